Source: an optimization exercise on an open RTL-to-GDS flow (aim: small area, a short achievable clock period and few clock cycles). Production flows keep margins and buffers that such runs may drop. The RTL was checked by simulation tests, not by an equivalence proof against the original design. The runs stand in the order in which they began. Some may have run side by side, so a run need not build on the results above it, and the first need not be the original design. Some runs may be left out. An edit can pass the tests and still lose a function that they never use. Power figures rest on the tool's default switching activity, not on a simulated workload.

`flow/run.sh`:
```
#!/bin/bash
# synth_recipe.tcl (not shown) runs the flow's synth.tcl, then flattens the netlist and writes it again
# the make line also repeats each setting of config.mk as NAME=value (left out here)
make -C /OpenROAD-flow-scripts/flow DESIGN_CONFIG=/design/flow/config.mk WORK_HOME=/design/flow/orfs CLKGATE_MAP_FILE= SYNTH_SCRIPT=/design/flow/synth_recipe.tcl finish
```
`flow/config.mk`:
```
export PLATFORM = sky130hd
export DESIGN_NAME = cpu
export DESIGN_NICKNAME = cpu
export VERILOG_FILES = /design/flow/design.v
export SDC_FILE = /design/flow/constraint.sdc
export NUM_CORES = 4
export LEC_CHECK = 0
export CAP_MARGIN = 20
export CORE_MARGIN = 2
export CORE_UTILIZATION = 40
export SLEW_MARGIN = 20
```
`flow/constraint.sdc`:
```
create_clock -name core_clock -period 5.5 [get_ports {clk}]
set_input_delay 1.1000 -clock core_clock [delete_from_list [all_inputs] [get_ports {clk}]]
set_output_delay 1.1000 -clock core_clock [all_outputs]
set_load 0.01 [all_outputs]
```
`flow/design.v`:
```
module instruction_register(in, load, instruction, clk);
  parameter n = 16;   
  input clk, load ;
  input  [n-1:0] in ;
  output [n-1:0] instruction ;
  reg    [n-1:0] instruction ;
  wire   [n-1:0] next_out ;
  assign next_out = load ? in : instruction;
  always @(posedge clk) begin
    instruction <= next_out;  
  end
endmodule
module Instruction_Decoder(
  input [15:0] instruction,
  input [2:0] nsel,
  output [2:0] opcode,
  output [1:0] op,
  output [2:0] writenum,
  output [2:0] readnum,
  output [1:0] shift,
  output [15:0] sximm8,
  output [15:0] sximm5,
  output [1:0] ALUop
);
wire [2:0] Rn, Rd, Rm;
reg [2:0] num;
assign opcode = instruction [15:13];
assign op = instruction [12:11];
assign shift = instruction [4:3];
assign ALUop = instruction [12:11];
assign Rn = instruction [10:8];
assign Rd = instruction [7:5];
assign Rm = instruction [2:0];
Mux #(3) muxInDecoder (
  .Rn(Rn),
  .Rd(Rd),
  .Rm(Rm),
  .nsel(nsel),
  .num(num)
);
assign writenum = num;
assign readnum = num;
SignExtension #(8,16) extend8(
  .in(instruction[7:0]),
  .out(sximm8)
);
SignExtension #(5,16) extend5(
  .in(instruction[4:0]),
  .out(sximm5)
);
endmodule: Instruction_Decoder
module Mux(Rn, Rd, Rm, nsel, num);
 parameter n = 3;
  input [n-1:0] Rm, Rd, Rn ;   
  input [2:0]   nsel ; 
  output[n-1:0] num ;
  reg [n-1:0] num ;
  always_comb begin
    case(nsel) 				 
      3'b100: num = Rn ;
      3'b010: num = Rd ;
      3'b001: num = Rm ;
      default: num =  {n{1'b0}} ;
    endcase
  end
endmodule: Mux
module SignExtension #(
  parameter InputWidth  = 8,
  parameter OutputWidth = 16
) (
  input  logic signed [InputWidth-1:0]  in,
  output logic signed [OutputWidth-1:0] out
);
  assign out = { {OutputWidth-InputWidth{in[InputWidth-1]}}, in };
endmodule
module fsm_controller(reset,w,loads, s,op, opcode,clk,loada,loadb,loadc,asel,bsel,vsel,write,nsel);
input reset, s,clk;
input [1:0] op;
input [2:0] opcode;
output reg w, loada,loadb,loadc,asel,bsel,write,loads;
output reg [2:0] nsel;
output reg [1:0] vsel;
wire [3:0]  next_state_reset; 
reg [3:0] current_state;
reg [3:0] next_state;
assign next_state_reset = reset ? 4'b0000 : next_state;
always @(posedge clk) begin
	current_state <= next_state_reset;
end
always @(*) begin     
    casex({current_state,s,opcode,op})
        {4'b0000,6'b1xxxxx}: next_state = 4'b0001;
        {4'b0000,6'bxxxxxx}: next_state = 4'b0000;
        {4'b0001,6'bx11010}: next_state = 4'b0110;
        {4'b0001,6'bx11000}: next_state = 4'b0011;
        {4'b0011, 6'bx11000}: next_state = 4'b1111;
        {4'b1111, 6'bxxxxxx}: next_state = 4'b0101;
        {4'b0110,6'bxxxxxx}: next_state = 4'b0000;
        {4'b0001,6'bxxxxxx}: next_state = 4'b0011;
        {4'b0011,6'bx11000}: next_state = 4'b0111;
        {4'b0111,6'bxxxxx}: next_state = 4'b0101;
        {4'b0011,6'bx10111}: next_state = 4'b1000;
        {4'b0011,6'bx101xx}: next_state = 4'b0010;
        {4'b0010,6'bxxxx00}: next_state = 4'b1001;
        {4'b0010,6'bxxxx01}: next_state = 4'b1010;
        {4'b0010,6'bxxxx10}: next_state = 4'b1011;
        {4'b1000,6'bxxxxxx}: next_state = 4'b0101;
        {4'b1001, 6'bxxxxxx}: next_state = 4'b0111;
        {4'b1011, 6'bxxxxxx}: next_state = 4'b0111;
        {4'b1010, 6'bxxxxxx}: next_state = 4'b0000;
        default: next_state = 4'b0000;
    endcase
end
always @(*) begin
    case(current_state)  
        4'b0000: {w, loada, loadb, loadc, vsel, asel, bsel, nsel, loads, write} = 13'b1000000000000; 
        4'b0001: {w, loada, loadb, loadc, vsel, asel, bsel, nsel, loads, write} = 13'b0000000000000;
        4'b0110: {w, loada, loadb, loadc, vsel, asel, bsel, nsel, loads, write} = 13'b0000100010001;
        4'b0010: {w, loada, loadb, loadc, vsel, asel, bsel, nsel, loads, write} = 13'b0100000010000;
        4'b0011: {w, loada, loadb, loadc, vsel, asel, bsel, nsel, loads, write} = 13'b0010000000100;
        4'b1001: {w, loada, loadb, loadc, vsel, asel, bsel, nsel, loads, write} = 13'b0001000000000;
        4'b0101: {w, loada, loadb, loadc, vsel, asel, bsel, nsel, loads, write} = 13'b0000000001001;
        4'b0111: {w, loada, loadb, loadc, vsel, asel, bsel, nsel, loads, write} = 13'b0001000000000;
        4'b1111: {w, loada, loadb, loadc, vsel, asel, bsel, nsel, loads, write} = 13'b0_0_0_1_00_1_000000;
        4'b1000: {w, loada, loadb, loadc, vsel, asel, bsel, nsel, loads, write} = 13'b0001001000000; 
        4'b1010: {w, loada, loadb, loadc, vsel, asel, bsel, nsel, loads, write} = 13'b0000000000010;
        4'b1011: {w, loada, loadb, loadc, vsel, asel, bsel, nsel, loads, write} = 13'b0001000000000;
        default: {w, loada, loadb, loadc, vsel, asel, bsel, nsel, loads, write} = 13'b0000000000000;
    endcase
end
endmodule
module shifter(in, shift, sout);
input [15:0] in;
input [1:0] shift;
output [15:0] sout;
reg [15:0] sout;
always_comb begin
    case(shift)
    2'b00: sout = in;
    2'b01: sout = {in[14:0], 1'b0};
    2'b10: sout = {1'b0, in[15:1]};
    2'b11: sout = {in[15], in[15:1]};
    default: sout = in;
    endcase
end
endmodule
module ALU (
    Ain, 
    Bin,
    ALUop,
    out,
    status
);
input [15:0] Ain, Bin;
input [1:0] ALUop;
output reg [15:0] out;
output [2:0] status;
wire Z;
wire N;
wire V;
always @(*) begin
    case(ALUop)
    2'b00: out = Ain + Bin;
    2'b01: out = Ain - Bin;
    2'b10: out = Ain & Bin;
    2'b11: out = -Bin;
    default: out = Ain;
    endcase
end
assign Z = (out==16'b0) ? 1'b1 : 1'b0;
assign N = (out[15]== 1'b1) ? 1'b1 : 1'b0;
assign V = (Ain[15] == 0  && Bin[15] == 0 && out[15] == 1) ? 1'b1 :
			  (Ain[15] == 1  && Bin[15] == 1 && out[15] == 0) ? 1'b1 : 1'b0;
assign status = {N,V,Z};
endmodule
module regfile(data_in, writenum, write, readnum, clk, data_out);
  input [15:0] data_in;
  input [2:0] writenum, readnum;
  input write, clk;
  output signed [15:0] data_out;
  wire [7:0] onehotWrite;
  wire [7:0] onehotRead;
  wire [15:0] R0, R1, R2, R3, R4, R5, R6, R7;
  assign onehotWrite = 8'd1 << writenum;
  assign onehotRead = 8'd1 << readnum;
regfile_load #(16) load0(
   .clk(clk),
   .en(onehotWrite[0] & write),
   .in(data_in),
   .out(R0)
);
regfile_load #(16) load1(
   .clk(clk),
   .en(onehotWrite[1] & write),
   .in(data_in),
   .out(R1)
);
regfile_load #(16) load2(
   .clk(clk),
   .en(onehotWrite[2] & write),
   .in(data_in),
   .out(R2)
);
regfile_load #(16) load3(
   .clk(clk),
   .en(onehotWrite[3] & write),
   .in(data_in),
   .out(R3)
);
regfile_load #(16) load4(
   .clk(clk),
   .en(onehotWrite[4] & write),
   .in(data_in),
   .out(R4)
);
regfile_load #(16) load5(
   .clk(clk),
   .en(onehotWrite[5] & write),
   .in(data_in),
   .out(R5)
);
regfile_load #(16) load6(
   .clk(clk),
   .en(onehotWrite[6] & write),
   .in(data_in),
   .out(R6)
);
regfile_load #(16) load7(
   .clk(clk),
   .en(onehotWrite[7] & write),
   .in(data_in),
   .out(R7)
);
assign data_out = (onehotRead == 8'b00000001) ? R0 :
                  (onehotRead == 8'b00000010) ? R1 :
                  (onehotRead == 8'b00000100) ? R2 :
                  (onehotRead == 8'b00001000) ? R3 :
                  (onehotRead == 8'b00010000) ? R4 :
                  (onehotRead == 8'b00100000) ? R5 :
                  (onehotRead == 8'b01000000) ? R6 :
                  (onehotRead == 8'b10000000) ? R7 :
                  16'b0;
endmodule: regfile
module regfile_load(clk,en,in, out);
parameter n=16;  
input clk, en;
input [n-1:0] in;
output reg [n-1:0] out;
wire [n-1:0] next_out;
assign next_out = (en) ? in : out;
always @(posedge clk) begin
    out <= next_out;
end
endmodule
module datapath(
  input [2:0] writenum,
  input write,
  input [2:0] readnum,
  input clk,
  output signed [15:0] datapath_out,
  input [1:0] vsel,
  input asel,
  input bsel,
  input loada,
  input loadb,
  input loadc,
  input loads,
  input [15:0] sximm8,
  input [15:0] sximm5,
  input [15:0] mdata,
  input [7:0] PC,
  input [1:0] shift,
  input [1:0] ALUop,
  output N,
  output V,
  output Z
);
wire [15:0] data_in;
wire [15:0] data_out;
reg [15:0] in;
reg [15:0] sout;
reg [15:0] Ain;
reg [15:0] Bin;
reg [15:0] out;
reg [15:0] A3out;
wire [2:0] status;
reg [2:0] statusout;
assign data_in = (vsel == 2'b00) ? datapath_out :
                (vsel == 2'b01) ? {8'b0, PC} :
                (vsel == 2'b10) ? sximm8 :
                (vsel == 2'b11) ? mdata : 16'b0;  
regfile REGFILE (
  .data_in(data_in),
  .writenum(writenum),
  .write(write),
  .readnum(readnum),
  .clk(clk),
  .data_out(data_out)
);
reg_load #(16) A3(
   .clk(clk),
   .en(loada),
   .in(data_out),
   .out(A3out)
);
source_mux_a A6(
  .sel(asel),
  .in(A3out),
  .out(Ain)
);
reg_load #(16) B4(
   .clk(clk),
   .en(loadb),
   .in(data_out),
   .out(in)
);
shifter U1_inst (
  .in(in),
  .shift(shift),
  .sout(sout)
);
source_mux_b B7(
  .bsel(bsel),
  .data_input(sximm5),   
  .shifter_output(sout),
  .data_out(Bin)
);
ALU alu_inst (
    .Ain(Ain),
    .Bin(Bin),
    .ALUop(ALUop),
    .out(out),
    .status(status)
);
always_ff @ (posedge clk) begin
	if(loads)
	 statusout <= status;
	else
	statusout <= statusout;
	end
assign N = statusout[2];
assign V = statusout[1];
assign Z = statusout[0];
reg_load #(16) C5(
   .clk(clk),
   .en(loadc),
   .in(out),
   .out(datapath_out)
);
endmodule: datapath
module reg_load(clk,en,in, out);
parameter n=16;  
input clk, en;
input [n-1:0] in;
output reg [n-1:0] out;
wire [n-1:0] next_out;
assign next_out = (en) ? in : out;
always @(posedge clk) begin
    out <= next_out;  
end
endmodule
module source_mux_a(sel, in, out);
input sel;
input [15:0] in;
output [15:0] out;
assign out = (sel) ? 16'b0 : in;
endmodule
module source_mux_b(bsel, data_input,shifter_output, data_out);
input bsel;
input [15:0] data_input;
input [15:0] shifter_output;
output [15:0] data_out;
assign data_out = (bsel) ? data_input : shifter_output  ;
endmodule 
module cpu(clk,reset,s,load,in,out,N,V,Z,w);
input clk, reset, s, load;
input [15:0] in;
output [15:0] out;
output N, V, Z, w;
wire [15:0] instruction, sximm5, sximm8, mdata;  
wire [7:0] PC;
wire [2:0] opcode, writenum, readnum, nsel;
wire [1:0] op, vsel, shift, ALUop;
wire loada, loadb, loadc, loads, asel, bsel, write;
assign mdata = 16'd0;
assign PC = 8'd0;
instruction_register #(16) instructionRegister(
    .in(in),
    .load(load),
    .instruction(instruction),
    .clk(clk)
);
Instruction_Decoder instructionDecoder(
  .instruction(instruction),
  .nsel(nsel),  
  .opcode(opcode),  
  .op(op),  
  .writenum(writenum),  
  .readnum(readnum),  
  .shift(shift),  
  .sximm8(sximm8),  
  .sximm5(sximm5),  
  .ALUop(ALUop)  
);
fsm_controller FSM(
    .clk(clk),
    .s(s),
    .reset(reset),
    .opcode(opcode),
    .op(op),
    .vsel(vsel),
    .nsel(nsel),
    .w(w),
    .loada(loada),
    .loadb(loadb),
    .loadc(loadc),
    .loads(loads),
    .asel(asel),
    .bsel(bsel),
    .write(write)
);
datapath DP(
    .writenum(writenum),
    .readnum(readnum),
    .write(write),
    .clk(clk),
    .datapath_out(out),
    .vsel(vsel),
    .asel(asel),
    .bsel(bsel),
    .loada(loada),
    .loadb(loadb),
    .loadc(loadc),
    .loads(loads),
    .sximm5(sximm5),
    .sximm8(sximm8),
    .mdata(mdata),
    .PC(PC), 			 
    .shift(shift),
    .ALUop(ALUop),
    .Z(Z), 			 
	.N(N),
	.V(V)
);
endmodule
```
==> run summary, run 1 <==
* Run status: finished clean
* IO buf count at 39
* Vias per inst at roughly 5.6
* Setup repair after global routing missed its margin: false
* Post-synth top area cell: sky130_fd_sc_hd__edfxtp_1
* FF+latch count, synth at a little under 200
* Row Count at between 50 and 60
* Proportion of power drawn by flip-flops and latches at between 50 and 60%
* Detailed Route WL at approximately 26000 µm
* Number of violations of the max-capacitance limit at 0
* Final antenna diode count at 0
* Post-synth EDFFs at around 200
* Critical Path Sink Type: flop
* WS Path Type: flop to flop
* Number of gates resized after cts at 0
* Crit path launch type: flop
* Max transition margin at between 20% and 30%
* Synth Instances at 915
* Clock sink count at roughly 200
* Crit share post-route at 80.6%
* Top flip-flop cell by instance count after synthesis: sky130_fd_sc_hd__edfxtp_1
* Filler Cell Count at approximately 2300
* Synthesized area at 10400 µm²
* Final count of pins violating max slew at 0
* DP HPWL at about 18000 µm
* Standard cell core area at roughly 25000 µm²
* Initial core utilization at about 40%
* # hold bufs at CTS at 0
* Slew at the pin closest to its max-slew limit at around 1.1 ns
* Layout Utilization at 46.3%
* Antenna violations before repair at 0
* Largest net degree at the start of global routing at 39
* Switching share of power at around 25%
* I/O pin total at 40
* Clock edge transition at the registers on the reported setup and hold paths at ~0.080 ns
* Number of nets still failing antenna checks after routing at 0
* Leak pwr at 4.35 nW
* DRC at 0
* Path category of the worst min-delay check: flop to flop
* Weighted congestion at the end of routability-driven global placement at between 0.8 and 0.9
* Combinational fraction of design power at roughly 10%
* Critical-path maximum fanout at 13
* Highest achievable clock rate at approximately 230 MHz
* Clk Latency, worst-skew pair at around 0.44 ns
* Die Wd at ~160 µm
* Overflow after GRT at 0
* Post-CTS Setup Repair Bufs at 0
* Total die area at between 20000 and 30000 µm²
* Die boundary height at between 150 and 200 µm
* Worst endpoint data arrival time at approximately 4.7 ns
* Yosys warning count at 8
* Sequential-to-total area share from yosys stat at 57.3%
* Total power per unit cell area at 279 nW/µm²
* Pint at 0.00245 W
* Number of H-tree levels at 4
* WL per Instance at ~20 µm
* Area growth syn-to-layout at 13.4%
* Initial DRC Count at ~500
* Clock network fraction of total power at between 30 and 40%
* Worst reg-to-reg setup slack at roughly 1.1 ns
* Minimum clock period at 4.43 ns
* Number of failing hold endpoints at the final stage at 0
* Number of CTS-inserted buffers at 17
* Buffers from clock root to sink, at most at 2
* Total Routing Usage GR at roughly 20%
* Yosys cell types at 73
* Post-synthesis area per instance at between 10 and 15 µm²
* Clock tree from TritonCTS: yes
* Root Driver: sky130_fd_sc_hd__clkbuf_16
* Max IR drop VDD at 192 µV
* Leading cell types by total area after synthesis: sky130_fd_sc_hd__edfxtp_1 57%, sky130_fd_sc_hd__nand2_1 5.9%, sky130_fd_sc_hd__ha_1 4.3%, sky130_fd_sc_hd__mux2i_1 3.3%, sky130_fd_sc_hd__and3_1 2.4%
* Leading cell type in the layout, fill and taps excluded: sky130_fd_sc_hd__edfxtp_1
* Worst EP required at just under 6 ns
* Setup-violating endpoint count in the final report at 0
* Psw at a little over 0.0008 W
* Global-route wire length before repair at between 30000 and 40000 µm
* Via count of the routed design at ~7200
* Worst setup skew after layout at around 0.012 ns
* Ys async rst share at 0%
* Number of search-and-repair iterations in the first detailed-routing pass at 4
* Portion of synthesized cell area occupied by the leading cell type at a little under three fifths
* Final layout net count at 1004
* Number of global-route vias before repair at 6807
* Layout cell share with drive strength beyond 1 at a little under a tenth
* Commonest cells after routing, fill and taps aside: 195 x sky130_fd_sc_hd__edfxtp_1, 162 x sky130_fd_sc_hd__nand2_1, 48 x sky130_fd_sc_hd__o21ai_0, 41 x sky130_fd_sc_hd__nor2_1, 39 x sky130_fd_sc_hd__clkdlybuf4s50_1
* TNS Setup at 0 ns
through the flow:
stage | cell area [µm²] | cells | setup WS, ns | total power (W) | hold slack [ns]
final | 11700 | 1289 | 1.07 | 0.00327 | 0.582
after detailed placement | 11100 | 1257 | 1.11 | 0.00203 | 0.573
after floorplan | 10400 | 915 | 1.61 | 0.00194 | 0.534
after global placement | 11100 | 1257 | 1.22 | 0.00202 | 0.562
after global routing | 11700 | 1289 | 0.646 | 0.00338 | 0.601
after CTS | 11700 | 1289 | 1.07 | 0.00330 | 0.579
critical path, cell delays in order, from the launching register on:
cell	delay, ns
sky130_fd_sc_hd__dfxtp_1	0.46
sky130_fd_sc_hd__ha_1	0.41
sky130_fd_sc_hd__mux2i_1	0.15
sky130_fd_sc_hd__nand2b_1	0.33
sky130_fd_sc_hd__and2_1	0.28
sky130_fd_sc_hd__nand2_1	0.07
sky130_fd_sc_hd__ha_1	0.20
sky130_fd_sc_hd__inv_1	0.07
sky130_fd_sc_hd__fa_1	0.45
sky130_fd_sc_hd__a21oi_1	0.22
sky130_fd_sc_hd__o22ai_1	0.15
sky130_fd_sc_hd__o21ai_1	0.35
sky130_fd_sc_hd__o21a_1	0.24
sky130_fd_sc_hd__mux2_2	0.35
sky130_fd_sc_hd__o2bb2ai_1	0.18
sky130_fd_sc_hd__o211ai_1	0.12
sky130_fd_sc_hd__nor4_2	0.23
worst paths after layout:
kind                                               from              end  cells after the start
worst max-delay path               FSM.current_state[1]  DP.statusout[0]                     16
worst min-delay path            DP.REGFILE.load0.out[2]     DP.A3.out[2]                      1
worst max register to register     FSM.current_state[1]  DP.statusout[0]                     16
worst min register to register  DP.REGFILE.load0.out[2]     DP.A3.out[2]                      1
routing by layer:
metal  part of all wire (%)  vias to the layer above  global-route usage, %
li1                       -                     3476                      -
met1                     47                     3513                   27.2
met2                     48                      158                   32.9
met3                    3.7                       20                   2.89
met4                    1.3                        0                   4.70
met5                      0                        -                      0
area by class of cell:
| type | count | area (µm²) | share of cell area [%] |
|---|---|---|---|
| Tap cell | 330 | 413 | 3.52 |
| Clock inverter | 14 | 180 | 1.53 |
| Sequential cell | 199 | 5940 | 50.6 |
| Multi-Input combinational cell | 634 | 4120 | 35.1 |
| Clock buffer | 18 | 429 | 3.66 |
| Timing Repair Buffer | 57 | 526 | 4.48 |
| Inverter | 37 | 139 | 1.18 |
logic make-up after synthesis:
logic type,count (synthesis),share of synthesized area [%]
AND/OR/NAND/NOR,346,15.9
buffers and inverters,82,3.46
AO/OA/AOI/OAI,194,13.2
adder cells (fa/ha/maj),38,4.74
XOR/XNOR,13,1.10
multiplexers,43,4.27
flip-flops,199,57.3
power by group through the flow:
stage / combinational (W) / sequential, W / clock [W]
after floorplan: 0.000238 / 0.00170 / 0
after global placement: 0.000313 / 0.00171 / 0
after detailed placement: 0.000315 / 0.00171 / 0
after CTS: 0.000317 / 0.00168 / 0.00130
after global routing: 0.000353 / 0.00168 / 0.00135
final: 0.000320 / 0.00168 / 0.00128
synthesized netlist by cell type, types with 7 or more instances:
master / number
sky130_fd_sc_hd__a211oi_1: 11
sky130_fd_sc_hd__a21o_1: 7
sky130_fd_sc_hd__a21oi_1: 28
sky130_fd_sc_hd__a221o_1: 14
sky130_fd_sc_hd__a311oi_1: 14
sky130_fd_sc_hd__and2_1: 22
sky130_fd_sc_hd__and3_1: 40
sky130_fd_sc_hd__buf_2: 13
sky130_fd_sc_hd__clkbuf_1: 23
sky130_fd_sc_hd__edfxtp_1: 195
sky130_fd_sc_hd__ha_1: 36
sky130_fd_sc_hd__inv_1: 37
sky130_fd_sc_hd__mux2_2: 9
sky130_fd_sc_hd__mux2i_1: 34
sky130_fd_sc_hd__nand2_1: 162
sky130_fd_sc_hd__nand3_1: 17
sky130_fd_sc_hd__nor2_1: 41
sky130_fd_sc_hd__nor3_1: 20
sky130_fd_sc_hd__nor4_1: 7
sky130_fd_sc_hd__o211ai_1: 8
sky130_fd_sc_hd__o21a_1: 9
sky130_fd_sc_hd__o21ai_0: 49
sky130_fd_sc_hd__xor2_1: 7
Testbench counts, summed over its fixed seeds: cycles 131,278.
==> run 2, diff against run 1 <==
==> flow/design.v (replaced) <==
module Instruction_Decoder(
  input        pend,
  input  [2:0] in_n, in_m,    
  input  [2:0] ir_n, ir_m,    
  input        en_n, en_m,    
  input  [7:0] busy,          
  output [7:0] sel_n, sel_m,  
  output       fwd_n, fwd_m   
);
wire [7:0] dn = pend ? (8'd1 << ir_n) : (8'd1 << in_n);
wire [7:0] dm = pend ? (8'd1 << ir_m) : (8'd1 << in_m);
assign sel_n = dn & ~busy & {8{en_n}};
assign sel_m = dm & ~busy & {8{en_m}};
assign fwd_n = |(dn & busy) & en_n;
assign fwd_m = |(dm & busy) & en_m;
endmodule
module ALU(
  input  [15:0] p,       
  input  [15:0] g,       
  input         inv,     
  input         a15,     
  input         is_and,  
  input         wc,      
  input         cmp,     
  input  [15:0] c,       
  input  [2:0]  nvz,     
  output [15:0] res,     
  output [15:0] out_n,   
  output [2:0]  nvz_n    
);
wire [15:0] gl [0:4];
wire [15:0] pl [0:4];
assign gl[0] = g;
assign pl[0] = p;
genvar l, i;
generate
  for (l = 0; l < 4; l = l + 1) begin : lvl
    for (i = 0; i < 16; i = i + 1) begin : bt
      if (i >= (1 << l)) begin : comb
        assign gl[l+1][i] = gl[l][i] | (pl[l][i] & gl[l][i - (1 << l)]);
        assign pl[l+1][i] = pl[l][i] & pl[l][i - (1 << l)];
      end else begin : pass
        assign gl[l+1][i] = gl[l][i];
        assign pl[l+1][i] = pl[l][i];
      end
    end
  end
endgenerate
wire [15:0] cy = {gl[4][14:0], 1'b0};
wire [15:0] r0 = is_and ? g : (p ^ {16{inv}});
wire [15:0] r1 = is_and ? g : ~(p ^ {16{inv}});
wire [15:0] o0 = wc ? r0 : c;
wire [15:0] o1 = wc ? r1 : c;
genvar k;
generate
  for (k = 0; k < 16; k = k + 1) begin : sel
    assign res[k]   = cy[k] ? r1[k] : r0[k];
    assign out_n[k] = cy[k] ? o1[k] : o0[k];
  end
endgenerate
wire r15 = ~(p[15] ^ cy[15]);
assign nvz_n = cmp ? {r15, p[15] & (r15 ^ a15), &p} : nvz;
endmodule
module cpu(clk,reset,s,load,in,out,N,V,Z,w);
input clk, reset, s, load;
input [15:0] in;
output [15:0] out;
output N, V, Z, w;
reg [15:0] ir;
reg [15:0] R [0:7];
reg pending;
always @(posedge clk) begin
  if (load) ir <= in;
  pending <= s & ~load & ~reset;
end
wire [15:0] ins = pending ? ir : in;
wire [2:0] opcode = ins[15:13];
wire [1:0] op = ins[12:11];
wire [2:0] rn = ins[10:8];
wire [2:0] rd = ins[7:5];
wire [1:0] sh = ins[4:3];
wire [2:0] rm = ins[2:0];
wire go = ((s & load) | pending) & ~reset;
wire is_movi = (opcode == 3'b110) & (op == 2'b10);
wire is_mov  = (opcode == 3'b110) & (op == 2'b00);
wire is_alu  = (opcode == 3'b101);
wire is_cmp  = is_alu & (op == 2'b01);
wire is_and  = is_alu & (op == 2'b10);
wire writes_c = is_mov | (is_alu & (op != 2'b01));
wire use_a   = is_alu & (op != 2'b11);    
wire inv     = is_alu & op[0];
reg [15:0] p2, g2;
reg a15_2, inv2, and2, wr2, wc2, cmp2;
reg [2:0] wa2;
reg [15:0] c;
reg [2:0] nvz;
wire [15:0] res, out_n;
wire [2:0] nvz_n;
wire [7:0] busy = {8{wr2}} & (8'd1 << wa2);
wire [7:0] sel_n, sel_m;
wire fwd_n, fwd_m;
Instruction_Decoder dec(.pend(pending), .in_n(in[10:8]), .in_m(in[2:0]),
  .ir_n(ir[10:8]), .ir_m(ir[2:0]), .en_n(1'b1), .en_m(~is_movi), .busy(busy),
  .sel_n(sel_n), .sel_m(sel_m), .fwd_n(fwd_n), .fwd_m(fwd_m));
reg [15:0] a, bs;
integer k;
always @(*) begin
  a  = {16{fwd_n}} & res;
  bs = {16{fwd_m}} & res;
  for (k = 0; k < 8; k = k + 1) begin
    a  = a  | ({16{sel_n[k]}} & R[k]);
    bs = bs | ({16{sel_m[k]}} & R[k]);
  end
end
reg  [15:0] b;
always @(*)
  case (sh)
    2'b00: b = bs;
    2'b01: b = {bs[14:0], 1'b0};
    2'b10: b = {1'b0, bs[15:1]};
    default: b = {bs[15], bs[15:1]};
  endcase
wire [15:0] x = is_movi ? {{8{ins[7]}}, ins[7:0]} : ((use_a ? a : 16'd0) ^ {16{inv}});
always @(posedge clk) begin
  p2    <= x ^ b;
  g2    <= x & b;
  a15_2 <= a[15];
  inv2  <= inv;
  and2  <= is_and;
  wr2   <= go & (is_movi | writes_c);
  wc2   <= go & writes_c;
  cmp2  <= go & is_cmp;
  wa2   <= is_movi ? rn : rd;
end
ALU alu(.p(p2), .g(g2), .inv(inv2), .a15(a15_2), .is_and(and2), .wc(wc2),
        .cmp(cmp2), .c(c), .nvz(nvz), .res(res), .out_n(out_n), .nvz_n(nvz_n));
always @(posedge clk) begin
  if (wr2) R[wa2] <= res;
  c   <= out_n;
  nvz <= nvz_n;
end
assign out = out_n;
assign {N, V, Z} = nvz_n;
assign w = ~pending;
endmodule
==> flow/flow/run.sh (new file) <==
#!/bin/bash
# The standard layout, with plain buffers (rather than the delay cells
# buffer_ports picks by default) on the input and output ports.
set -euo pipefail
bash standard.sh BUFFER_PORTS_ARGS="-buffer_cell sky130_fd_sc_hd__buf_2" finish > standard.log 2>&1
==> flow/standard.sh (new file) <==
#!/bin/bash
# synth_recipe.tcl (not shown) runs the flow's synth.tcl, then flattens the netlist and writes it again
# the make line also repeats each setting of config.mk as NAME=value (left out here)
make -C /OpenROAD-flow-scripts/flow DESIGN_CONFIG=/design/flow/config.mk WORK_HOME=/design/flow/orfs CLKGATE_MAP_FILE= SYNTH_SCRIPT=/design/flow/synth_recipe.tcl "${@:-finish}"
--- a/flow/config.mk
+++ b/flow/config.mk
@@ -8,4 +8,10 @@
 export CAP_MARGIN = 20
 export CORE_MARGIN = 2
 export CORE_UTILIZATION = 40
+export CTS_BUF_LIST = sky130_fd_sc_hd__clkbuf_8
+export CTS_CLUSTER_DIAMETER = 60
+export CTS_CLUSTER_SIZE = 20
+export SETUP_SLACK_MARGIN = 2.5
 export SLEW_MARGIN = 20
+export SYNTH_HIERARCHICAL = 1
+export TNS_END_PERCENT = 0
removed: flow/run.sh
==> run 2 against run 1 <==
Net effect:
- wire length up 7.7%
- sequential share of layout area down 1.0 points
- via count up 0.35%
- sequential power up 15%
- power up 15%
- critical endpoint is now out[10]
- register-to-register slack better by 0.91 ns
- highest routed layer unchanged
- clock power down 21%
- clock skew up 0.040 ns
- worst hold slack worse by 0.11 ns
==> run summary, run 2 <==
* Met1 Resource Use GR at 29.2% (+2.0 points)
* FF+latch count, synth at 205 (+3.0%)
* Overflow after GRT at 0 (unchanged)
* Worst reg-to-reg setup slack at 1.98 ns (+0.91 ns)
* Global-route wire length before repair at 42700 µm (+7.5%)
* Setup-violating endpoint count in the final report at 0 (unchanged)
* Crit share post-route at 66.2% (-14 points)
* Largest stage delay, worst path at 0.37 ns (-0.09 ns)
* Post-synth top area cell: sky130_fd_sc_hd__edfxtp_1
* Worst reg2reg endpoint: p2[15]
* Worst path buffer plus inverter count at 2 (+1)
* Root Driver: sky130_fd_sc_hd__clkbuf_8
* DP HPWL at 18300 µm (-0.68%)
* Max IR drop VDD at 201 µV (+4.8%)
* Power Total at 0.00377 W (+15%)
* Largest Register: R
* Largest net degree at the start of global routing at 32 (-18%)
* Total die area at 26100 µm² (-4.0%)
* Synth Instances at 813 (-11%)
* Sequential-to-total area share from yosys stat at 55.8% (-1.5 points)
* TNS Setup at 0 ns (unchanged)
* Critical-path maximum fanout at 3 (-10)
* Final layout net count at 893 (-11%)
* Highest achievable clock rate at 275 MHz (+22%)
* Via count of the routed design at 7192 (+0.35%)
* Commonest cells after routing, fill and taps aside: 144 x sky130_fd_sc_hd__edfxtp_1, 52 x sky130_fd_sc_hd__dfxtp_1, 49 x sky130_fd_sc_hd__a22oi_1, 39 x sky130_fd_sc_hd__nor2_1, 38 x sky130_fd_sc_hd__buf_2
* Hold Slack at 0.473 ns (-0.109 ns)
* Reg-to-Reg Start: pending
* Leading cell type in the layout, fill and taps excluded: sky130_fd_sc_hd__edfxtp_1
* Hold path depth at 2 (+1)
* Sequence of cells on the critical path: a211oi_4, o211ai_1, a221oi_2, xnor2_1, mux2i_1, buf_4, mux2_4, buf_6
* Worst setup skew after layout at 0.0514 ns (+0.0397 ns)
* Total power per unit cell area at 335 nW/µm² (+20%)
* Portion of synthesized cell area occupied by the leading cell type at 43.5% (-13 points)
* Crit path launch type: flop
* Flip-flop count of the largest register after layout at between 100 and 150
* Layout cell share with drive strength beyond 1 at 21.6% (+13 points)
* Area growth syn-to-layout at 13.1%
* IO buf count at 39 (unchanged)
* # hold bufs at CTS at 0 (unchanged)
* Number of search-and-repair iterations in the first detailed-routing pass at 8 (+4)
* Worst Hold Endpoint: c[15]
* I/O pin total at 40 (unchanged)
* Yosys warning count at 8 (unchanged)
* Met3 usage in global routing at 3.31% (+0.42 points)
* Minimum clock period at 3.64 ns (-0.795 ns)
* Depth of the worst register-to-register path at 12 (-4)
* Crit-path slowest cell: sky130_fd_sc_hd__dfxtp_4
* Detailed Route WL at 28000 µm (+7.7%)
* Met2 global-route usage at 35.3% (+2.4 points)
* Row Count at 57 (-1.7%)
* Yosys cell types at 61 (-16%)
* WL per Instance at 23.5 µm (+16%)
* Run status: finished clean
* Final count of pins violating max slew at 0 (unchanged)
* Critical Path Sink Type: output port
* Vias per inst at 6.02 (+8.3%)
* Initial core utilization at 40.8% (-0.046 points)
* Die boundary height at 162 µm (-2.0%)
* Post-synth EDFFs at 144 (-26%)
* Clock edge transition at the registers on the reported setup and hold paths at 0.10 ns (+0.02 ns)
* Buffers from clock root to sink, at most at 3 (+1)
* Number of H-tree levels at 1 (-3)
* Cell types with the highest counts after synthesis: 144 x sky130_fd_sc_hd__edfxtp_1, 61 x sky130_fd_sc_hd__dfxtp_1, 49 x sky130_fd_sc_hd__a22oi_1
* Multi-input combinational cell area at 4260 µm² (+3.5%)
* Register area at 5560 µm² (-6.3%)
* Post-synthesis area per instance at 12.2 µm² (+7.9%)
* Leak pwr at 4.00 nW (-8.1%)
* Number of global-route vias before repair at 7216 (+6.0%)
* Ys async rst share at 0% (unchanged)
* Slew at the pin closest to its max-slew limit at 0.961 ns (-0.125 ns)
* Initial DRC Count at 975 (+95%)
* Number of violations of the max-capacitance limit at 0 (unchanged)
* Final antenna diode count at 0 (unchanged)
* Total Routing Usage GR at 21.5% (+1.8 points)
* Clock tree from TritonCTS: yes
* Setup repair after global routing missed its margin: true
* Antenna violations before repair at 0 (unchanged)
* Clk Latency, worst-skew pair at 0.56 ns (+0.12 ns)
* Die Wd at 162 µm (-2.0%)
* Kind of cell with the highest combined delay on the critical path: compound AO/OA/AOI/OAI gates
* Number of CTS-inserted buffers at 19 (+2)
* WS Path Type: flop to output port
* Filler Cell Count at 2199 (-5.3%)
* Leading cell types by total area after synthesis: sky130_fd_sc_hd__edfxtp_1 44%, sky130_fd_sc_hd__dfxtp_1 12%, sky130_fd_sc_hd__mux2i_1 3.8%, sky130_fd_sc_hd__a22oi_1 3.7%, sky130_fd_sc_hd__a222oi_1 3.2%
* Startpoint of the lowest-slack hold path: c[15]
* Layout Utilization at 46.2% (-0.16 points)
* Clock sink count at 205 (+3.0%)
* Path category of the worst min-delay check: flop to flop
* Most heavily used metal layer in global routing: met2
* Synthesized area at 9930 µm² (-4.1%)
* Weighted congestion at the end of routability-driven global placement at 0.892 (+4.7%)
* Worst EP required at 4.40 ns (-1.37 ns)
* Standard cell core area at 24300 µm² (-4.0%)
* Post-place instance area at 10600 µm² (-4.4%)
* Number of nets still failing antenna checks after routing at 0 (unchanged)
* Max transition margin at 35.6% (+8.0 points)
* Worst endpoint data arrival time at 2.54 ns (-2.16 ns)
* Final Cell Area at 11200 µm² (-4.3%)
* Count leader, synth: sky130_fd_sc_hd__edfxtp_1
* DRC at 0 (unchanged)
* Number of failing hold endpoints at the final stage at 0 (unchanged)
* Top flip-flop cell by instance count after synthesis: sky130_fd_sc_hd__edfxtp_1
-- run 2: cell count changes after synthesis, sizes merged, moves of 20 or more --
| cell | delta |
|---|---|
| nand2 | -143 |
| dfxtp | +57 |
| edfxtp | -51 |
| a22oi | +49 |
| and3 | -37 |
| a222oi | +32 |
| a22o | +27 |
| and2 | -20 |
| clkbuf | +20 |
| ha | -20 |
| inv | -20 |
-- run 2: metal layers --
metal,vias up,share of wire [%]
li1,3303,-
met4,0,2.7
met5,-,0
met1,3471,43
met3,63,8.0
met2,355,46
-- run 2: how the worst max path moves through the flow --
stage          depth (start not counted)      end  startpoint
2_1_floorplan                         13   p2[15]      in[11]
3_3_place_gp                          13   p2[10]      in[10]
3_5_place_dp                          13   p2[15]      in[11]
4_1_cts                                8  out[10]       p2[1]
5_1_grt                                8  out[10]       g2[0]
6_report                               8  out[10]       p2[1]
-- run 2: cell families after synthesis --
kind of cell / synth area share, %
flops: 55.8
fa+ha+maj: 2.02
mux: 7.18
other cells: 0.0378
compound gates: 19.2
buf+inv: 3.44
simple gates: 8.35
xor+xnor: 3.97
-- run 2: Yosys stat by module, one instance, submodules excluded --
module	flip-flops and latches	cell area, µm²	cells inside
cpu	205	8330	584
ALU	0	1160	169
Instruction_Decoder	0	447	60
-- run 2: report_power, final --
part	internal, W	leakage, nW	total [W]	switching (W)
combinational	0.000316	1.97	0.000814	0.000498
sequential	0.00186	1.82	0.00194	0.0000829
clock	0.000416	0.211	0.00101	0.000591
total	0.00259	4.00	0.00377	0.00117
-- run 2: area by class of cell --
class                   count  area share [%]
clock buffers              19            2.33
clock inverters            15            1.55
inverters                  18           0.613
multi-input cells         537            37.9
flip-flops and latches    205            49.5
well taps                 324            3.61
repair buffers             76            4.44
-- run 2: repair_timing --
action | 4_1_cts | 5_1_grt
cloned | 0 | 0
setup endpoints to repair | 53 | 51
buffers inserted | 7 | 0
gates resized for setup | 22 | 4
pin swaps | 8 | 0
-- run 2: worst min-delay path, stage by stage (launching register included) --
cell and delay [ns]:
sky130_fd_sc_hd__dfxtp_1 0.31, sky130_fd_sc_hd__inv_1 0.04, sky130_fd_sc_hd__o22ai_1 0.07
-- run 2: per-stage QoR --
step,setup slack (ns),cells
6_report,1.86,1194
5_1_grt,1.72,1194
4_1_cts,1.84,1194
3_5_place_dp,1.08,1153
3_3_place_gp,1.11,1153
2_1_floorplan,2.04,816
Testbench counts for the RTL of run 2, summed over its fixed seeds: cycles 24,064.
==> run 3, diff against run 2 <==
--- a/flow/design.v
+++ b/flow/design.v
@@ -100,7 +100,7 @@
 wire [7:0] sel_n, sel_m;
 wire fwd_n, fwd_m;
 Instruction_Decoder dec(.pend(pending), .in_n(in[10:8]), .in_m(in[2:0]),
-  .ir_n(ir[10:8]), .ir_m(ir[2:0]), .en_n(1'b1), .en_m(~is_movi), .busy(busy),
+  .ir_n(ir[10:8]), .ir_m(ir[2:0]), .en_n(1'b1), .en_m(1'b1), .busy(busy),
   .sel_n(sel_n), .sel_m(sel_m), .fwd_n(fwd_n), .fwd_m(fwd_m));
 reg [15:0] a, bs;
 integer k;
@@ -112,15 +112,19 @@
     bs = bs | ({16{sel_m[k]}} & R[k]);
   end
 end
-reg  [15:0] b;
+wire sh_n = ~is_movi & (sh == 2'b00);    
+wire sh_l = ~is_movi & (sh == 2'b01);    
+wire sh_r = ~is_movi & sh[1];            
+wire sh_a = ~is_movi & (sh == 2'b11);    
+wire [15:0] b = ({16{sh_n}} & bs) | ({16{sh_l}} & {bs[14:0], 1'b0}) |
+                ({16{sh_r}} & {1'b0, bs[15:1]}) | {sh_a & bs[15], 15'd0};
+wire [15:0] imm = {{8{ins[7]}}, ins[7:0]};
+wire [15:0] x0 = is_movi ? imm : {16{inv}};
+wire [15:0] x1 = is_movi ? imm : {16{use_a ^ inv}};
+reg  [15:0] x;
 always @(*)
-  case (sh)
-    2'b00: b = bs;
-    2'b01: b = {bs[14:0], 1'b0};
-    2'b10: b = {1'b0, bs[15:1]};
-    default: b = {bs[15], bs[15:1]};
-  endcase
-wire [15:0] x = is_movi ? {{8{ins[7]}}, ins[7:0]} : ((use_a ? a : 16'd0) ^ {16{inv}});
+  for (k = 0; k < 16; k = k + 1)
+    x[k] = a[k] ? x1[k] : x0[k];
 always @(posedge clk) begin
   p2    <= x ^ b;
   g2    <= x & b;
==> run 3 against run 2 <==
Net effect:
- via count is 6.6% higher
- worst setup slack got worse by 0.054 ns
- register-to-register slack about the same
- design area grew 0.93%
- clock power is 7% higher
- wire length grew 4.8%
- non-clock buffer count is 1 higher
- global-route usage up 0.70 points
==> run summary, run 3 <==
* Final antenna diode count at 0 (unchanged)
* Synth Instances at 839 (+3.2%)
* Number of search-and-repair iterations in the first detailed-routing pass at 8 (unchanged)
* Run status: finished clean
* Filler Cell Count at 2240 (+1.9%)
* Worst setup slack before clock tree synthesis at 1.67 ns (+0.586 ns)
* Final layout net count at 930 (+4.1%)
* Final count of pins violating max slew at 0 (unchanged)
* Vias per inst at 6.22 (+3.2%)
* Setup repair after global routing missed its margin: true
* Critical Path Sink Type: output port
* Total power per unit cell area at 335 nW/µm² (about the same)
* Sequence of cells on the critical path: o211ai_1, buf_4, o2111ai_4, a41oi_2, xnor2_1, mux2_4, mux2_2, buf_2
* Number of H-tree levels at 1 (unchanged)
* Crit share post-route at 67.1% (+0.98 points)
* Cell types with the highest counts after synthesis: 144 x sky130_fd_sc_hd__edfxtp_1, 90 x sky130_fd_sc_hd__a22oi_1, 61 x sky130_fd_sc_hd__dfxtp_1
* Die boundary height at 162 µm (+0.46%)
* Number of CTS-inserted buffers at 22 (+3)
* Depth of the worst register-to-register path at 13 (+1)
* Kind of cell with the highest combined delay on the critical path: multiplexers
* Buffers from clock root to sink, at most at 3 (unchanged)
* Number of nets still failing antenna checks after routing at 0 (unchanged)
* Critical-path maximum fanout at 11 (+8)
* Hold path depth at 2 (unchanged)
* Largest net degree at the start of global routing at 28 (-13%)
* Clock sink count at 205 (unchanged)
* Minimum clock period at 3.69 ns (+0.0539 ns)
* Largest stage delay, worst path at 0.40 ns (+0.03 ns)
* Worst path buffer plus inverter count at 2 (unchanged)
* Flip-flop count of the largest register after layout at 128 (unchanged)
* Post-synth top area cell: sky130_fd_sc_hd__edfxtp_1
* Leading cell types by total area after synthesis: sky130_fd_sc_hd__edfxtp_1 43%, sky130_fd_sc_hd__dfxtp_1 12%, sky130_fd_sc_hd__a22oi_1 6.7%, sky130_fd_sc_hd__a222oi_1 3.1%, sky130_fd_sc_hd__mux2i_1 2.4%
* WP depth at 8 (unchanged)
* Worst endpoint data arrival time at 2.59 ns (+0.05 ns)
* Weighted congestion at the end of routability-driven global placement at 0.899 (+0.80%)
* Commonest cells after routing, fill and taps aside: 144 x sky130_fd_sc_hd__edfxtp_1, 90 x sky130_fd_sc_hd__a22oi_1, 55 x sky130_fd_sc_hd__dfxtp_1, 39 x sky130_fd_sc_hd__nand3_1
* Number of failing hold endpoints at the final stage at 0 (unchanged)
* Root Driver: sky130_fd_sc_hd__clkbuf_8
* Synthesized area at 10000 µm² (+0.94%)
* Path category of the worst min-delay check: flop to flop
* Post-synth EDFFs at 144 (unchanged)
* IO buf count at 39 (unchanged)
* Detailed Route WL at 29400 µm (+4.8%)
* Sequential-to-total area share from yosys stat at 55.3% (-0.52 points)
* Beginning of the critical path: p2[4]
* TNS Setup at 0 ns (unchanged)
* Area growth syn-to-layout at 13.1% (about the same)
* Clock edge transition at the registers on the reported setup and hold paths at 0.12 ns (+0.02 ns)
* WL per Instance at 23.8 µm (+1.4%)
* Leading cell type in the layout, fill and taps excluded: sky130_fd_sc_hd__edfxtp_1
* Clock tree from TritonCTS: yes
* Crit path launch type: flop
* FF+latch count, synth at 205 (unchanged)
* Slew at the pin closest to its max-slew limit at 1.08 ns (+0.115 ns)
* Antenna violations before repair at 0 (unchanged)
* Max transition margin at 27.9% (-7.7 points)
* Crit-path slowest cell: sky130_fd_sc_hd__dfxtp_2
* Leak pwr at 4.00 nW (+0.16%)
* Portion of synthesized cell area occupied by the leading cell type at 43.1% (-0.41 points)
* DRC at 0 (unchanged)
* Via count of the routed design at 7670 (+6.6%)
* Max IR drop VDD at 138 µV (-31%)
* Post-synthesis area per instance at 11.9 µm² (-2.2%)
* Yosys cell types at 67 (+9.8%)
* Worst EP required at 4.40 ns (about the same)
* Final worst setup slack at 1.81 ns (-0.0539 ns)
* Initial DRC Count at 1095 (+12%)
* Number of violations of the max-capacitance limit at 0 (unchanged)
* Worst reg2reg endpoint: p2[11]
* Clk Latency, worst-skew pair at 0.56 ns (about the same)
* Number of global-route vias before repair at 7477 (+3.6%)
* DP HPWL at 19500 µm (+6.6%)
* # hold bufs at CTS at 0 (unchanged)
* Initial core utilization at 41.0% (+0.15 points)
* Total die area at 26300 µm² (+0.92%)
* Capture point of the critical path: out[9]
* Global-route wire length before repair at 44400 µm (+4.1%)
* WS Path Type: flop to output port
* Standard cell core area at 24500 µm² (+0.59%)
* Highest achievable clock rate at 271 MHz (-1.5%)
* Count leader, synth: sky130_fd_sc_hd__edfxtp_1
* Row Count at 57 (unchanged)
* I/O pin total at 40 (unchanged)
* Worst setup skew after layout at 0.0226 ns (-0.0288 ns)
* Overflow after GRT at 0 (unchanged)
* Layout cell share with drive strength beyond 1 at 20.7% (-0.95 points)
* Ys async rst share at 0% (unchanged)
* Largest Register: R
* Top flip-flop cell by instance count after synthesis: sky130_fd_sc_hd__edfxtp_1
* Die Wd at 162 µm (+0.46%)
* Setup-violating endpoint count in the final report at 0 (unchanged)
* Yosys warning count at 8 (unchanged)
* Worst reg-to-reg setup slack at 1.97 ns (about the same)
* Reg-to-Reg Start: g2[2]
* Total Routing Usage GR at 22.2% (+0.70 points)
-- run 3: routing by layer --
| metal | global-route usage, % | up-vias | share of wire (%) |
|---|---|---|---|
| li1 | - | 3464 | - |
| met1 | 29.6 | 3660 | 41 |
| met2 | 34.8 | 448 | 44 |
| met3 | 4.93 | 98 | 10 |
| met4 | 9.53 | 0 | 4.7 |
| met5 | 0 | - | 0 |
-- run 3: layout make-up --
type	instances	area (µm²)	share of cell area, %
repair buffers	77	487	4.29
clock buffers	23	317	2.79
well taps	324	405	3.58
flip-flops and latches	205	5560	49.0
clock inverters	17	161	1.42
multi-input cells	572	4350	38.3
inverters	16	61.3	0.541
-- run 3: power by group --
part           internal (W)  switching (W)  total (W)  leakage (nW)
Sequential          0.00186      0.0000850    0.00195          1.82
Clock              0.000439       0.000637    0.00108         0.243
Combinational      0.000296       0.000479   0.000775          1.94
Total               0.00260        0.00120    0.00380          4.00
-- run 3: how the worst min path moves through the flow --
stage	startpoint	end
2_1_floorplan	c[8]	c[8]
3_3_place_gp	c[15]	c[15]
3_5_place_dp	c[7]	c[7]
4_1_cts	c[4]	c[4]
5_1_grt	c[8]	c[8]
6_report	c[4]	c[4]
-- run 3: metrics by stage --
stage / utilization, % / cells / power (W) / hold WS (ns) / cell area (µm²)
3_5_place_dp: 44.0 / 1188 / 0.00271 / 0.462 / 10800
2_1_floorplan: - / 846 / 0.00243 / 0.473 / 10100
3_3_place_gp: 44.0 / 1188 / 0.00270 / 0.453 / 10800
4_1_cts: 46.2 / 1232 / 0.00380 / 0.478 / 11300
6_report: 46.3 / 1234 / 0.00380 / 0.468 / 11300
5_1_grt: 46.3 / 1234 / 0.00397 / 0.491 / 11300
-- run 3: cell families (layout without fill, tap and decap cells) --
family                   Yosys count  in the layout  synth area share [%]
AND/OR/NAND/NOR                  194            194                  10.4
XOR/XNOR                          32             32                  2.80
adder cells (fa/ha/maj)           16             16                  2.00
other                              1              8                0.0374
flip-flops                       205            205                  55.3
buffers and inverters             69            133                  3.09
multiplexers                      50             50                  5.77
AO/OA/AOI/OAI                    272            272                  20.6
-- run 3: modules after synthesis (local to each module, per instance) --
module	area, µm²	cells	flops+latches	times used
ALU	1160	169	0	1
Instruction_Decoder	447	60	0	1
cpu	8420	610	205	1
-- run 3: worst min-delay path, cell delays in order (launching register included) --
cell and delay (ns):
sky130_fd_sc_hd__dfxtp_1 0.31, sky130_fd_sc_hd__inv_1 0.04, sky130_fd_sc_hd__o22ai_1 0.07
-- run 3: repair_timing --
action | CTS | global route
gates resized for setup | 10 | 6
buffers inserted | 4 | 2
setup endpoints to repair | 51 | 53
pin swaps | 4 | 3
Testbench counts for the RTL of run 3, summed over its fixed seeds: cycles 24,064.
==> run 4, diff against run 3 <==
--- a/flow/design.v
+++ b/flow/design.v
@@ -14,6 +14,14 @@
 assign fwd_n = |(dn & busy) & en_n;
 assign fwd_m = |(dm & busy) & en_m;
 endmodule
+module shifter(
+  input  s,
+  input  a0,
+  input  a1,
+  output y
+);
+assign y = s ? a1 : a0;
+endmodule
 module ALU(
   input  [15:0] p,       
   input  [15:0] g,       
@@ -22,6 +30,7 @@
   input         is_and,  
   input         wc,      
   input         cmp,     
+  input         movi,    
   input  [15:0] c,       
   input  [2:0]  nvz,     
   output [15:0] res,     
@@ -48,18 +57,22 @@
 endgenerate
 wire [15:0] cy = {gl[4][14:0], 1'b0};
 wire [15:0] r0 = is_and ? g : (p ^ {16{inv}});
-wire [15:0] r1 = is_and ? g : ~(p ^ {16{inv}});
 wire [15:0] o0 = wc ? r0 : c;
-wire [15:0] o1 = wc ? r1 : c;
+wire [15:0] o1 = wc ? (is_and ? g : ~r0) : c;
 genvar k;
 generate
   for (k = 0; k < 16; k = k + 1) begin : sel
-    assign res[k]   = cy[k] ? r1[k] : r0[k];
-    assign out_n[k] = cy[k] ? o1[k] : o0[k];
+    shifter mo(.s(cy[k]), .a0(o0[k]), .a1(o1[k]), .y(out_n[k]));
   end
 endgenerate
-wire r15 = ~(p[15] ^ cy[15]);
-assign nvz_n = cmp ? {r15, p[15] & (r15 ^ a15), &p} : nvz;
+assign res = movi ? p : out_n;
+wire n0 = cmp ? ~p[15] : nvz[2];
+wire n1 = cmp ? p[15] : nvz[2];
+wire v0 = cmp ? p[15] & (~p[15] ^ a15) : nvz[1];
+wire v1 = cmp ? p[15] & (p[15] ^ a15) : nvz[1];
+shifter mn(.s(cy[15]), .a0(n0), .a1(n1), .y(nvz_n[2]));
+shifter mv(.s(cy[15]), .a0(v0), .a1(v1), .y(nvz_n[1]));
+assign nvz_n[0] = cmp ? &p : nvz[0];
 endmodule
 module cpu(clk,reset,s,load,in,out,N,V,Z,w);
 input clk, reset, s, load;
@@ -90,7 +103,7 @@
 wire use_a   = is_alu & (op != 2'b11);    
 wire inv     = is_alu & op[0];
 reg [15:0] p2, g2;
-reg a15_2, inv2, and2, wr2, wc2, cmp2;
+reg a15_2, inv2, and2, wr2, wc2, cmp2, movi2;
 reg [2:0] wa2;
 reg [15:0] c;
 reg [2:0] nvz;
@@ -100,7 +113,7 @@
 wire [7:0] sel_n, sel_m;
 wire fwd_n, fwd_m;
 Instruction_Decoder dec(.pend(pending), .in_n(in[10:8]), .in_m(in[2:0]),
-  .ir_n(ir[10:8]), .ir_m(ir[2:0]), .en_n(1'b1), .en_m(1'b1), .busy(busy),
+  .ir_n(ir[10:8]), .ir_m(ir[2:0]), .en_n(1'b1), .en_m(~is_movi), .busy(busy),
   .sel_n(sel_n), .sel_m(sel_m), .fwd_n(fwd_n), .fwd_m(fwd_m));
 reg [15:0] a, bs;
 integer k;
@@ -112,19 +125,15 @@
     bs = bs | ({16{sel_m[k]}} & R[k]);
   end
 end
-wire sh_n = ~is_movi & (sh == 2'b00);    
-wire sh_l = ~is_movi & (sh == 2'b01);    
-wire sh_r = ~is_movi & sh[1];            
-wire sh_a = ~is_movi & (sh == 2'b11);    
-wire [15:0] b = ({16{sh_n}} & bs) | ({16{sh_l}} & {bs[14:0], 1'b0}) |
-                ({16{sh_r}} & {1'b0, bs[15:1]}) | {sh_a & bs[15], 15'd0};
-wire [15:0] imm = {{8{ins[7]}}, ins[7:0]};
-wire [15:0] x0 = is_movi ? imm : {16{inv}};
-wire [15:0] x1 = is_movi ? imm : {16{use_a ^ inv}};
-reg  [15:0] x;
+reg  [15:0] b;
 always @(*)
-  for (k = 0; k < 16; k = k + 1)
-    x[k] = a[k] ? x1[k] : x0[k];
+  case (sh)
+    2'b00: b = bs;
+    2'b01: b = {bs[14:0], 1'b0};
+    2'b10: b = {1'b0, bs[15:1]};
+    default: b = {bs[15], bs[15:1]};
+  endcase
+wire [15:0] x = is_movi ? {{8{ins[7]}}, ins[7:0]} : ((use_a ? a : 16'd0) ^ {16{inv}});
 always @(posedge clk) begin
   p2    <= x ^ b;
   g2    <= x & b;
@@ -134,10 +143,11 @@
   wr2   <= go & (is_movi | writes_c);
   wc2   <= go & writes_c;
   cmp2  <= go & is_cmp;
+  movi2 <= is_movi;
   wa2   <= is_movi ? rn : rd;
 end
 ALU alu(.p(p2), .g(g2), .inv(inv2), .a15(a15_2), .is_and(and2), .wc(wc2),
-        .cmp(cmp2), .c(c), .nvz(nvz), .res(res), .out_n(out_n), .nvz_n(nvz_n));
+        .cmp(cmp2), .movi(movi2), .c(c), .nvz(nvz), .res(res), .out_n(out_n), .nvz_n(nvz_n));
 always @(posedge clk) begin
   if (wr2) R[wa2] <= res;
   c   <= out_n;
==> run 4 against run 3 <==
Net effect:
- largest cell class unchanged
- sequential share of layout area fell by 1.0 points
- highest routed layer unchanged
- largest power group unchanged
- worst setup slack improved by 0.083 ns
- area after synthesis grew 3.0%
==> run summary, run 4 <==
* Initial core utilization at 40.9% (-0.096 points)
* Via count of the routed design at 7852 (+2.4%)
* Initial DRC Count at 986 (-10%)
* Critical-path maximum fanout at 5 (-6)
* Row Count at 58 (+1.8%)
* Antenna violations before repair at 0 (unchanged)
* Worst path buffer plus inverter count at 1 (-1)
* Synthesized area at 10300 µm² (+3.0%)
* Buffers from clock root to sink, at most at 3 (unchanged)
* Path category of the worst min-delay check: flop to flop
* WL per Instance at 23.6 µm (-0.89%)
* IO buf count at 39 (unchanged)
* Count leader, synth: sky130_fd_sc_hd__edfxtp_1
* Synth Instances at 894 (+6.6%)
* Clock edge transition at the registers on the reported setup and hold paths at 0.11 ns (about the same)
* Detailed Route WL at 30100 µm (+2.4%)
* Worst setup skew after layout at 0.0317 ns (+0.00910 ns)
* Post-synth EDFFs at 144 (unchanged)
* Leading cell types by total area after synthesis: sky130_fd_sc_hd__edfxtp_1 42%, sky130_fd_sc_hd__dfxtp_1 12%, sky130_fd_sc_hd__a22oi_1 6.3%, sky130_fd_sc_hd__mux2_2 3.9%, sky130_fd_sc_hd__a21oi_1 3.2%
* Root Driver: sky130_fd_sc_hd__clkbuf_8
* Kind of cell with the highest combined delay on the critical path: compound AO/OA/AOI/OAI gates
* Worst setup slack before clock tree synthesis at 1.36 ns (-0.311 ns)
* Max transition margin at 25.2% (-2.7 points)
* Highest achievable clock rate at 277 MHz (+2.3%)
* Clock sink count at 206 (+0.49%)
* Number of violations of the max-capacitance limit at 0 (unchanged)
* Number of nets still failing antenna checks after routing at 0 (unchanged)
* Slew at the pin closest to its max-slew limit at 1.12 ns (+0.0429 ns)
* Ys async rst share at 0% (unchanged)
* Number of global-route vias before repair at 7426 (-0.68%)
* Minimum clock period at 3.61 ns (-0.0827 ns)
* Post-place instance area at 11100 µm² (+2.9%)
* Worst EP required at 4.40 ns (about the same)
* Hold Slack at 0.500 ns (+0.0323 ns)
* Final layout net count at 970 (+4.3%)
* Flip-flop count of the largest register after layout at 128 (unchanged)
* Die Wd at 165 µm (+1.4%)
* TNS Setup at 0 ns (unchanged)
* Largest net degree at the start of global routing at 36 (+29%)
* Final worst setup slack at 1.89 ns (+0.0827 ns)
* Layout cell share with drive strength beyond 1 at 21.7% (+1.0 points)
* Run status: finished clean
* FF+latch count, synth at 206 (+0.49%)
* # hold bufs at CTS at 0 (unchanged)
* Clock tree from TritonCTS: yes
* Leading cell type in the layout, fill and taps excluded: sky130_fd_sc_hd__edfxtp_1
* Final Cell Area at 11600 µm² (+2.6%)
* Total Routing Usage GR at 22.0% (-0.19 points)
* Overflow after GRT at 0 (unchanged)
* Number of search-and-repair iterations in the first detailed-routing pass at 9 (+1)
* Setup repair after global routing missed its margin: true
* I/O pin total at 40 (unchanged)
* Total die area at 27100 µm² (+2.9%)
* Leak pwr at 4.19 nW (+4.7%)
* Post-synthesis area per instance at 11.6 µm² (-3.3%)
* Critical Path Sink Type: output port
* Power Total at 0.00410 W (+7.8%)
* Largest Register: R
* Worst endpoint data arrival time at 2.51 ns (-0.08 ns)
* WS Path Type: flop to output port
* Crit-path slowest cell: sky130_fd_sc_hd__dfxtp_4
* Cell types with the highest counts after synthesis: 144 x sky130_fd_sc_hd__edfxtp_1, 86 x sky130_fd_sc_hd__a22oi_1, 65 x sky130_fd_sc_hd__a21oi_1
* Total power per unit cell area at 352 nW/µm² (+5.2%)
* Yosys warning count at 8 (unchanged)
* Crit share post-route at 65.6% (-1.5 points)
* Top flip-flop cell by instance count after synthesis: sky130_fd_sc_hd__edfxtp_1
* Vias per inst at 6.16 (-0.92%)
* Number of CTS-inserted buffers at 18 (-18%)
* Sequence of cells on the critical path: a21oi_2, nor2b_2, o32a_4, a21o_1, a221o_1, mux2_4, buf_6
* Final antenna diode count at 0 (unchanged)
* DP HPWL at 19800 µm (+1.8%)
* Number of failing hold endpoints at the final stage at 0 (unchanged)
* Final count of pins violating max slew at 0 (unchanged)
* Portion of synthesized cell area occupied by the leading cell type at 41.9% (-1.3 points)
* Largest stage delay, worst path at 0.38 ns (-0.02 ns)
* Sequential-to-total area share from yosys stat at 53.9% (-1.4 points)
* Weighted congestion at the end of routability-driven global placement at 0.869 (-3.3%)
* Crit path launch type: flop
* Number of H-tree levels at 1 (unchanged)
* Area growth syn-to-layout at 12.6%
* Yosys cell types at 61 (-9.0%)
* Standard cell core area at 25300 µm² (+3.2%)
* Commonest cells after routing, fill and taps aside: 144 x sky130_fd_sc_hd__edfxtp_1, 86 x sky130_fd_sc_hd__a22oi_1, 63 x sky130_fd_sc_hd__a21oi_1, 63 x sky130_fd_sc_hd__nor2_1, 55 x sky130_fd_sc_hd__dfxtp_1
* Clk Latency, worst-skew pair at 0.54 ns (-0.02 ns)
* Max IR drop VDD at 308 µV (+120%)
* Die boundary height at 165 µm (+1.4%)
* DRC at 0 (unchanged)
* Setup-violating endpoint count in the final report at 0 (unchanged)
* Post-synth top area cell: sky130_fd_sc_hd__edfxtp_1
* Global-route wire length before repair at 45000 µm (+1.3%)
run 4: cell count changes in the layout (fill, tap and decap cells not counted), sizes merged, moves of 7 or more:
cell,change
a21bo,-8
a21oi,+32
o21ba,+8
nand3,-26
o211ai,-7
nor2,+39
xnor2,-24
nand2,+7
mux2,+35
xor2,+8
a2bb2oi,-7
run 4: per-stage QoR:
stage | std cells | utilization, %
final | 1275 | 46.0
after global routing | 1275 | 46.0
after CTS | 1274 | 45.9
after detailed placement | 1236 | 43.8
after global placement | 1236 | 43.8
after floorplan | 897 | -
run 4: logic make-up (layout without fill, tap and decap cells):
| kind of cell | count (synthesis) | in the layout | synth area share, % |
|---|---|---|---|
| XOR/XNOR | 16 | 16 | 1.36 |
| multiplexers | 83 | 83 | 9.65 |
| other | 2 | 5 | 0.0727 |
| buffers and inverters | 78 | 126 | 3.17 |
| adder cells (fa/ha/maj) | 16 | 16 | 1.94 |
| AND/OR/NAND/NOR | 226 | 226 | 11.4 |
| flip-flops | 206 | 206 | 53.9 |
| AO/OA/AOI/OAI | 267 | 267 | 18.5 |
run 4: final timing paths:
path	from	to	slack [ns]	cells after the start
max	p2[4]	out[15]	1.89	7
min	nvz[0]	nvz[0]	0.50	1
max reg2reg	p2[4]	p2[15]	1.91	12
min reg2reg	nvz[0]	nvz[0]	0.50	1
run 4: cell type report:
type,instances,area [µm²]
clock buffer,19,262
sequential,206,5580
tap,330,413
multi-input combinational,613,4640
inverter,21,83.8
timing repair buffer,74,500
clock inverter,12,145
fill,2255,13600
run 4: timing repair:
action	in CTS	in global routing
setup buffers	7	1
gates resized for setup	9	9
setup endpoints to repair	52	52
hold endpoints to repair	0	0
pin swaps	5	5
run 4: power breakdown:
part / switching (W) / internal (W) / total (W)
sequential: 0.000102 / 0.00193 / 0.00203
combinational: 0.000634 / 0.000430 / 0.00106
clock: 0.000593 / 0.000409 / 0.00100
run 4: layer usage:
layer  vias to the layer above  track usage [%]  routed length (µm)  share of wire, %
li1                       3597                -                   -                 -
met1                      3738             29.7               12500                42
met2                       432             35.6               13800                46
met3                        85             4.37                2950               9.8
met4                         0             7.11                 883               2.9
met5                         -                0                   0                 0
run 4: per-module statistics from Yosys (local to each module, per instance):
module               flip-flops and latches  cells  cell area, µm²  copies in the design
Instruction_Decoder                       0     60             447                     1
shifter                                   0      1            15.0                    18
ALU                                       0    211            1270                     1
cpu                                     206    605            8340                     1
run 4: worst reg2reg max path: stages (launching register included):
cell                       delay (ns)
sky130_fd_sc_hd__dfxtp_4         0.38
sky130_fd_sc_hd__a21oi_2         0.13
sky130_fd_sc_hd__nor2b_2         0.06
sky130_fd_sc_hd__o32a_4          0.38
sky130_fd_sc_hd__a21o_1          0.18
sky130_fd_sc_hd__a221o_1         0.38
sky130_fd_sc_hd__mux2_4          0.36
sky130_fd_sc_hd__mux2_4          0.34
sky130_fd_sc_hd__a222oi_1        0.38
sky130_fd_sc_hd__and3_1          0.24
sky130_fd_sc_hd__nand2_1         0.08
sky130_fd_sc_hd__a221o_1         0.33
sky130_fd_sc_hd__ha_1            0.27
Testbench counts for the RTL of run 4, summed over its fixed seeds: cycles 24,064.
==> run 5, diff against run 4 <==
--- a/flow/design.v
+++ b/flow/design.v
@@ -15,12 +15,12 @@
 assign fwd_m = |(dm & busy) & en_m;
 endmodule
 module shifter(
-  input  s,
-  input  a0,
-  input  a1,
-  output y
+  input  [15:0] cy,
+  input         t,
+  input  [15:0] d,
+  output [15:0] y
 );
-assign y = s ? a1 : a0;
+assign y = d ^ (cy & {16{t}});
 endmodule
 module ALU(
   input  [15:0] p,       
@@ -30,7 +30,6 @@
   input         is_and,  
   input         wc,      
   input         cmp,     
-  input         movi,    
   input  [15:0] c,       
   input  [2:0]  nvz,     
   output [15:0] res,     
@@ -58,21 +57,11 @@
 wire [15:0] cy = {gl[4][14:0], 1'b0};
 wire [15:0] r0 = is_and ? g : (p ^ {16{inv}});
 wire [15:0] o0 = wc ? r0 : c;
-wire [15:0] o1 = wc ? (is_and ? g : ~r0) : c;
-genvar k;
-generate
-  for (k = 0; k < 16; k = k + 1) begin : sel
-    shifter mo(.s(cy[k]), .a0(o0[k]), .a1(o1[k]), .y(out_n[k]));
-  end
-endgenerate
-assign res = movi ? p : out_n;
-wire n0 = cmp ? ~p[15] : nvz[2];
-wire n1 = cmp ? p[15] : nvz[2];
-wire v0 = cmp ? p[15] & (~p[15] ^ a15) : nvz[1];
-wire v1 = cmp ? p[15] & (p[15] ^ a15) : nvz[1];
-shifter mn(.s(cy[15]), .a0(n0), .a1(n1), .y(nvz_n[2]));
-shifter mv(.s(cy[15]), .a0(v0), .a1(v1), .y(nvz_n[1]));
-assign nvz_n[0] = cmp ? &p : nvz[0];
+shifter fr(.cy(cy), .t(~is_and), .d(r0), .y(res));
+shifter fo(.cy(cy), .t(wc & ~is_and), .d(o0), .y(out_n));
+wire [1:0] nv0 = cmp ? {~p[15], p[15] & (~p[15] ^ a15)} : nvz[2:1];
+wire [1:0] nv1 = cmp ? {p[15], p[15] & (p[15] ^ a15)} : nvz[2:1];
+assign nvz_n = {cy[15] ? nv1 : nv0, cmp ? &p : nvz[0]};
 endmodule
 module cpu(clk,reset,s,load,in,out,N,V,Z,w);
 input clk, reset, s, load;
@@ -103,7 +92,7 @@
 wire use_a   = is_alu & (op != 2'b11);    
 wire inv     = is_alu & op[0];
 reg [15:0] p2, g2;
-reg a15_2, inv2, and2, wr2, wc2, cmp2, movi2;
+reg a15_2, inv2, and2, wr2, wc2, cmp2;
 reg [2:0] wa2;
 reg [15:0] c;
 reg [2:0] nvz;
@@ -113,7 +102,7 @@
 wire [7:0] sel_n, sel_m;
 wire fwd_n, fwd_m;
 Instruction_Decoder dec(.pend(pending), .in_n(in[10:8]), .in_m(in[2:0]),
-  .ir_n(ir[10:8]), .ir_m(ir[2:0]), .en_n(1'b1), .en_m(~is_movi), .busy(busy),
+  .ir_n(ir[10:8]), .ir_m(ir[2:0]), .en_n(1'b1), .en_m(1'b1), .busy(busy),
   .sel_n(sel_n), .sel_m(sel_m), .fwd_n(fwd_n), .fwd_m(fwd_m));
 reg [15:0] a, bs;
 integer k;
@@ -125,15 +114,19 @@
     bs = bs | ({16{sel_m[k]}} & R[k]);
   end
 end
-reg  [15:0] b;
+wire sh_n = ~is_movi & (sh == 2'b00);    
+wire sh_l = ~is_movi & (sh == 2'b01);    
+wire sh_r = ~is_movi & sh[1];            
+wire sh_a = ~is_movi & (sh == 2'b11);    
+wire [15:0] b = ({16{sh_n}} & bs) | ({16{sh_l}} & {bs[14:0], 1'b0}) |
+                ({16{sh_r}} & {1'b0, bs[15:1]}) | {sh_a & bs[15], 15'd0};
+wire [15:0] imm = {{8{ins[7]}}, ins[7:0]};
+wire [15:0] x0 = is_movi ? imm : {16{inv}};
+wire [15:0] x1 = is_movi ? imm : {16{use_a ^ inv}};
+reg  [15:0] x;
 always @(*)
-  case (sh)
-    2'b00: b = bs;
-    2'b01: b = {bs[14:0], 1'b0};
-    2'b10: b = {1'b0, bs[15:1]};
-    default: b = {bs[15], bs[15:1]};
-  endcase
-wire [15:0] x = is_movi ? {{8{ins[7]}}, ins[7:0]} : ((use_a ? a : 16'd0) ^ {16{inv}});
+  for (k = 0; k < 16; k = k + 1)
+    x[k] = a[k] ? x1[k] : x0[k];
 always @(posedge clk) begin
   p2    <= x ^ b;
   g2    <= x & b;
@@ -143,11 +136,10 @@
   wr2   <= go & (is_movi | writes_c);
   wc2   <= go & writes_c;
   cmp2  <= go & is_cmp;
-  movi2 <= is_movi;
   wa2   <= is_movi ? rn : rd;
 end
 ALU alu(.p(p2), .g(g2), .inv(inv2), .a15(a15_2), .is_and(and2), .wc(wc2),
-        .cmp(cmp2), .movi(movi2), .c(c), .nvz(nvz), .res(res), .out_n(out_n), .nvz_n(nvz_n));
+        .cmp(cmp2), .c(c), .nvz(nvz), .res(res), .out_n(out_n), .nvz_n(nvz_n));
 always @(posedge clk) begin
   if (wr2) R[wa2] <= res;
   c   <= out_n;
==> run 5 against run 4 <==
Net effect:
- design area down 1.5%
- worst hold slack worse by 0.0089 ns
- sequential power fell by 3%
- worst setup slack better by 0.025 ns
- synthesized cell count is 1.3% lower
- global-route usage about the same
- maximum frequency up 0.69%
- count of clock-buffer cells in the layout did not move
- final cell count decreased by 0.55%
==> run summary, run 5 <==
* Largest stage delay, worst path at 0.37 ns (about the same)
* Crit-path slowest cell: sky130_fd_sc_hd__dfxtp_4
* Crit share post-route at 65.2% (-0.45 points)
* WL per Instance at 23.3 µm (-1.3%)
* Largest Register: R
* Final count of pins violating max slew at 0 (unchanged)
* Worst reg2reg endpoint: p2[11]
* Sequence of cells on the critical path: a211oi_2, o21ai_2, a221o_2, a221o_1, a21o_1, nand2_2, xnor2_2, buf_2
* Post-synthesis area per instance at 11.7 µm² (+0.97%)
* Worst setup skew after layout at 0.0243 ns (-0.00747 ns)
* DRC at 0 (unchanged)
* Max transition margin at 18.5% (-6.6 points)
* Weighted congestion at the end of routability-driven global placement at 0.899 (+3.4%)
* Layout cell share with drive strength beyond 1 at 20.7% (-1.0 points)
* Worst reg-to-reg setup slack at 2.06 ns (+0.15 ns)
* DP HPWL at 20100 µm (+1.3%)
* Clk Latency, worst-skew pair at 0.55 ns (about the same)
* Via count of the routed design at 7793 (-0.75%)
* Run status: finished clean
* Psw at 0.00115 W (-13%)
* Number of global-route vias before repair at 7615 (+2.5%)
* IO buf count at 39 (unchanged)
* Depth of the worst register-to-register path at 13 (+1)
* Standard cell core area at 25200 µm² (-0.29%)
* Combinational fraction of design power at 21.1% (-4.9 points)
* Row Count at 58 (unchanged)
* Multiplexer fraction of the synthesized cell area at 5.45% (-4.2 points)
* Final layout net count at 962 (-0.82%)
* Top flip-flop cell by instance count after synthesis: sky130_fd_sc_hd__edfxtp_1
* Leading cell types by total area after synthesis: sky130_fd_sc_hd__edfxtp_1 42%, sky130_fd_sc_hd__dfxtp_1 12%, sky130_fd_sc_hd__a22oi_1 6.6%, sky130_fd_sc_hd__xnor2_1 4.2%, sky130_fd_sc_hd__a222oi_1 3.0%
* Max IR drop VDD at 258 µV (-16%)
* Leak pwr at 4.03 nW (-3.9%)
* I/O pin total at 40 (unchanged)
* TNS Setup at 0 ns (unchanged)
* Worst endpoint data arrival time at 2.49 ns (-0.02 ns)
* Worst EP required at 4.40 ns (about the same)
* Number of H-tree levels at 1 (unchanged)
* Vias per inst at 6.15 (-0.20%)
* Clock network fraction of total power at 26.3% (+1.8 points)
* Synth Instances at 882 (-1.3%)
* Critical-path maximum fanout at 2 (-3)
* Portion of synthesized cell area occupied by the leading cell type at 42.0% (+0.16 points)
* Area growth syn-to-layout at 11.3%
* Setup repair after global routing missed its margin: true
* Post-synth EDFFs at 144 (unchanged)
* Worst path buffer plus inverter count at 1 (unchanged)
* # hold bufs at CTS at 0 (unchanged)
* Share of the synthesized netlist area taken by xor and xnor gates at 4.17% (+2.8 points)
* Number of CTS-inserted buffers at 18 (unchanged)
* Clock sink count at 205 (-0.49%)
* Number of nets still failing antenna checks after routing at 0 (unchanged)
* Leading cell type in the layout, fill and taps excluded: sky130_fd_sc_hd__edfxtp_1
* Crit path launch type: flop
* WS Path Type: flop to output port
* Count leader, synth: sky130_fd_sc_hd__edfxtp_1
* Flip-flop count of the largest register after layout at 128 (unchanged)
* Initial core utilization at 40.8% (-0.041 points)
* Reg-to-Reg Start: p2[3]
* Fraction of the mapped netlist area in compound gates at 18.9% (+0.41 points)
* Synth Area in Adders at 1.95% (+0.0075 points)
* Sequential-to-total area share from yosys stat at 53.9% (about the same)
* Final antenna diode count at 0 (unchanged)
* Initial DRC Count at 1091 (+11%)
* Hold path depth at 2 (+1)
* Number of violations of the max-capacitance limit at 0 (unchanged)
* Proportion of power drawn by flip-flops and latches at 52.6% (+3.0 points)
* Post-synth top area cell: sky130_fd_sc_hd__edfxtp_1
* Worst Hold Endpoint: nvz[0]
* Largest family of logic cells by synthesized area: compound AO/OA/AOI/OAI gates
* Slew at the pin closest to its max-slew limit at 1.22 ns (+0.0964 ns)
* Die boundary height at 164 µm (-0.19%)
* Power Total at 0.00373 W (-8.9%)
* Switching share of power at 30.8% (-1.6 points)
* Total die area at 27000 µm² (-0.38%)
* Total power per unit cell area at 326 nW/µm² (-7.5%)
* Yosys warning count at 8 (unchanged)
* Total Routing Usage GR at 22.0% (about the same)
* Pint at 0.00258 W (-6.8%)
* Kind of cell with the highest combined delay on the critical path: compound AO/OA/AOI/OAI gates
* Buffers from clock root to sink, at most at 3 (unchanged)
* Number of search-and-repair iterations in the first detailed-routing pass at 10 (+1)
* Largest net degree at the start of global routing at 35 (-2.8%)
* Number of failing hold endpoints at the final stage at 0 (unchanged)
* Setup-violating endpoint count in the final report at 0 (unchanged)
* Minimum clock period at 3.59 ns (-0.0247 ns)
* Ys async rst share at 0% (unchanged)
* Die Wd at 164 µm (-0.19%)
* Overflow after GRT at 0 (unchanged)
* Yosys cell types at 68 (+11%)
* Detailed Route WL at 29500 µm (-1.8%)
* Critical Path Sink Type: output port
* Root Driver: sky130_fd_sc_hd__clkbuf_8
* Highest achievable clock rate at 279 MHz (+0.69%)
* Global-route wire length before repair at 45000 µm (about the same)
* Commonest cells after routing, fill and taps aside: 144 x sky130_fd_sc_hd__edfxtp_1, 90 x sky130_fd_sc_hd__a22oi_1, 72 x sky130_fd_sc_hd__nand2_1, 53 x sky130_fd_sc_hd__dfxtp_1, 45 x sky130_fd_sc_hd__xnor2_1
* Synthesized area at 10300 µm² (-0.39%)
* Cell types with the highest counts after synthesis: 144 x sky130_fd_sc_hd__edfxtp_1, 90 x sky130_fd_sc_hd__a22oi_1, 72 x sky130_fd_sc_hd__nand2_1
* Startpoint of the lowest-slack hold path: nvz[0]
* Antenna violations before repair at 0 (unchanged)
* FF+latch count, synth at 205 (-0.49%)
* Clock tree from TritonCTS: yes
* Synth Area in Simple Gates at 12.1% (+0.70 points)
* Path category of the worst min-delay check: flop to flop
* Clock edge transition at the registers on the reported setup and hold paths at 0.11 ns (about the same)
run 5: worst reg2reg max path, stage by stage, from the launching register on:
cell and delay [ns]:
sky130_fd_sc_hd__dfxtp_1 0.41, sky130_fd_sc_hd__o211ai_1 0.13, sky130_fd_sc_hd__o21ai_2 0.20, sky130_fd_sc_hd__a221o_2 0.21
sky130_fd_sc_hd__buf_4 0.13, sky130_fd_sc_hd__a21oi_2 0.06, sky130_fd_sc_hd__o21ai_1 0.24, sky130_fd_sc_hd__nand2_2 0.09
sky130_fd_sc_hd__xnor2_1 0.84, sky130_fd_sc_hd__a22oi_1 0.20, sky130_fd_sc_hd__and3_1 0.25, sky130_fd_sc_hd__a21bo_2 0.21
sky130_fd_sc_hd__nand3_1 0.12, sky130_fd_sc_hd__ha_1 0.27
run 5: cell families (layout without fill, tap and decap cells):
family,Yosys count,after routing
compound gates,259,259
simple gates,235,235
flops,205,205
buf+inv,67,115
xor+xnor,49,49
mux,49,49
fa+ha+maj,16,16
other cells,2,10
run 5: worst max path at each step:
stage	cells after the start	start	to	slack, ns
final	8	p2[1]	out[13]	1.91
after detailed placement	10	in[2]	p2[12]	1.70
after global routing	8	p2[1]	out[13]	1.82
after floorplan	10	in[10]	p2[12]	2.41
after CTS	8	p2[1]	out[13]	1.89
after global placement	10	in[2]	p2[7]	1.71
run 5: metal layers:
layer	vias up	global-route usage, %	wire length [µm]
met5	-	0	0
met4	0	8.17	949
met3	74	4.19	2780
met2	417	34.8	13300
met1	3748	29.9	12500
li1	3554	-	-
run 5: repair_timing:
action,CTS,global route
endpoints found under the setup margin,51,52
setup buffers,5,0
resized for setup,8,9
hold endpoints to repair,0,0
pin swaps,5,1
run 5: Yosys stat by module (local to each module, per instance):
module,flip-flops and latches,copies in the design,cells inside
Instruction_Decoder,0,1,60
shifter,0,2,34
cpu,205,1,610
ALU,0,1,144
run 5: final cells by class:
type	count	area [µm²]
Inverter	9	33.8
Tap cell	330	413
Clock inverter	13	148
Sequential cell	205	5560
Timing Repair Buffer	74	458
Multi-Input combinational cell	618	4570
Clock buffer	19	262
Fill cell	2305	13700
run 5: power groups by stage:
stage	Combinational, W	Sequential, W	Clock (W)
6_report	0.000788	0.00196	0.000980
5_1_grt	0.000859	0.00198	0.00105
4_1_cts	0.000769	0.00196	0.000998
3_5_place_dp	0.000753	0.00199	0
3_3_place_gp	0.000743	0.00199	0
2_1_floorplan	0.000521	0.00195	0
run 5: through the flow:
step,instance area (µm²),instances,setup slack (ns),util [%],hold slack [ns]
2_1_floorplan,10300,890,2.41,-,0.489
3_3_place_gp,10900,1231,1.71,43.4,0.477
3_5_place_dp,10900,1231,1.70,43.4,0.480
4_1_cts,11400,1268,1.89,45.3,0.495
5_1_grt,11400,1268,1.82,45.5,0.511
6_report,11400,1268,1.91,45.5,0.491
Testbench counts for the RTL of run 5, summed over its fixed seeds: cycles 24,064.
==> run 6, diff against run 5 <==
--- a/flow/design.v
+++ b/flow/design.v
@@ -13,14 +13,6 @@
 assign sel_m = dm & ~busy & {8{en_m}};
 assign fwd_n = |(dn & busy) & en_n;
 assign fwd_m = |(dm & busy) & en_m;
-endmodule
-module shifter(
-  input  [15:0] cy,
-  input         t,
-  input  [15:0] d,
-  output [15:0] y
-);
-assign y = d ^ (cy & {16{t}});
 endmodule
 module ALU(
   input  [15:0] p,       
@@ -56,12 +48,18 @@
 endgenerate
 wire [15:0] cy = {gl[4][14:0], 1'b0};
 wire [15:0] r0 = is_and ? g : (p ^ {16{inv}});
+wire [15:0] r1 = is_and ? g : ~(p ^ {16{inv}});
 wire [15:0] o0 = wc ? r0 : c;
-shifter fr(.cy(cy), .t(~is_and), .d(r0), .y(res));
-shifter fo(.cy(cy), .t(wc & ~is_and), .d(o0), .y(out_n));
-wire [1:0] nv0 = cmp ? {~p[15], p[15] & (~p[15] ^ a15)} : nvz[2:1];
-wire [1:0] nv1 = cmp ? {p[15], p[15] & (p[15] ^ a15)} : nvz[2:1];
-assign nvz_n = {cy[15] ? nv1 : nv0, cmp ? &p : nvz[0]};
+wire [15:0] o1 = wc ? r1 : c;
+genvar k;
+generate
+  for (k = 0; k < 16; k = k + 1) begin : sel
+    assign res[k]   = cy[k] ? r1[k] : r0[k];
+    assign out_n[k] = cy[k] ? o1[k] : o0[k];
+  end
+endgenerate
+wire r15 = ~(p[15] ^ cy[15]);
+assign nvz_n = cmp ? {r15, p[15] & (r15 ^ a15), &p} : nvz;
 endmodule
 module cpu(clk,reset,s,load,in,out,N,V,Z,w);
 input clk, reset, s, load;
--- a/flow/config.mk
+++ b/flow/config.mk
@@ -11,7 +11,7 @@
 export CTS_BUF_LIST = sky130_fd_sc_hd__clkbuf_8
 export CTS_CLUSTER_DIAMETER = 60
 export CTS_CLUSTER_SIZE = 20
-export SETUP_SLACK_MARGIN = 2.5
+export SETUP_SLACK_MARGIN = 3.0
 export SLEW_MARGIN = 20
 export SYNTH_HIERARCHICAL = 1
 export TNS_END_PERCENT = 0
==> run 6 against run 5 <==
Net effect:
- still clean on timing, DRC and antenna
- maximum frequency fell by 2.9%
- via count fell by 1.6%
- sequential power is essentially flat
- wire length shrank 0.56%
- area after synthesis down 2.5%
- combinational power down 2%
- global-route usage increased by 0.19 points
- count of clock-buffer cells in the layout increased by 4
- largest cell class unchanged
- largest power group unchanged
- highest routed layer unchanged
==> run summary, run 6 <==
* Run status: finished clean
* Combinational fraction of design power at 20.4% (-0.7 points)
* Row Count at 57 (-1.7%)
* Synthesized area at 10000 µm² (-2.5%)
* Setup repair after global routing missed its margin: true
* Clk Latency, worst-skew pair at 0.56 ns (about the same)
* Minimum clock period at 3.69 ns (+0.107 ns)
* Final count of pins violating max slew at 0 (unchanged)
* Critical Path Sink Type: output port
* Commonest cells after routing, fill and taps aside: 144 x sky130_fd_sc_hd__edfxtp_1, 90 x sky130_fd_sc_hd__a22oi_1, 55 x sky130_fd_sc_hd__dfxtp_1, 39 x sky130_fd_sc_hd__nand3_1
* Number of search-and-repair iterations in the first detailed-routing pass at 8 (-2)
* Initial DRC Count at 1095 (+0.37%)
* Max IR drop VDD at 138 µV (-46%)
* Total Routing Usage GR at 22.2% (+0.19 points)
* Layout cell share with drive strength beyond 1 at 20.7% (-0.023 points)
* Via count of the routed design at 7670 (-1.6%)
* Met3 usage in global routing at 4.93% (+0.74 points)
* DRC at 0 (unchanged)
* Worst endpoint data arrival time at 2.59 ns (+0.10 ns)
* Clock sink count at 205 (unchanged)
* Switching share of power at 31.6% (+0.79 points)
* Post-synthesis area per instance at 11.9 µm² (+2.5%)
* Leak pwr at 4.00 nW (-0.57%)
* Most heavily used metal layer in global routing: met2
* Die Wd at 162 µm (-1.2%)
* TNS Setup at 0 ns (unchanged)
* Max transition margin at 27.9% (+9.3 points)
* Cell types with the highest counts after synthesis: 144 x sky130_fd_sc_hd__edfxtp_1, 90 x sky130_fd_sc_hd__a22oi_1, 61 x sky130_fd_sc_hd__dfxtp_1
* DP HPWL at 19500 µm (-3.1%)
* Worst reg-to-reg setup slack at 1.97 ns (-0.09 ns)
* Area growth syn-to-layout at 13.1%
* Final antenna diode count at 0 (unchanged)
* Beginning of the critical path: p2[4]
* Worst setup skew after layout at 0.0226 ns (-0.00163 ns)
* WL per Instance at 23.8 µm (+2.2%)
* Crit path launch type: flop
* # hold bufs at CTS at 0 (unchanged)
* Yosys warning count at 8 (unchanged)
* Capture point of the critical path: out[9]
* Vias per inst at 6.22 (+1.1%)
* Synth Instances at 839 (-4.9%)
* Number of global-route vias before repair at 7477 (-1.8%)
* Crit-path slowest cell: sky130_fd_sc_hd__dfxtp_2
* Ys async rst share at 0% (unchanged)
* Clock edge transition at the registers on the reported setup and hold paths at 0.12 ns (about the same)
* Overflow after GRT at 0 (unchanged)
* Proportion of power drawn by flip-flops and latches at 51.3% (-1.3 points)
* Largest net degree at the start of global routing at 28 (-20%)
* Number of H-tree levels at 1 (unchanged)
* Clock network fraction of total power at 28.3% (+2.0 points)
* Initial core utilization at 41.0% (+0.14 points)
* Global-route wire length before repair at 44400 µm (-1.2%)
* Total die area at 26300 µm² (-2.5%)
* Sequential-to-total area share from yosys stat at 55.3% (+1.4 points)
* Flip-flop count of the largest register after layout at 128 (unchanged)
* Kind of cell with the highest combined delay on the critical path: multiplexers
* Final worst setup slack at 1.81 ns (-0.107 ns)
* Pint at 0.00260 W (+0.65%)
* Final Cell Area at 11300 µm² (-0.96%)
* Slew at the pin closest to its max-slew limit at 1.08 ns (-0.139 ns)
* Buffers from clock root to sink, at most at 3 (unchanged)
* WP depth at 8 (unchanged)
* Crit share post-route at 67.1% (+2.0 points)
* Root Driver: sky130_fd_sc_hd__clkbuf_8
* Path category of the worst min-delay check: flop to flop
* I/O pin total at 40 (unchanged)
* Met1 Resource Use GR at 29.6% (-0.28 points)
* Number of CTS-inserted buffers at 22 (+4)
* Depth of the worst register-to-register path at 13 (unchanged)
* Worst setup slack before clock tree synthesis at 1.67 ns (-0.0276 ns)
* Total power per unit cell area at 335 nW/µm² (+2.8%)
* Die boundary height at 162 µm (-1.2%)
* Post-place instance area at 10800 µm² (-1.7%)
* Standard cell core area at 24500 µm² (-2.9%)
* Number of violations of the max-capacitance limit at 0 (unchanged)
* Met2 global-route usage at 34.8% (about the same)
* Sequence of cells on the critical path: o211ai_1, buf_4, o2111ai_4, a41oi_2, xnor2_1, mux2_4, mux2_2, buf_2
* Number of nets still failing antenna checks after routing at 0 (unchanged)
* Reg-to-Reg Start: g2[2]
* Yosys cell types at 67 (-1.5%)
* Critical-path maximum fanout at 11 (+9)
* Highest achievable clock rate at 271 MHz (-2.9%)
* WS Path Type: flop to output port
* Antenna violations before repair at 0 (unchanged)
* Worst path buffer plus inverter count at 2 (+1)
* Count leader, synth: sky130_fd_sc_hd__edfxtp_1
* Leading cell type in the layout, fill and taps excluded: sky130_fd_sc_hd__edfxtp_1
* Portion of synthesized cell area occupied by the leading cell type at 43.1% (+1.1 points)
* IO buf count at 39 (unchanged)
* Setup-violating endpoint count in the final report at 0 (unchanged)
* Worst EP required at 4.40 ns (about the same)
* Detailed Route WL at 29400 µm (-0.56%)
* Worst reg2reg endpoint: p2[11]
* Number of failing hold endpoints at the final stage at 0 (unchanged)
* Largest Register: R
* Top flip-flop cell by instance count after synthesis: sky130_fd_sc_hd__edfxtp_1
* Clock tree from TritonCTS: yes
* Final layout net count at 930 (-3.3%)
* Hold Slack at 0.468 ns (-0.0234 ns)
* Largest stage delay, worst path at 0.40 ns (+0.03 ns)
* Post-synth top area cell: sky130_fd_sc_hd__edfxtp_1
* FF+latch count, synth at 205 (unchanged)
* Psw at 0.00120 W (+4.4%)
* Leading cell types by total area after synthesis: sky130_fd_sc_hd__edfxtp_1 43%, sky130_fd_sc_hd__dfxtp_1 12%, sky130_fd_sc_hd__a22oi_1 6.7%, sky130_fd_sc_hd__a222oi_1 3.1%, sky130_fd_sc_hd__mux2i_1 2.4%
* Post-synth EDFFs at 144 (unchanged)
* Weighted congestion at the end of routability-driven global placement at 0.899 (about the same)
## run 6: changes by cell type after synthesis, moves of 6 or more
cell and change:
sky130_fd_sc_hd__inv_1 +6, sky130_fd_sc_hd__xor2_1 +8, sky130_fd_sc_hd__a21oi_1 +8, sky130_fd_sc_hd__nand2_1 -37, sky130_fd_sc_hd__o21ai_0 -9, sky130_fd_sc_hd__xnor2_1 -25, sky130_fd_sc_hd__nand2_2 -10, sky130_fd_sc_hd__nor2_1 +10
## run 6: Yosys stat by module, one instance, submodules excluded
module | times used | flip-flops and latches | cells
ALU | 1 | 0 | 169
Instruction_Decoder | 1 | 0 | 60
cpu | 1 | 205 | 610
## run 6: how the worst min path moves through the flow
stage	cells after the start	slack, ns	endpoint	startpoint
6_report	2	0.47	c[4]	c[4]
5_1_grt	1	0.49	c[8]	c[8]
4_1_cts	2	0.48	c[4]	c[4]
3_5_place_dp	1	0.46	c[7]	c[7]
3_3_place_gp	2	0.45	c[15]	c[15]
2_1_floorplan	1	0.47	c[8]	c[8]
## run 6: worst register-to-register path: cells and delay by family, from the launching register on
family                   cells  cell delay, ns
AO/OA/AOI/OAI                7            2.05
buffers and inverters        2            0.32
XOR/XNOR                     1            0.15
adder cells (fa/ha/maj)      1            0.28
flip-flops                   1            0.36
AND/OR/NAND/NOR              2            0.26
## run 6: layout make-up
class	count	area (µm²)
fill	2240	13100
sequential	205	5560
multi-input combinational	572	4350
timing repair buffer	77	487
tap	324	405
clock buffer	23	317
clock inverter	17	161
inverter	16	61.3
## run 6: power groups by stage
stage,Clock (W),Sequential [W],Combinational [W]
2_1_floorplan,0,0.00195,0.000482
3_3_place_gp,0,0.00198,0.000726
3_5_place_dp,0,0.00198,0.000735
4_1_cts,0.00110,0.00194,0.000756
5_1_grt,0.00116,0.00196,0.000846
6_report,0.00108,0.00195,0.000775
## run 6: what timing repair did
action                     4_1_cts  5_1_grt
setup endpoints to repair       73       87
resized for setup               10        6
pin swaps                        4        3
buffers inserted                 4        2
## run 6: metal layers
metal / wire [µm] / part of all wire (%) / vias to the layer above
met1: 12100 / 41 / 3660
met3: 3010 / 10 / 98
met2: 12900 / 44 / 448
li1: - / - / 3464
met4: 1370 / 4.7 / 0
met5: 0 / 0 / -
## run 6: cells by family (layout without fill, tap and decap cells)
group,count (synthesis),in the layout,synth area share (%)
compound gates,272,272,20.6
flops,205,205,55.3
simple gates,194,194,10.4
buf+inv,69,133,3.09
mux,50,50,5.77
xor+xnor,32,32,2.80
fa+ha+maj,16,16,2.00
other cells,1,8,0.0374
## run 6: per-stage QoR
step / total power, W / cells / utilization [%]
after floorplan: 0.00243 / 846 / -
after global placement: 0.00270 / 1188 / 44.0
after detailed placement: 0.00271 / 1188 / 44.0
after CTS: 0.00380 / 1232 / 46.2
after global routing: 0.00397 / 1234 / 46.3
final: 0.00380 / 1234 / 46.3
Testbench counts for the RTL of run 6, summed over its fixed seeds: cycles 24,064.
==> run 7, diff against run 6 <==
--- a/flow/design.v
+++ b/flow/design.v
@@ -14,6 +14,14 @@
 assign fwd_n = |(dn & busy) & en_n;
 assign fwd_m = |(dm & busy) & en_m;
 endmodule
+module shifter(
+  input  [15:0] cy,
+  input         t,
+  input  [15:0] d,
+  output [15:0] y
+);
+assign y = d ^ (cy & {16{t}});
+endmodule
 module ALU(
   input  [15:0] p,       
   input  [15:0] g,       
@@ -28,38 +36,55 @@
   output [15:0] out_n,   
   output [2:0]  nvz_n    
 );
-wire [15:0] gl [0:4];
-wire [15:0] pl [0:4];
-assign gl[0] = g;
-assign pl[0] = p;
-genvar l, i;
-generate
-  for (l = 0; l < 4; l = l + 1) begin : lvl
-    for (i = 0; i < 16; i = i + 1) begin : bt
-      if (i >= (1 << l)) begin : comb
-        assign gl[l+1][i] = gl[l][i] | (pl[l][i] & gl[l][i - (1 << l)]);
-        assign pl[l+1][i] = pl[l][i] & pl[l][i - (1 << l)];
-      end else begin : pass
-        assign gl[l+1][i] = gl[l][i];
-        assign pl[l+1][i] = pl[l][i];
-      end
-    end
-  end
-endgenerate
-wire [15:0] cy = {gl[4][14:0], 1'b0};
+wire [14:0] ng1, g2, ng3, g4;
+wire [14:2] np1;
+wire [14:4] p2;
+wire [14:8] np3;
+ks_l0 l0(.g(g[14:0]), .p(p[14:0]), .ng(ng1), .np(np1));
+ks_l1 l1(.ng(ng1), .np(np1), .g(g2), .p(p2));
+ks_l2 l2(.g(g2), .p(p2), .ng(ng3), .np(np3));
+ks_l3 l3(.ng(ng3), .np(np3), .g(g4));
+wire [15:0] cy = {g4, 1'b0};
 wire [15:0] r0 = is_and ? g : (p ^ {16{inv}});
-wire [15:0] r1 = is_and ? g : ~(p ^ {16{inv}});
 wire [15:0] o0 = wc ? r0 : c;
-wire [15:0] o1 = wc ? r1 : c;
-genvar k;
-generate
-  for (k = 0; k < 16; k = k + 1) begin : sel
-    assign res[k]   = cy[k] ? r1[k] : r0[k];
-    assign out_n[k] = cy[k] ? o1[k] : o0[k];
-  end
-endgenerate
-wire r15 = ~(p[15] ^ cy[15]);
-assign nvz_n = cmp ? {r15, p[15] & (r15 ^ a15), &p} : nvz;
+shifter fr(.cy(cy), .t(~is_and), .d(r0), .y(res));
+shifter fo(.cy(cy), .t(wc & ~is_and), .d(o0), .y(out_n));
+wire [1:0] nv0 = cmp ? {~p[15], p[15] & (~p[15] ^ a15)} : nvz[2:1];
+wire [1:0] nv1 = cmp ? {p[15], p[15] & (p[15] ^ a15)} : nvz[2:1];
+assign nvz_n = {cy[15] ? nv1 : nv0, cmp ? &p : nvz[0]};
+endmodule
+module ks_l0(
+  input  [14:0] g, p,
+  output [14:0] ng,    
+  output [14:2] np     
+);
+assign ng = {~(g[14:1] | (p[14:1] & g[13:0])), ~g[0]};
+assign np = ~(p[14:2] & p[13:1]);
+endmodule
+module ks_l1(
+  input  [14:0] ng,
+  input  [14:2] np,
+  output [14:0] g,
+  output [14:4] p
+);
+assign g = {~(ng[14:2] & (np[14:2] | ng[12:0])), ~ng[1:0]};
+assign p = ~(np[14:4] | np[12:2]);
+endmodule
+module ks_l2(
+  input  [14:0] g,
+  input  [14:4] p,
+  output [14:0] ng,
+  output [14:8] np
+);
+assign ng = {~(g[14:4] | (p[14:4] & g[10:0])), ~g[3:0]};
+assign np = ~(p[14:8] & p[10:4]);
+endmodule
+module ks_l3(
+  input  [14:0] ng,
+  input  [14:8] np,
+  output [14:0] g
+);
+assign g = {~(ng[14:8] & (np[14:8] | ng[6:0])), ~ng[7:0]};
 endmodule
 module cpu(clk,reset,s,load,in,out,N,V,Z,w);
 input clk, reset, s, load;
--- a/flow/config.mk
+++ b/flow/config.mk
@@ -9,9 +9,9 @@
 export CORE_MARGIN = 2
 export CORE_UTILIZATION = 40
 export CTS_BUF_LIST = sky130_fd_sc_hd__clkbuf_8
-export CTS_CLUSTER_DIAMETER = 60
-export CTS_CLUSTER_SIZE = 20
-export SETUP_SLACK_MARGIN = 3.0
+export CTS_CLUSTER_DIAMETER = 50
+export CTS_CLUSTER_SIZE = 16
+export SETUP_SLACK_MARGIN = 2.5
 export SLEW_MARGIN = 20
 export SYNTH_HIERARCHICAL = 1
 export TNS_END_PERCENT = 0
==> run 7 against run 6 <==
Net effect:
- first-iteration DRC count rose by 11%
- via count rose by 7.3%
- worst setup slack improved by 0.50 ns
- critical path depth fell by 1
- count of clock-buffer cells in the layout rose by 4
==> run summary, run 7 <==
* Hold Slack at 0.465 ns (-0.00273 ns)
* Overflow after GRT at 0 (unchanged)
* Capture point of the critical path: out[9]
* Setup-violating endpoint count in the final report at 0 (unchanged)
* DP HPWL at 21200 µm (+9.0%)
* Worst EP required at 4.40 ns (about the same)
* Count leader, synth: sky130_fd_sc_hd__edfxtp_1
* Number of H-tree levels at 1 (unchanged)
* Run status: finished clean
* Number of CTS-inserted buffers at 27 (+23%)
* Synth Instances at 917 (+9.3%)
* Global-route wire length before repair at 47700 µm (+7.4%)
* Buffers from clock root to sink, at most at 3 (unchanged)
* Yosys warning count at 7 (-1)
* Vias per inst at 6.13 (-1.3%)
* Post-synth top area cell: sky130_fd_sc_hd__edfxtp_1
* Post-synthesis area per instance at 11.4 µm² (-4.5%)
* Depth of the worst register-to-register path at 9 (-4)
* Cell repeated most along the worst path: sky130_fd_sc_hd__nand2_1
* Worst endpoint data arrival time at 2.09 ns (-0.50 ns)
* Worst reg-to-reg setup slack at 2.40 ns (+0.43 ns)
* Synthesized area at 10500 µm² (+4.4%)
* Largest Register: R
* Final count of pins violating max slew at 0 (unchanged)
* Row Count at 59 (+3.5%)
* Cell types with the highest counts after synthesis: 144 x sky130_fd_sc_hd__edfxtp_1, 90 x sky130_fd_sc_hd__a22oi_1, 83 x sky130_fd_sc_hd__nand2_1
* Crit share post-route at 58.0% (-9.1 points)
* Beginning of the critical path: p2[8]
* Leak pwr at 4.39 nW (+9.6%)
* Portion of synthesized cell area occupied by the leading cell type at 41.3% (-1.8 points)
* Initial core utilization at 40.5% (-0.49 points)
* TNS Setup at 0 ns (unchanged)
* Die Wd at 166 µm (+2.1%)
* Reg-to-Reg Start: wa2[2]
* Placed cells at 1275 (+7.3%)
* Sequential-to-total area share from yosys stat at 53.0% (-2.3 points)
* Via count of the routed design at 8227 (+7.3%)
* Number of nets still failing antenna checks after routing at 0 (unchanged)
* Largest stage delay, worst path at 0.41 ns (about the same)
* DRC at 0 (unchanged)
* Highest achievable clock rate at 314 MHz (+16%)
* Worst reg2reg endpoint: p2[11]
* Post-synth EDFFs at 144 (unchanged)
* Antenna violations before repair at 0 (unchanged)
* Clock tree from TritonCTS: yes
* Leading cell type in the layout, fill and taps excluded: sky130_fd_sc_hd__edfxtp_1
* Max IR drop VDD at 289 µV (+110%)
* Kind of cell with the highest combined delay on the critical path: simple AND/OR/NAND/NOR gates
* Number of search-and-repair iterations in the first detailed-routing pass at 9 (+1)
* Layout Utilization at 47.5% (+1.2 points)
* Critical-path maximum fanout at 5 (-6)
* Layout cell share with drive strength beyond 1 at 28.9% (+8.3 points)
* Path category of the worst min-delay check: flop to flop
* Non-filler instance count after layout at 1341 (+8.7%)
* Final layout net count at 1022 (+9.9%)
* # hold bufs at CTS at 0 (unchanged)
* Number of global-route vias before repair at 8048 (+7.6%)
* Initial DRC Count at 1212 (+11%)
* Critical Path Sink Type: output port
* Total die area at 27500 µm² (+4.3%)
* Die boundary height at 166 µm (+2.1%)
* Area growth syn-to-layout at 17.3%
* Yosys cell types at 60 (-10%)
* WS Path Type: flop to output port
* I/O pin total at 40 (unchanged)
* Number of violations of the max-capacitance limit at 0 (unchanged)
* Crit-path slowest cell: sky130_fd_sc_hd__dfxtp_4
* Setup repair after global routing missed its margin: true
* Largest net degree at the start of global routing at 35 (+25%)
* Root Driver: sky130_fd_sc_hd__clkbuf_8
* Clock sink count at 205 (unchanged)
* Sequence of cells on the critical path: nand2_1, nor2_2, nand2_1, o21ai_2, nand2_1, xnor2_1, buf_2
* Clk Latency, worst-skew pair at 0.57 ns (about the same)
* Number of failing hold endpoints at the final stage at 0 (unchanged)
* Worst setup skew after layout at 0.0205 ns (-0.00212 ns)
* FF+latch count, synth at 205 (unchanged)
* Detailed Route WL at 31600 µm (+7.5%)
* Crit path launch type: flop
* Max transition margin at 24.0% (-3.9 points)
* Final antenna diode count at 0 (unchanged)
* Leading cell types by total area after synthesis: sky130_fd_sc_hd__edfxtp_1 41%, sky130_fd_sc_hd__dfxtp_1 12%, sky130_fd_sc_hd__a22oi_1 6.5%, sky130_fd_sc_hd__xnor2_1 3.7%, sky130_fd_sc_hd__nand2_1 3.0%
* Minimum clock period at 3.19 ns (-0.503 ns)
* Top flip-flop cell by instance count after synthesis: sky130_fd_sc_hd__edfxtp_1
* Flip-flop count of the largest register after layout at 128 (unchanged)
* Standard cell core area at 25800 µm² (+5.6%)
* Clock edge transition at the registers on the reported setup and hold paths at 0.08 ns (-0.04 ns)
* Total Routing Usage GR at 22.2% (+0.025 points)
* Total power per unit cell area at 338 nW/µm² (+0.77%)
* Weighted congestion at the end of routability-driven global placement at 0.915 (+1.8%)
* Slew at the pin closest to its max-slew limit at 1.14 ns (+0.0644 ns)
* Ys async rst share at 0% (unchanged)
* WL per Instance at 23.6 µm (-1.1%)
* Worst path buffer plus inverter count at 1 (-1)
* WP depth at 7 (-1)
* Commonest cells after routing, fill and taps aside: 144 x sky130_fd_sc_hd__edfxtp_1, 90 x sky130_fd_sc_hd__a22oi_1, 80 x sky130_fd_sc_hd__nand2_1, 43 x sky130_fd_sc_hd__buf_4, 42 x sky130_fd_sc_hd__dfxtp_1
* IO buf count at 39 (unchanged)
==> run 7: through the flow <==
step,setup WS (ns),instance area [µm²],power (W)
finish,2.31,12300,0.00414
global placement,1.67,11100,0.00278
detailed placement,1.62,11100,0.00279
CTS,2.34,12000,0.00409
floorplan,2.41,10500,0.00250
global route,2.24,12300,0.00432
==> run 7: routing by layer <==
metal / vias to the layer above / wire [µm] / GRT usage, %
li1: 3708 / - / -
met1: 3983 / 12900 / 29.5
met2: 439 / 14800 / 36.6
met3: 97 / 2730 / 3.86
met4: 0 / 1190 / 8.32
met5: - / 0 / 0
==> run 7: repair_timing <==
action | in CTS | in global routing
pin swaps | 9 | 8
resized for setup | 74 | 34
setup buffers | 10 | 7
setup endpoints to repair | 52 | 51
gates cloned | 0 | 0
==> run 7: area by class of cell <==
cell class | count | area, µm²
Multi-Input combinational cell | 646 | 5000
Sequential cell | 205 | 5600
Timing Repair Buffer | 87 | 591
Inverter | 19 | 71.3
Clock inverter | 22 | 218
Tap cell | 335 | 419
Fill cell | 2326 | 13600
Clock buffer | 27 | 372
==> run 7: worst min-delay path by stage <==
stage,start,to,depth (start not counted)
floorplan,nvz[0],nvz[0],2
CTS,nvz[0],nvz[0],2
finish,nvz[1],nvz[1],2
detailed placement,nvz[0],nvz[0],2
global route,nvz[1],nvz[1],2
global placement,nvz[2],nvz[2],1
==> run 7: report_power, final <==
part / switching, W / total [W] / internal [W]
Clock: 0.000681 / 0.00124 / 0.000559
Combinational: 0.000560 / 0.000927 / 0.000367
Sequential: 0.0000975 / 0.00198 / 0.00188
Total: 0.00134 / 0.00414 / 0.00281
==> run 7: logic make-up after synthesis <==
logic type	after synthesis	synth area share [%]
xor gates and xnor gates	51	4.70
adders and majority gates	16	1.91
DFF	205	53.0
muxes	50	5.46
other	2	0.0718
and+or+nand+nor	245	11.9
buffers and inverters	74	3.87
AOI/OAI and AO/OA	274	19.0
==> run 7: worst reg2reg max path: stages, from the launching register on <==
cell and delay, ns:
sky130_fd_sc_hd__dfxtp_1 0.51, sky130_fd_sc_hd__nand2b_1 0.25, sky130_fd_sc_hd__nor2_1 0.14, sky130_fd_sc_hd__nor3_2 0.85, sky130_fd_sc_hd__buf_4 0.34, sky130_fd_sc_hd__a22oi_1 0.09
sky130_fd_sc_hd__and3_1 0.22, sky130_fd_sc_hd__a21bo_2 0.22, sky130_fd_sc_hd__nand3_1 0.11, sky130_fd_sc_hd__ha_1 0.24
==> run 7: per-module statistics from Yosys, one instance, submodules excluded <==
| module | copies in the design | area [µm²] | flip-flops and latches | cells inside |
|---|---|---|---|---|
| cpu | 1 | 8420 | 205 | 610 |
| shifter | 2 | 244 | 0 | 34 |
| ks_l2 | 1 | 96.3 | 0 | 22 |
| Instruction_Decoder | 1 | 447 | 0 | 60 |
| ALU | 1 | 708 | 0 | 88 |
| ks_l3 | 1 | 65.1 | 0 | 15 |
| ks_l1 | 1 | 114 | 0 | 26 |
| ks_l0 | 1 | 123 | 0 | 28 |
Testbench counts for the RTL of run 7, summed over its fixed seeds: cycles 24,064.
==> run 8, diff against run 7 <==
--- a/flow/config.mk
+++ b/flow/config.mk
@@ -8,9 +8,6 @@
 export CAP_MARGIN = 20
 export CORE_MARGIN = 2
 export CORE_UTILIZATION = 40
-export CTS_BUF_LIST = sky130_fd_sc_hd__clkbuf_8
-export CTS_CLUSTER_DIAMETER = 50
-export CTS_CLUSTER_SIZE = 16
 export SETUP_SLACK_MARGIN = 2.5
 export SLEW_MARGIN = 20
 export SYNTH_HIERARCHICAL = 1
==> run 8 against run 7 <==
Net effect:
- global-route usage decreased by 0.086 points
- non-clock buffer count increased by 3
- first-iteration DRC count decreased by 1.7%
- sequential power about the same
- still clean
- critical endpoint is now p2[3]
- core utilization increased by 1.2 points
- critical path depth increased by 4
- combinational power increased by 2%
- maximum frequency increased by 1.7%
==> run summary, run 8 <==
* Run status: finished clean
* TNS Setup at 0 ns (unchanged)
* Clock sink count at 205 (unchanged)
* Total power per unit cell area at 354 nW/µm² (+4.8%)
* Non-filler instance count after layout at 1336 (-0.37%)
* WS Path Type: primary input to flop
* Crit path launch type: primary input
* Initial core utilization at 40.5% (unchanged)
* Placed cells at 1275 (unchanged)
* Initial DRC Count at 1192 (-1.7%)
* Cell types with the highest counts after synthesis: 144 x sky130_fd_sc_hd__edfxtp_1, 90 x sky130_fd_sc_hd__a22oi_1, 83 x sky130_fd_sc_hd__nand2_1
* Overflow after GRT at 0 (unchanged)
* Worst setup skew after layout at 0.0134 ns (-0.00715 ns)
* IO buf count at 39 (unchanged)
* Total Routing Usage GR at 22.1% (-0.086 points)
* Setup-violating endpoint count in the final report at 0 (unchanged)
* Number of search-and-repair iterations in the first detailed-routing pass at 7 (-2)
* Die Wd at 166 µm (unchanged)
* Sequential-to-total area share from yosys stat at 53.0% (unchanged)
* Final layout net count at 1021 (-0.098%)
* Area growth syn-to-layout at 20.2%
* Path category of the worst min-delay check: flop to flop
* Post-synth top area cell: sky130_fd_sc_hd__edfxtp_1
* Clock edge transition at the registers on the reported setup and hold paths at 0.07 ns (about the same)
* Yosys cell types at 60 (unchanged)
* Buffers from clock root to sink, at most at 3 (unchanged)
* Top flip-flop cell by instance count after synthesis: sky130_fd_sc_hd__edfxtp_1
* Largest Register: R
* Via count of the routed design at 8242 (+0.18%)
* Number of failing hold endpoints at the final stage at 0 (unchanged)
* Critical-path maximum fanout at 5 (unchanged)
* Flip-flop count of the largest register after layout at 128 (unchanged)
* Post-synth EDFFs at 144 (unchanged)
* Largest net degree at the start of global routing at 35 (unchanged)
* Total die area at 27500 µm² (unchanged)
* Final antenna diode count at 0 (unchanged)
* Portion of synthesized cell area occupied by the leading cell type at 41.3% (unchanged)
* Highest achievable clock rate at 319 MHz (+1.7%)
* Number of nets still failing antenna checks after routing at 0 (unchanged)
* Number of global-route vias before repair at 7989 (-0.73%)
* Number of CTS-inserted buffers at 23 (-15%)
* Clock tree from TritonCTS: yes
* Minimum clock period at 3.14 ns (-0.0520 ns)
* Root Driver: sky130_fd_sc_hd__clkbuf_16
* Standard cell core area at 25800 µm² (unchanged)
* Max IR drop VDD at 357 µV (+23%)
* Detailed Route WL at 31800 µm (+0.74%)
* Filler Cell Count at 2260 (-2.8%)
* Leak pwr at 4.47 nW (+1.9%)
* I/O pin total at 40 (unchanged)
* Register area at 5600 µm² (about the same)
* Layout cell share with drive strength beyond 1 at 29.2% (+0.24 points)
* Synth Instances at 917 (unchanged)
* Hold path depth at 2 (unchanged)
* Critical Path Sink Type: flop
* Worst EP required at 5.91 ns (+1.51 ns)
* Yosys warning count at 7 (unchanged)
* Crit share post-route at 57.0% (-0.95 points)
* FF+latch count, synth at 205 (unchanged)
* Antenna violations before repair at 0 (unchanged)
* Depth of the worst register-to-register path at 11 (+2)
* Layout Utilization at 48.7% (+1.2 points)
* Global-route wire length before repair at 47400 µm (-0.69%)
* Number of H-tree levels at 1 (unchanged)
* # hold bufs at CTS at 0 (unchanged)
* Vias per inst at 6.17 (+0.56%)
* Multi-input combinational cell area at 5090 µm² (+1.8%)
* Max transition margin at 26.7% (+2.7 points)
* WL per Instance at 23.8 µm (+1.1%)
* Ys async rst share at 0% (unchanged)
* Synthesized area at 10500 µm² (unchanged)
* Number of violations of the max-capacitance limit at 0 (unchanged)
* DP HPWL at 21200 µm (unchanged)
* Worst endpoint data arrival time at 3.55 ns (+1.46 ns)
* Row Count at 59 (unchanged)
* Final count of pins violating max slew at 0 (unchanged)
* Count leader, synth: sky130_fd_sc_hd__edfxtp_1
* Clk Latency, worst-skew pair at 0.52 ns (-0.05 ns)
* Setup repair after global routing missed its margin: true
* Post-synthesis area per instance at 11.4 µm² (unchanged)
* DRC at 0 (unchanged)
* Die boundary height at 166 µm (unchanged)
* Slew at the pin closest to its max-slew limit at 1.10 ns (-0.0401 ns)
* Weighted congestion at the end of routability-driven global placement at 0.915 (unchanged)
* Leading cell type in the layout, fill and taps excluded: sky130_fd_sc_hd__edfxtp_1
* Leading cell types by total area after synthesis: sky130_fd_sc_hd__edfxtp_1 41%, sky130_fd_sc_hd__dfxtp_1 12%, sky130_fd_sc_hd__a22oi_1 6.5%, sky130_fd_sc_hd__xnor2_1 3.7%, sky130_fd_sc_hd__nand2_1 3.0%
* Commonest cells after routing, fill and taps aside: 144 x sky130_fd_sc_hd__edfxtp_1, 89 x sky130_fd_sc_hd__a22oi_1, 79 x sky130_fd_sc_hd__nand2_1, 43 x sky130_fd_sc_hd__buf_4, 42 x sky130_fd_sc_hd__dfxtp_1
[run 8: cell counts after synthesis]
Identical to the previous run, type by type.
[run 8: critical path: stages]
cell                       delay, ns
sky130_fd_sc_hd__buf_8          0.10
sky130_fd_sc_hd__mux2i_4        0.27
sky130_fd_sc_hd__mux2i_1        0.25
sky130_fd_sc_hd__o22ai_1        0.10
sky130_fd_sc_hd__or2_4          0.30
sky130_fd_sc_hd__buf_6          0.12
sky130_fd_sc_hd__a222oi_1       0.48
sky130_fd_sc_hd__nand4_1        0.22
sky130_fd_sc_hd__mux2i_1        0.19
sky130_fd_sc_hd__a21oi_1        0.10
sky130_fd_sc_hd__ha_1           0.30
[run 8: repair_timing]
action | CTS | global route
pin swaps | 7 | 32
cloned | 0 | 0
setup endpoints to repair | 51 | 51
gates resized for setup | 70 | 69
buffers inserted | 8 | 12
[run 8: modules after synthesis (local to each module, per instance)]
module,cells inside,flip-flops and latches,copies in the design,cell area (µm²)
ks_l2,22,0,1,96.3
ks_l3,15,0,1,65.1
cpu,610,205,1,8420
shifter,34,0,2,244
ks_l1,26,0,1,114
ks_l0,28,0,1,123
Instruction_Decoder,60,0,1,447
ALU,88,0,1,708
[run 8: final cells by class]
cell class                 instances  share of cell area [%]
inverter                          19                   0.567
sequential                       205                    44.5
multi-input combinational        646                    40.5
clock inverter                    15                    1.22
tap                              335                    3.33
timing repair buffer              90                    5.20
clock buffer                      26                    4.66
[run 8: report_power, final]
part,internal [W],switching (W)
Sequential,0.00188,0.0000982
Clock,0.000907,0.000622
Combinational,0.000374,0.000568
[run 8: cells by family after synthesis]
| kind of cell | after synthesis | synth area share, % |
|---|---|---|
| simple gates | 245 | 11.9 |
| compound gates | 274 | 19.0 |
| xor+xnor | 51 | 4.70 |
| fa+ha+maj | 16 | 1.91 |
| buf+inv | 74 | 3.87 |
| other cells | 2 | 0.0718 |
| flops | 205 | 53.0 |
| mux | 50 | 5.46 |
[run 8: metrics by stage]
stage	power, W	hold WS [ns]	setup slack (ns)	cell area, µm²
after floorplan	0.00250	0.486	2.41	10500
after global placement	0.00278	0.457	1.67	11100
final	0.00445	0.461	2.36	12600
after CTS	0.00436	0.473	2.40	12200
after global routing	0.00461	0.490	2.24	12600
after detailed placement	0.00279	0.463	1.62	11100
[run 8: layer usage]
metal  GRT usage (%)  routed length, µm  share of wire (%)  vias to the layer above
met5               0                  0                  0                        -
met4            9.15               1350                4.3                        0
met3            4.00               3080                9.7                      105
met2            36.2              14800                 47                      471
met1            29.0              12600                 39                     3955
li1                -                  -                  -                     3711
[run 8: final timing paths]
kind         startpoint  slack [ns]     end
max reg2reg     pending        2.45   p2[3]
min              nvz[1]        0.46  nvz[1]
max               in[2]        2.36   p2[3]
min reg2reg      nvz[1]        0.46  nvz[1]
==> run 9, diff against run 8 <==
--- a/flow/design.v
+++ b/flow/design.v
@@ -14,13 +14,13 @@
 assign fwd_n = |(dn & busy) & en_n;
 assign fwd_m = |(dm & busy) & en_m;
 endmodule
-module shifter(
-  input  [15:0] cy,
-  input         t,
-  input  [15:0] d,
-  output [15:0] y
+module shifter #(parameter W = 16) (
+  input  [W-1:0] cy,
+  input  [W-1:0] t,
+  input  [W-1:0] d,
+  output [W-1:0] y
 );
-assign y = d ^ (cy & {16{t}});
+assign y = d ^ (cy & t);
 endmodule
 module ALU(
   input  [15:0] p,       
@@ -47,11 +47,13 @@
 wire [15:0] cy = {g4, 1'b0};
 wire [15:0] r0 = is_and ? g : (p ^ {16{inv}});
 wire [15:0] o0 = wc ? r0 : c;
-shifter fr(.cy(cy), .t(~is_and), .d(r0), .y(res));
-shifter fo(.cy(cy), .t(wc & ~is_and), .d(o0), .y(out_n));
-wire [1:0] nv0 = cmp ? {~p[15], p[15] & (~p[15] ^ a15)} : nvz[2:1];
-wire [1:0] nv1 = cmp ? {p[15], p[15] & (p[15] ^ a15)} : nvz[2:1];
-assign nvz_n = {cy[15] ? nv1 : nv0, cmp ? &p : nvz[0]};
+shifter fr(.cy(cy), .t({16{~is_and}}), .d(r0), .y(res));
+shifter fo(.cy(cy), .t({16{wc & ~is_and}}), .d(o0), .y(out_n));
+wire n0 = cmp ? ~p[15] : nvz[2];
+wire v0 = cmp ? p[15] & (~p[15] ^ a15) : nvz[1];
+shifter #(2) fnv(.cy({2{cy[15]}}), .t({cmp, cmp & p[15]}), .d({n0, v0}),
+                 .y(nvz_n[2:1]));
+assign nvz_n[0] = cmp ? &p : nvz[0];
 endmodule
 module ks_l0(
   input  [14:0] g, p,
--- a/flow/config.mk
+++ b/flow/config.mk
@@ -8,6 +8,9 @@
 export CAP_MARGIN = 20
 export CORE_MARGIN = 2
 export CORE_UTILIZATION = 40
+export CTS_BUF_LIST = sky130_fd_sc_hd__clkbuf_8
+export CTS_CLUSTER_DIAMETER = 50
+export CTS_CLUSTER_SIZE = 16
 export SETUP_SLACK_MARGIN = 2.5
 export SLEW_MARGIN = 20
 export SYNTH_HIERARCHICAL = 1
==> run 9 against run 8 <==
Net effect:
- synthesized cell count down 0.22%
- area after synthesis down 1.3%
- sequential cell count unchanged
- sequential share of layout area up 0.65 points
- wire length up 0.56%
- design area down 1.3%
- critical endpoint is now N
==> run summary, run 9 <==
* Initial DRC Count at 1010 (-15%)
* Total die area at 27100 µm² (-1.3%)
* Power Total at 0.00400 W (-10%)
* Cell repeated most along the worst path: sky130_fd_sc_hd__nand2_2
* Sequence of cells on the critical path: nand2_2, nor2_2, nand2_1, o21ai_4, nand2_2, xnor2_2, buf_2
* Minimum clock period at 3.10 ns (-0.0368 ns)
* Path category of the worst min-delay check: flop to flop
* Antenna violations before repair at 0 (unchanged)
* Number of nets still failing antenna checks after routing at 0 (unchanged)
* Max transition margin at 25.0% (-1.6 points)
* Total Routing Usage GR at 22.9% (+0.81 points)
* Final layout net count at 1022 (+0.098%)
* Total power per unit cell area at 323 nW/µm² (-8.8%)
* Area growth syn-to-layout at 20.1% (about the same)
* Final worst setup slack at 2.40 ns (+0.0368 ns)
* Leading cell types by total area after synthesis: sky130_fd_sc_hd__edfxtp_1 42%, sky130_fd_sc_hd__dfxtp_1 12%, sky130_fd_sc_hd__a22oi_1 6.5%, sky130_fd_sc_hd__xnor2_1 4.3%, sky130_fd_sc_hd__nand2_1 3.5%
* Commonest cells after routing, fill and taps aside: 144 x sky130_fd_sc_hd__edfxtp_1, 90 x sky130_fd_sc_hd__a22oi_1, 88 x sky130_fd_sc_hd__nand2_1, 39 x sky130_fd_sc_hd__buf_2, 39 x sky130_fd_sc_hd__buf_4
* Portion of synthesized cell area occupied by the leading cell type at 41.9% (+0.54 points)
* Slew at the pin closest to its max-slew limit at 1.12 ns (+0.0166 ns)
* Via count of the routed design at 8262 (+0.24%)
* Number of CTS-inserted buffers at 23 (unchanged)
* Buffers from clock root to sink, at most at 3 (unchanged)
* Detailed Route WL at 32000 µm (+0.56%)
* Worst setup skew after layout at 0.0378 ns (+0.0244 ns)
* Number of global-route vias before repair at 7892 (-1.2%)
* FF+latch count, synth at 205 (unchanged)
* Hold path depth at 1 (-1)
* Yosys cell types at 58 (-3.3%)
* Setup-violating endpoint count in the final report at 0 (unchanged)
* Largest Register: R
* Top flip-flop cell by instance count after synthesis: sky130_fd_sc_hd__edfxtp_1
* Weighted congestion at the end of routability-driven global placement at 0.920 (+0.59%)
* Clock sink count at 205 (unchanged)
* Leak pwr at 4.40 nW (-1.5%)
* WL per Instance at 24.0 µm (+0.86%)
* Worst endpoint data arrival time at 2.00 ns (-1.55 ns)
* Final antenna diode count at 0 (unchanged)
* Sequential-to-total area share from yosys stat at 53.7% (+0.69 points)
* Yosys warning count at 7 (unchanged)
* Overflow after GRT at 0 (unchanged)
* Largest stage delay, worst path at 0.40 ns (-0.08 ns)
* Critical Path Sink Type: output port
* DP HPWL at 20300 µm (-4.5%)
* Standard cell core area at 25300 µm² (-2.3%)
* I/O pin total at 40 (unchanged)
* Die boundary height at 165 µm (-0.63%)
* Crit-path slowest cell: sky130_fd_sc_hd__dfxtp_4
* Clock tree from TritonCTS: yes
* Run status: finished clean
* Initial core utilization at 40.9% (+0.40 points)
* Critical-path maximum fanout at 5 (unchanged)
* Post-synth top area cell: sky130_fd_sc_hd__edfxtp_1
* Count leader, synth: sky130_fd_sc_hd__edfxtp_1
* Setup repair after global routing missed its margin: true
* Number of search-and-repair iterations in the first detailed-routing pass at 10 (+3)
* Final count of pins violating max slew at 0 (unchanged)
* Filler Cell Count at 2249 (-0.49%)
* Worst setup slack before clock tree synthesis at 1.59 ns (-0.0370 ns)
* DRC at 0 (unchanged)
* Final Cell Area at 12400 µm² (-1.3%)
* Number of failing hold endpoints at the final stage at 0 (unchanged)
* # hold bufs at CTS at 0 (unchanged)
* Number of H-tree levels at 1 (unchanged)
* Crit share post-route at 56.4% (-0.67 points)
* TNS Setup at 0 ns (unchanged)
* Worst EP required at 4.40 ns (-1.51 ns)
* Post-synth EDFFs at 144 (unchanged)
* Ys async rst share at 0% (unchanged)
* Clk Latency, worst-skew pair at 0.58 ns (+0.06 ns)
* Number of violations of the max-capacitance limit at 0 (unchanged)
* Cell types with the highest counts after synthesis: 144 x sky130_fd_sc_hd__edfxtp_1, 96 x sky130_fd_sc_hd__nand2_1, 90 x sky130_fd_sc_hd__a22oi_1
* Crit path launch type: flop
* Depth of the worst register-to-register path at 10 (-1)
* Vias per inst at 6.20 (+0.54%)
* Root Driver: sky130_fd_sc_hd__clkbuf_8
* Flip-flop count of the largest register after layout at 128 (unchanged)
* Row Count at 58 (-1.7%)
* Placed cells at 1265 (-0.78%)
* Highest achievable clock rate at 322 MHz (+1.2%)
* IO buf count at 39 (unchanged)
* Die Wd at 165 µm (-0.63%)
* Max IR drop VDD at 247 µV (-31%)
* Post-place instance area at 11000 µm² (-0.96%)
* Synth Instances at 915 (-0.22%)
* Layout cell share with drive strength beyond 1 at 30.3% (+1.2 points)
* Synthesized area at 10300 µm² (-1.3%)
* WS Path Type: flop to output port
* Global-route wire length before repair at 46700 µm (-1.5%)
* Post-synthesis area per instance at 11.3 µm² (-1.1%)
* Leading cell type in the layout, fill and taps excluded: sky130_fd_sc_hd__edfxtp_1
* Clock edge transition at the registers on the reported setup and hold paths at 0.09 ns (+0.02 ns)
* Non-filler instance count after layout at 1332 (-0.30%)
* Largest net degree at the start of global routing at 37 (+5.7%)
-- run 9: through the flow --
stage          utilization [%]  hold WS, ns
6_report                  49.1        0.488
5_1_grt                   49.1        0.511
4_1_cts                   47.2        0.479
3_5_place_dp              43.6        0.445
3_3_place_gp              43.6        0.462
2_1_floorplan                -        0.489
-- run 9: report_power, final --
group | total, W | switching, W | internal, W
Sequential | 0.00197 | 0.0000935 | 0.00188
Clock | 0.00107 | 0.000632 | 0.000438
Combinational | 0.000963 | 0.000581 | 0.000382
-- run 9: kinds of logic (layout without fill, tap and decap cells) --
logic type / after synthesis / in the layout / share of synthesized area [%]
buf+inv: 70 / 148 / 3.34
xor+xnor: 51 / 51 / 4.32
compound gates: 275 / 275 / 19.3
flops: 205 / 205 / 53.7
fa+ha+maj: 16 / 16 / 1.94
mux: 49 / 49 / 5.46
simple gates: 247 / 248 / 11.9
other cells: 2 / 10 / 0.0727
-- run 9: final timing paths --
kind | start | endpoint | slack (ns)
setup / recovery | p2[7] | N | 2.40
hold / removal | nvz[0] | nvz[0] | 0.49
setup reg to reg | wr2 | p2[15] | 2.44
hold reg to reg | nvz[0] | nvz[0] | 0.49
-- run 9: layout make-up --
cell class,instances,area [µm²],area share (%)
Clock buffer,23,317,2.55
Tap cell,330,413,3.33
Inverter,19,71.3,0.575
Multi-Input combinational cell,649,5170,41.6
Timing Repair Buffer,88,671,5.40
Sequential cell,205,5610,45.2
Clock inverter,18,166,1.34
-- run 9: critical path, delay by kind of cell, from the launching register on --
kind	cells	cell delay, ns
simple gates	4	0.52
flops	1	0.40
buf+inv	1	0.15
compound gates	1	0.21
xor+xnor	1	0.17
-- run 9: metal layers --
layer	wire [µm]	vias to the layer above	GRT usage, %
li1	-	3708	-
met1	12800	3967	30.3
met2	14800	488	37.1
met3	3240	99	4.50
met4	1250	0	9.29
met5	0	-	0
-- run 9: timing repair --
item | in CTS | in global routing
gates cloned | 0 | 2
resized for setup | 88 | 70
pin swaps | 10 | 16
setup buffers | 10 | 14
endpoints found under the setup margin | 51 | 50
-- run 9: Yosys stat by module (local to each module, per instance), excerpt --
module | flops+latches | copies in the design
ALU | 0 | 1
Instruction_Decoder | 0 | 1
cpu | 205 | 1
ks_l0 | 0 | 1
ks_l1 | 0 | 1
ks_l2 | 0 | 1
ks_l3 | 0 | 1
shifter | 0 | 2
Testbench counts for the RTL of run 9, summed over its fixed seeds: cycles 24,064.
==> run 10, diff against run 9 <==
--- a/flow/design.v
+++ b/flow/design.v
@@ -14,13 +14,13 @@
 assign fwd_n = |(dn & busy) & en_n;
 assign fwd_m = |(dm & busy) & en_m;
 endmodule
-module shifter #(parameter W = 16) (
-  input  [W-1:0] cy,
-  input  [W-1:0] t,
-  input  [W-1:0] d,
-  output [W-1:0] y
+module shifter(
+  input  [15:0] cy,
+  input         t,
+  input  [15:0] d,
+  output [15:0] y
 );
-assign y = d ^ (cy & t);
+assign y = d ^ (cy & {16{t}});
 endmodule
 module ALU(
   input  [15:0] p,       
@@ -47,13 +47,11 @@
 wire [15:0] cy = {g4, 1'b0};
 wire [15:0] r0 = is_and ? g : (p ^ {16{inv}});
 wire [15:0] o0 = wc ? r0 : c;
-shifter fr(.cy(cy), .t({16{~is_and}}), .d(r0), .y(res));
-shifter fo(.cy(cy), .t({16{wc & ~is_and}}), .d(o0), .y(out_n));
-wire n0 = cmp ? ~p[15] : nvz[2];
-wire v0 = cmp ? p[15] & (~p[15] ^ a15) : nvz[1];
-shifter #(2) fnv(.cy({2{cy[15]}}), .t({cmp, cmp & p[15]}), .d({n0, v0}),
-                 .y(nvz_n[2:1]));
-assign nvz_n[0] = cmp ? &p : nvz[0];
+shifter fr(.cy(cy), .t(~is_and), .d(r0), .y(res));
+shifter fo(.cy(cy), .t(wc & ~is_and), .d(o0), .y(out_n));
+wire [1:0] nv0 = cmp ? {~p[15], p[15] & (~p[15] ^ a15)} : nvz[2:1];
+wire [1:0] nv1 = cmp ? {p[15], p[15] & (p[15] ^ a15)} : nvz[2:1];
+assign nvz_n = {cy[15] ? nv1 : nv0, cmp ? &p : nvz[0]};
 endmodule
 module ks_l0(
   input  [14:0] g, p,
--- a/flow/config.mk
+++ b/flow/config.mk
@@ -11,7 +11,7 @@
 export CTS_BUF_LIST = sky130_fd_sc_hd__clkbuf_8
 export CTS_CLUSTER_DIAMETER = 50
 export CTS_CLUSTER_SIZE = 16
-export SETUP_SLACK_MARGIN = 2.5
+export SETUP_SLACK_MARGIN = 2.1
 export SLEW_MARGIN = 20
 export SYNTH_HIERARCHICAL = 1
 export TNS_END_PERCENT = 0
==> run 10 against run 9 <==
Net effect:
- clock skew shrank 0.018 ns
- final cell count is 1.6% lower
- area after synthesis is 1.3% higher
- critical path depth unchanged
- global-route usage down 0.51 points
- non-clock buffer count decreased by 27
- critical endpoint unchanged
- highest routed layer unchanged
==> run summary, run 10 <==
* Worst setup skew after layout at 0.0195 ns (-0.0183 ns)
* Largest net degree at the start of global routing at 35 (-5.4%)
* Number of global-route vias before repair at 8018 (+1.6%)
* Yosys warning count at 7 (unchanged)
* Standard cell core area at 25800 µm² (+2.3%)
* Final antenna diode count at 0 (unchanged)
* Global-route wire length before repair at 47800 µm (+2.4%)
* Die boundary height at 166 µm (+0.63%)
* Final count of pins violating max slew at 0 (unchanged)
* Worst Hold Endpoint: nvz[0]
* Die Wd at 166 µm (+0.63%)
* Clock tree from TritonCTS: yes
* Worst EP required at 4.40 ns (about the same)
* Sequential-to-total area share from yosys stat at 53.0% (-0.69 points)
* Crit path launch type: flop
* Antenna violations before repair at 0 (unchanged)
* Detailed Route WL at 31800 µm (-0.73%)
* Post-synthesis area per instance at 11.4 µm² (+1.1%)
* Buffers from clock root to sink, at most at 3 (unchanged)
* Final layout net count at 994 (-2.7%)
* Number of violations of the max-capacitance limit at 0 (unchanged)
* Worst endpoint data arrival time at 2.28 ns (+0.28 ns)
* Number of nets still failing antenna checks after routing at 0 (unchanged)
* Total Routing Usage GR at 22.4% (-0.51 points)
* Synthesized area at 10500 µm² (+1.3%)
* Number of CTS-inserted buffers at 25 (+8.7%)
* Via count of the routed design at 8117 (-1.8%)
* Number of search-and-repair iterations in the first detailed-routing pass at 8 (-2)
* Startpoint of the lowest-slack hold path: nvz[0]
* Total power per unit cell area at 339 nW/µm² (+5.0%)
* Highest achievable clock rate at 296 MHz (-8.3%)
* Synth Instances at 917 (+0.22%)
* WS Path Type: flop to output port
* Layout cell share with drive strength beyond 1 at 21.1% (-9.2 points)
* Post-synth top area cell: sky130_fd_sc_hd__edfxtp_1
* Worst reg-to-reg setup slack at 2.17 ns (-0.27 ns)
* Run status: finished clean
* # hold bufs at CTS at 0 (unchanged)
* DP HPWL at 20100 µm (-0.82%)
* Initial core utilization at 40.5% (-0.40 points)
* Ys async rst share at 0% (unchanged)
* WL per Instance at 24.2 µm (+0.87%)
* Hold path depth at 2 (+1)
* Critical-path maximum fanout at 4 (-1)
* Overflow after GRT at 0 (unchanged)
* Clk Latency, worst-skew pair at 0.56 ns (-0.02 ns)
* Crit share post-route at 61.5% (+5.1 points)
* FF+latch count, synth at 205 (unchanged)
* Portion of synthesized cell area occupied by the leading cell type at 41.3% (-0.54 points)
* Depth of the worst register-to-register path at 9 (-1)
* Setup-violating endpoint count in the final report at 0 (unchanged)
* Leak pwr at 4.04 nW (-8.3%)
* Clock edge transition at the registers on the reported setup and hold paths at 0.08 ns (about the same)
* Beginning of the critical path: g2[7]
* Vias per inst at 6.19 (-0.18%)
* Area growth syn-to-layout at 12.6%
* Leading cell types by total area after synthesis: sky130_fd_sc_hd__edfxtp_1 41%, sky130_fd_sc_hd__dfxtp_1 12%, sky130_fd_sc_hd__a22oi_1 6.5%, sky130_fd_sc_hd__xnor2_1 3.7%, sky130_fd_sc_hd__nand2_1 3.0%
* Initial DRC Count at 1057 (+4.7%)
* Minimum clock period at 3.38 ns (+0.280 ns)
* Commonest cells after routing, fill and taps aside: 144 x sky130_fd_sc_hd__edfxtp_1, 90 x sky130_fd_sc_hd__a22oi_1, 83 x sky130_fd_sc_hd__nand2_1, 55 x sky130_fd_sc_hd__dfxtp_1, 41 x sky130_fd_sc_hd__a21oi_1
* Number of failing hold endpoints at the final stage at 0 (unchanged)
* TNS Setup at 0 ns (unchanged)
* Top flip-flop cell by instance count after synthesis: sky130_fd_sc_hd__edfxtp_1
* Setup repair after global routing missed its margin: true
* Row Count at 59 (+1.7%)
* Weighted congestion at the end of routability-driven global placement at 0.920 (about the same)
* Number of H-tree levels at 1 (unchanged)
* Max IR drop VDD at 235 µV (-4.8%)
* Cell types with the highest counts after synthesis: 144 x sky130_fd_sc_hd__edfxtp_1, 90 x sky130_fd_sc_hd__a22oi_1, 83 x sky130_fd_sc_hd__nand2_1
* Root Driver: sky130_fd_sc_hd__clkbuf_8
* Count leader, synth: sky130_fd_sc_hd__edfxtp_1
* Power Total at 0.00399 W (-0.30%)
* Max transition margin at 22.6% (-2.4 points)
* Largest Register: R
* I/O pin total at 40 (unchanged)
* Leading cell type in the layout, fill and taps excluded: sky130_fd_sc_hd__edfxtp_1
* Worst reg2reg endpoint: p2[2]
* DRC at 0 (unchanged)
* Reg-to-Reg Start: pending
* Path category of the worst min-delay check: flop to flop
* Flip-flop count of the largest register after layout at 128 (unchanged)
* Total die area at 27500 µm² (+1.3%)
* Clock sink count at 205 (unchanged)
* Critical Path Sink Type: output port
* Slew at the pin closest to its max-slew limit at 1.16 ns (+0.0403 ns)
* IO buf count at 39 (unchanged)
* Post-synth EDFFs at 144 (unchanged)
* Yosys cell types at 60 (+3.4%)
==> run 10: cells by family (layout without fill, tap and decap cells) <==
kind of cell / after synthesis / count (layout) / synth area share [%]
AOI/OAI and AO/OA: 274 / 274 / 19.0
and+or+nand+nor: 245 / 245 / 11.9
DFF: 205 / 205 / 53.0
buffers and inverters: 74 / 125 / 3.87
xor gates and xnor gates: 51 / 51 / 4.70
muxes: 50 / 50 / 5.46
adders and majority gates: 16 / 16 / 1.91
other: 2 / 10 / 0.0718
==> run 10: through the flow <==
step / std cells / worst slack, ns / instance area [µm²] / hold slack, ns / util [%]
2_1_floorplan: 925 / 2.22 / 10500 / 0.486 / -
4_1_cts: 1307 / 2.03 / 11600 / 0.474 / 45.1
3_3_place_gp: 1262 / 1.39 / 11100 / 0.460 / 42.9
3_5_place_dp: 1262 / 1.30 / 11100 / 0.461 / 42.9
6_report: 1311 / 2.12 / 11800 / 0.472 / 45.6
5_1_grt: 1311 / 1.97 / 11800 / 0.491 / 45.6
==> run 10: area by class of cell <==
type,count,area [µm²]
clock buffers,25,344
multi-input cells,646,4780
clock inverters,20,216
repair buffers,61,389
well taps,335,419
fillers,2365,14100
flip-flops and latches,205,5560
inverters,19,71.3
==> run 10: modules after synthesis (local to each module, per instance) <==
module / copies in the design / flops+latches / cell area, µm² / cells
ks_l3: 1 / 0 / 65.1 / 15
cpu: 1 / 205 / 8420 / 610
ks_l1: 1 / 0 / 114 / 26
ks_l2: 1 / 0 / 96.3 / 22
ALU: 1 / 0 / 708 / 88
Instruction_Decoder: 1 / 0 / 447 / 60
ks_l0: 1 / 0 / 123 / 28
shifter: 2 / 0 / 244 / 34
==> run 10: worst max path at each step <==
stage                     cells after the start      to
final                                         7       N
after global placement                       10  p2[15]
after global routing                          8       V
after floorplan                              10  p2[12]
after detailed placement                     10  p2[15]
after CTS                                    11  p2[13]
==> run 10: per-layer routing <==
layer	track usage, %	share of wire, %
met5	0	0
met2	35.3	45
met1	29.8	40
met4	9.45	3.3
met3	5.22	11
==> run 10: repair_timing <==
item / in CTS / in global routing
gates resized for setup: 5 / 17
endpoints found under the setup margin: 44 / 39
pin swaps: 1 / 1
buffers inserted: 0 / 4
==> run 10: worst max-delay path: stages (launching register included) <==
cell and delay (ns):
sky130_fd_sc_hd__dfxtp_1 0.37, sky130_fd_sc_hd__a21oi_1 0.25, sky130_fd_sc_hd__o21ai_1 0.12, sky130_fd_sc_hd__a21oi_1 0.27, sky130_fd_sc_hd__o21ai_4 0.14, sky130_fd_sc_hd__xnor2_1 0.16, sky130_fd_sc_hd__mux2_2 0.28, sky130_fd_sc_hd__buf_2 0.14
==> run 10: power breakdown <==
part	switching (W)	leakage [nW]	total (W)	internal (W)
logic	0.000524	1.94	0.000834	0.000310
registers	0.0000893	1.82	0.00196	0.00187
clock network	0.000669	0.279	0.00120	0.000529
Testbench counts for the RTL of run 10, summed over its fixed seeds: cycles 24,064.
==> run 11, diff against run 10 <==
==> flow/config.mk (replaced) <==
export PLATFORM = sky130hd
export DESIGN_NAME = cpu
export DESIGN_NICKNAME = cpu
export VERILOG_FILES = /design/flow/design.v
export SDC_FILE = /design/flow/constraint.sdc
export NUM_CORES = 4
export LEC_CHECK = 0
export CAP_MARGIN = 20
export CORE_MARGIN = 2
export CORE_UTILIZATION = 40
export CTS_BUF_LIST = sky130_fd_sc_hd__clkbuf_4
export CTS_CLUSTER_DIAMETER = 40
export CTS_CLUSTER_SIZE = 10
export SETUP_SLACK_MARGIN = 2.5
export SLEW_MARGIN = 20
export SYNTH_HIERARCHICAL = 1
export TNS_END_PERCENT = 0
==> run 11 against run 10 <==
Net effect:
- still clean
- register-to-register slack improved by 0.14 ns
- first-iteration DRC count rose by 2.6%
- clock skew increased by 0.042 ns
- worst setup slack gained 0.14 ns
- core utilization is 1.5 points higher
- largest cell class unchanged
- largest power group unchanged
- highest routed layer unchanged
==> run summary, run 11 <==
* Worst EP required at 4.40 ns (about the same)
* Layout cell share with drive strength beyond 1 at 29.5% (+8.4 points)
* Setup repair after global routing missed its margin: true
* Post-place instance area at 11100 µm² (+0.36%)
* Crit share post-route at 58.9% (-2.5 points)
* Total die area at 27500 µm² (unchanged)
* Crit-path slowest cell: sky130_fd_sc_hd__dfxtp_1
* Path category of the worst min-delay check: flop to flop
* Worst path buffer plus inverter count at 1 (unchanged)
* Sequential-to-total area share from yosys stat at 53.0% (unchanged)
* Post-synthesis area per instance at 11.4 µm² (unchanged)
* Leading cell types by total area after synthesis: sky130_fd_sc_hd__edfxtp_1 41%, sky130_fd_sc_hd__dfxtp_1 12%, sky130_fd_sc_hd__a22oi_1 6.5%, sky130_fd_sc_hd__xnor2_1 3.7%, sky130_fd_sc_hd__nand2_1 3.0%
* Clock sink count at 205 (unchanged)
* Worst endpoint data arrival time at 2.14 ns (-0.14 ns)
* Yosys cell types at 60 (unchanged)
* Synthesized area at 10500 µm² (unchanged)
* Number of nets still failing antenna checks after routing at 0 (unchanged)
* Pint at 0.00286 W (+5.6%)
* Post-synth EDFFs at 144 (unchanged)
* Initial core utilization at 40.5% (unchanged)
* WL per Instance at 23.6 µm (-2.6%)
* Total power per unit cell area at 338 nW/µm² (-0.30%)
* Final Cell Area at 12200 µm² (+3.4%)
* Yosys warning count at 7 (unchanged)
* Leak pwr at 4.35 nW (+7.7%)
* Run status: finished clean
* Via count of the routed design at 8228 (+1.4%)
* Largest stage delay, worst path at 0.37 ns (about the same)
* Largest net degree at the start of global routing at 35 (unchanged)
* Kind of cell with the highest combined delay on the critical path: compound AO/OA/AOI/OAI gates
* WS Path Type: flop to output port
* I/O pin total at 40 (unchanged)
* Synth Instances at 917 (unchanged)
* Top flip-flop cell by instance count after synthesis: sky130_fd_sc_hd__edfxtp_1
* TNS Setup at 0 ns (unchanged)
* Buffers from clock root to sink, at most at 3 (unchanged)
* Number of search-and-repair iterations in the first detailed-routing pass at 7 (-1)
* DRC at 0 (unchanged)
* Detailed Route WL at 31900 µm (+0.27%)
* Highest achievable clock rate at 309 MHz (+4.3%)
* Critical-path maximum fanout at 3 (-1)
* Row Count at 59 (unchanged)
* Number of failing hold endpoints at the final stage at 0 (unchanged)
* Clock tree from TritonCTS: yes
* Initial DRC Count at 1085 (+2.6%)
* Setup-violating endpoint count in the final report at 0 (unchanged)
* Minimum clock period at 3.24 ns (-0.140 ns)
* Sequence of cells on the critical path: a21oi_4, o21ai_2, a21oi_2, o21ai_2, xnor2_2, mux2_2, buf_2
* Final count of pins violating max slew at 0 (unchanged)
* Global-route wire length before repair at 48300 µm (+1.0%)
* Worst setup skew after layout at 0.0611 ns (+0.0417 ns)
* Post-synth top area cell: sky130_fd_sc_hd__edfxtp_1
* Proportion of power drawn by flip-flops and latches at 48.1% (-1.0 points)
* Critical Path Sink Type: output port
* Final layout net count at 1031 (+3.7%)
* Die boundary height at 166 µm (unchanged)
* Number of H-tree levels at 2 (+1)
* Clk Latency, worst-skew pair at 0.67 ns (+0.11 ns)
* Cell types with the highest counts after synthesis: 144 x sky130_fd_sc_hd__edfxtp_1, 90 x sky130_fd_sc_hd__a22oi_1, 83 x sky130_fd_sc_hd__nand2_1
* Flip-flop count of the largest register after layout at 128 (unchanged)
* Max transition margin at 23.4% (+0.80 points)
* Root Driver: sky130_fd_sc_hd__clkbuf_4
* Number of global-route vias before repair at 8207 (+2.4%)
* Number of violations of the max-capacitance limit at 0 (unchanged)
* DP HPWL at 21200 µm (+5.6%)
* Ys async rst share at 0% (unchanged)
* Hold Slack at 0.468 ns (-0.00431 ns)
* Crit path launch type: flop
* Overflow after GRT at 0 (unchanged)
* Placed cells at 1275 (+1.0%)
* IO buf count at 39 (unchanged)
* Portion of synthesized cell area occupied by the leading cell type at 41.3% (unchanged)
* Psw at 0.00125 W (-2.4%)
* Total Routing Usage GR at 22.6% (+0.15 points)
* Clock edge transition at the registers on the reported setup and hold paths at 0.09 ns (about the same)
* Combinational fraction of design power at 22.5% (+1.6 points)
* Count leader, synth: sky130_fd_sc_hd__edfxtp_1
* Cell repeated most along the worst path: sky130_fd_sc_hd__o21ai_2
* Number of CTS-inserted buffers at 34 (+36%)
* Non-filler instance count after layout at 1349 (+2.9%)
* Area growth syn-to-layout at 16.4%
* FF+latch count, synth at 205 (unchanged)
* Vias per inst at 6.10 (-1.5%)
* Clock network fraction of total power at 29.4% (-0.6 points)
* Weighted congestion at the end of routability-driven global placement at 0.915 (-0.60%)
* Antenna violations before repair at 1 (+1)
* Max IR drop VDD at 237 µV (+0.89%)
* Leading cell type in the layout, fill and taps excluded: sky130_fd_sc_hd__edfxtp_1
* Slew at the pin closest to its max-slew limit at 1.14 ns (-0.0145 ns)
* Switching share of power at 30.4% (-1.7 points)
* Standard cell core area at 25800 µm² (unchanged)
* Commonest cells after routing, fill and taps aside: 144 x sky130_fd_sc_hd__edfxtp_1, 90 x sky130_fd_sc_hd__a22oi_1, 76 x sky130_fd_sc_hd__nand2_1, 45 x sky130_fd_sc_hd__buf_4
* Largest Register: R
* Die Wd at 166 µm (unchanged)
==> run 11: cell counts after synthesis <==
No cell type changed its count.
==> run 11: power by group through the flow <==
stage	Sequential (W)	Combinational, W	Clock (W)
5_1_grt	0.00199	0.00100	0.00130
2_1_floorplan	0.00196	0.000548	0
3_3_place_gp	0.00199	0.000790	0
3_5_place_dp	0.00199	0.000802	0
4_1_cts	0.00198	0.000881	0.00124
6_report	0.00198	0.000926	0.00121
==> run 11: worst min-delay path, stage by stage (launching register included) <==
cell                      delay, ns
sky130_fd_sc_hd__dfxtp_1       0.31
sky130_fd_sc_hd__inv_1         0.04
sky130_fd_sc_hd__o21ai_1       0.07
==> run 11: metal layers <==
metal | track usage, % | vias up | wire, µm
li1 | - | 3731 | -
met1 | 29.1 | 3971 | 12700
met2 | 37.1 | 436 | 15100
met3 | 4.93 | 90 | 2950
met4 | 9.07 | 0 | 1120
met5 | 0 | - | 0
==> run 11: per-module statistics from Yosys, one instance, submodules excluded <==
| module | cells inside | times used |
|---|---|---|
| cpu | 610 | 1 |
| ks_l3 | 15 | 1 |
| ks_l0 | 28 | 1 |
| Instruction_Decoder | 60 | 1 |
| shifter | 34 | 2 |
| ks_l1 | 26 | 1 |
| ks_l2 | 22 | 1 |
| ALU | 88 | 1 |
==> run 11: logic make-up (layout without fill, tap and decap cells) <==
family	after synthesis	after routing	share of synthesized area [%]
mux	50	50	5.46
fa+ha+maj	16	16	1.91
other cells	2	11	0.0718
buf+inv	74	162	3.87
xor+xnor	51	51	4.70
simple gates	245	245	11.9
compound gates	274	274	19.0
flops	205	205	53.0
==> run 11: worst paths after layout <==
check | start | endpoint | slack, ns | cells past startpoint
max | g2[1] | N | 2.26 | 7
min | nvz[1] | nvz[1] | 0.47 | 2
max reg2reg | wa2[2] | p2[13] | 2.31 | 9
min reg2reg | nvz[1] | nvz[1] | 0.47 | 2
==> run 11: repair_timing <==
item | in CTS | in global routing
cloned | 0 | 0
hold buffers | 0 | 0
setup buffers | 16 | 3
endpoints found under the setup margin | 52 | 51
pin swaps | 11 | 7
gates resized for setup | 92 | 17
==> run 11: final cells by class <==
cell class,instances,area [µm²]
antenna,1,2.50
tap,335,419
multi-input combinational,646,4960
clock inverter,18,251
fill,2326,13700
inverter,19,71.3
clock buffer,36,270
sequential,205,5610
timing repair buffer,89,597
==> run 11: per-stage QoR <==
step / setup slack (ns) / utilization [%] / power [W]
floorplan: 2.41 / - / 0.00250
global route: 2.12 / 47.1 / 0.00429
finish: 2.26 / 47.1 / 0.00411
detailed placement: 1.62 / 43.0 / 0.00279
global placement: 1.67 / 43.0 / 0.00278
CTS: 2.30 / 46.7 / 0.00409
==> run 12, diff against run 11 <==
--- a/flow/design.v
+++ b/flow/design.v
@@ -9,18 +9,24 @@
 );
 wire [7:0] dn = pend ? (8'd1 << ir_n) : (8'd1 << in_n);
 wire [7:0] dm = pend ? (8'd1 << ir_m) : (8'd1 << in_m);
-assign sel_n = dn & ~busy & {8{en_n}};
-assign sel_m = dm & ~busy & {8{en_m}};
+selgate gn(.a(dn), .b(~busy & {8{en_n}}), .y(sel_n));
+selgate gm(.a(dm), .b(~busy & {8{en_m}}), .y(sel_m));
 assign fwd_n = |(dn & busy) & en_n;
 assign fwd_m = |(dm & busy) & en_m;
 endmodule
-module shifter(
-  input  [15:0] cy,
-  input         t,
-  input  [15:0] d,
-  output [15:0] y
+module selgate(
+  input  [7:0] a, b,
+  output [7:0] y
 );
-assign y = d ^ (cy & {16{t}});
+assign y = a & b;
+endmodule
+module shifter #(parameter W = 16) (
+  input  [W-1:0] cy,
+  input  [W-1:0] t,
+  input  [W-1:0] d,
+  output [W-1:0] y
+);
+assign y = d ^ (cy & t);
 endmodule
 module ALU(
   input  [15:0] p,       
@@ -47,11 +53,13 @@
 wire [15:0] cy = {g4, 1'b0};
 wire [15:0] r0 = is_and ? g : (p ^ {16{inv}});
 wire [15:0] o0 = wc ? r0 : c;
-shifter fr(.cy(cy), .t(~is_and), .d(r0), .y(res));
-shifter fo(.cy(cy), .t(wc & ~is_and), .d(o0), .y(out_n));
-wire [1:0] nv0 = cmp ? {~p[15], p[15] & (~p[15] ^ a15)} : nvz[2:1];
-wire [1:0] nv1 = cmp ? {p[15], p[15] & (p[15] ^ a15)} : nvz[2:1];
-assign nvz_n = {cy[15] ? nv1 : nv0, cmp ? &p : nvz[0]};
+shifter fr(.cy(cy), .t({16{~is_and}}), .d(r0), .y(res));
+shifter fo(.cy(cy), .t({16{wc & ~is_and}}), .d(o0), .y(out_n));
+wire n0 = cmp ? ~p[15] : nvz[2];
+wire v0 = cmp ? p[15] & (~p[15] ^ a15) : nvz[1];
+shifter #(2) fnv(.cy({2{cy[15]}}), .t({cmp, cmp & p[15]}), .d({n0, v0}),
+                 .y(nvz_n[2:1]));
+assign nvz_n[0] = cmp ? &p : nvz[0];
 endmodule
 module ks_l0(
   input  [14:0] g, p,
--- a/flow/config.mk
+++ b/flow/config.mk
@@ -8,9 +8,9 @@
 export CAP_MARGIN = 20
 export CORE_MARGIN = 2
 export CORE_UTILIZATION = 40
-export CTS_BUF_LIST = sky130_fd_sc_hd__clkbuf_4
-export CTS_CLUSTER_DIAMETER = 40
-export CTS_CLUSTER_SIZE = 10
+export CTS_BUF_LIST = sky130_fd_sc_hd__clkbuf_8
+export CTS_CLUSTER_DIAMETER = 50
+export CTS_CLUSTER_SIZE = 16
 export SETUP_SLACK_MARGIN = 2.5
 export SLEW_MARGIN = 20
 export SYNTH_HIERARCHICAL = 1
==> run 12 against run 11 <==
Net effect:
- core utilization increased by 1.3 points
- critical endpoint is now out[3]
- critical path depth is 1 lower
- area after synthesis is essentially flat
- design area up 2.7%
- still clean
- clock power hardly changed
- wire length up 0.19%
- highest routed layer unchanged
- power down 0.35%
==> run summary, run 12 <==
* Detailed-route wire length on metal 1 at 12900 µm (+1.3%)
* Non-filler instance count after layout at 1370 (+1.6%)
* Largest stage delay, worst path at 0.40 ns (+0.03 ns)
* Crit-path slowest cell: sky130_fd_sc_hd__dfxtp_4
* Vias per inst at 6.14 (+0.63%)
* Crit share post-route at 56.9% (-2.0 points)
* Buffers from clock root to sink, at most at 3 (unchanged)
* Setup repair after global routing missed its margin: true
* Flip-flop count of the largest register after layout at 128 (unchanged)
* Cell types with the highest counts after synthesis: 144 x sky130_fd_sc_hd__edfxtp_1, 104 x sky130_fd_sc_hd__nand2_1, 90 x sky130_fd_sc_hd__a22oi_1
* Post-synthesis area per instance at 11.1 µm² (-2.7%)
* Max transition margin at 29.5% (+6.1 points)
* Crit path launch type: flop
* Top sig layer: met4
* Total power per unit cell area at 328 nW/µm² (-3.0%)
* Minimum clock period at 3.13 ns (-0.109 ns)
* Via count of the routed design at 8409 (+2.2%)
* Row Count at 59 (unchanged)
* Sequence of cells on the critical path: buf_4, xnor2_1, o21ai_1, mux2_4, xnor2_2, buf_2
* Leading cell type in the layout, fill and taps excluded: sky130_fd_sc_hd__edfxtp_1
* Synth Instances at 943 (+2.8%)
* WS Path Type: flop to output port
* Beginning of the critical path: inv2
* Post-synth top area cell: sky130_fd_sc_hd__edfxtp_1
* Capture point of the critical path: out[3]
* Ys async rst share at 0% (unchanged)
* Overflow after GRT at 0 (unchanged)
* Kind of cell with the highest combined delay on the critical path: flip-flops
* Slew at the pin closest to its max-slew limit at 1.05 ns (-0.0922 ns)
* Critical-path maximum fanout at 6 (+3)
* Clock sink count at 205 (unchanged)
* Yosys cell types at 62 (+3.3%)
* Sequential-to-total area share from yosys stat at 53.0% (about the same)
* Filler Cell Count at 2300 (-1.1%)
* Setup-violating endpoint count in the final report at 0 (unchanged)
* Number of search-and-repair iterations in the first detailed-routing pass at 9 (+2)
* Final antenna diode count at 0 (-1)
* Final count of pins violating max slew at 0 (unchanged)
* Layout cell share with drive strength beyond 1 at 28.8% (-0.72 points)
* Final layout net count at 1053 (+2.1%)
* Worst setup skew after layout at 0.0168 ns (-0.0443 ns)
* Routed length on met3 at 3200 µm (+8.5%)
* Critical Path Sink Type: output port
* Area growth syn-to-layout at 19.5%
* Worst setup slack before clock tree synthesis at 1.57 ns (-0.0562 ns)
* WP depth at 6 (-1)
* Hold Slack at 0.482 ns (+0.0139 ns)
* Worst reg-to-reg setup slack at 2.37 ns (+0.06 ns)
* Number of nets still failing antenna checks after routing at 0 (unchanged)
* Worst reg2reg endpoint: p2[9]
* Depth of the worst register-to-register path at 12 (+3)
* Worst path buffer plus inverter count at 2 (+1)
* Run status: finished clean
* Reg-to-Reg Start: wa2[2]
* Commonest cells after routing, fill and taps aside: 144 x sky130_fd_sc_hd__edfxtp_1, 93 x sky130_fd_sc_hd__nand2_1, 90 x sky130_fd_sc_hd__a22oi_1, 42 x sky130_fd_sc_hd__dfxtp_1, 39 x sky130_fd_sc_hd__buf_4
* DP HPWL at 20000 µm (-5.8%)
* Root Driver: sky130_fd_sc_hd__clkbuf_8
* Startpoint of the lowest-slack hold path: nvz[0]
* Number of global-route vias before repair at 7898 (-3.8%)
* Top flip-flop cell by instance count after synthesis: sky130_fd_sc_hd__edfxtp_1
* Worst endpoint data arrival time at 2.03 ns (-0.11 ns)
* Antenna violations before repair at 0 (-1)
* Highest achievable clock rate at 319 MHz (+3.5%)
* TNS Setup at 0 ns (unchanged)
* IO buf count at 39 (unchanged)
* Synthesized area at 10500 µm² (about the same)
* Largest Register: R
* Portion of synthesized cell area occupied by the leading cell type at 41.3% (about the same)
* # hold bufs at CTS at 0 (unchanged)
* Max IR drop VDD at 278 µV (+17%)
* Initial core utilization at 40.5% (about the same)
* Global-route wire length before repair at 47100 µm (-2.4%)
* Leak pwr at 4.47 nW (+2.9%)
* Register area at 5600 µm² (-0.11%)
* Leading cell types by total area after synthesis: sky130_fd_sc_hd__edfxtp_1 41%, sky130_fd_sc_hd__dfxtp_1 12%, sky130_fd_sc_hd__a22oi_1 6.5%, sky130_fd_sc_hd__xnor2_1 4.3%, sky130_fd_sc_hd__nand2_1 3.7%
* Clk Latency, worst-skew pair at 0.56 ns (-0.11 ns)
* Standard cell core area at 25800 µm² (unchanged)
* Number of violations of the max-capacitance limit at 0 (unchanged)
* Initial DRC Count at 1172 (+8.0%)
* DRC at 0 (unchanged)
* Yosys warning count at 7 (unchanged)
* Clock edge transition at the registers on the reported setup and hold paths at 0.10 ns (about the same)
* I/O pin total at 40 (unchanged)
* Die boundary height at 166 µm (about the same)
* Multi-input combinational cell area at 5160 µm² (+4.2%)
* Worst EP required at 4.40 ns (about the same)
* Total die area at 27500 µm² (about the same)
* Count leader, synth: sky130_fd_sc_hd__edfxtp_1
* Number of failing hold endpoints at the final stage at 0 (unchanged)
* Path category of the worst min-delay check: flop to flop
* Weighted congestion at the end of routability-driven global placement at 0.891 (-2.6%)
* Routed wire length on met2 at 14600 µm (-3.0%)
* Detailed Route WL at 31900 µm (+0.19%)
* Placed cells at 1293 (+1.4%)
* Number of CTS-inserted buffers at 24 (-29%)
* Number of H-tree levels at 1 (-1)
* Post-synth EDFFs at 144 (unchanged)
* Final worst setup slack at 2.37 ns (+0.109 ns)
* Total Routing Usage GR at 21.8% (-0.77 points)
* WL per Instance at 23.3 µm (-1.3%)
* Die Wd at 166 µm (about the same)
* Clock tree from TritonCTS: yes
* FF+latch count, synth at 205 (unchanged)
* Largest net degree at the start of global routing at 30 (-14%)
run 12: cell count changes in the layout (fill, tap and decap cells not counted), sizes merged, moves of 6 or more:
cell    delta
nor2      +21
and2      +16
nor3      -16
nand2     +11
nor2b     +11
clkbuf     -9
inv        +9
o21ai      -7
and3b      -6
nor3b      -6
run 12: area by class of cell:
| cell class | count | area share [%] |
|---|---|---|
| Clock inverter | 19 | 1.58 |
| Inverter | 23 | 0.690 |
| Sequential cell | 205 | 44.8 |
| Clock buffer | 25 | 2.75 |
| Tap cell | 335 | 3.35 |
| Timing Repair Buffer | 88 | 5.52 |
| Multi-Input combinational cell | 675 | 41.3 |
run 12: logic make-up after synthesis:
kind of cell / share of synthesized area [%]
multiplexers: 5.63
AO/OA/AOI/OAI: 19.0
flip-flops: 53.0
adder cells (fa/ha/maj): 1.91
other: 0.0718
buffers and inverters: 3.44
XOR/XNOR: 4.27
AND/OR/NAND/NOR: 12.6
run 12: where the power goes:
group | internal (W) | switching [W] | total, W | leakage [nW]
logic | 0.000383 | 0.000562 | 0.000945 | 2.37
clock network | 0.000520 | 0.000656 | 0.00118 | 0.277
registers | 0.00188 | 0.0000983 | 0.00198 | 1.83
run 12: worst min-delay path by stage:
stage,to,slack [ns],cells past startpoint
after global routing,nvz[0],0.50,1
after detailed placement,nvz[0],0.45,1
after floorplan,a15_2,0.49,2
after CTS,nvz[0],0.47,1
after global placement,nvz[0],0.46,1
final,nvz[0],0.48,1
run 12: through the flow:
step | utilization, % | instance area (µm²) | power [W]
2_1_floorplan | - | 10500 | 0.00250
3_3_place_gp | 42.5 | 11000 | 0.00276
3_5_place_dp | 42.5 | 11000 | 0.00277
4_1_cts | 46.5 | 12000 | 0.00404
5_1_grt | 48.4 | 12500 | 0.00427
6_report | 48.4 | 12500 | 0.00410
run 12: layer usage:
layer  GRT usage, %  up-vias
li1               -     3777
met1           30.3     4035
met2           34.7      495
met3           3.84      102
met4           7.11        0
met5              0        -
run 12: per-module statistics from Yosys, one instance, submodules excluded, excerpt:
module               copies in the design  flip-flops and latches
ALU                                     1                       0
Instruction_Decoder                     1                       0
cpu                                     1                     205
ks_l0                                   1                       0
ks_l1                                   1                       0
ks_l2                                   1                       0
ks_l3                                   1                       0
selgate                                 2                       0
shifter                                 2                       0
run 12: timing repair:
item,4_1_cts,5_1_grt
endpoints found under the setup margin,51,51
gates cloned,0,4
buffers inserted,13,16
gates resized for setup,95,65
pin swaps,18,27
Testbench counts for the RTL of run 12, summed over its fixed seeds: cycles 24,064.
==> run 13, diff against run 12 <==
--- a/flow/design.v
+++ b/flow/design.v
@@ -9,16 +9,10 @@
 );
 wire [7:0] dn = pend ? (8'd1 << ir_n) : (8'd1 << in_n);
 wire [7:0] dm = pend ? (8'd1 << ir_m) : (8'd1 << in_m);
-selgate gn(.a(dn), .b(~busy & {8{en_n}}), .y(sel_n));
-selgate gm(.a(dm), .b(~busy & {8{en_m}}), .y(sel_m));
+assign sel_n = dn & ~busy & {8{en_n}};
+assign sel_m = dm & ~busy & {8{en_m}};
 assign fwd_n = |(dn & busy) & en_n;
 assign fwd_m = |(dm & busy) & en_m;
-endmodule
-module selgate(
-  input  [7:0] a, b,
-  output [7:0] y
-);
-assign y = a & b;
 endmodule
 module shifter #(parameter W = 16) (
   input  [W-1:0] cy,
--- a/flow/config.mk
+++ b/flow/config.mk
@@ -7,7 +7,7 @@
 export LEC_CHECK = 0
 export CAP_MARGIN = 20
 export CORE_MARGIN = 2
-export CORE_UTILIZATION = 40
+export CORE_UTILIZATION = 50
 export CTS_BUF_LIST = sky130_fd_sc_hd__clkbuf_8
 export CTS_CLUSTER_DIAMETER = 50
 export CTS_CLUSTER_SIZE = 16
==> run 13 against run 12 <==
Net effect:
- clock power increased by 4%
- core utilization up 12 points
- final cell count decreased by 6.9%
- worst hold slack improved by 0.0066 ns
- synthesized cell count is 3.0% lower
- sequential cell count is the same
- power is 0.65% higher
- largest cell class unchanged
- highest routed layer unchanged
==> run summary, run 13 <==
* Synthesized area at 10300 µm² (-1.3%)
* Overflow after GRT at 0 (unchanged)
* Root Driver: sky130_fd_sc_hd__clkbuf_8
* Largest net degree at the start of global routing at 36 (+20%)
* Crit path launch type: primary input
* Critical-path maximum fanout at 16 (+10)
* FF+latch count, synth at 205 (unchanged)
* DP HPWL at 21800 µm (+8.9%)
* Path category of the worst min-delay check: flop to flop
* Highest achievable clock rate at 314 MHz (-1.6%)
* Post-synth top area cell: sky130_fd_sc_hd__edfxtp_1
* WS Path Type: primary input to flop
* Number of violations of the max-capacitance limit at 0 (unchanged)
* Number of search-and-repair iterations in the first detailed-routing pass at 9 (unchanged)
* Yosys warning count at 7 (unchanged)
* Die boundary height at 148 µm (-11%)
* Minimum clock period at 3.18 ns (+0.0518 ns)
* Max IR drop VDD at 221 µV (-21%)
* Post-place instance area at 10900 µm² (-0.56%)
* Total power per unit cell area at 338 nW/µm² (+3.1%)
* Ys async rst share at 0% (unchanged)
* Sequential-to-total area share from yosys stat at 53.7% (+0.69 points)
* Layout Utilization at 60.3% (+12 points)
* Initial DRC Count at 1006 (-14%)
* Setup-violating endpoint count in the final report at 0 (unchanged)
* Final layout net count at 1021 (-3.0%)
* Area growth syn-to-layout at 18.1%
* IO buf count at 39 (unchanged)
* Multi-input combinational cell area at 4990 µm² (-3.3%)
* Die Wd at 148 µm (-11%)
* Synth Instances at 915 (-3.0%)
* Portion of synthesized cell area occupied by the leading cell type at 41.9% (+0.54 points)
* Crit share post-route at 57.9% (+0.94 points)
* Final Cell Area at 12200 µm² (-2.4%)
* Largest Register: R
* Critical Path Sink Type: flop
* Clock edge transition at the registers on the reported setup and hold paths at 0.08 ns (-0.02 ns)
* Worst endpoint data arrival time at 3.62 ns (+1.59 ns)
* Top flip-flop cell by instance count after synthesis: sky130_fd_sc_hd__edfxtp_1
* Post-synthesis area per instance at 11.3 µm² (+1.7%)
* Setup repair after global routing missed its margin: true
* Vias per inst at 6.59 (+7.4%)
* Standard cell core area at 20200 µm² (-22%)
* WL per Instance at 26.3 µm (+13%)
* DRC at 0 (unchanged)
* Final count of pins violating max slew at 0 (unchanged)
* Leading cell type in the layout, fill and taps excluded: sky130_fd_sc_hd__edfxtp_1
* Worst EP required at 5.94 ns (+1.54 ns)
* Commonest cells after routing, fill and taps aside: 144 x sky130_fd_sc_hd__edfxtp_1, 90 x sky130_fd_sc_hd__a22oi_1, 87 x sky130_fd_sc_hd__nand2_1, 42 x sky130_fd_sc_hd__dfxtp_1
* Max transition margin at 20.3% (-9.2 points)
* Via count of the routed design at 8411 (+0.024%)
* Slew at the pin closest to its max-slew limit at 1.19 ns (+0.136 ns)
* Clk Latency, worst-skew pair at 0.59 ns (+0.03 ns)
* Count leader, synth: sky130_fd_sc_hd__edfxtp_1
* Leading cell types by total area after synthesis: sky130_fd_sc_hd__edfxtp_1 42%, sky130_fd_sc_hd__dfxtp_1 12%, sky130_fd_sc_hd__a22oi_1 6.5%, sky130_fd_sc_hd__xnor2_1 4.3%, sky130_fd_sc_hd__nand2_1 3.5%
* Clock sink count at 205 (unchanged)
* Row Count at 52 (-12%)
* Final antenna diode count at 0 (unchanged)
* Clock tree from TritonCTS: yes
* Number of global-route vias before repair at 8241 (+4.3%)
* Layout cell share with drive strength beyond 1 at 28.5% (-0.26 points)
* Register area at 5610 µm² (about the same)
* Post-synth EDFFs at 144 (unchanged)
* Run status: finished clean
* Number of nets still failing antenna checks after routing at 0 (unchanged)
* Number of CTS-inserted buffers at 27 (+13%)
* Flip-flop count of the largest register after layout at 128 (unchanged)
* Number of failing hold endpoints at the final stage at 0 (unchanged)
* Buffers from clock root to sink, at most at 3 (unchanged)
* I/O pin total at 40 (unchanged)
* Cell types with the highest counts after synthesis: 144 x sky130_fd_sc_hd__edfxtp_1, 96 x sky130_fd_sc_hd__nand2_1, 90 x sky130_fd_sc_hd__a22oi_1
* Total Routing Usage GR at 30.6% (+8.8 points)
* Total die area at 21800 µm² (-21%)
* Weighted congestion at the end of routability-driven global placement at 0.971 (+9.0%)
* Global-route wire length before repair at 50100 µm (+6.4%)
* Filler Cell Count at 1650 (-28%)
* Worst setup skew after layout at 0.0428 ns (+0.0260 ns)
* Initial core utilization at 51.1% (+11 points)
* Detailed Route WL at 33600 µm (+5.2%)
* Leak pwr at 4.30 nW (-4.0%)
* Antenna violations before repair at 0 (unchanged)
* Number of H-tree levels at 1 (unchanged)
* TNS Setup at 0 ns (unchanged)
* Yosys cell types at 58 (-6.5%)
[run 13: changes by cell type after synthesis, moves of 3 or more]
cell	previous run	this run
sky130_fd_sc_hd__inv_1	22	19
sky130_fd_sc_hd__and3b_1	1	7
sky130_fd_sc_hd__mux2i_1	20	23
sky130_fd_sc_hd__o22ai_1	9	13
sky130_fd_sc_hd__nor3_1	16	32
sky130_fd_sc_hd__nand2_1	104	96
sky130_fd_sc_hd__nor2_1	45	24
sky130_fd_sc_hd__nor3b_1	2	8
sky130_fd_sc_hd__o21ai_1	25	33
sky130_fd_sc_hd__and2_1	16	0
sky130_fd_sc_hd__nor2b_1	14	4
[run 13: critical path, stage by stage]
cell                       delay (ns)
sky130_fd_sc_hd__buf_2           0.13
sky130_fd_sc_hd__nor3b_1         0.26
sky130_fd_sc_hd__o21ai_2         0.15
sky130_fd_sc_hd__nor3_4          0.81
sky130_fd_sc_hd__a22oi_1         0.28
sky130_fd_sc_hd__nand4_1         0.26
sky130_fd_sc_hd__o221ai_1        0.14
sky130_fd_sc_hd__a21oi_1         0.22
sky130_fd_sc_hd__ha_1            0.25
[run 13: logic make-up after synthesis]
| logic type | count (synthesis) | synth area share [%] |
|---|---|---|
| AO/OA/AOI/OAI | 275 | 19.3 |
| XOR/XNOR | 51 | 4.32 |
| adder cells (fa/ha/maj) | 16 | 1.94 |
| buffers and inverters | 70 | 3.34 |
| flip-flops | 205 | 53.7 |
| multiplexers | 49 | 5.46 |
| other | 2 | 0.0727 |
| AND/OR/NAND/NOR | 247 | 11.9 |
[run 13: final cells by class]
class                           count  area share (%)
Sequential cell                   205            45.9
Multi-Input combinational cell    648            40.9
Timing Repair Buffer               84            4.98
Clock buffer                       27            3.05
Tap cell                          270            2.77
Clock inverter                     23            1.75
Inverter                           19           0.584
[run 13: through the flow]
step / cells / hold WS (ns) / worst slack (ns) / power (W)
3_5_place_dp: 1202 / 0.486 / 1.51 / 0.00278
4_1_cts: 1271 / 0.491 / 2.39 / 0.00408
3_3_place_gp: 1202 / 0.465 / 1.64 / 0.00276
5_1_grt: 1276 / 0.502 / 2.29 / 0.00429
6_report: 1276 / 0.488 / 2.32 / 0.00413
2_1_floorplan: 923 / 0.489 / 2.41 / 0.00248
[run 13: per-module statistics from Yosys (local to each module, per instance), excerpt]
module / area (µm²) / flip-flops and latches
shifter: 200 / 0
cpu: 8420 / 205
ALU: 637 / 0
ks_l2: 96.3 / 0
ks_l1: 114 / 0
ks_l0: 123 / 0
Instruction_Decoder: 447 / 0
[run 13: final timing paths]
path	to	cells after the start	slack, ns	start
worst max-delay path	p2[11]	9	2.32	in[1]
worst min-delay path	nvz[0]	1	0.49	nvz[0]
worst max register to register	p2[11]	8	2.38	wa2[1]
worst min register to register	nvz[0]	1	0.49	nvz[0]
[run 13: power by group]
part | internal (W) | switching (W)
registers | 0.00188 | 0.0000970
clock network | 0.000521 | 0.000704
logic | 0.000347 | 0.000578
total | 0.00275 | 0.00138
[run 13: repair_timing]
action                     4_1_cts  5_1_grt
setup endpoints to repair       51       51
hold buffers                     0        0
gates cloned                     0        0
hold endpoints to repair         0        0
resized for setup              105       20
pin swaps                       16        7
setup buffers                   19        5
[run 13: layer usage]
layer	global-route usage, %	routed length, µm	up-vias	share of wire, %
met1	41.6	13400	4095	40
li1	-	-	3717	-
met5	0	0	-	0
met2	49.0	15500	523	46
met4	9.57	974	0	2.9
met3	6.98	3720	76	11
Testbench counts for the RTL of run 13, summed over its fixed seeds: cycles 24,064.
==> run 14, diff against run 13 <==
--- a/flow/config.mk
+++ b/flow/config.mk
@@ -7,10 +7,11 @@
 export LEC_CHECK = 0
 export CAP_MARGIN = 20
 export CORE_MARGIN = 2
-export CORE_UTILIZATION = 50
+export CORE_UTILIZATION = 40
 export CTS_BUF_LIST = sky130_fd_sc_hd__clkbuf_8
 export CTS_CLUSTER_DIAMETER = 50
 export CTS_CLUSTER_SIZE = 16
+export PLACE_DENSITY = 0.8
 export SETUP_SLACK_MARGIN = 2.5
 export SLEW_MARGIN = 20
 export SYNTH_HIERARCHICAL = 1
==> run 14 against run 13 <==
Net effect:
- highest routed layer unchanged
- largest cell class unchanged
- still clean on timing, DRC and antenna
- non-clock buffer count shrank 1
- maximum frequency grew 0.47%
- worst hold slack lost 0.010 ns
- wire length shrank 8.9%
- count of clock-buffer cells in the layout shrank 6
- sequential share of layout area is essentially flat
- design area is essentially flat
- global-route usage shrank 8.7 points
- area after synthesis is the same
==> run summary, run 14 <==
* Commonest cells after routing, fill and taps aside: 144 x sky130_fd_sc_hd__edfxtp_1, 90 x sky130_fd_sc_hd__nand2_1, 90 x sky130_fd_sc_hd__a22oi_1, 43 x sky130_fd_sc_hd__dfxtp_1, 39 x sky130_fd_sc_hd__buf_4
* Die Wd at 165 µm (+11%)
* Max transition margin at 25.9% (+5.6 points)
* Critical Path Sink Type: flop
* Antenna violations before repair at 1 (+1)
* Path category of the worst min-delay check: flop to flop
* Leading cell type in the layout, fill and taps excluded: sky130_fd_sc_hd__edfxtp_1
* Vias per inst at 6.41 (-2.8%)
* Buffers from clock root to sink, at most at 3 (unchanged)
* Run status: finished clean
* Worst EP required at 5.92 ns (-0.02 ns)
* Cell types with the highest counts after synthesis: 144 x sky130_fd_sc_hd__edfxtp_1, 96 x sky130_fd_sc_hd__nand2_1, 90 x sky130_fd_sc_hd__a22oi_1
* Largest net degree at the start of global routing at 35 (-2.8%)
* Number of search-and-repair iterations in the first detailed-routing pass at 6 (-3)
* Flip-flop count of the largest register after layout at 128 (unchanged)
* Post-place instance area at 11000 µm² (+0.77%)
* Synth Instances at 915 (unchanged)
* Post-synth top area cell: sky130_fd_sc_hd__edfxtp_1
* Layout cell share with drive strength beyond 1 at 28.5% (-0.073 points)
* Initial core utilization at 40.9% (-10 points)
* Post-synthesis area per instance at 11.3 µm² (unchanged)
* Total die area at 27100 µm² (+24%)
* DP HPWL at 19700 µm (-9.6%)
* Detailed Route WL at 30600 µm (-8.9%)
* Total Routing Usage GR at 21.9% (-8.7 points)
* Worst setup skew after layout at 0.0210 ns (-0.0218 ns)
* Clock edge transition at the registers on the reported setup and hold paths at 0.09 ns (about the same)
* TNS Setup at 0 ns (unchanged)
* Row Count at 58 (+12%)
* Root Driver: sky130_fd_sc_hd__clkbuf_8
* Clock tree from TritonCTS: yes
* Yosys warning count at 7 (unchanged)
* Leak pwr at 4.35 nW (+1.3%)
* Setup-violating endpoint count in the final report at 0 (unchanged)
* Worst endpoint data arrival time at 3.59 ns (-0.03 ns)
* Setup repair after global routing missed its margin: true
* Post-synth EDFFs at 144 (unchanged)
* Crit share post-route at 57.6% (-0.27 points)
* Number of global-route vias before repair at 8284 (+0.52%)
* Clk Latency, worst-skew pair at 0.54 ns (-0.05 ns)
* Initial DRC Count at 1421 (+41%)
* WL per Instance at 23.1 µm (-12%)
* Number of nets still failing antenna checks after routing at 0 (unchanged)
* Yosys cell types at 58 (unchanged)
* Critical-path maximum fanout at 10 (-6)
* Final Cell Area at 12200 µm² (about the same)
* Number of CTS-inserted buffers at 21 (-22%)
* Total power per unit cell area at 322 nW/µm² (-4.7%)
* Via count of the routed design at 8462 (+0.61%)
* Final layout net count at 1014 (-0.69%)
* Final antenna diode count at 0 (unchanged)
* DRC at 0 (unchanged)
* Highest achievable clock rate at 316 MHz (+0.47%)
* WS Path Type: primary input to flop
* Global-route wire length before repair at 45700 µm (-8.8%)
* Synthesized area at 10300 µm² (unchanged)
* Count leader, synth: sky130_fd_sc_hd__edfxtp_1
* FF+latch count, synth at 205 (unchanged)
* Largest Register: R
* Die boundary height at 165 µm (+11%)
* Power Total at 0.00393 W (-4.7%)
* Minimum clock period at 3.17 ns (-0.0150 ns)
* Hold Slack at 0.478 ns (-0.0101 ns)
* Crit path launch type: primary input
* Ys async rst share at 0% (unchanged)
* Leading cell types by total area after synthesis: sky130_fd_sc_hd__edfxtp_1 42%, sky130_fd_sc_hd__dfxtp_1 12%, sky130_fd_sc_hd__a22oi_1 6.5%, sky130_fd_sc_hd__xnor2_1 4.3%, sky130_fd_sc_hd__nand2_1 3.5%
* Portion of synthesized cell area occupied by the leading cell type at 41.9% (unchanged)
* Number of failing hold endpoints at the final stage at 0 (unchanged)
* Final count of pins violating max slew at 0 (unchanged)
* Number of H-tree levels at 1 (unchanged)
* Sequential-to-total area share from yosys stat at 53.7% (unchanged)
* Weighted congestion at the end of routability-driven global placement at 0.944 (-2.8%)
* Clock sink count at 205 (unchanged)
* Number of violations of the max-capacitance limit at 0 (unchanged)
* Max IR drop VDD at 335 µV (+52%)
* Overflow after GRT at 0 (unchanged)
* Top flip-flop cell by instance count after synthesis: sky130_fd_sc_hd__edfxtp_1
* IO buf count at 39 (unchanged)
* I/O pin total at 40 (unchanged)
* Standard cell core area at 25300 µm² (+25%)
* Area growth syn-to-layout at 18.1% (about the same)
* Slew at the pin closest to its max-slew limit at 1.11 ns (-0.0752 ns)
==> run 14: per-layer routing <==
layer | global-route usage [%] | part of all wire (%) | up-vias | wire length, µm
met5 | 0 | 0 | - | 0
met4 | 11.5 | 5.5 | 0 | 1670
met3 | 5.95 | 13 | 150 | 4050
met2 | 35.5 | 46 | 665 | 14100
met1 | 26.7 | 35 | 3952 | 10800
li1 | - | - | 3695 | -
==> run 14: what timing repair did <==
item                       in CTS  in global routing
pin swaps                      19                  6
hold buffers                    0                  0
setup buffers                  10                  5
resized for setup             105                 34
setup endpoints to repair      51                 50
gates cloned                    0                  1
==> run 14: per-module statistics from Yosys, one instance, submodules excluded, excerpt <==
| module | flip-flops and latches | cell area (µm²) | cells |
|---|---|---|---|
| cpu | 205 | 8420 | 610 |
| ALU | 0 | 637 | 86 |
| Instruction_Decoder | 0 | 447 | 60 |
| shifter | 0 | 200 | 32 |
| ks_l0 | 0 | 123 | 28 |
| ks_l2 | 0 | 96.3 | 22 |
==> run 14: cell families (layout without fill, tap and decap cells) <==
group | after synthesis | after routing | synth area share (%)
compound gates | 275 | 275 | 19.3
simple gates | 247 | 247 | 11.9
flops | 205 | 205 | 53.7
buf+inv | 70 | 138 | 3.34
xor+xnor | 51 | 51 | 4.32
mux | 49 | 49 | 5.46
fa+ha+maj | 16 | 16 | 1.94
other cells | 2 | 10 | 0.0727
==> run 14: cell type report <==
type	count	area, µm²
Timing Repair Buffer	83	586
Clock buffer	21	289
Tap cell	330	413
Fill cell	2125	13100
Inverter	19	71.3
Sequential cell	205	5600
Multi-Input combinational cell	648	5120
Clock inverter	15	120
==> run 14: path summary, 6_finish.rpt <==
| check | startpoint | to | slack [ns] | cells past startpoint |
|---|---|---|---|---|
| setup / recovery | in[1] | p2[10] | 2.33 | 10 |
| hold / removal | nvz[0] | nvz[0] | 0.48 | 1 |
| setup reg to reg | wr2 | p2[10] | 2.37 | 9 |
| hold reg to reg | nvz[0] | nvz[0] | 0.48 | 1 |
==> run 14: through the flow <==
stage	setup WS [ns]	instances	util [%]
after global routing	2.26	1321	48.3
after global placement	1.76	1269	43.6
after CTS	2.43	1315	47.2
after floorplan	2.41	923	-
final	2.33	1321	48.3
after detailed placement	1.70	1269	43.6
==> run 14: critical path, cell delays in order <==
cell and delay, ns:
sky130_fd_sc_hd__buf_2 0.13, sky130_fd_sc_hd__nor3_1 0.06, sky130_fd_sc_hd__o21ai_1 0.39, sky130_fd_sc_hd__nor3_4 0.18, sky130_fd_sc_hd__buf_4 0.24, sky130_fd_sc_hd__a222oi_1 0.75
sky130_fd_sc_hd__nand2_1 0.13, sky130_fd_sc_hd__o22ai_1 0.19, sky130_fd_sc_hd__a21oi_1 0.10, sky130_fd_sc_hd__ha_1 0.30
==> run 14: power by group <==
group	switching, W	internal, W	total [W]
sequential	0.000103	0.00188	0.00198
combinational	0.000572	0.000403	0.000975
clock	0.000584	0.000391	0.000975
total	0.00126	0.00267	0.00393
==> run 15, diff against run 14 <==
--- a/flow/design.v
+++ b/flow/design.v
@@ -4,15 +4,23 @@
   input  [2:0] ir_n, ir_m,    
   input        en_n, en_m,    
   input  [7:0] busy,          
+  input        wr,            
+  input  [2:0] wa,            
   output [7:0] sel_n, sel_m,  
   output       fwd_n, fwd_m   
 );
 wire [7:0] dn = pend ? (8'd1 << ir_n) : (8'd1 << in_n);
 wire [7:0] dm = pend ? (8'd1 << ir_m) : (8'd1 << in_m);
-assign sel_n = dn & ~busy & {8{en_n}};
-assign sel_m = dm & ~busy & {8{en_m}};
-assign fwd_n = |(dn & busy) & en_n;
-assign fwd_m = |(dm & busy) & en_m;
+selgate gn(.a(dn), .b(~busy & {8{en_n}}), .y(sel_n));
+selgate gm(.a(dm), .b(~busy & {8{en_m}}), .y(sel_m));
+assign fwd_n = en_n & wr & (pend ? (ir_n == wa) : (in_n == wa));
+assign fwd_m = en_m & wr & (pend ? (ir_m == wa) : (in_m == wa));
+endmodule
+module selgate(
+  input  [7:0] a, b,
+  output [7:0] y
+);
+assign y = a & b;
 endmodule
 module shifter #(parameter W = 16) (
   input  [W-1:0] cy,
@@ -26,6 +34,7 @@
   input  [15:0] p,       
   input  [15:0] g,       
   input         inv,     
+  input         invo,    
   input         a15,     
   input         is_and,  
   input         wc,      
@@ -46,7 +55,7 @@
 ks_l3 l3(.ng(ng3), .np(np3), .g(g4));
 wire [15:0] cy = {g4, 1'b0};
 wire [15:0] r0 = is_and ? g : (p ^ {16{inv}});
-wire [15:0] o0 = wc ? r0 : c;
+wire [15:0] o0 = wc ? (is_and ? g : (p ^ {16{invo}})) : c;
 shifter fr(.cy(cy), .t({16{~is_and}}), .d(r0), .y(res));
 shifter fo(.cy(cy), .t({16{wc & ~is_and}}), .d(o0), .y(out_n));
 wire n0 = cmp ? ~p[15] : nvz[2];
@@ -117,7 +126,7 @@
 wire use_a   = is_alu & (op != 2'b11);    
 wire inv     = is_alu & op[0];
 reg [15:0] p2, g2;
-reg a15_2, inv2, and2, wr2, wc2, cmp2;
+reg a15_2, inv2, inv2o, and2, wr2, wc2, cmp2;
 reg [2:0] wa2;
 reg [15:0] c;
 reg [2:0] nvz;
@@ -127,7 +136,7 @@
 wire [7:0] sel_n, sel_m;
 wire fwd_n, fwd_m;
 Instruction_Decoder dec(.pend(pending), .in_n(in[10:8]), .in_m(in[2:0]),
-  .ir_n(ir[10:8]), .ir_m(ir[2:0]), .en_n(1'b1), .en_m(1'b1), .busy(busy),
+  .ir_n(ir[10:8]), .ir_m(ir[2:0]), .en_n(1'b1), .en_m(1'b1), .busy(busy), .wr(wr2), .wa(wa2),
   .sel_n(sel_n), .sel_m(sel_m), .fwd_n(fwd_n), .fwd_m(fwd_m));
 reg [15:0] a, bs;
 integer k;
@@ -157,13 +166,14 @@
   g2    <= x & b;
   a15_2 <= a[15];
   inv2  <= inv;
+  inv2o <= inv;    
   and2  <= is_and;
   wr2   <= go & (is_movi | writes_c);
   wc2   <= go & writes_c;
   cmp2  <= go & is_cmp;
   wa2   <= is_movi ? rn : rd;
 end
-ALU alu(.p(p2), .g(g2), .inv(inv2), .a15(a15_2), .is_and(and2), .wc(wc2),
+ALU alu(.p(p2), .g(g2), .inv(inv2), .invo(inv2o), .a15(a15_2), .is_and(and2), .wc(wc2),
         .cmp(cmp2), .c(c), .nvz(nvz), .res(res), .out_n(out_n), .nvz_n(nvz_n));
 always @(posedge clk) begin
   if (wr2) R[wa2] <= res;
--- a/flow/config.mk
+++ b/flow/config.mk
@@ -11,7 +11,6 @@
 export CTS_BUF_LIST = sky130_fd_sc_hd__clkbuf_8
 export CTS_CLUSTER_DIAMETER = 50
 export CTS_CLUSTER_SIZE = 16
-export PLACE_DENSITY = 0.8
 export SETUP_SLACK_MARGIN = 2.5
 export SLEW_MARGIN = 20
 export SYNTH_HIERARCHICAL = 1
==> run 15 against run 14 <==
Net effect:
- critical path type is now flop to flop
- synthesized cell count grew 7.2%
- first-iteration DRC count shrank 19%
- sequential share of layout area shrank 0.88 points
- design area grew 2.1%
- register-to-register slack lost 0.03 ns
- combinational power shrank 2.9%
- largest cell class unchanged
- critical path depth shrank 2
- non-clock buffer count shrank 7
- still clean on timing, DRC and antenna
- core utilization shrank 0.64 points
- area after synthesis grew 3.2%
==> run summary, run 15 <==
* Post-synthesis area per instance at 10.9 µm² (-3.7%)
* Number of failing hold endpoints at the final stage at 0 (unchanged)
* Number of nets still failing antenna checks after routing at 0 (unchanged)
* Number of CTS-inserted buffers at 26 (+24%)
* Placed cells at 1334 (+5.1%)
* Crit share post-route at 57.5% (-0.13 points)
* Met3 usage in global routing at 3.69% (-2.3 points)
* Post-synth top area cell: sky130_fd_sc_hd__edfxtp_1
* Clk Latency, worst-skew pair at 0.59 ns (+0.05 ns)
* Number of search-and-repair iterations in the first detailed-routing pass at 19 (+13)
* Worst setup skew after layout at 0.0517 ns (+0.0307 ns)
* Multiplexer fraction of the synthesized cell area at 3.39% (-2.1 points)
* Top flip-flop cell by instance count after synthesis: sky130_fd_sc_hd__edfxtp_1
* Synth Instances at 981 (+7.2%)
* Minimum clock period at 3.16 ns (-0.00705 ns)
* FF+latch count, synth at 205 (unchanged)
* Number of H-tree levels at 1 (unchanged)
* I/O pin total at 40 (unchanged)
* Psw at 0.00137 W (+8.4%)
* Depth of the worst register-to-register path at 8 (-1)
* Highest achievable clock rate at 316 MHz (+0.22%)
* Max IR drop VDD at 170 µV (-49%)
* Root Driver: sky130_fd_sc_hd__clkbuf_8
* Portion of synthesized cell area occupied by the leading cell type at 40.5% (-1.3 points)
* Hold path depth at 1 (unchanged)
* Ys async rst share at 0% (unchanged)
* Worst EP required at 5.96 ns (+0.04 ns)
* Flip-flop count of the largest register after layout at 128 (unchanged)
* Path category of the worst min-delay check: flop to flop
* Slew at the pin closest to its max-slew limit at 0.962 ns (-0.149 ns)
* Leak pwr at 4.47 nW (+2.6%)
* Die boundary height at 167 µm (+1.6%)
* Synth Area in Simple Gates at 13.0% (+1.0 points)
* Count leader, synth: sky130_fd_sc_hd__edfxtp_1
* Non-filler instance count after layout at 1404 (+6.3%)
* Max transition margin at 35.4% (+9.5 points)
* Final count of pins violating max slew at 0 (unchanged)
* Most heavily used metal layer in global routing: met2
* Leading cell types by total area after synthesis: sky130_fd_sc_hd__edfxtp_1 41%, sky130_fd_sc_hd__dfxtp_1 11%, sky130_fd_sc_hd__a22oi_1 6.3%, sky130_fd_sc_hd__xnor2_1 4.7%, sky130_fd_sc_hd__nand2_1 3.0%
* IO buf count at 39 (unchanged)
* Critical-path maximum fanout at 16 (+6)
* Setup-violating endpoint count in the final report at 0 (unchanged)
* Largest Register: R
* Largest net degree at the start of global routing at 34 (-2.9%)
* Total die area at 28000 µm² (+3.2%)
* Proportion of power drawn by flip-flops and latches at 47.9% (-2.5 points)
* Met1 Resource Use GR at 29.5% (+2.8 points)
* DRC at 0 (unchanged)
* Fraction of the mapped netlist area in compound gates at 20.1% (+0.81 points)
* Setup repair after global routing missed its margin: true
* Yosys cell types at 59 (+1.7%)
* Total Routing Usage GR at 21.9% (about the same)
* Number of violations of the max-capacitance limit at 0 (unchanged)
* Overflow after GRT at 0 (unchanged)
* Clock edge transition at the registers on the reported setup and hold paths at 0.09 ns (about the same)
* Synthesized area at 10700 µm² (+3.2%)
* Die Wd at 167 µm (+1.6%)
* Row Count at 59 (+1.7%)
* Switching share of power at 32.9% (+0.84 points)
* Layout cell share with drive strength beyond 1 at 23.1% (-5.4 points)
* TNS Setup at 0 ns (unchanged)
* Total power per unit cell area at 333 nW/µm² (+3.5%)
* Standard cell core area at 26100 µm² (+3.5%)
* Clock sink count at 205 (unchanged)
* Commonest cells after routing, fill and taps aside: 144 x sky130_fd_sc_hd__edfxtp_1, 90 x sky130_fd_sc_hd__a22oi_1, 75 x sky130_fd_sc_hd__nand2_1, 42 x sky130_fd_sc_hd__dfxtp_1, 41 x sky130_fd_sc_hd__xnor2_1
* Vias per inst at 5.99 (-6.5%)
* Detailed Route WL at 31400 µm (+2.7%)
* Post-synth EDFFs at 144 (unchanged)
* WS Path Type: flop to flop
* Pint at 0.00279 W (+4.4%)
* DP HPWL at 20400 µm (+3.4%)
* Yosys warning count at 7 (unchanged)
* Sequential-to-total area share from yosys stat at 52.0% (-1.7 points)
* Leading cell type in the layout, fill and taps excluded: sky130_fd_sc_hd__edfxtp_1
* Final layout net count at 1086 (+7.1%)
* Weighted congestion at the end of routability-driven global placement at 0.902 (-4.5%)
* WL per Instance at 22.4 µm (-3.3%)
* Initial core utilization at 40.8% (-0.092 points)
* Combinational fraction of design power at 22.8% (-2.0 points)
* Worst reg-to-reg setup slack at 2.34 ns (-0.03 ns)
* Buffers from clock root to sink, at most at 3 (unchanged)
* Cell types with the highest counts after synthesis: 144 x sky130_fd_sc_hd__edfxtp_1, 90 x sky130_fd_sc_hd__a22oi_1, 85 x sky130_fd_sc_hd__nand2_1
* Clock network fraction of total power at 29.3% (+4.5 points)
* Number of global-route vias before repair at 8178 (-1.3%)
* Area growth syn-to-layout at 16.8%
* Clock tree from TritonCTS: yes
* Critical Path Sink Type: flop
* Share of the synthesized netlist area taken by xor and xnor gates at 5.99% (+1.7 points)
* Met2 global-route usage at 35.1% (-0.42 points)
* Final antenna diode count at 0 (unchanged)
* Largest family of logic cells by synthesized area: compound AO/OA/AOI/OAI gates
* Initial DRC Count at 1148 (-19%)
* Worst endpoint data arrival time at 3.62 ns (+0.03 ns)
* Crit path launch type: flop
* Synth Area in Adders at 1.88% (-0.061 points)
* Global-route wire length before repair at 47500 µm (+3.9%)
* Antenna violations before repair at 0 (-1)
* Run status: finished clean
* # hold bufs at CTS at 0 (unchanged)
* Via count of the routed design at 8409 (-0.63%)
run 15: cell types whose count changed after synthesis, sizes merged, moves of 12 or more:
cell    change
nand2b     +19
a21boi     +16
and2       +16
inv        +16
mux2       -16
nor2b      +16
nor3       -16
o211ai     +16
xor2       +16
nor2       +12
run 15: cells by family after synthesis:
group,after synthesis
multiplexers,29
buffers and inverters,89
XOR/XNOR,73
flip-flops,205
AND/OR/NAND/NOR,272
adder cells (fa/ha/maj),16
other,2
AO/OA/AOI/OAI,295
run 15: metal layers:
metal	part of all wire, %	up-vias
li1	-	3859
met1	41	3981
met2	46	461
met3	9.0	108
met4	3.3	0
met5	0	-
run 15: final timing paths:
check / to / startpoint
setup / recovery: p2[14] / pending
hold reg to reg: nvz[0] / nvz[0]
setup reg to reg: p2[14] / pending
hold / removal: nvz[0] / nvz[0]
run 15: layout make-up:
type                            count  area, µm²
Fill cell                        2337      13700
Sequential cell                   205       5610
Multi-Input combinational cell    705       5170
Timing Repair Buffer               76        522
Tap cell                          335        419
Clock buffer                       28        385
Clock inverter                     19        210
Inverter                           35        135
Timing Repair inverter              1       5.00
run 15: worst max-delay path, cell delays in order, from the launching register on:
cell and delay, ns:
sky130_fd_sc_hd__dfxtp_4 0.55, sky130_fd_sc_hd__mux2i_1 0.44, sky130_fd_sc_hd__and3_1 0.21, sky130_fd_sc_hd__and2_1 0.76
sky130_fd_sc_hd__a22oi_1 0.22, sky130_fd_sc_hd__and3_1 0.26, sky130_fd_sc_hd__a21bo_2 0.21, sky130_fd_sc_hd__nand3_1 0.13
sky130_fd_sc_hd__ha_1 0.25
run 15: per-stage QoR:
step | hold WS (ns) | worst slack (ns) | total power, W | area, µm² | util, %
6_report | 0.469 | 2.34 | 0.00415 | 12500 | 47.7
5_1_grt | 0.492 | 2.27 | 0.00436 | 12500 | 47.7
4_1_cts | 0.475 | 2.41 | 0.00414 | 12300 | 47.1
3_5_place_dp | 0.445 | 1.84 | 0.00281 | 11200 | 43.0
3_3_place_gp | 0.441 | 1.88 | 0.00280 | 11200 | 43.0
2_1_floorplan | 0.474 | 2.48 | 0.00253 | 10800 | -
run 15: repair_timing:
item                       in CTS  in global routing
setup buffers                  19                  3
cloned                          0                  1
pin swaps                      12                  5
gates resized for setup        90                 34
setup endpoints to repair      52                 51
run 15: per-module statistics from Yosys (local to each module, per instance), excerpt:
| module | cell area (µm²) | flip-flops and latches |
|---|---|---|
| ALU | 903 | 0 |
| ks_l0 | 123 | 0 |
| ks_l1 | 114 | 0 |
| selgate | 50.0 | 0 |
| ks_l2 | 96.3 | 0 |
| cpu | 8420 | 205 |
| shifter | 200 | 0 |
| Instruction_Decoder | 415 | 0 |
| ks_l3 | 65.1 | 0 |
run 15: power by group through the flow:
stage / sequential, W / clock (W) / combinational [W]
floorplan: 0.00197 / 0 / 0.000556
global placement: 0.00201 / 0 / 0.000787
detailed placement: 0.00201 / 0 / 0.000799
CTS: 0.00198 / 0.00125 / 0.000905
global route: 0.00200 / 0.00132 / 0.00104
finish: 0.00199 / 0.00122 / 0.000947
Testbench counts for the RTL of run 15, summed over its fixed seeds: cycles 24,064.
==> run 16, diff against run 15 <==
==> flow/design.v: back to that of run 9 <==
--- a/flow/config.mk
+++ b/flow/config.mk
@@ -11,6 +11,7 @@
 export CTS_BUF_LIST = sky130_fd_sc_hd__clkbuf_8
 export CTS_CLUSTER_DIAMETER = 50
 export CTS_CLUSTER_SIZE = 16
+export PLACE_DENSITY = 0.92
 export SETUP_SLACK_MARGIN = 2.5
 export SLEW_MARGIN = 20
 export SYNTH_HIERARCHICAL = 1
==> run 16 against run 15 <==
Net effect:
- register-to-register slack lost 0.02 ns
- maximum frequency fell by 8.5%
- clock skew shrank 0.027 ns
- critical path type is now flop to output port
- critical endpoint is now out[9]
==> run summary, run 16 <==
* Run status: finished clean
* Post-synthesis area per instance at 11.3 µm² (+3.8%)
* Final Cell Area at 12600 µm² (+0.93%)
* Most heavily used metal layer in global routing: met2
* Worst reg2reg endpoint: p2[12]
* Pint at 0.00272 W (-2.3%)
* Setup-violating endpoint count in the final report at 0 (unchanged)
* TNS Setup at 0 ns (unchanged)
* Number of H-tree levels at 1 (unchanged)
* Highest achievable clock rate at 290 MHz (-8.5%)
* Clock sink count at 205 (unchanged)
* Max transition margin at 24.5% (-11 points)
* Met3 usage in global routing at 5.83% (+2.1 points)
* Number of nets still failing antenna checks after routing at 0 (unchanged)
* IO buf count at 39 (unchanged)
* Clock network fraction of total power at 24.4% (-4.9 points)
* Number of CTS-inserted buffers at 21 (-19%)
* Ys async rst share at 0% (unchanged)
* Crit share post-route at 62.8% (+5.3 points)
* WS Path Type: flop to output port
* Number of search-and-repair iterations in the first detailed-routing pass at 12 (-7)
* Global-route wire length before repair at 46400 µm (-2.3%)
* Via count of the routed design at 9200 (+9.4%)
* Clock tree from TritonCTS: yes
* I/O pin total at 40 (unchanged)
* Largest net degree at the start of global routing at 36 (+5.9%)
* Worst endpoint data arrival time at 2.35 ns (-1.27 ns)
* Overflow after GRT at 0 (unchanged)
* Worst setup slack before clock tree synthesis at 1.65 ns (-0.192 ns)
* Switching share of power at 33.7% (+0.88 points)
* Worst path buffer plus inverter count at 1 (+1)
* Worst EP required at 4.40 ns (-1.56 ns)
* Area growth syn-to-layout at 21.7%
* Leading cell type in the layout, fill and taps excluded: sky130_fd_sc_hd__edfxtp_1
* Kind of cell with the highest combined delay on the critical path: compound AO/OA/AOI/OAI gates
* Largest stage delay, worst path at 0.39 ns (-0.37 ns)
* Leak pwr at 4.57 nW (+2.2%)
* Yosys warning count at 7 (unchanged)
* Crit-path slowest cell: sky130_fd_sc_hd__a21oi_2
* Final count of pins violating max slew at 0 (unchanged)
* Path category of the worst min-delay check: flop to flop
* DRC at 0 (unchanged)
* Vias per inst at 6.84 (+14%)
* Setup repair after global routing missed its margin: true
* Number of violations of the max-capacitance limit at 0 (unchanged)
* DP HPWL at 19300 µm (-5.3%)
* Worst Hold Endpoint: nvz[0]
* Depth of the worst register-to-register path at 10 (+2)
* Hold path depth at 1 (unchanged)
* Detailed Route WL at 34800 µm (+11%)
* Worst setup skew after layout at 0.0249 ns (-0.0268 ns)
* Die boundary height at 165 µm (-1.5%)
* Number of failing hold endpoints at the final stage at 0 (unchanged)
* Count leader, synth: sky130_fd_sc_hd__edfxtp_1
* Cell types with the highest counts after synthesis: 144 x sky130_fd_sc_hd__edfxtp_1, 96 x sky130_fd_sc_hd__nand2_1, 90 x sky130_fd_sc_hd__a22oi_1
* Die Wd at 165 µm (-1.5%)
* Antenna violations before repair at 1 (+1)
* Sequence of cells on the critical path: a21oi_2, o21ai_1, a21oi_1, o21ai_2, nand2_2, xnor2_4, buf_2
* Yosys cell types at 58 (-1.7%)
* Clock edge transition at the registers on the reported setup and hold paths at 0.08 ns (about the same)
* WL per Instance at 25.9 µm (+16%)
* Max IR drop VDD at 309 µV (+81%)
* Post-place instance area at 11000 µm² (-2.1%)
* Power Total at 0.00411 W (-0.99%)
* Final antenna diode count at 0 (unchanged)
* Startpoint of the lowest-slack hold path: nvz[0]
* Total die area at 27100 µm² (-3.1%)
* Portion of synthesized cell area occupied by the leading cell type at 41.9% (+1.3 points)
* Post-synth EDFFs at 144 (unchanged)
* Proportion of power drawn by flip-flops and latches at 48.4% (+0.5 points)
* Slew at the pin closest to its max-slew limit at 1.13 ns (+0.170 ns)
* Standard cell core area at 25300 µm² (-3.4%)
* Largest Register: R
* Initial DRC Count at 1763 (+54%)
* Row Count at 58 (-1.7%)
* Critical Path Sink Type: output port
* Number of global-route vias before repair at 8546 (+4.5%)
* Total power per unit cell area at 327 nW/µm² (-1.9%)
* FF+latch count, synth at 205 (unchanged)
* Synth Instances at 915 (-6.7%)
* Sequential-to-total area share from yosys stat at 53.7% (+1.7 points)
* Buffers from clock root to sink, at most at 3 (unchanged)
* Met2 global-route usage at 36.9% (+1.8 points)
* Weighted congestion at the end of routability-driven global placement at 0.984 (+9.2%)
* Commonest cells after routing, fill and taps aside: 144 x sky130_fd_sc_hd__edfxtp_1, 90 x sky130_fd_sc_hd__a22oi_1, 88 x sky130_fd_sc_hd__nand2_1, 60 x sky130_fd_sc_hd__buf_4, 39 x sky130_fd_sc_hd__dfxtp_1
* Minimum clock period at 3.45 ns (+0.293 ns)
* Synthesized area at 10300 µm² (-3.1%)
* Filler Cell Count at 1965 (-16%)
* Critical-path maximum fanout at 5 (-11)
* Top flip-flop cell by instance count after synthesis: sky130_fd_sc_hd__edfxtp_1
* Final worst setup slack at 2.05 ns (-0.293 ns)
* Leading cell types by total area after synthesis: sky130_fd_sc_hd__edfxtp_1 42%, sky130_fd_sc_hd__dfxtp_1 12%, sky130_fd_sc_hd__a22oi_1 6.5%, sky130_fd_sc_hd__xnor2_1 4.3%, sky130_fd_sc_hd__nand2_1 3.5%
* Combinational fraction of design power at 27.2% (+4.4 points)
* Post-synth top area cell: sky130_fd_sc_hd__edfxtp_1
* Flip-flop count of the largest register after layout at 128 (unchanged)
* Met1 Resource Use GR at 25.9% (-3.6 points)
* Root Driver: sky130_fd_sc_hd__clkbuf_8
* # hold bufs at CTS at 0 (unchanged)
* Clk Latency, worst-skew pair at 0.56 ns (-0.03 ns)
* Beginning of the critical path: p2[8]
* Layout cell share with drive strength beyond 1 at 31.2% (+8.1 points)
* Worst reg-to-reg setup slack at 2.32 ns (-0.02 ns)
* Final layout net count at 1038 (-4.4%)
* Reg-to-Reg Start: pending
* Total Routing Usage GR at 22.2% (+0.32 points)
* Crit path launch type: flop
* Initial core utilization at 40.9% (+0.092 points)
* Psw at 0.00139 W (+1.7%)
==> run 16: kinds of logic (layout without fill, tap and decap cells) <==
group                      Yosys count  count (layout)  share of synthesized area [%]
and+or+nand+nor                    247             248                           11.9
DFF                                205             205                           53.7
adders and majority gates           16              16                           1.94
muxes                               49              49                           5.46
other                                2              10                         0.0727
buffers and inverters               70             162                           3.34
AOI/OAI and AO/OA                  275             275                           19.3
xor gates and xnor gates            51              51                           4.32
==> run 16: routing by layer <==
| metal | up-vias | part of all wire [%] | routed length (µm) |
|---|---|---|---|
| met5 | - | 0.037 | 13 |
| met4 | 2 | 8.1 | 2810 |
| met3 | 296 | 15 | 5120 |
| met2 | 873 | 45 | 15700 |
| met1 | 4291 | 32 | 11200 |
| li1 | 3738 | - | - |
==> run 16: layout make-up <==
cell class	count	area (µm²)	share of cell area, %
Inverter	19	71.3	0.567
Multi-Input combinational cell	649	5260	41.9
Tap cell	330	413	3.28
Timing Repair Buffer	106	808	6.43
Clock buffer	21	289	2.30
Sequential cell	205	5600	44.6
Clock inverter	16	125	0.995
==> run 16: timing repair <==
item                       4_1_cts  5_1_grt
pin swaps                       14       32
resized for setup              102       72
setup endpoints to repair       51       51
buffers inserted                20       20
gates cloned                     0        2
==> run 16: power groups by stage <==
stage | sequential (W) | clock (W) | combinational (W)
after CTS | 0.00196 | 0.000991 | 0.000892
after floorplan | 0.00195 | 0 | 0.000531
after global routing | 0.00200 | 0.00105 | 0.00117
after detailed placement | 0.00198 | 0 | 0.000770
final | 0.00199 | 0.00100 | 0.00112
after global placement | 0.00198 | 0 | 0.000742
==> run 16: worst max-delay path by stage <==
stage                         end  slack [ns]  depth (start not counted)
after floorplan            p2[12]        2.41                         10
after global placement      p2[1]        1.81                         10
after detailed placement    p2[1]        1.65                         10
after CTS                 out[13]        2.45                          6
after global routing            V        2.00                          7
final                      out[9]        2.05                          7
==> run 16: Yosys stat by module, one instance, submodules excluded, excerpt <==
module               flip-flops and latches  cell area, µm²
ks_l1                                     0             114
ks_l3                                     0            65.1
ks_l2                                     0            96.3
ks_l0                                     0             123
cpu                                     205            8420
shifter                                   0             200
ALU                                       0             637
Instruction_Decoder                       0             447
==> run 16: worst register-to-register path: stages, from the launching register on <==
cell	delay [ns]
sky130_fd_sc_hd__dfxtp_4	0.40
sky130_fd_sc_hd__buf_4	0.18
sky130_fd_sc_hd__nor3b_1	0.13
sky130_fd_sc_hd__o21ai_1	0.39
sky130_fd_sc_hd__o22ai_2	0.22
sky130_fd_sc_hd__or2_4	0.35
sky130_fd_sc_hd__a222oi_1	0.39
sky130_fd_sc_hd__nand4_1	0.25
sky130_fd_sc_hd__o221ai_1	0.31
sky130_fd_sc_hd__a21oi_1	0.13
sky130_fd_sc_hd__ha_1	0.33
==> run 16: through the flow <==
stage | hold slack [ns] | util [%] | std cells
global route | 0.511 | 49.8 | 1346
detailed placement | 0.449 | 43.6 | 1267
CTS | 0.475 | 47.5 | 1324
floorplan | 0.489 | - | 923
global placement | 0.447 | 43.6 | 1267
finish | 0.512 | 49.8 | 1346
Testbench counts for the RTL of run 16, summed over its fixed seeds: cycles 24,064.
==> run 17, diff against run 16 <==
--- a/flow/config.mk
+++ b/flow/config.mk
@@ -11,7 +11,8 @@
 export CTS_BUF_LIST = sky130_fd_sc_hd__clkbuf_8
 export CTS_CLUSTER_DIAMETER = 50
 export CTS_CLUSTER_SIZE = 16
-export PLACE_DENSITY = 0.92
+export GPL_TIMING_DRIVEN = 0
+export PLACE_DENSITY = 0.8
 export SETUP_SLACK_MARGIN = 2.5
 export SLEW_MARGIN = 20
 export SYNTH_HIERARCHICAL = 1
==> run 17 against run 16 <==
Net effect:
- core utilization decreased by 1.8 points
- final cell count is 0.59% higher
- worst setup slack improved by 0.20 ns
- combinational power decreased by about 20%
- global-route usage grew 0.82 points
- first-iteration DRC count is 12% lower
- via count down 5.3%
- register-to-register slack lost 0.07 ns
- clock power rose by 7%
- die area unchanged
- critical path depth grew 2
- design area shrank 3.7%
- largest power group unchanged
==> run summary, run 17 <==
* Run status: finished clean
* Via count of the routed design at 8711 (-5.3%)
* Minimum clock period at 3.26 ns (-0.197 ns)
* Number of nets still failing antenna checks after routing at 0 (unchanged)
* Crit path launch type: primary input
* DRC at 0 (unchanged)
* Overflow after GRT at 0 (unchanged)
* Cell types with the highest counts after synthesis: 144 x sky130_fd_sc_hd__edfxtp_1, 96 x sky130_fd_sc_hd__nand2_1, 90 x sky130_fd_sc_hd__a22oi_1
* I/O pin total at 40 (unchanged)
* Detailed-route wire length on metal 1 at 10900 µm (-2.5%)
* Number of violations of the max-capacitance limit at 0 (unchanged)
* Flip-flop count of the largest register after layout at 128 (unchanged)
* Leading cell types by total area after synthesis: sky130_fd_sc_hd__edfxtp_1 42%, sky130_fd_sc_hd__dfxtp_1 12%, sky130_fd_sc_hd__a22oi_1 6.5%, sky130_fd_sc_hd__xnor2_1 4.3%, sky130_fd_sc_hd__nand2_1 3.5%
* Die Wd at 165 µm (unchanged)
* Clock sink count at 205 (unchanged)
* Area growth syn-to-layout at 17.2%
* Top flip-flop cell by instance count after synthesis: sky130_fd_sc_hd__edfxtp_1
* Post-synth EDFFs at 144 (unchanged)
* Setup repair after global routing missed its margin: true
* Highest achievable clock rate at 307 MHz (+6.0%)
* Standard cell core area at 25300 µm² (unchanged)
* Hold Slack at 0.483 ns (-0.0287 ns)
* Post-synth top area cell: sky130_fd_sc_hd__edfxtp_1
* Leak pwr at 4.34 nW (-4.9%)
* Worst setup skew after layout at 0.0530 ns (+0.0281 ns)
* Row Count at 58 (unchanged)
* Layout Utilization at 48.0% (-1.8 points)
* Vias per inst at 6.43 (-5.9%)
* Clock tree from TritonCTS: yes
* Layout cell share with drive strength beyond 1 at 24.7% (-6.5 points)
* Portion of synthesized cell area occupied by the leading cell type at 41.9% (unchanged)
* Routed wire length on met2 at 14500 µm (-7.5%)
* Number of failing hold endpoints at the final stage at 0 (unchanged)
* # hold bufs at CTS at 0 (unchanged)
* Total Routing Usage GR at 23.0% (+0.82 points)
* Path category of the worst min-delay check: flop to flop
* Count leader, synth: sky130_fd_sc_hd__edfxtp_1
* Ys async rst share at 0% (unchanged)
* Detailed Route WL at 31900 µm (-8.3%)
* Max IR drop VDD at 258 µV (-16%)
* Final antenna diode count at 0 (unchanged)
* Max transition margin at 26.9% (+2.4 points)
* Power Total at 0.00393 W (-4.5%)
* Final Cell Area at 12100 µm² (-3.7%)
* Global-route wire length before repair at 47400 µm (+2.0%)
* Reg-to-Reg Start: wa2[2]
* Sequential-to-total area share from yosys stat at 53.7% (unchanged)
* Synth Instances at 915 (unchanged)
* Final count of pins violating max slew at 0 (unchanged)
* Yosys cell types at 58 (unchanged)
* Initial DRC Count at 1545 (-12%)
* Post-place instance area at 11100 µm² (+1.2%)
* Critical Path Sink Type: flop
* Filler Cell Count at 2193 (+12%)
* Setup-violating endpoint count in the final report at 0 (unchanged)
* Antenna violations before repair at 0 (-1)
* Worst EP required at 5.93 ns (+1.53 ns)
* WL per Instance at 23.6 µm (-8.8%)
* Die boundary height at 165 µm (unchanged)
* Number of search-and-repair iterations in the first detailed-routing pass at 10 (-2)
* Synthesized area at 10300 µm² (unchanged)
* DP HPWL at 22500 µm (+16%)
* Multi-input combinational cell area at 4760 µm² (-9.6%)
* Total power per unit cell area at 324 nW/µm² (-0.82%)
* Beginning of the critical path: in[2]
* Slew at the pin closest to its max-slew limit at 1.09 ns (-0.0435 ns)
* Weighted congestion at the end of routability-driven global placement at 0.983 (-0.17%)
* WS Path Type: primary input to flop
* Top sig layer: met4
* Largest Register: R
* Root Driver: sky130_fd_sc_hd__clkbuf_8
* Final layout net count at 1047 (+0.87%)
* IO buf count at 39 (unchanged)
* TNS Setup at 0 ns (unchanged)
* Number of CTS-inserted buffers at 21 (unchanged)
* Leading cell type in the layout, fill and taps excluded: sky130_fd_sc_hd__edfxtp_1
* Startpoint of the lowest-slack hold path: nvz[0]
* Routed length on met3 at 4670 µm (-8.9%)
* Crit share post-route at 59.2% (-3.6 points)
* Number of global-route vias before repair at 8486 (-0.70%)
* Clock edge transition at the registers on the reported setup and hold paths at 0.09 ns (about the same)
* Total die area at 27100 µm² (unchanged)
* Initial core utilization at 40.9% (unchanged)
* FF+latch count, synth at 205 (unchanged)
* Post-synthesis area per instance at 11.3 µm² (unchanged)
* Worst endpoint data arrival time at 3.68 ns (+1.33 ns)
* Number of H-tree levels at 1 (unchanged)
* Register area at 5570 µm² (-0.56%)
* Critical-path maximum fanout at 10 (+5)
* Clk Latency, worst-skew pair at 0.57 ns (about the same)
* Largest net degree at the start of global routing at 19 (-47%)
* Yosys warning count at 7 (unchanged)
* Buffers from clock root to sink, at most at 3 (unchanged)
* Commonest cells after routing, fill and taps aside: 144 x sky130_fd_sc_hd__edfxtp_1, 96 x sky130_fd_sc_hd__nand2_1, 90 x sky130_fd_sc_hd__a22oi_1, 48 x sky130_fd_sc_hd__dfxtp_1, 47 x sky130_fd_sc_hd__buf_2
==> run 17: cell count changes in the layout (fill, tap and decap cells not counted), sizes merged <==
cell and change:
bufinv +2, clkinv +1, clkbuf +31, buf -20, inv -8, or2 -1, clkinvlp +3
==> run 17: area by class of cell <==
class                   count  area share (%)
well taps                 330            3.41
plain buffers              51            2.78
flip-flops and latches    205            46.0
inverters                  19           0.620
multi-input cells         648            39.3
clock buffers              22            2.50
clock inverters            14            1.35
repair buffers             65            4.05
==> run 17: critical path, cell delays in order <==
cell and delay, ns:
sky130_fd_sc_hd__buf_8 0.10, sky130_fd_sc_hd__mux2_4 0.30, sky130_fd_sc_hd__nor3_2 0.62, sky130_fd_sc_hd__clkbuf_2 0.48
sky130_fd_sc_hd__a22oi_1 0.16, sky130_fd_sc_hd__nand3_1 0.25, sky130_fd_sc_hd__o211ai_1 0.12, sky130_fd_sc_hd__a21oi_1 0.27
sky130_fd_sc_hd__ha_1 0.28
==> run 17: kinds of logic after synthesis <==
group	synth area share, %
AO/OA/AOI/OAI	19.3
AND/OR/NAND/NOR	11.9
flip-flops	53.7
buffers and inverters	3.34
XOR/XNOR	4.32
multiplexers	5.46
adder cells (fa/ha/maj)	1.94
other	0.0727
==> run 17: metal layers <==
metal / global-route usage (%) / vias to the layer above
met5: 0 / -
met4: 11.6 / 0
met3: 7.21 / 173
met2: 37.0 / 709
met1: 28.0 / 4073
li1: - / 3756
==> run 17: final timing paths <==
check                 to  slack (ns)  cells past startpoint
setup reg to reg  p2[15]        2.25                      9
hold / removal    nvz[0]        0.48                      1
hold reg to reg   nvz[0]        0.48                      1
setup / recovery  p2[15]        2.24                      9
==> run 17: repair_timing <==
action | CTS | global route
pin swaps | 3 | 8
buffers inserted | 6 | 8
endpoints found under the hold margin | 0 | 0
gates resized for setup | 58 | 47
endpoints found under the setup margin | 51 | 52
cloned | 0 | 1
==> run 17: report_power, final <==
group / switching, W / total [W] / leakage (nW) / internal (W)
combinational: 0.000558 / 0.000899 / 2.28 / 0.000341
clock: 0.000577 / 0.00107 / 0.238 / 0.000495
sequential: 0.0000837 / 0.00196 / 1.82 / 0.00187
==> run 17: per-stage QoR <==
step                      setup WS, ns  cells
after floorplan                   2.41    923
after global placement            1.28   1292
after detailed placement          1.27   1303
after CTS                         2.34   1345
after global routing              2.23   1354
final                             2.24   1354
==> run 17: per-module statistics from Yosys (local to each module, per instance), a selection <==
module	area (µm²)	cells inside
ALU	637	86
Instruction_Decoder	447	60
cpu	8420	610
ks_l0	123	28
ks_l1	114	26
ks_l2	96.3	22
ks_l3	65.1	15
shifter	200	32
==> run 18, diff against run 17 <==
--- a/flow/config.mk
+++ b/flow/config.mk
@@ -11,7 +11,7 @@
 export CTS_BUF_LIST = sky130_fd_sc_hd__clkbuf_8
 export CTS_CLUSTER_DIAMETER = 50
 export CTS_CLUSTER_SIZE = 16
-export GPL_TIMING_DRIVEN = 0
+export GPL_ROUTABILITY_DRIVEN = 0
 export PLACE_DENSITY = 0.8
 export SETUP_SLACK_MARGIN = 2.5
 export SLEW_MARGIN = 20
==> run 18 against run 17 <==
Net effect:
- clock skew down 0.027 ns
- non-clock buffer count shrank 22
- via count grew 0.36%
- register-to-register slack improved by 0.20 ns
- critical path depth is 2 lower
- sequential share of layout area down 1.6 points
- critical path type is now flop to output port
- largest power group unchanged
==> run summary, run 18 <==
* Sequence of cells on the critical path: nand2_1, nor2_1, nand2_1, o21ai_2, nand2_1, xnor2_2, buf_2
* Final antenna diode count at 0 (unchanged)
* Root Driver: sky130_fd_sc_hd__clkbuf_8
* Buffers from clock root to sink, at most at 3 (unchanged)
* Clock tree from TritonCTS: yes
* WL per Instance at 24.2 µm (+2.5%)
* Final count of pins violating max slew at 0 (unchanged)
* Critical Path Sink Type: output port
* Proportion of power drawn by flip-flops and latches at 46.5% (-3.3 points)
* Critical-path maximum fanout at 5 (-5)
* Minimum clock period at 3.30 ns (+0.0411 ns)
* Via count of the routed design at 8742 (+0.36%)
* Ys async rst share at 0% (unchanged)
* DRC at 0 (unchanged)
* Largest Register: R
* Clock network fraction of total power at 27.9% (+0.6 points)
* Number of failing hold endpoints at the final stage at 0 (unchanged)
* Worst endpoint data arrival time at 2.20 ns (-1.48 ns)
* Synthesized area at 10300 µm² (unchanged)
* Post-synth top area cell: sky130_fd_sc_hd__edfxtp_1
* IO buf count at 39 (unchanged)
* Detailed Route WL at 32300 µm (+1.2%)
* Layout Utilization at 49.9% (+2.0 points)
* Total Routing Usage GR at 22.3% (-0.69 points)
* Largest stage delay, worst path at 0.42 ns (-0.20 ns)
* Vias per inst at 6.54 (+1.6%)
* Overflow after GRT at 0 (unchanged)
* Leading cell type in the layout, fill and taps excluded: sky130_fd_sc_hd__edfxtp_1
* Setup repair after global routing missed its margin: true
* Number of nets still failing antenna checks after routing at 0 (unchanged)
* Total die area at 27100 µm² (unchanged)
* Number of CTS-inserted buffers at 23 (+9.5%)
* Most heavily used metal layer in global routing: met2
* Switching share of power at 32.4% (+1.4 points)
* Met3 usage in global routing at 5.40% (-1.8 points)
* Crit-path slowest cell: sky130_fd_sc_hd__dfxtp_2
* Top flip-flop cell by instance count after synthesis: sky130_fd_sc_hd__edfxtp_1
* Global-route wire length before repair at 46700 µm (-1.5%)
* WS Path Type: flop to output port
* FF+latch count, synth at 205 (unchanged)
* Sequential-to-total area share from yosys stat at 53.7% (unchanged)
* Number of search-and-repair iterations in the first detailed-routing pass at 8 (-2)
* Hold path depth at 1 (unchanged)
* Highest achievable clock rate at 303 MHz (-1.2%)
* Worst path buffer plus inverter count at 1 (-1)
* Crit path launch type: flop
* Count leader, synth: sky130_fd_sc_hd__edfxtp_1
* Run status: finished clean
* Die Wd at 165 µm (unchanged)
* DP HPWL at 19000 µm (-15%)
* Power Total at 0.00427 W (+8.7%)
* Final worst setup slack at 2.20 ns (-0.0411 ns)
* WP depth at 7 (-2)
* Number of violations of the max-capacitance limit at 0 (unchanged)
* Number of global-route vias before repair at 8287 (-2.3%)
* Worst setup slack before clock tree synthesis at 1.67 ns (+0.407 ns)
* Clock sink count at 205 (unchanged)
* Largest net degree at the start of global routing at 35 (+16)
* Worst EP required at 4.40 ns (-1.53 ns)
* Max IR drop VDD at 313 µV (+21%)
* Die boundary height at 165 µm (unchanged)
* Pint at 0.00289 W (+6.5%)
* Filler Cell Count at 2035 (-7.2%)
* Post-synthesis area per instance at 11.3 µm² (unchanged)
* Clk Latency, worst-skew pair at 0.57 ns (about the same)
* Psw at 0.00138 W (+13%)
* Path category of the worst min-delay check: flop to flop
* Area growth syn-to-layout at 22.1%
* Total power per unit cell area at 339 nW/µm² (+4.3%)
* Combinational fraction of design power at 25.6% (+2.7 points)
* Register area at 5600 µm² (+0.49%)
* Max transition margin at 25.8% (-1.1 points)
* Portion of synthesized cell area occupied by the leading cell type at 41.9% (unchanged)
* Met1 Resource Use GR at 28.2% (+0.18 points)
* Kind of cell with the highest combined delay on the critical path: simple AND/OR/NAND/NOR gates
* Standard cell core area at 25300 µm² (unchanged)
* Row Count at 58 (unchanged)
* TNS Setup at 0 ns (unchanged)
* Depth of the worst register-to-register path at 9 (unchanged)
* Slew at the pin closest to its max-slew limit at 1.11 ns (+0.0241 ns)
* Worst setup skew after layout at 0.0259 ns (-0.0271 ns)
* Met2 global-route usage at 36.5% (-0.44 points)
* I/O pin total at 40 (unchanged)
* Cell types with the highest counts after synthesis: 144 x sky130_fd_sc_hd__edfxtp_1, 96 x sky130_fd_sc_hd__nand2_1, 90 x sky130_fd_sc_hd__a22oi_1
* Initial core utilization at 40.9% (unchanged)
* Crit share post-route at 60.0% (+0.75 points)
* Number of H-tree levels at 1 (unchanged)
* Leak pwr at 4.56 nW (+5.1%)
* Yosys warning count at 7 (unchanged)
* Cell repeated most along the worst path: sky130_fd_sc_hd__nand2_1
* Setup-violating endpoint count in the final report at 0 (unchanged)
* Yosys cell types at 58 (unchanged)
* Leading cell types by total area after synthesis: sky130_fd_sc_hd__edfxtp_1 42%, sky130_fd_sc_hd__dfxtp_1 12%, sky130_fd_sc_hd__a22oi_1 6.5%, sky130_fd_sc_hd__xnor2_1 4.3%, sky130_fd_sc_hd__nand2_1 3.5%
* Commonest cells after routing, fill and taps aside: 144 x sky130_fd_sc_hd__edfxtp_1, 90 x sky130_fd_sc_hd__a22oi_1, 82 x sky130_fd_sc_hd__nand2_1, 48 x sky130_fd_sc_hd__buf_4, 41 x sky130_fd_sc_hd__xnor2_2
* Flip-flop count of the largest register after layout at 128 (unchanged)
* Synth Instances at 915 (unchanged)
* Antenna violations before repair at 0 (unchanged)
* Multi-input combinational cell area at 5310 µm² (+12%)
* Post-synth EDFFs at 144 (unchanged)
* Final layout net count at 1027 (-1.9%)
* Initial DRC Count at 1566 (+1.4%)
* Layout cell share with drive strength beyond 1 at 32.3% (+7.6 points)
* Clock edge transition at the registers on the reported setup and hold paths at 0.10 ns (about the same)
run 18: per-stage QoR:
| stage | cell area [µm²] | hold slack, ns | cells |
|---|---|---|---|
| final | 12600 | 0.513 | 1337 |
| after global routing | 12600 | 0.521 | 1337 |
| after CTS | 12300 | 0.490 | 1329 |
| after detailed placement | 11000 | 0.486 | 1268 |
| after global placement | 11000 | 0.456 | 1268 |
| after floorplan | 10400 | 0.489 | 923 |
run 18: cell families after synthesis:
logic type	count (synthesis)	share of synthesized area (%)
adder cells (fa/ha/maj)	16	1.94
buffers and inverters	70	3.34
other	2	0.0727
multiplexers	49	5.46
AO/OA/AOI/OAI	275	19.3
flip-flops	205	53.7
AND/OR/NAND/NOR	247	11.9
XOR/XNOR	51	4.32
run 18: Yosys stat by module, one instance, submodules excluded, a selection:
| module | flip-flops and latches | cells inside | copies in the design |
|---|---|---|---|
| ALU | 0 | 86 | 1 |
| shifter | 0 | 32 | 2 |
| ks_l0 | 0 | 28 | 1 |
| Instruction_Decoder | 0 | 60 | 1 |
| ks_l3 | 0 | 15 | 1 |
| ks_l2 | 0 | 22 | 1 |
| ks_l1 | 0 | 26 | 1 |
| cpu | 205 | 610 | 1 |
run 18: final timing paths:
kind / from / endpoint / slack, ns
max: p2[10] / out[12] / 2.20
min: nvz[0] / nvz[0] / 0.51
max reg2reg: and2 / p2[3] / 2.45
min reg2reg: nvz[0] / nvz[0] / 0.51
run 18: area by class of cell:
type,instances,area share [%]
clock buffers,24,2.62
clock inverters,17,1.66
inverters,19,0.566
multi-input cells,648,42.1
flip-flops and latches,205,44.4
well taps,330,3.27
repair buffers,94,5.38
run 18: power groups by stage:
| stage | Combinational [W] | Sequential [W] | Clock (W) |
|---|---|---|---|
| after CTS | 0.000972 | 0.00197 | 0.00120 |
| after floorplan | 0.000531 | 0.00195 | 0 |
| after detailed placement | 0.000773 | 0.00198 | 0 |
| after global placement | 0.000748 | 0.00198 | 0 |
| after global routing | 0.00115 | 0.00199 | 0.00126 |
| final | 0.00109 | 0.00199 | 0.00119 |
run 18: layer usage:
metal  vias up  routed length (µm)
met2       720               14800
met3       170                4250
li1       3728                   -
met4         0                1770
met5         -                   0
met1      4124               11500
run 18: timing repair:
item | CTS | global route
hold buffers | 0 | 0
setup buffers | 20 | 8
gates resized for setup | 140 | 47
setup endpoints to repair | 51 | 50
pin swaps | 37 | 17
hold endpoints to repair | 0 | 0
==> run 19, diff against run 18 <==
--- a/flow/config.mk
+++ b/flow/config.mk
@@ -11,8 +11,7 @@
 export CTS_BUF_LIST = sky130_fd_sc_hd__clkbuf_8
 export CTS_CLUSTER_DIAMETER = 50
 export CTS_CLUSTER_SIZE = 16
-export GPL_ROUTABILITY_DRIVEN = 0
-export PLACE_DENSITY = 0.8
+export PLACE_DENSITY = 0.7
 export SETUP_SLACK_MARGIN = 2.5
 export SLEW_MARGIN = 20
 export SYNTH_HIERARCHICAL = 1
==> run 19 against run 18 <==
Net effect:
- count of clock-buffer cells in the layout increased by 2
- global-route usage decreased by 0.26 points
- sequential share of layout area increased by 0.71 points
- clock power decreased by 3%
- area after synthesis unchanged
- first-iteration DRC count decreased by 12%
- design area decreased by 1.4%
- core utilization decreased by 0.72 points
- critical path type unchanged
- largest cell class unchanged
- highest routed layer unchanged
==> run summary, run 19 <==
* Leak pwr at 4.46 nW (-2.3%)
* Register area at 5610 µm² (+0.13%)
* Via count of the routed design at 8293 (-5.1%)
* Critical-path maximum fanout at 7 (+2)
* Number of violations of the max-capacitance limit at 0 (unchanged)
* Max IR drop VDD at 287 µV (-8.5%)
* Number of nets still failing antenna checks after routing at 0 (unchanged)
* Largest net degree at the start of global routing at 25 (-29%)
* Total Routing Usage GR at 22.1% (-0.26 points)
* Setup-violating endpoint count in the final report at 0 (unchanged)
* Standard cell core area at 25300 µm² (unchanged)
* Sequence of cells on the critical path: buf_12, xnor2_1, o21ai_2, mux2_2, xnor2_2, buf_2
* IO buf count at 39 (unchanged)
* Clk Latency, worst-skew pair at 0.58 ns (about the same)
* Count leader, synth: sky130_fd_sc_hd__edfxtp_1
* Worst endpoint data arrival time at 2.04 ns (-0.16 ns)
* Detailed Route WL at 30900 µm (-4.2%)
* Clock edge transition at the registers on the reported setup and hold paths at 0.09 ns (about the same)
* WL per Instance at 23.2 µm (-4.0%)
* Final count of pins violating max slew at 0 (unchanged)
* Worst reg2reg endpoint: p2[15]
* Area growth syn-to-layout at 20.3%
* Run status: finished clean
* Number of global-route vias before repair at 8045 (-2.9%)
* WS Path Type: flop to output port
* Leading cell types by total area after synthesis: sky130_fd_sc_hd__edfxtp_1 42%, sky130_fd_sc_hd__dfxtp_1 12%, sky130_fd_sc_hd__a22oi_1 6.5%, sky130_fd_sc_hd__xnor2_1 4.3%, sky130_fd_sc_hd__nand2_1 3.5%
* Synthesized area at 10300 µm² (unchanged)
* Final worst setup slack at 2.36 ns (+0.158 ns)
* Yosys cell types at 58 (unchanged)
* Die boundary height at 165 µm (unchanged)
* Max transition margin at 21.4% (-4.4 points)
* Post-place instance area at 11000 µm² (+0.20%)
* TNS Setup at 0 ns (unchanged)
* Weighted congestion at the end of routability-driven global placement at roughly 0.92
* Multi-input combinational cell area at 5160 µm² (-2.8%)
* Global-route wire length before repair at 46000 µm (-1.4%)
* Minimum clock period at 3.14 ns (-0.158 ns)
* Total power per unit cell area at 330 nW/µm² (-2.5%)
* Crit-path slowest cell: sky130_fd_sc_hd__dfxtp_4
* Clock tree from TritonCTS: yes
* I/O pin total at 40 (unchanged)
* Initial DRC Count at 1382 (-12%)
* Layout Utilization at 49.2% (-0.72 points)
* Crit path launch type: flop
* Ys async rst share at 0% (unchanged)
* Root Driver: sky130_fd_sc_hd__clkbuf_8
* Synth Instances at 915 (unchanged)
* Overflow after GRT at 0 (unchanged)
* Hold path depth at 1 (unchanged)
* Clock sink count at 205 (unchanged)
* DRC at 0 (unchanged)
* Largest stage delay, worst path at 0.38 ns (-0.04 ns)
* Slew at the pin closest to its max-slew limit at 1.17 ns (+0.0570 ns)
* Leading cell type in the layout, fill and taps excluded: sky130_fd_sc_hd__edfxtp_1
* Row Count at 58 (unchanged)
* Worst EP required at 4.40 ns (about the same)
* Top flip-flop cell by instance count after synthesis: sky130_fd_sc_hd__edfxtp_1
* Worst setup slack before clock tree synthesis at 1.68 ns (+0.00386 ns)
* Kind of cell with the highest combined delay on the critical path: flip-flops
* Buffers from clock root to sink, at most at 3 (unchanged)
* Setup repair after global routing missed its margin: true
* Post-synthesis area per instance at 11.3 µm² (unchanged)
* Number of search-and-repair iterations in the first detailed-routing pass at 9 (+1)
* Vias per inst at 6.22 (-4.9%)
* Final Cell Area at 12400 µm² (-1.4%)
* Power Total at 0.00410 W (-3.9%)
* Post-synth top area cell: sky130_fd_sc_hd__edfxtp_1
* Sequential-to-total area share from yosys stat at 53.7% (unchanged)
* Layout cell share with drive strength beyond 1 at 30.9% (-1.4 points)
* Largest Register: R
* Filler Cell Count at 2145 (+5.4%)
* Antenna violations before repair at 0 (unchanged)
* Startpoint of the lowest-slack hold path: nvz[0]
* Yosys warning count at 7 (unchanged)
* Commonest cells after routing, fill and taps aside: 144 x sky130_fd_sc_hd__edfxtp_1, 90 x sky130_fd_sc_hd__a22oi_1, 85 x sky130_fd_sc_hd__nand2_1, 43 x sky130_fd_sc_hd__buf_4, 42 x sky130_fd_sc_hd__dfxtp_1
* Number of failing hold endpoints at the final stage at 0 (unchanged)
* Cell types with the highest counts after synthesis: 144 x sky130_fd_sc_hd__edfxtp_1, 96 x sky130_fd_sc_hd__nand2_1, 90 x sky130_fd_sc_hd__a22oi_1
* Final layout net count at 1024 (-0.29%)
* Flip-flop count of the largest register after layout at 128 (unchanged)
* FF+latch count, synth at 205 (unchanged)
* Worst Hold Endpoint: nvz[0]
* Crit share post-route at 57.1% (-2.9 points)
* Die Wd at 165 µm (unchanged)
* Depth of the worst register-to-register path at 10 (+1)
* Critical Path Sink Type: output port
* Portion of synthesized cell area occupied by the leading cell type at 41.9% (unchanged)
* Final antenna diode count at 0 (unchanged)
* Post-synth EDFFs at 144 (unchanged)
* Worst setup skew after layout at 0.0417 ns (+0.0158 ns)
* Number of CTS-inserted buffers at 24 (+4.3%)
* DP HPWL at 19700 µm (+3.6%)
* Reg-to-Reg Start: wa2[1]
* Worst path buffer plus inverter count at 2 (+1)
* Initial core utilization at 40.9% (unchanged)
* Number of H-tree levels at 1 (unchanged)
* Path category of the worst min-delay check: flop to flop
* Total die area at 27100 µm² (unchanged)
* Worst reg-to-reg setup slack at 2.48 ns (+0.03 ns)
* Highest achievable clock rate at 318 MHz (+5.0%)
-- run 19: kinds of logic after synthesis --
logic type,synth area share [%]
xor gates and xnor gates,4.32
muxes,5.46
DFF,53.7
AOI/OAI and AO/OA,19.3
buffers and inverters,3.34
adders and majority gates,1.94
other,0.0727
and+or+nand+nor,11.9
-- run 19: worst max path at each step --
stage / startpoint / to / slack (ns) / cells after the start
6_report: inv2 / out[5] / 2.36 / 6
5_1_grt: inv2 / out[5] / 2.24 / 6
4_1_cts: p2[12] / N / 2.43 / 7
3_5_place_dp: in[2] / p2[2] / 1.68 / 10
3_3_place_gp: in[2] / p2[14] / 1.73 / 10
2_1_floorplan: in[10] / p2[12] / 2.41 / 10
-- run 19: where the power goes --
part / internal, W / total [W] / leakage [nW] / switching (W)
registers: 0.00188 / 0.00198 / 1.83 / 0.000103
clock network: 0.000521 / 0.00115 / 0.271 / 0.000631
logic: 0.000393 / 0.000970 / 2.36 / 0.000577
total: 0.00279 / 0.00410 / 4.46 / 0.00131
-- run 19: timing repair --
action,CTS,global route
cloned,0,1
hold buffers,0,0
resized for setup,89,66
setup endpoints to repair,51,50
pin swaps,13,22
setup buffers,11,9
-- run 19: through the flow --
step           instances  hold slack [ns]
3_3_place_gp        1271            0.456
2_1_floorplan        923            0.489
5_1_grt             1334            0.491
3_5_place_dp        1271            0.451
6_report            1334            0.475
4_1_cts             1324            0.470
-- run 19: layer usage --
metal	share of wire, %	up-vias	global-route usage (%)
li1	-	3708	-
met1	40	3995	30.0
met2	45	506	34.4
met3	11	84	5.05
met4	3.1	0	8.54
met5	0	-	0
-- run 19: layout make-up --
class	count	area share, %
sequential	205	45.1
multi-input combinational	648	41.5
timing repair buffer	90	5.21
tap	330	3.32
clock buffer	26	2.88
clock inverter	16	1.36
inverter	19	0.574
-- run 19: worst reg2reg max path, cell delays in order, from the launching register on --
cell and delay, ns:
sky130_fd_sc_hd__dfxtp_1 0.32, sky130_fd_sc_hd__nand2b_1 0.31, sky130_fd_sc_hd__nor3_1 0.54, sky130_fd_sc_hd__mux2i_1 0.16, sky130_fd_sc_hd__o22ai_1 0.19, sky130_fd_sc_hd__or2_4 0.33
sky130_fd_sc_hd__a22oi_1 0.14, sky130_fd_sc_hd__and3_1 0.21, sky130_fd_sc_hd__and3_1 0.17, sky130_fd_sc_hd__a221o_1 0.26, sky130_fd_sc_hd__ha_1 0.27
-- run 19: modules after synthesis (local to each module, per instance), excerpt --
module / times used / cell area, µm² / flip-flops and latches
cpu: 1 / 8420 / 205
ks_l1: 1 / 114 / 0
shifter: 2 / 200 / 0
Instruction_Decoder: 1 / 447 / 0
ks_l0: 1 / 123 / 0
ks_l3: 1 / 65.1 / 0
==> run 20, diff against run 19 <==
--- a/flow/design.v
+++ b/flow/design.v
@@ -24,10 +24,10 @@
 endmodule
 module ALU(
   input  [15:0] p,       
-  input  [15:0] g,       
+  input  [14:0] g,       
+  input  [14:2] q,       
   input         inv,     
   input         a15,     
-  input         is_and,  
   input         wc,      
   input         cmp,     
   input  [15:0] c,       
@@ -36,57 +36,47 @@
   output [15:0] out_n,   
   output [2:0]  nvz_n    
 );
-wire [14:0] ng1, g2, ng3, g4;
-wire [14:2] np1;
-wire [14:4] p2;
-wire [14:8] np3;
-ks_l0 l0(.g(g[14:0]), .p(p[14:0]), .ng(ng1), .np(np1));
-ks_l1 l1(.ng(ng1), .np(np1), .g(g2), .p(p2));
-ks_l2 l2(.g(g2), .p(p2), .ng(ng3), .np(np3));
-ks_l3 l3(.ng(ng3), .np(np3), .g(g4));
-wire [15:0] cy = {g4, 1'b0};
-wire [15:0] r0 = is_and ? g : (p ^ {16{inv}});
+wire [14:0] ng2, g3, ng4;
+wire [14:4] np2;
+wire [14:8] p3;
+ks_l1 l1(.g(g), .p(q), .ng(ng2), .np(np2));
+ks_l2 l2(.ng(ng2), .np(np2), .g(g3), .p(p3));
+ks_l3 l3(.g(g3), .p(p3), .ng(ng4));
+wire [15:0] ncy = {ng4, 1'b1};
+wire [15:0] r0 = p ^ {16{inv}};
 wire [15:0] o0 = wc ? r0 : c;
-shifter fr(.cy(cy), .t({16{~is_and}}), .d(r0), .y(res));
-shifter fo(.cy(cy), .t({16{wc & ~is_and}}), .d(o0), .y(out_n));
+shifter fr(.cy(ncy), .t(16'hffff), .d(~r0), .y(res));
+shifter fo(.cy(ncy), .t({16{wc}}), .d(o0 ^ {16{wc}}), .y(out_n));
 wire n0 = cmp ? ~p[15] : nvz[2];
 wire v0 = cmp ? p[15] & (~p[15] ^ a15) : nvz[1];
-shifter #(2) fnv(.cy({2{cy[15]}}), .t({cmp, cmp & p[15]}), .d({n0, v0}),
-                 .y(nvz_n[2:1]));
+wire [1:0] tnv = {cmp, cmp & p[15]};
+shifter #(2) fnv(.cy({2{ncy[15]}}), .t(tnv), .d({n0, v0} ^ tnv), .y(nvz_n[2:1]));
 assign nvz_n[0] = cmp ? &p : nvz[0];
 endmodule
-module ks_l0(
-  input  [14:0] g, p,
-  output [14:0] ng,    
-  output [14:2] np     
+module ks_l1(
+  input  [14:0] g,
+  input  [14:2] p,
+  output [14:0] ng,
+  output [14:4] np
 );
-assign ng = {~(g[14:1] | (p[14:1] & g[13:0])), ~g[0]};
-assign np = ~(p[14:2] & p[13:1]);
-endmodule
-module ks_l1(
-  input  [14:0] ng,
-  input  [14:2] np,
-  output [14:0] g,
-  output [14:4] p
-);
-assign g = {~(ng[14:2] & (np[14:2] | ng[12:0])), ~ng[1:0]};
-assign p = ~(np[14:4] | np[12:2]);
+assign ng = {~(g[14:2] | (p[14:2] & g[12:0])), ~g[1:0]};
+assign np = ~(p[14:4] & p[12:2]);
 endmodule
 module ks_l2(
-  input  [14:0] g,
-  input  [14:4] p,
-  output [14:0] ng,
-  output [14:8] np
+  input  [14:0] ng,
+  input  [14:4] np,
+  output [14:0] g,
+  output [14:8] p
 );
-assign ng = {~(g[14:4] | (p[14:4] & g[10:0])), ~g[3:0]};
-assign np = ~(p[14:8] & p[10:4]);
+assign g = {~(ng[14:4] & (np[14:4] | ng[10:0])), ~ng[3:0]};
+assign p = ~(np[14:8] | np[10:4]);
 endmodule
 module ks_l3(
-  input  [14:0] ng,
-  input  [14:8] np,
-  output [14:0] g
+  input  [14:0] g,
+  input  [14:8] p,
+  output [14:0] ng
 );
-assign g = {~(ng[14:8] & (np[14:8] | ng[6:0])), ~ng[7:0]};
+assign ng = {~(g[14:8] | (p[14:8] & g[6:0])), ~g[7:0]};
 endmodule
 module cpu(clk,reset,s,load,in,out,N,V,Z,w);
 input clk, reset, s, load;
@@ -116,8 +106,10 @@
 wire writes_c = is_mov | (is_alu & (op != 2'b01));
 wire use_a   = is_alu & (op != 2'b11);    
 wire inv     = is_alu & op[0];
-reg [15:0] p2, g2;
-reg a15_2, inv2, and2, wr2, wc2, cmp2;
+reg [15:0] p2;
+reg [14:0] g2;     
+reg [14:2] q2;     
+reg a15_2, inv2, wr2, wc2, cmp2;
 reg [2:0] wa2;
 reg [15:0] c;
 reg [2:0] nvz;
@@ -152,18 +144,20 @@
 always @(*)
   for (k = 0; k < 16; k = k + 1)
     x[k] = a[k] ? x1[k] : x0[k];
+wire [15:0] p1 = is_and ? (x & b) : (x ^ b);
+wire [15:0] g1 = is_and ? 16'd0 : (x & b);
 always @(posedge clk) begin
-  p2    <= x ^ b;
-  g2    <= x & b;
+  p2    <= p1;
+  g2    <= {g1[14:1] | (p1[14:1] & g1[13:0]), g1[0]};
+  q2    <= p1[14:2] & p1[13:1];
   a15_2 <= a[15];
   inv2  <= inv;
-  and2  <= is_and;
   wr2   <= go & (is_movi | writes_c);
   wc2   <= go & writes_c;
   cmp2  <= go & is_cmp;
   wa2   <= is_movi ? rn : rd;
 end
-ALU alu(.p(p2), .g(g2), .inv(inv2), .a15(a15_2), .is_and(and2), .wc(wc2),
+ALU alu(.p(p2), .g(g2), .q(q2), .inv(inv2), .a15(a15_2), .wc(wc2),
         .cmp(cmp2), .c(c), .nvz(nvz), .res(res), .out_n(out_n), .nvz_n(nvz_n));
 always @(posedge clk) begin
   if (wr2) R[wa2] <= res;
--- a/flow/config.mk
+++ b/flow/config.mk
@@ -11,7 +11,7 @@
 export CTS_BUF_LIST = sky130_fd_sc_hd__clkbuf_8
 export CTS_CLUSTER_DIAMETER = 50
 export CTS_CLUSTER_SIZE = 16
-export PLACE_DENSITY = 0.7
+export PLACE_DENSITY = 0.8
 export SETUP_SLACK_MARGIN = 2.5
 export SLEW_MARGIN = 20
 export SYNTH_HIERARCHICAL = 1
==> run 20 against run 19 <==
Net effect:
- critical endpoint is now p2[14]
- largest power group unchanged
- core utilization decreased by 3.4 points
- worst hold slack improved by 0.0026 ns
- global-route usage decreased by 1.9 points
- power decreased by 1.6%
- worst setup slack got worse by 0.20 ns
==> run summary, run 20 <==
* Run status: finished clean
* Largest net degree at the start of global routing at 44 (+76%)
* Post-synth top area cell: sky130_fd_sc_hd__edfxtp_1
* Top flip-flop cell by instance count after synthesis: sky130_fd_sc_hd__edfxtp_1
* Power Total at 0.00404 W (-1.6%)
* Setup-violating endpoint count in the final report at 0 (unchanged)
* Number of nets still failing antenna checks after routing at 0 (unchanged)
* Yosys warning count at 7 (unchanged)
* Total die area at 28600 µm² (+5.3%)
* Sequence of cells on the critical path: buf_2, nor3b_1, o21ai_1, o22ai_1, or2_4, a222oi_1, and3_1, a21bo_2, nand3_1, ha_1, mux2_2
* Standard cell core area at 26900 µm² (+6.4%)
* Commonest cells after routing, fill and taps aside: 144 x sky130_fd_sc_hd__edfxtp_1, 87 x sky130_fd_sc_hd__a22oi_1, 69 x sky130_fd_sc_hd__dfxtp_1, 67 x sky130_fd_sc_hd__nand2_1, 52 x sky130_fd_sc_hd__nand3_1
* Post-synth EDFFs at 144 (unchanged)
* Kind of cell with the highest combined delay on the critical path: compound AO/OA/AOI/OAI gates
* Register area at 5770 µm² (+2.9%)
* DRC at 0 (unchanged)
* Crit-path slowest cell: sky130_fd_sc_hd__or2_4
* Number of H-tree levels at 1 (unchanged)
* Path category of the worst min-delay check: flop to flop
* Highest achievable clock rate at 299 MHz (-6.1%)
* Setup repair after global routing missed its margin: true
* FF+latch count, synth at 216 (+5.4%)
* WS Path Type: primary input to flop
* Synth Instances at 946 (+3.4%)
* Max transition margin at 22.2% (+0.74 points)
* Clock tree from TritonCTS: yes
* Initial core utilization at 40.5% (-0.38 points)
* Sequential-to-total area share from yosys stat at 52.9% (-0.74 points)
* WL per Instance at 21.6 µm (-6.9%)
* Startpoint of the lowest-slack hold path: nvz[0]
* Final layout net count at 1051 (+2.6%)
* Cell types with the highest counts after synthesis: 144 x sky130_fd_sc_hd__edfxtp_1, 87 x sky130_fd_sc_hd__a22oi_1, 72 x sky130_fd_sc_hd__dfxtp_1
* Overflow after GRT at 0 (unchanged)
* Clk Latency, worst-skew pair at 0.55 ns (-0.03 ns)
* Total power per unit cell area at 328 nW/µm² (-0.59%)
* Total Routing Usage GR at 20.2% (-1.9 points)
* Worst setup skew after layout at 0.0314 ns (-0.0103 ns)
* Final worst setup slack at 2.16 ns (-0.203 ns)
* Largest Register: R
* Detailed Route WL at 29600 µm (-4.4%)
* Reg-to-Reg Start: inv2
* Initial DRC Count at 1266 (-8.4%)
* Global-route wire length before repair at 45500 µm (-1.1%)
* Number of search-and-repair iterations in the first detailed-routing pass at 9 (unchanged)
* Buffers from clock root to sink, at most at 3 (unchanged)
* Final Cell Area at 12300 µm² (-1.0%)
* Critical-path maximum fanout at 16 (+9)
* Row Count at 60 (+3.4%)
* Leak pwr at 4.37 nW (-1.9%)
* Minimum clock period at 3.34 ns (+0.203 ns)
* Crit path launch type: primary input
* Leading cell types by total area after synthesis: sky130_fd_sc_hd__edfxtp_1 40%, sky130_fd_sc_hd__dfxtp_1 13%, sky130_fd_sc_hd__a22oi_1 6.0%, sky130_fd_sc_hd__xnor2_1 4.1%, sky130_fd_sc_hd__a222oi_1 2.9%
* Beginning of the critical path: in[9]
* Via count of the routed design at 8487 (+2.3%)
* Clock sink count at 216 (+5.4%)
* Area growth syn-to-layout at 12.9%
* Number of violations of the max-capacitance limit at 0 (unchanged)
* Slew at the pin closest to its max-slew limit at 1.16 ns (-0.00640 ns)
* Largest stage delay, worst path at 0.38 ns (about the same)
* Leading cell type in the layout, fill and taps excluded: sky130_fd_sc_hd__edfxtp_1
* Post-place instance area at 11600 µm² (+5.4%)
* Vias per inst at 6.19 (-0.35%)
* Die Wd at 169 µm (+2.6%)
* Crit share post-route at 60.8% (+3.7 points)
* Number of global-route vias before repair at 8202 (+2.0%)
* TNS Setup at 0 ns (unchanged)
* Weighted congestion at the end of routability-driven global placement at 1.01 (+9.5%)
* I/O pin total at 40 (unchanged)
* Critical Path Sink Type: flop
* Ys async rst share at 0% (unchanged)
* Flip-flop count of the largest register after layout at 128 (unchanged)
* Worst endpoint data arrival time at 3.78 ns (+1.74 ns)
* Worst setup slack before clock tree synthesis at 1.56 ns (-0.114 ns)
* Yosys cell types at 58 (unchanged)
* Layout cell share with drive strength beyond 1 at 21.2% (-9.7 points)
* Root Driver: sky130_fd_sc_hd__clkbuf_8
* Number of CTS-inserted buffers at 21 (-13%)
* IO buf count at 39 (unchanged)
* Count leader, synth: sky130_fd_sc_hd__edfxtp_1
* Final antenna diode count at 0 (unchanged)
* Filler Cell Count at 2338 (+9.0%)
* Number of failing hold endpoints at the final stage at 0 (unchanged)
* Post-synthesis area per instance at 11.5 µm² (+2.0%)
* Clock edge transition at the registers on the reported setup and hold paths at 0.10 ns (about the same)
* Synthesized area at 10900 µm² (+5.4%)
* Multi-input combinational cell area at 5060 µm² (-2.0%)
* Antenna violations before repair at 0 (unchanged)
* Portion of synthesized cell area occupied by the leading cell type at 39.7% (-2.2 points)
* Final count of pins violating max slew at 0 (unchanged)
* Worst EP required at 5.94 ns (+1.54 ns)
* Max IR drop VDD at 174 µV (-39%)
* Die boundary height at 169 µm (+2.6%)
* Worst path buffer plus inverter count at 1 (-1)
* DP HPWL at 19700 µm (-0.28%)
run 20: cell types whose count changed after synthesis, moves of 8 or more:
cell	before	now
sky130_fd_sc_hd__a211oi_1	3	14
sky130_fd_sc_hd__a21oi_1	42	31
sky130_fd_sc_hd__a21oi_2	1	9
sky130_fd_sc_hd__dfxtp_1	61	72
sky130_fd_sc_hd__mux2_4	3	15
sky130_fd_sc_hd__nand2_1	96	67
sky130_fd_sc_hd__nand3_1	37	52
sky130_fd_sc_hd__nor2_1	24	37
sky130_fd_sc_hd__nor3b_1	8	20
sky130_fd_sc_hd__o21ai_1	33	19
sky130_fd_sc_hd__o21ai_2	8	0
run 20: routing by layer:
metal  part of all wire, %  global-route usage (%)  vias to the layer above
met5                     0                       0                        -
met4                   4.2                    8.10                        0
met3                    12                    5.10                      122
met2                    46                    33.8                      563
met1                    37                    25.1                     4000
li1                      -                       -                     3802
run 20: where the power goes:
part           internal, W  total, W  switching, W
logic             0.000372  0.000928      0.000556
clock network     0.000468   0.00105      0.000585
registers          0.00198   0.00206     0.0000786
run 20: final cells by class:
class	instances	area share, %
clock buffer	22	2.46
clock inverter	15	1.21
inverter	19	0.580
multi-input combinational	679	41.1
sequential	216	46.9
tap	341	3.47
timing repair buffer	78	4.24
run 20: through the flow:
step	hold slack (ns)	utilization, %	cells
2_1_floorplan	0.489	-	970
3_3_place_gp	0.462	43.2	1320
3_5_place_dp	0.466	43.2	1320
4_1_cts	0.481	45.3	1364
5_1_grt	0.520	45.8	1370
6_report	0.478	45.8	1370
run 20: worst min-delay path, stage by stage (launching register included):
cell	delay [ns]
sky130_fd_sc_hd__dfxtp_1	0.31
sky130_fd_sc_hd__inv_1	0.04
sky130_fd_sc_hd__o22ai_1	0.08
run 20: worst paths after layout:
check	end	slack, ns	cells after the start
setup / recovery	p2[14]	2.16	11
hold / removal	nvz[0]	0.48	2
setup reg to reg	p2[2]	2.18	8
hold reg to reg	nvz[0]	0.48	2
run 20: cell families after synthesis:
family / Yosys count / synth area share, %
and+or+nand+nor: 261 / 12.7
AOI/OAI and AO/OA: 259 / 17.7
DFF: 216 / 52.9
buffers and inverters: 75 / 3.41
muxes: 66 / 7.26
xor gates and xnor gates: 51 / 4.10
adders and majority gates: 16 / 1.84
other: 2 / 0.0690
run 20: repair_timing:
action	4_1_cts	5_1_grt
resized for setup	10	16
pin swaps	3	14
buffers inserted	7	6
gates cloned	0	0
endpoints found under the setup margin	63	63
hold buffers	0	0
run 20: per-module statistics from Yosys (local to each module, per instance), excerpt:
module | copies in the design | cells inside | cell area, µm² | flip-flops and latches
cpu | 1 | 704 | 9280 | 216
ALU | 1 | 51 | 433 | 0
shifter | 2 | 32 | 200 | 0
ks_l1 | 1 | 26 | 118 | 0
ks_l2 | 1 | 22 | 96.3 | 0
ks_l3 | 1 | 15 | 91.3 | 0
Testbench counts for the RTL of run 20, summed over its fixed seeds: cycles 24,064.
==> run 21, diff against run 20 <==
==> flow/design.v: back to that of run 9 <==
--- a/flow/config.mk
+++ b/flow/config.mk
@@ -11,7 +11,7 @@
 export CTS_BUF_LIST = sky130_fd_sc_hd__clkbuf_8
 export CTS_CLUSTER_DIAMETER = 50
 export CTS_CLUSTER_SIZE = 16
-export PLACE_DENSITY = 0.8
+export PLACE_DENSITY = 0.65
 export SETUP_SLACK_MARGIN = 2.5
 export SLEW_MARGIN = 20
 export SYNTH_HIERARCHICAL = 1
==> run 21 against run 20 <==
Net effect:
- global-route usage up 2.5 points
- clock power about the same
- sequential cell count down 11
- area after synthesis down 5.1%
- sequential share of layout area down 1.8 points
- first-iteration DRC count down 9.6%
- die area down 5.0%
- count of clock-buffer cells in the layout up 1
- final cell count down 3.1%
- critical endpoint is now out[3]
- largest power group unchanged
- highest routed layer unchanged
==> run summary, run 21 <==
* WL per Instance at 23.5 µm (+9.0%)
* DP HPWL at 20100 µm (+2.2%)
* Multi-input combinational cell area at 5240 µm² (+3.6%)
* Number of search-and-repair iterations in the first detailed-routing pass at 8 (-1)
* Reg-to-Reg Start: wr2
* Cell types with the highest counts after synthesis: 144 x sky130_fd_sc_hd__edfxtp_1, 96 x sky130_fd_sc_hd__nand2_1, 90 x sky130_fd_sc_hd__a22oi_1
* Minimum clock period at 3.08 ns (-0.266 ns)
* Flip-flop count of the largest register after layout at 128 (unchanged)
* Total power per unit cell area at 322 nW/µm² (-2.0%)
* Final layout net count at 1019 (-3.0%)
* Number of H-tree levels at 1 (unchanged)
* TNS Setup at 0 ns (unchanged)
* Clk Latency, worst-skew pair at 0.56 ns (about the same)
* Largest net degree at the start of global routing at 35 (-20%)
* Count leader, synth: sky130_fd_sc_hd__edfxtp_1
* Layout Utilization at 49.2% (+3.5 points)
* Buffers from clock root to sink, at most at 3 (unchanged)
* Crit path launch type: flop
* Ys async rst share at 0% (unchanged)
* Final count of pins violating max slew at 0 (unchanged)
* Beginning of the critical path: inv2
* Number of violations of the max-capacitance limit at 0 (unchanged)
* Vias per inst at 6.26 (+1.1%)
* Highest achievable clock rate at 325 MHz (+8.7%)
* IO buf count at 39 (unchanged)
* Commonest cells after routing, fill and taps aside: 144 x sky130_fd_sc_hd__edfxtp_1, 90 x sky130_fd_sc_hd__a22oi_1, 87 x sky130_fd_sc_hd__nand2_1, 40 x sky130_fd_sc_hd__buf_4
* Setup repair after global routing missed its margin: true
* Synthesized area at 10300 µm² (-5.1%)
* Synth Instances at 915 (-3.3%)
* Hold Slack at 0.469 ns (-0.00911 ns)
* Weighted congestion at the end of routability-driven global placement at 0.934 (-7.3%)
* Placed cells at 1269 (-3.9%)
* WS Path Type: flop to output port
* Path category of the worst min-delay check: flop to flop
* Row Count at 58 (-3.3%)
* Clock tree from TritonCTS: yes
* Number of failing hold endpoints at the final stage at 0 (unchanged)
* Worst endpoint data arrival time at 1.98 ns (-1.80 ns)
* Max transition margin at 22.8% (+0.67 points)
* Slew at the pin closest to its max-slew limit at 1.15 ns (-0.0145 ns)
* Antenna violations before repair at 0 (unchanged)
* Crit share post-route at 55.9% (-4.8 points)
* Critical-path maximum fanout at 7 (-9)
* Clock sink count at 205 (-5.1%)
* Post-synthesis area per instance at 11.3 µm² (-1.9%)
* Post-synth EDFFs at 144 (unchanged)
* Number of nets still failing antenna checks after routing at 0 (unchanged)
* Overflow after GRT at 0 (unchanged)
* Sequential-to-total area share from yosys stat at 53.7% (+0.74 points)
* Initial core utilization at 40.9% (+0.38 points)
* Total die area at 27100 µm² (-5.0%)
* Detailed Route WL at 31200 µm (+5.6%)
* DRC at 0 (unchanged)
* Area growth syn-to-layout at 20.3%
* Standard cell core area at 25300 µm² (-6.0%)
* Critical Path Sink Type: output port
* # hold bufs at CTS at 0 (unchanged)
* Via count of the routed design at 8316 (-2.0%)
* Filler Cell Count at 2196 (-6.1%)
* Die Wd at 165 µm (-2.5%)
* Leading cell type in the layout, fill and taps excluded: sky130_fd_sc_hd__edfxtp_1
* Root Driver: sky130_fd_sc_hd__clkbuf_8
* Worst setup skew after layout at 0.0230 ns (-0.00839 ns)
* Number of CTS-inserted buffers at 22 (+4.8%)
* Run status: finished clean
* Number of global-route vias before repair at 8012 (-2.3%)
* Max IR drop VDD at 293 µV (+68%)
* Non-filler instance count after layout at 1328 (-3.1%)
* Yosys cell types at 58 (unchanged)
* Setup-violating endpoint count in the final report at 0 (unchanged)
* Worst EP required at 4.40 ns (-1.54 ns)
* Largest Register: R
* Layout cell share with drive strength beyond 1 at 30.8% (+9.6 points)
* Initial DRC Count at 1144 (-9.6%)
* Startpoint of the lowest-slack hold path: nvz[0]
* Final antenna diode count at 0 (unchanged)
* Die boundary height at 165 µm (-2.5%)
* Total Routing Usage GR at 22.7% (+2.5 points)
* Leak pwr at 4.43 nW (+1.4%)
* Register area at 5610 µm² (-2.8%)
* I/O pin total at 40 (unchanged)
* Post-synth top area cell: sky130_fd_sc_hd__edfxtp_1
* Leading cell types by total area after synthesis: sky130_fd_sc_hd__edfxtp_1 42%, sky130_fd_sc_hd__dfxtp_1 12%, sky130_fd_sc_hd__a22oi_1 6.5%, sky130_fd_sc_hd__xnor2_1 4.3%, sky130_fd_sc_hd__nand2_1 3.5%
* Power Total at 0.00400 W (-0.93%)
* Clock edge transition at the registers on the reported setup and hold paths at 0.09 ns (about the same)
* Global-route wire length before repair at 46500 µm (+2.3%)
* Portion of synthesized cell area occupied by the leading cell type at 41.9% (+2.2 points)
* FF+latch count, synth at 205 (-5.1%)
* Yosys warning count at 7 (unchanged)
* Top flip-flop cell by instance count after synthesis: sky130_fd_sc_hd__edfxtp_1
run 21: changes by cell type in the layout (fill, tap and decap cells not counted), sizes merged, moves of 11 or more:
cell / change
a211oi: -11
nand2: +29
dfxtp: -11
nand3: -15
nor2: -13
conb: -16
o21ai: +22
nor3b: -13
mux2: -15
run 21: metal layers:
layer  routed length, µm  up-vias  share of wire, %  track usage (%)
met2               14700      488                47             37.9
met5                   0        -                 0                0
li1                    -     3705                 -                -
met1               12100     4017                39             29.6
met4                1300        0               4.2             8.58
met3                3140      106                10             3.89
run 21: per-stage QoR:
step / area, µm² / worst slack, ns
detailed placement: 11000 / 1.65
floorplan: 10400 / 2.41
CTS: 12000 / 2.43
global placement: 11000 / 1.69
global route: 12400 / 2.31
finish: 12400 / 2.42
run 21: timing repair:
item,in CTS,in global routing
cloned,0,1
pin swaps,20,15
gates resized for setup,110,59
setup endpoints to repair,51,49
buffers inserted,11,8
run 21: power by group:
group / internal [W] / switching (W) / leakage [nW] / total (W)
sequential: 0.00188 / 0.000101 / 1.83 / 0.00198
combinational: 0.000413 / 0.000583 / 2.38 / 0.000996
clock: 0.000423 / 0.000602 / 0.226 / 0.00102
total: 0.00271 / 0.00129 / 4.43 / 0.00400
run 21: area by class of cell:
type / count / area share (%)
clock buffers: 23 / 2.55
repair buffers: 87 / 5.20
inverters: 19 / 0.574
clock inverters: 16 / 1.08
well taps: 330 / 3.32
flip-flops and latches: 205 / 45.1
multi-input cells: 648 / 42.1
run 21: path summary, 6_finish.rpt:
| path | to | slack, ns | cells after the start |
|---|---|---|---|
| setup / recovery | out[3] | 2.42 | 6 |
| hold / removal | nvz[0] | 0.47 | 1 |
| setup reg to reg | p2[15] | 2.49 | 10 |
| hold reg to reg | nvz[0] | 0.47 | 1 |
run 21: kinds of logic (layout without fill, tap and decap cells):
logic type	after synthesis	count (layout)	synth area share (%)
other cells	2	10	0.0727
mux	49	49	5.46
buf+inv	70	145	3.34
compound gates	275	275	19.3
flops	205	205	53.7
fa+ha+maj	16	16	1.94
xor+xnor	51	51	4.32
simple gates	247	247	11.9
run 21: worst max-delay path, stage by stage (launching register included):
cell                      delay (ns)
sky130_fd_sc_hd__dfxtp_4        0.38
sky130_fd_sc_hd__buf_12         0.15
sky130_fd_sc_hd__xnor2_1        0.15
sky130_fd_sc_hd__o21ai_1        0.13
sky130_fd_sc_hd__mux2_2         0.31
sky130_fd_sc_hd__xnor2_2        0.15
sky130_fd_sc_hd__buf_2          0.16
run 21: per-module statistics from Yosys, one instance, submodules excluded, excerpt:
module	cells	copies in the design
ALU	86	1
ks_l3	15	1
ks_l0	28	1
Instruction_Decoder	60	1
shifter	32	2
ks_l1	26	1
cpu	610	1
ks_l2	22	1
Testbench counts for the RTL of run 21, summed over its fixed seeds: cycles 24,064.
==> run 22, diff against run 21 <==
--- a/flow/config.mk
+++ b/flow/config.mk
@@ -11,7 +11,7 @@
 export CTS_BUF_LIST = sky130_fd_sc_hd__clkbuf_8
 export CTS_CLUSTER_DIAMETER = 50
 export CTS_CLUSTER_SIZE = 16
-export PLACE_DENSITY = 0.65
+export PLACE_DENSITY = 0.75
 export SETUP_SLACK_MARGIN = 2.5
 export SLEW_MARGIN = 20
 export SYNTH_HIERARCHICAL = 1
==> run 22 against run 21 <==
Net effect:
- non-clock buffer count decreased by 1
- design area decreased by 2.2%
- count of clock-buffer cells in the layout decreased by 1
- final cell count decreased by 0.30%
- maximum frequency decreased by 3.7%
- sequential cell count unchanged
- via count increased by 0.70%
- power decreased by 0.91%
- critical endpoint is now out[11]
- largest cell class unchanged
==> run summary, run 22 <==
* Switching share of power at 31.4% (-0.76 points)
* Flip-flop count of the largest register after layout at 128 (unchanged)
* Detailed Route WL at 29800 µm (-4.5%)
* Number of search-and-repair iterations in the first detailed-routing pass at 10 (+2)
* Leading cell types by total area after synthesis: sky130_fd_sc_hd__edfxtp_1 42%, sky130_fd_sc_hd__dfxtp_1 12%, sky130_fd_sc_hd__a22oi_1 6.5%, sky130_fd_sc_hd__xnor2_1 4.3%, sky130_fd_sc_hd__nand2_1 3.5%
* Yosys warning count at 7 (unchanged)
* Sequential-to-total area share from yosys stat at 53.7% (unchanged)
* Overflow after GRT at 0 (unchanged)
* Proportion of power drawn by flip-flops and latches at 49.7% (+0.2 points)
* Via count of the routed design at 8374 (+0.70%)
* Setup repair after global routing missed its margin: true
* Synth Instances at 915 (unchanged)
* Global-route wire length before repair at 45200 µm (-2.9%)
* WL per Instance at 22.5 µm (-4.2%)
* Initial core utilization at 40.9% (unchanged)
* Clock sink count at 205 (unchanged)
* Ys async rst share at 0% (unchanged)
* Leading cell type in the layout, fill and taps excluded: sky130_fd_sc_hd__edfxtp_1
* Number of nets still failing antenna checks after routing at 0 (unchanged)
* Total die area at 27100 µm² (unchanged)
* Top flip-flop cell by instance count after synthesis: sky130_fd_sc_hd__edfxtp_1
* Die Wd at 165 µm (unchanged)
* Layout cell share with drive strength beyond 1 at 27.9% (-2.9 points)
* DP HPWL at 19300 µm (-3.8%)
* DRC at 0 (unchanged)
* Worst setup skew after layout at 0.0175 ns (-0.00547 ns)
* Post-synthesis area per instance at 11.3 µm² (unchanged)
* Area growth syn-to-layout at 17.8%
* Vias per inst at 6.32 (+1.0%)
* Critical-path maximum fanout at 5 (-2)
* Highest achievable clock rate at 313 MHz (-3.7%)
* Total power per unit cell area at 326 nW/µm² (+1.3%)
* Number of violations of the max-capacitance limit at 0 (unchanged)
* FF+latch count, synth at 205 (unchanged)
* Commonest cells after routing, fill and taps aside: 144 x sky130_fd_sc_hd__edfxtp_1, 90 x sky130_fd_sc_hd__nand2_1, 90 x sky130_fd_sc_hd__a22oi_1, 44 x sky130_fd_sc_hd__dfxtp_1, 41 x sky130_fd_sc_hd__buf_4
* Max IR drop VDD at 331 µV (+13%)
* Worst endpoint data arrival time at 2.09 ns (+0.11 ns)
* Root Driver: sky130_fd_sc_hd__clkbuf_8
* Clock network fraction of total power at 26.4% (+0.8 points)
* Standard cell core area at 25300 µm² (unchanged)
* Number of CTS-inserted buffers at 21 (-4.5%)
* Placed cells at 1269 (unchanged)
* Slew at the pin closest to its max-slew limit at 1.17 ns (+0.0158 ns)
* Post-synth top area cell: sky130_fd_sc_hd__edfxtp_1
* Final layout net count at 1017 (-0.20%)
* Worst EP required at 4.40 ns (about the same)
* Clock edge transition at the registers on the reported setup and hold paths at 0.09 ns (about the same)
* Number of H-tree levels at 1 (unchanged)
* Clock tree from TritonCTS: yes
* Largest net degree at the start of global routing at 36 (+2.9%)
* Max transition margin at 22.3% (-0.50 points)
* Antenna violations before repair at 0 (unchanged)
* Crit path launch type: flop
* Final antenna diode count at 0 (unchanged)
* WS Path Type: flop to output port
* Initial DRC Count at 1303 (+14%)
* Weighted congestion at the end of routability-driven global placement at 0.942 (+0.87%)
* Count leader, synth: sky130_fd_sc_hd__edfxtp_1
* Hold Slack at 0.478 ns (+0.00957 ns)
* Portion of synthesized cell area occupied by the leading cell type at 41.9% (unchanged)
* Buffers from clock root to sink, at most at 3 (unchanged)
* Number of global-route vias before repair at 8224 (+2.6%)
* Total Routing Usage GR at 21.6% (-1.1 points)
* Path category of the worst min-delay check: flop to flop
* Combinational fraction of design power at 23.9% (-1.0 points)
* Synthesized area at 10300 µm² (unchanged)
* Clk Latency, worst-skew pair at 0.55 ns (about the same)
* Run status: finished clean
* IO buf count at 39 (unchanged)
* # hold bufs at CTS at 0 (unchanged)
* Crit share post-route at 58.1% (+2.1 points)
* TNS Setup at 0 ns (unchanged)
* Cell types with the highest counts after synthesis: 144 x sky130_fd_sc_hd__edfxtp_1, 96 x sky130_fd_sc_hd__nand2_1, 90 x sky130_fd_sc_hd__a22oi_1
* Psw at 0.00124 W (-3.3%)
* Critical Path Sink Type: output port
* Minimum clock period at 3.19 ns (+0.118 ns)
* Pint at 0.00272 W (+0.20%)
* Post-synth EDFFs at 144 (unchanged)
* Final count of pins violating max slew at 0 (unchanged)
* Die boundary height at 165 µm (unchanged)
* Non-filler instance count after layout at 1324 (-0.30%)
* Leak pwr at 4.32 nW (-2.5%)
* Largest Register: R
* Yosys cell types at 58 (unchanged)
* Setup-violating endpoint count in the final report at 0 (unchanged)
* I/O pin total at 40 (unchanged)
* Number of failing hold endpoints at the final stage at 0 (unchanged)
* Row Count at 58 (unchanged)
[run 22: changes by cell type in the layout (fill, tap and decap cells not counted), sizes merged]
cell,before,now
clkinv,7,3
clkbuf,24,22
inv,25,27
bufinv,0,1
clkinvlp,3,2
[run 22: critical path: stages, from the launching register on]
cell                      delay [ns]
sky130_fd_sc_hd__dfxtp_4        0.38
sky130_fd_sc_hd__a21oi_1        0.23
sky130_fd_sc_hd__o21ai_2        0.15
sky130_fd_sc_hd__a21oi_1        0.24
sky130_fd_sc_hd__o21ai_2        0.12
sky130_fd_sc_hd__nand2_1        0.13
sky130_fd_sc_hd__xnor2_2        0.13
sky130_fd_sc_hd__buf_2          0.16
[run 22: Yosys stat by module, one instance, submodules excluded, excerpt]
| module | area (µm²) | cells inside | copies in the design |
|---|---|---|---|
| ALU | 637 | 86 | 1 |
| Instruction_Decoder | 447 | 60 | 1 |
| ks_l3 | 65.1 | 15 | 1 |
| ks_l0 | 123 | 28 | 1 |
| ks_l2 | 96.3 | 22 | 1 |
| shifter | 200 | 32 | 2 |
| ks_l1 | 114 | 26 | 1 |
| cpu | 8420 | 610 | 1 |
[run 22: final cells by class]
class | instances | area (µm²)
clock buffer | 22 | 303
clock inverter | 14 | 140
fill | 2188 | 13100
inverter | 19 | 71.3
multi-input combinational | 648 | 5030
sequential | 205 | 5590
tap | 330 | 413
timing repair buffer | 86 | 614
[run 22: power by group through the flow]
| stage | clock network, W | registers (W) | logic (W) |
|---|---|---|---|
| 2_1_floorplan | 0 | 0.00195 | 0.000531 |
| 3_3_place_gp | 0 | 0.00198 | 0.000751 |
| 3_5_place_dp | 0 | 0.00198 | 0.000769 |
| 4_1_cts | 0.00105 | 0.00196 | 0.000883 |
| 5_1_grt | 0.00112 | 0.00198 | 0.00102 |
| 6_report | 0.00105 | 0.00197 | 0.000947 |
[run 22: path summary, 6_finish.rpt]
| path | slack, ns | cells past startpoint | from | endpoint |
|---|---|---|---|---|
| hold / removal | 0.48 | 1 | nvz[0] | nvz[0] |
| hold reg to reg | 0.48 | 1 | nvz[0] | nvz[0] |
| setup / recovery | 2.31 | 7 | p2[6] | out[11] |
| setup reg to reg | 2.43 | 9 | and2 | p2[5] |
[run 22: cells by family (layout without fill, tap and decap cells)]
| kind of cell | after synthesis | count (layout) | synth area share, % |
|---|---|---|---|
| compound gates | 275 | 275 | 19.3 |
| simple gates | 247 | 247 | 11.9 |
| flops | 205 | 205 | 53.7 |
| buf+inv | 70 | 141 | 3.34 |
| xor+xnor | 51 | 51 | 4.32 |
| mux | 49 | 49 | 5.46 |
| fa+ha+maj | 16 | 16 | 1.94 |
| other cells | 2 | 10 | 0.0727 |
[run 22: timing repair]
| item | CTS | global route |
|---|---|---|
| gates resized for setup | 92 | 36 |
| gates cloned | 0 | 0 |
| setup endpoints to repair | 51 | 50 |
| pin swaps | 19 | 14 |
| setup buffers | 12 | 6 |
[run 22: through the flow]
step           power, W  setup WS, ns  instance area (µm²)  util [%]
2_1_floorplan   0.00248          2.41                10400         -
3_3_place_gp    0.00273          1.72                11000      43.6
3_5_place_dp    0.00275          1.67                11000      43.6
4_1_cts         0.00390          2.40                12000      47.3
5_1_grt         0.00412          2.25                12200      48.2
6_report        0.00396          2.31                12200      48.2
[run 22: metal layers]
layer / global-route usage [%] / vias up / wire length [µm]
met5: 0 / - / 0
met1: 27.4 / 3926 / 11100
li1: - / 3696 / -
met3: 4.75 / 127 / 3650
met2: 34.9 / 625 / 13600
met4: 10.9 / 0 / 1430

[separate check: timing with driven ports]
The results above use ideal ports. As a check the final layouts listed here were re-extracted and re-timed, cells and wires unchanged. Step 1 (the two cells are an assumption about what drives the block):
set clk [get_ports {clk}]
set_driving_cell -lib_cell sky130_fd_sc_hd__clkbuf_16 $clk
set_driving_cell -lib_cell sky130_fd_sc_hd__buf_2 [delete_from_list [all_inputs] $clk]
Step 2 moves the port delays by t, midway between the first and last clock arrival at a register: inputs arrive t later, outputs are due t later. That takes back most of the time a late clock gives input paths. a / b / c = ideal ports / drivers / drivers and shift; a / b = the first two.
run	shift t [ns]	setup WS [ns]	latest minus earliest clock arrival (ns)
run 1	0.482	1.067 / 1.067 / 1.067	0.014 / 0.014
run 2	0.585	1.861 / 1.814 / 1.366	0.052 / 0.052
run 3	0.587	1.807 / 1.766 / 1.527	0.022 / 0.023
run 4	0.571	1.890 / 1.847 / 1.409	0.036 / 0.036
run 5	0.583	1.915 / 1.868 / 1.657	0.025 / 0.025
run 6	0.587	1.807 / 1.766 / 1.527	0.022 / 0.023
run 7	0.603	2.310 / 2.267 / 1.767	0.021 / 0.020
run 8	0.556	2.362 / 2.354 / 1.814	0.015 / 0.015
run 9	0.607	2.399 / 2.353 / 1.828	0.037 / 0.038
run 10	0.597	2.119 / 2.075 / 1.628	0.021 / 0.021
run 11	0.678	2.260 / 2.218 / 1.659	0.063 / 0.062
run 12	0.601	2.368 / 2.323 / 1.809	0.018 / 0.018
run 13	0.613	2.317 / 2.328 / 1.724	0.044 / 0.043
run 14	0.575	2.332 / 2.340 / 1.777	0.021 / 0.021
run 15	0.611	2.339 / 2.339 / 1.765	0.052 / 0.052
run 16	0.591	2.046 / 2.002 / 1.663	0.025 / 0.025
run 17	0.580	2.243 / 2.239 / 1.660	0.053 / 0.053
run 18	0.598	2.202 / 2.155 / 1.881	0.026 / 0.026
run 19	0.599	2.360 / 2.317 / 1.891	0.041 / 0.041
run 20	0.581	2.158 / 2.164 / 1.583	0.034 / 0.034
run 21	0.593	2.424 / 2.375 / 1.909	0.023 / 0.023
run 22	0.586	2.306 / 2.264 / 1.845	0.018 / 0.018
After both steps every run listed still meets setup and hold. For run 11, which loses most, drivers alone change the setup slack by -0.042 ns; drivers and shift together by -0.601 ns.
